Background: an optimization exercise with open tools, aiming at small area. Do not read the settings as production practice. RTL that was checked went through simulation tests only; none was proved equivalent to the original. Order is by start time. A run may have started before the one above it ended, and the first run may already hold edits. Not every run is shown, and edits may drop behaviour that the tests do not exercise. Only the layout flow was run in runs 1 to 3; the RTL was not checked for function there. No activity file was given, so power comes from the tool's default toggle rates.

==> flow/design.v <==
module adder(
	  input	[31:0] data_a,
	  input	[31:0] data_b,
	  output [31:0] out
    );
assign out = data_a + data_b;
endmodule	 
module alu #(parameter WIDTH=32)
    (
	  input [3:0] control,
	  input [WIDTH-1:0] DATA_A,
	  input [WIDTH-1:0] DATA_B,
      output reg [WIDTH-1:0] OUT,
      input CI,
	  output reg CO,
	  output reg OVF,
	  output N, Z
    );
localparam Addition=4'b0000,
		  ShiftLeftLogical=4'b0001,  
		  SetLessThanSigned=4'b0010,
		  SetLessThanUnsigned=4'b0011,
		  EXOR=4'b0100,
		  ShiftRightLogical=4'b0101, 
		  ShifRightArithmetic=4'b0110,	
		  ORR=4'b0111,
		  AND=4'b1000,
		  SubtractionAB=4'b1011,
		  Move_Through=4'b1001,
		  Move_Not=4'b1010;
assign N = OUT[WIDTH-1];
assign Z = ~(|OUT);
always@(*) begin
	case(control)
		ShiftLeftLogical: begin
			OUT = DATA_A << DATA_B[4:0];
			CO = 1'b0;
			OVF = 1'b0;
		end
		ShiftRightLogical: begin
			OUT = DATA_A >> DATA_B[4:0];
			CO = 1'b0;
			OVF = 1'b0;
		end
		ShifRightArithmetic: begin
			OUT = $signed(DATA_A) >>> DATA_B[4:0];
			CO = 1'b0;
			OVF = 1'b0;
		end
		SetLessThanUnsigned: begin
			OUT = ($unsigned(DATA_A) < $unsigned(DATA_B));
			CO = 1'b0;
			OVF = 1'b0;
		end
		SetLessThanSigned: begin
			OUT = ($signed(DATA_A) < $signed(DATA_B));
			CO = 1'b0;
			OVF = 1'b0;
		end
		AND:begin
			OUT = DATA_A & DATA_B;
			CO = 1'b0;
			OVF = 1'b0;
		end
		EXOR:begin
			OUT = DATA_A ^ DATA_B;
			CO = 1'b0;
			OVF = 1'b0;
		end
		SubtractionAB:begin
			{CO,OUT} =  DATA_A +  $unsigned(~DATA_B) +  1'b1;
			OVF = (DATA_A[WIDTH-1] & ~DATA_B[WIDTH-1] & ~OUT[WIDTH-1]) | (~DATA_A[WIDTH-1] & DATA_B[WIDTH-1] & OUT[WIDTH-1]);
		end
		Addition:begin
			{CO,OUT} = DATA_A + DATA_B;
			OVF = (DATA_A[WIDTH-1] & DATA_B[WIDTH-1] & ~OUT[WIDTH-1]) | (~DATA_A[WIDTH-1] & ~DATA_B[WIDTH-1] & OUT[WIDTH-1]);
		end
		ORR:begin
			OUT = DATA_A | DATA_B;
			CO = 1'b0;
			OVF = 1'b0;
		end
		Move_Through:begin
			OUT = DATA_B;
			CO = 1'b0;
			OVF = 1'b0;
		end
		Move_Not:begin
			OUT = ~DATA_B;
			CO = 1'b0;
			OVF = 1'b0;
		end
		default:begin
            OUT = {WIDTH{1'b0}};
            CO = 1'b0;
            OVF = 1'b0;
		end
	endcase
end
endmodule	 
module alu_decoder(
    input funct7_5,
    input op_5,
    input [2:0] funct3,
    input [1:0] ALUOp,
    output reg [3:0] ALUControl
);
always @(*)
begin
    case(ALUOp)
        2'b00: ALUControl = 4'b0000;          
        2'b01: ALUControl = 4'b1011;          
        2'b10: begin
            case(funct3)
                3'b000: begin
                    ALUControl = {op_5,funct7_5} == 2'b11 ? 4'b1011 : 4'b0000;
                end
                3'b001: ALUControl = 4'b0001;
                3'b010: ALUControl = 4'b0010;
                3'b011: ALUControl = 4'b0011;
                3'b100: ALUControl = 4'b0100;
                3'b101: begin
                    ALUControl = funct7_5 == 1'b1 ? 4'b0110 : 4'b0101;
                end
                3'b110: ALUControl = 4'b0111;
                3'b111: ALUControl = 4'b1000;
            endcase
            end
        2'b11: ALUControl = 4'b1001;
    endcase
end
endmodule
module cond_unit(
    input [2:0]funct3,
    input Zero,
    input Overflow,
    input Negative,
    input CarryOut,
    output reg isCondSatisfied
);
always @(*) begin
    case (funct3)
        3'b000 : isCondSatisfied = Zero;                          
        3'b001 : isCondSatisfied = ~Zero;                         
        3'b100 : isCondSatisfied = Negative ^ Overflow;           
        3'b101 : isCondSatisfied = ~(Negative ^ Overflow);        
        3'b110 : isCondSatisfied = ~CarryOut;                     
        3'b111 : isCondSatisfied = CarryOut;                      
        default: isCondSatisfied = 1'b0;
    endcase
end
endmodule
module pc_logic(
    input [2:0] funct3,
    input Zero,
    input Overflow,
    input Negative,
    input CarryOut,
    input Branch, 
    input Jump, 
    input op_3,      
    output reg [1:0] PCSrc
);
wire isCondSatisfied;
cond_unit c_unit(.Zero(Zero), .Negative(Negative), .CarryOut(CarryOut), .Overflow(Overflow), .funct3(funct3), .isCondSatisfied(isCondSatisfied));
always @(*)
begin
    if (Jump == 1'b1 & op_3 == 1'b0) begin
        PCSrc = 2'b10;   
    end else if (Jump == 1'b1 |( Branch == 1'b1 & isCondSatisfied == 1'b1)) begin
        PCSrc = 2'b01;   
    end else begin
        PCSrc = 2'b00; 
    end
end
endmodule
module main_decoder(
    input [6:0] op,
    input [2:0] funct3,
    input [1:0] UARTOp,
    output reg RegWrite,
    output reg [2:0] ImmSrc,
    output reg ALUSrc,
    output reg MemWrite,
    output reg Branch,
    output reg [1:0] ALUOp,
    output reg Jump,
    output reg [1:0] ResultSrc,
    output reg [1:0] operation_byte_size,
    output reg [2:0] MemResultCtr,
    output reg [1:0] RegWriteSrcSelect
);
always @(*)
begin
    RegWrite = ~(op[5:0] == 6'b100011) | (op[6:0] == 7'b1100111 | op[6:0] == 7'b1101111); 
    case (op)
        7'b0000_011: ImmSrc = 3'b000;    
        7'b0010_011: ImmSrc = (funct3 == 3'b001 | funct3 == 3'b101) ? 3'b101 : 3'b000;
        7'b0010_111: ImmSrc = 3'b100;    
        7'b0100_011: ImmSrc = 3'b001;    
        7'b0110_011: ImmSrc = 3'b000;    
        7'b0110_111: ImmSrc = 3'b100;    
        7'b1100_011: ImmSrc = 3'b010;    
        7'b1100_111: ImmSrc = 3'b000;    
        7'b1101_111: ImmSrc = 3'b011;    
        default: ImmSrc = 3'b000;
    endcase
    ALUSrc = ~(op[6:0] == 7'b0110_011 | op[6:0] == 7'b1100_011);         
    MemWrite = (op[6:0] == 7'b0100_011);           
    Branch = (op[6:0] == 7'b1100_011);
    case (op)
        7'b0000_011: ALUOp =2'b00;       
        7'b0010_011: ALUOp =2'b10;       
        7'b0010_111: ALUOp =2'b00;    
        7'b0100_011: ALUOp =2'b00;       
        7'b0110_011: ALUOp =2'b10;       
        7'b0110_111: ALUOp =2'b11;        
        7'b1100_011: ALUOp =2'b01;       
        7'b1100_111: ALUOp =2'b00;       
        7'b1101_111: ALUOp =2'b00;    
        default: ALUOp =2'b00;
    endcase
    Jump = (op == 7'b1101_111 | op ==  7'b1100_111);
    ResultSrc[1] = (op == 7'b1101_111);      
    ResultSrc[0] = (op == 7'b0000_011);      
    if({op, funct3} == 10'b01_0001_1000) begin  
        operation_byte_size = 2'b00;            
    end else if({op, funct3} == 10'b01_0001_1001) begin      
        operation_byte_size = 2'b01; 
    end else begin
        operation_byte_size = 2'b11;         
    end
    case ({op, funct3})
        10'b00_0001_1000: MemResultCtr = 3'b001;
        10'b00_0001_1001: MemResultCtr = 3'b010;
        10'b00_0001_1010: MemResultCtr = 3'b011;
        10'b00_0001_1100: MemResultCtr = 3'b100;
        10'b00_0001_1101: MemResultCtr = 3'b101;
        default: MemResultCtr = 3'b000;
    endcase
    case (op)
        7'b1101_111: RegWriteSrcSelect = 2'b00;            
        7'b1100_111: RegWriteSrcSelect = 2'b00;            
        7'b0010_111: RegWriteSrcSelect = 2'b01;            
        7'b1100_111: RegWriteSrcSelect = 2'b00;           
        7'b1101_111: RegWriteSrcSelect = 2'b00;           
        default: begin 
            if(UARTOp == 2'b01) begin            
                 RegWriteSrcSelect = 2'b11;
            end else begin
                RegWriteSrcSelect = 2'b10;      
            end
        end     
    endcase
end
endmodule
module control_unit(
    output [1:0] PCSrc,
    output RegWrite,
    output [2:0] ImmSrc,
    output ALUSrc,
    output [3:0] ALUControl,
    output MemWrite,
    output [1:0] ResultSrc,
    output [1:0] operation_byte_size,
    output [2:0] MemResultCtr,
    input [6:0] op,
    input [2:0] funct3,
    input funct7_5,
    input Zero,
    input Negative,
    input Overflow,
    input CarryOut,
    input [31:0] ALUResult,          
    output [1:0] UARTOp,
    output [1:0] RegWriteSrcSelect
);
wire Branch;
wire [1:0] ALUOp;
wire Jump;
wire MemWriteINT;       
main_decoder m_decod(.op(op), .funct3(funct3), .RegWrite(RegWrite), .ImmSrc(ImmSrc), .ALUSrc(ALUSrc), .MemWrite(MemWriteINT),  .Branch(Branch), .ALUOp(ALUOp), .Jump(Jump), .ResultSrc(ResultSrc), .operation_byte_size(operation_byte_size), .MemResultCtr(MemResultCtr), .RegWriteSrcSelect(RegWriteSrcSelect), .UARTOp(UARTOp));
alu_decoder a_decod(.funct7_5(funct7_5), .op_5(op[5]), .funct3(funct3), .ALUOp(ALUOp), .ALUControl(ALUControl));
pc_logic p_logic(.funct3(funct3), .Zero(Zero), .Overflow(Overflow), .Negative(Negative), .CarryOut(CarryOut), .Branch(Branch), .Jump(Jump), .op_3(op[3]), .PCSrc(PCSrc));
assign UARTOp = 2'b00;
assign MemWrite = MemWriteINT & ~(UARTOp == 2'b10 | UARTOp == 2'b01);   
endmodule
module extender (
    output reg [31:0] out,
    input [31:0] in,
    input [2:0] control
);
always @(*) begin
    case (control)
        3'b000: out = {{20{in[31]}}, in[31:20]};     
        3'b001: out = {{20{in[31]}}, in[31:25], in[11:7]};
        3'b010: out = {{20{in[31]}}, in[7], in[30:25], in[11:8], 1'b0};
        3'b011: out = {{12{in[31]}}, in[19:12], in[20], in[30:21], 1'b0};
        3'b100: out = {{in[31:12]}, {12{1'b0}}};
        3'b101: out = {{20{1'b0}}, in[31:20]};       
        default: out = 32'd0;
    endcase
end
endmodule
module mem_res_extender (
    output reg [31:0] out,
    input [31:0] in,
    input [2:0] control
);
always @(*) begin
    case (control)
        3'b000: out = in;     
        3'b001: out = {{24{in[7]}}, in[7:0]};       
        3'b010: out = {{16{in[15]}}, in[15:0]};     
        3'b011: out = in;        
        3'b100: out = {{24{1'b0}}, in[7:0]};        
        3'b101: out = {{16{1'b0}}, in[15:0]};       
        default: out = in;
    endcase
end
endmodule
module mux_2to1 #(parameter WIDTH=4)
    (
	  input select,
	  input [WIDTH-1:0] input_0, input_1,
      output [WIDTH-1:0] output_value
    );
assign output_value = select ? input_1 : input_0;
endmodule
module mux_4to1 #(parameter WIDTH=4)
    (
	  input [1:0] select,
	  input [WIDTH-1:0] input_0, input_1, input_2, input_3,
      output reg [WIDTH-1:0] output_value
    );
always@(*) begin
	case(select)
		2'b00:output_value = input_0;
		2'b01:output_value = input_1;
		2'b10:output_value = input_2;
		2'b11:output_value = input_3;
		default: output_value = {WIDTH{1'b0}};
	endcase
end
endmodule
module mux_32to1 #(parameter WIDTH=4)
(
    input [4:0] select,
    input [WIDTH-1:0] input_0, input_1, input_2, input_3, input_4, input_5, input_6, input_7,
    input [WIDTH-1:0] input_8, input_9, input_10, input_11, input_12, input_13, input_14, input_15,
    input [WIDTH-1:0] input_16, input_17, input_18, input_19, input_20, input_21, input_22, input_23,
    input [WIDTH-1:0] input_24, input_25, input_26, input_27, input_28, input_29, input_30, input_31,
    output reg [WIDTH-1:0] output_value
);
always @(*) begin
    case (select)
        5'd0:  output_value = input_0;
        5'd1:  output_value = input_1;
        5'd2:  output_value = input_2;
        5'd3:  output_value = input_3;
        5'd4:  output_value = input_4;
        5'd5:  output_value = input_5;
        5'd6:  output_value = input_6;
        5'd7:  output_value = input_7;
        5'd8:  output_value = input_8;
        5'd9:  output_value = input_9;
        5'd10: output_value = input_10;
        5'd11: output_value = input_11;
        5'd12: output_value = input_12;
        5'd13: output_value = input_13;
        5'd14: output_value = input_14;
        5'd15: output_value = input_15;
        5'd16: output_value = input_16;
        5'd17: output_value = input_17;
        5'd18: output_value = input_18;
        5'd19: output_value = input_19;
        5'd20: output_value = input_20;
        5'd21: output_value = input_21;
        5'd22: output_value = input_22;
        5'd23: output_value = input_23;
        5'd24: output_value = input_24;
        5'd25: output_value = input_25;
        5'd26: output_value = input_26;
        5'd27: output_value = input_27;
        5'd28: output_value = input_28;
        5'd29: output_value = input_29;
        5'd30: output_value = input_30;
        5'd31: output_value = input_31;
        default: output_value = {WIDTH{1'b0}};
    endcase
end
endmodule
module decoder_5to32
(
    input [4:0] IN,
    output reg [31:0] OUT
);
always @(*) begin
    case(IN)
        5'd0:  OUT = 32'b00000000000000000000000000000001;
        5'd1:  OUT = 32'b00000000000000000000000000000010;
        5'd2:  OUT = 32'b00000000000000000000000000000100;
        5'd3:  OUT = 32'b00000000000000000000000000001000;
        5'd4:  OUT = 32'b00000000000000000000000000010000;
        5'd5:  OUT = 32'b00000000000000000000000000100000;
        5'd6:  OUT = 32'b00000000000000000000000001000000;
        5'd7:  OUT = 32'b00000000000000000000000010000000;
        5'd8:  OUT = 32'b00000000000000000000000100000000;
        5'd9:  OUT = 32'b00000000000000000000001000000000;
        5'd10: OUT = 32'b00000000000000000000010000000000;
        5'd11: OUT = 32'b00000000000000000000100000000000;
        5'd12: OUT = 32'b00000000000000000001000000000000;
        5'd13: OUT = 32'b00000000000000000010000000000000;
        5'd14: OUT = 32'b00000000000000000100000000000000;
        5'd15: OUT = 32'b00000000000000001000000000000000;
        5'd16: OUT = 32'b00000000000000010000000000000000;
        5'd17: OUT = 32'b00000000000000100000000000000000;
        5'd18: OUT = 32'b00000000000001000000000000000000;
        5'd19: OUT = 32'b00000000000010000000000000000000;
        5'd20: OUT = 32'b00000000000100000000000000000000;
        5'd21: OUT = 32'b00000000001000000000000000000000;
        5'd22: OUT = 32'b00000000010000000000000000000000;
        5'd23: OUT = 32'b00000000100000000000000000000000;
        5'd24: OUT = 32'b00000001000000000000000000000000;
        5'd25: OUT = 32'b00000010000000000000000000000000;
        5'd26: OUT = 32'b00000100000000000000000000000000;
        5'd27: OUT = 32'b00001000000000000000000000000000;
        5'd28: OUT = 32'b00010000000000000000000000000000;
        5'd29: OUT = 32'b00100000000000000000000000000000;
        5'd30: OUT = 32'b01000000000000000000000000000000;
        5'd31: OUT = 32'b10000000000000000000000000000000;
        default: OUT = 32'b0;
    endcase
end
endmodule
module register_rsten #(parameter WIDTH=32) (
	  input  clk, reset,we,
	  input	[WIDTH-1:0] data,
	  output reg [WIDTH-1:0] out
    );
always@(posedge clk) begin
	if (reset == 1'b1)
		out<={WIDTH{1'b0}};
	else if(we==1'b1)	
		out<=data;
end
endmodule	 
module register_file #(parameter WIDTH=32)
    (
	  input clk, write_enable, reset,
	  input [4:0] Source_select_0, Source_select_1, Debug_Source_select, Destination_select,
	  input	[WIDTH-1:0] DATA,
	  output [WIDTH-1:0] out_0, out_1, Debug_out
    );
wire [WIDTH-1:0] Reg_Out [31:0];
wire [31:0] Reg_enable;
genvar i;
register_rsten #(WIDTH) Reg_i (.clk(clk),.reset(reset),.we(1'b0),.data(32'h00),.out(Reg_Out[0]));
generate
    for (i = 1 ; i < 32 ; i = i + 1) begin : registers
        register_rsten #(WIDTH) Reg_i (.clk(clk),.reset(reset),.we(Reg_enable[i]& write_enable),.data(DATA),.out(Reg_Out[i]));
    end
endgenerate
decoder_5to32 dec (.IN(Destination_select),.OUT(Reg_enable));
mux_32to1 #(WIDTH) mux_0 (
    .select(Source_select_0),
    .input_0(Reg_Out[0]),
    .input_1(Reg_Out[1]),
    .input_2(Reg_Out[2]),
    .input_3(Reg_Out[3]),
    .input_4(Reg_Out[4]),
    .input_5(Reg_Out[5]),
    .input_6(Reg_Out[6]),
    .input_7(Reg_Out[7]),
    .input_8(Reg_Out[8]),
    .input_9(Reg_Out[9]),
    .input_10(Reg_Out[10]),
    .input_11(Reg_Out[11]),
    .input_12(Reg_Out[12]),
    .input_13(Reg_Out[13]),
    .input_14(Reg_Out[14]),
    .input_15(Reg_Out[15]),
    .input_16(Reg_Out[16]),
    .input_17(Reg_Out[17]),
    .input_18(Reg_Out[18]),
    .input_19(Reg_Out[19]),
    .input_20(Reg_Out[20]),
    .input_21(Reg_Out[21]),
    .input_22(Reg_Out[22]),
    .input_23(Reg_Out[23]),
    .input_24(Reg_Out[24]),
    .input_25(Reg_Out[25]),
    .input_26(Reg_Out[26]),
    .input_27(Reg_Out[27]),
    .input_28(Reg_Out[28]),
    .input_29(Reg_Out[29]),
    .input_30(Reg_Out[30]),
    .input_31(Reg_Out[31]),
    .output_value(out_0)
);
mux_32to1 #(WIDTH) mux_1 (
    .select(Source_select_1),
    .input_0(Reg_Out[0]),
    .input_1(Reg_Out[1]),
    .input_2(Reg_Out[2]),
    .input_3(Reg_Out[3]),
    .input_4(Reg_Out[4]),
    .input_5(Reg_Out[5]),
    .input_6(Reg_Out[6]),
    .input_7(Reg_Out[7]),
    .input_8(Reg_Out[8]),
    .input_9(Reg_Out[9]),
    .input_10(Reg_Out[10]),
    .input_11(Reg_Out[11]),
    .input_12(Reg_Out[12]),
    .input_13(Reg_Out[13]),
    .input_14(Reg_Out[14]),
    .input_15(Reg_Out[15]),
    .input_16(Reg_Out[16]),
    .input_17(Reg_Out[17]),
    .input_18(Reg_Out[18]),
    .input_19(Reg_Out[19]),
    .input_20(Reg_Out[20]),
    .input_21(Reg_Out[21]),
    .input_22(Reg_Out[22]),
    .input_23(Reg_Out[23]),
    .input_24(Reg_Out[24]),
    .input_25(Reg_Out[25]),
    .input_26(Reg_Out[26]),
    .input_27(Reg_Out[27]),
    .input_28(Reg_Out[28]),
    .input_29(Reg_Out[29]),
    .input_30(Reg_Out[30]),
    .input_31(Reg_Out[31]),
    .output_value(out_1)
);
mux_32to1 #(WIDTH) mux_2 (
    .select(Debug_Source_select),
    .input_0(Reg_Out[0]),
    .input_1(Reg_Out[1]),
    .input_2(Reg_Out[2]),
    .input_3(Reg_Out[3]),
    .input_4(Reg_Out[4]),
    .input_5(Reg_Out[5]),
    .input_6(Reg_Out[6]),
    .input_7(Reg_Out[7]),
    .input_8(Reg_Out[8]),
    .input_9(Reg_Out[9]),
    .input_10(Reg_Out[10]),
    .input_11(Reg_Out[11]),
    .input_12(Reg_Out[12]),
    .input_13(Reg_Out[13]),
    .input_14(Reg_Out[14]),
    .input_15(Reg_Out[15]),
    .input_16(Reg_Out[16]),
    .input_17(Reg_Out[17]),
    .input_18(Reg_Out[18]),
    .input_19(Reg_Out[19]),
    .input_20(Reg_Out[20]),
    .input_21(Reg_Out[21]),
    .input_22(Reg_Out[22]),
    .input_23(Reg_Out[23]),
    .input_24(Reg_Out[24]),
    .input_25(Reg_Out[25]),
    .input_26(Reg_Out[26]),
    .input_27(Reg_Out[27]),
    .input_28(Reg_Out[28]),
    .input_29(Reg_Out[29]),
    .input_30(Reg_Out[30]),
    .input_31(Reg_Out[31]),
    .output_value(Debug_out)
);
endmodule
module datapath(
    input clk,
    input reset,
    input [1:0]PCSrc,
    input RegWrite,
    input [2:0] ImmSrc,
    input ALUSrc,
    input [3:0] ALUControl,
    input MemWrite,
    input [1:0] ResultSrc,
    input [1:0] operation_byte_size, 
    input [2:0] MemResultCtr,
    output [6:0] op,
    output [2:0] funct3,
    output funct7_5,
    output Zero,
    output Negative,
    output Overflow,
    output CarryOut,
    input [4:0] Debug_Source_select,
    output [31:0] Debug_out,
    output [31:0] fetchPC,
    output [31:0]ALUResult,
    input [1:0] UARTOp,
    input [1:0] RegWriteSrcSelect,
    input [31:0] Instr,
    output [31:0] WriteData,
    input [31:0] MemReadResult
);
wire [31:0] PCNext;
wire [31:0] PC;
wire [31:0] PCPlus4;
wire [31:0] PCTarget;
wire [31:0] ImmExt;
wire [31:0] SrcA;
wire [31:0] SrcB;
wire [31:0] ReadData;
wire [31:0] Result;
wire [4:0] write_dest;
wire [31:0] WD3;
wire [31:0] FIFOOut = 32'b0;
assign fetchPC = PC;
mux_4to1 #(.WIDTH(32)) mux_b_pc(.select(PCSrc), .input_0(PCPlus4), .input_1(PCTarget), .input_2(ALUResult), .input_3(32'b0), .output_value(PCNext));
register_rsten #(.WIDTH(32)) pc_reg(.clk(clk), .reset(reset), .we(1'b1), .data(PCNext), .out(PC));
assign op = Instr[6:0];
assign funct3 = Instr[14:12];
assign funct7_5 = Instr[30];
assign write_dest = Instr[11:7];
adder pc_4_adder(.data_a(PC), .data_b(32'h0000_0004), .out(PCPlus4));
mux_4to1 #(.WIDTH(32)) mux_b_reg_f(.select(RegWriteSrcSelect), .input_0(PCPlus4), .input_1(PCTarget), .input_2(Result), .input_3(FIFOOut), .output_value(WD3));
register_file r_file(.clk(clk), .write_enable(RegWrite), .reset(reset), .Source_select_0(Instr[19:15]), .Source_select_1(Instr[24:20]), .Debug_Source_select(Debug_Source_select), .Destination_select(write_dest), .DATA(WD3), .out_0(SrcA), .out_1(WriteData), .Debug_out(Debug_out));
extender ext(.control(ImmSrc), .in(Instr), .out(ImmExt));
adder pc_imm_adder(.data_a(PC), .data_b(ImmExt), .out(PCTarget));
mux_2to1 #(.WIDTH(32)) mux_b_alu(.select(ALUSrc), .input_0(WriteData), .input_1(ImmExt), .output_value(SrcB));
alu alu_dp(.control(ALUControl), .DATA_A(SrcA), .DATA_B(SrcB), .OUT(ALUResult), .CI(1'b0), .CO(CarryOut), .OVF(Overflow), .N(Negative), .Z(Zero));
mem_res_extender mr_ext(.in(MemReadResult), .out(ReadData), .control(MemResultCtr));
mux_4to1 #(.WIDTH(32)) mux_a_mem(.select(ResultSrc), .input_0(ALUResult), .input_1(ReadData), .input_2(PCPlus4), .input_3(32'b0), .output_value(Result));
endmodule
module riscv(
    input clk,
    input reset,
    input [4:0] debug_reg_select,
    output [31:0] debug_reg_out,
    output [31:0] fetchPC,
    input  [31:0] imem_rdata,
    output [31:0] dmem_addr,
    output [31:0] dmem_wdata,
    output        dmem_we,
    output [1:0]  dmem_size,
    input  [31:0] dmem_rdata
);
wire [1:0] PCSrc;
wire RegWrite;
wire [2:0] ImmSrc;
wire ALUSrc;
wire [3:0] ALUControl;
wire MemWrite;
wire [1:0] ResultSrc;
wire [1:0] operation_byte_size;
wire [2:0] MemResultCtr;
wire [6:0] op;
wire [2:0] funct3;
wire funct7_5;
wire Zero;
wire Negative;
wire Overflow;
wire CarryOut;
wire [31:0] ALUResult;
wire [1:0] UARTOp;
wire [1:0] RegWriteSrcSelect;
datapath my_datapath(
    .clk(clk),
    .reset(reset),
    .PCSrc(PCSrc),
    .RegWrite(RegWrite),
    .ImmSrc(ImmSrc),
    .ALUSrc(ALUSrc),
    .ALUControl(ALUControl),
    .MemWrite(MemWrite),
    .ResultSrc(ResultSrc),
    .operation_byte_size(operation_byte_size),
    .MemResultCtr(MemResultCtr),
    .op(op),
    .funct3(funct3),
    .funct7_5(funct7_5),
    .Zero(Zero),
    .Negative(Negative),
    .Overflow(Overflow),
    .CarryOut(CarryOut),
    .Debug_Source_select(debug_reg_select),
    .Debug_out(debug_reg_out),
    .fetchPC(fetchPC),
    .ALUResult(ALUResult),
    .UARTOp(UARTOp),
    .RegWriteSrcSelect(RegWriteSrcSelect),
    .Instr(imem_rdata),
    .WriteData(dmem_wdata),
    .MemReadResult(dmem_rdata)
);
assign dmem_addr = ALUResult;
assign dmem_we   = MemWrite;
assign dmem_size = operation_byte_size;
control_unit my_controller(
    .PCSrc(PCSrc),
    .RegWrite(RegWrite),
    .ImmSrc(ImmSrc),
    .ALUSrc(ALUSrc),
    .ALUControl(ALUControl),
    .MemWrite(MemWrite),
    .ResultSrc(ResultSrc),
    .operation_byte_size(operation_byte_size),
    .MemResultCtr(MemResultCtr),
    .op(op),
    .funct3(funct3),
    .funct7_5(funct7_5),
    .Zero(Zero),
    .Negative(Negative),
    .Overflow(Overflow),
    .CarryOut(CarryOut),
    .ALUResult(ALUResult),
    .UARTOp(UARTOp),
    .RegWriteSrcSelect(RegWriteSrcSelect)
);
endmodule
==> flow/run.sh <==
#!/bin/bash
# synth_recipe.tcl (not shown) runs the flow's synth.tcl, then flattens the netlist and writes it again
# the make line also repeats each setting of config.mk as NAME=value (left out here)
make -C /OpenROAD-flow-scripts/flow DESIGN_CONFIG=/design/flow/config.mk WORK_HOME=/design/flow/orfs CLKGATE_MAP_FILE= SYNTH_SCRIPT=/design/flow/synth_recipe.tcl finish
==> flow/config.mk <==
export PLATFORM = sky130hd
export DESIGN_NAME = riscv
export DESIGN_NICKNAME = riscv
export VERILOG_FILES = /design/flow/design.v
export SDC_FILE = /design/flow/constraint.sdc
export NUM_CORES = 8
export LEC_CHECK = 0
export CAP_MARGIN = 20
export CORE_MARGIN = 2
export CORE_UTILIZATION = 25
export PLACE_DENSITY = 0.45
export SLEW_MARGIN = 20
==> flow/constraint.sdc <==
create_clock -name core_clock -period 15.0 [get_ports {clk}]
set_input_delay 3.0000 -clock core_clock [delete_from_list [all_inputs] [get_ports {clk}]]
set_output_delay 3.0000 -clock core_clock [all_outputs]
set_load 0.01 [all_outputs]
==> run_results.csv, run 1 <==
group,metric,value,unit
run_status,status,"finished clean",
route,wirelength,538,mm
cts,postCtsSetupBuffers,0,
synthesis,synth_edf_count,0,
cts,cts_root_buf,"clkbuf_16",
pwr,ir_drop,0.108,mV
floorplanning,io-pin-count,202,
place,portBuffers,201,
cts,cts.clk_slew.worst_paths,0.06,ns
pwr,p_clk_frac,0.447,
synthesis,syn_nets,8578,
timing,fin_skew,0.0546,ns
floorplanning,initial_core_util,0.252,
route,wire_per_inst,45.4,um
cts,clkLatencyLatePin,0.85,ns
setup_path,crit_path_end_kind,"primary output",
final_layout,layout-drive-gt1-share,0.110,
place,gp_congestion,1.05,
cts,clock-sinks,1024,
timing,maxSlewViolCount,0,
pwr,intPower,5050,uW
synthesis,ys_top_cells_by_area,"dfxtp_1 31%, a211oi_1 10%, a22oi_1 9.6%, nor2_1 6.9%, clkbuf_1 4.7%",
synthesis,synth_seq_cells,1024,
cts,cts_max_level,3,
min_path,holdPathStages,2,
min_path,hold_class,"reg -> reg",
route,ant_nets,0,
pwr,power.switching,2490,uW
setup_path,cp-startpoint,"imem_rdata[17]",
pwr,comb_power_share,0.170,
place,dpl_worst_slack,0.808,ns
timing,max_slew.worst_pin.slew,1.29,ns
flow_run,cap_viol_max_count,0,
global_routing,grtUsageTotal,0.387,
setup_path,ff2ff_path_depth,23,
min_path,min_from,"my_datapath.r_file.registers[12].Reg_i.out[13]",
synthesis,ys_warn_count,12,
timing,maxSlewHeadroom,0.139,
final_layout,final_cell_area,0.0776,mm2
timing,setup_viol,0,
route,dr.pass1.iters,14,
timing,rsz0062_at_grt,"no",
setup_path,cp_data_required_time,12.00,ns
setup_path,critPathLaunchType,"input port",
synthesis,synthFlopType,"dfxtp_1",
timing,post-route-period-util,0.982,
place,dp_hpwl,358,mm
route,route.detailed.drc,0,
synthesis,yosysSeqAreaShare,0.313,
global_routing,grt_pass1_wl,710,mm
route,avgViaCountPerCell,7.10,
global_routing,grt-ovfl-total,0,
setup_path,worstSetupPathType,"in -> out",
place,placed_area,0.0729,mm2
synthesis,synth_cells,8374,
floorplanning,core,0.260,mm2
floorplanning,rows,187,
synthesis,yosysMostFrequentCell,"nor2_1",
global_routing,grt_max_degree,100,
synthesis,yosysTopAreaCellShare,0.313,
timing,post-route-min-period,14.73,ns
cts,cts_tree,"yes",
cts,hold_buffers,0,
synthesis,synthArstFlopShare,0,
floorplanning,fp.dieH,516,um
timing,worst_slack,0.272,ns
route,dr.first_iter.drc_count,17044,
pwr,power_density,97.2,mW/mm2
pwr,p_sw_frac,0.330,
final_layout,syn2layout_area_growth,18.5,%
route,via_count,84192,
setup_path,r2r_start,"my_datapath.r_file.registers[28].Reg_i.out[4]",
pwr,p_seq_frac,0.383,
cts,cts_buffers,121,
setup_path,crit_arrival,11.73,ns
setup_path,path_max_fanout,16,
pwr,leakage,0.0267,uW
synthesis,yosysTopAreaCell,"dfxtp_1",
cts,post_cts_resized,0,
floorplanning,die_w,516,um
synthesis,netlist_area,0.0655,mm2
cts,clockBufferDepth,3,
synthesis,avgSynthCellArea,7.82,um2
final_layout,final_nets,8395,
timing,tns,0,ns
synthesis,synthDistinctLibCells,103,
floorplanning,die-area,0.266,mm2
global_routing,grt_pass1_vias,76072,
timing,max_clock_freq,67.9,MHz
synthesis,synth_common_cells,"1,212 x nor2_1, 1,024 x dfxtp_1, 879 x a211oi_1",
global_routing,antenna_found_initial,59,
setup_path,reg2reg_setup_slack,5.93,ns
timing,hold_viol,0,
==> placed cells by master, fill, tap and decap left out, types with 160 or more instances in the layout <==
cell type and instances:
a22o_1 160, and3_1 358, nor2_1 1073, nand4_1 179, dfxtp_1 1024, nand3_1 278, a22oi_1 833, clkdlybuf4s50_1 193
a21oi_1 295, a211oi_1 876, a221oi_1 181, nand2_1 294, o21ai_0 263, buf_4 364
==> area by class of cell <==
type,instances,area [um2]
inverter,134,508
clock buffer,159,3430
multi-input combinational,6324,42500
timing repair buffer,586,5160
tap,3496,4370
sequential,1024,20500
antenna,63,158
fill,27689,182000
clock inverter,68,1010
==> kinds of logic (layout without fill, tap and decap cells) <==
group	count (synthesis)	after routing	synth area share
AO/OA/AOI/OAI	3221	3221	0.364
AND/OR/NAND/NOR	2774	2774	0.207
XOR/XNOR	72	72	0.00963
adder cells (fa/ha/maj)	133	133	0.0258
other	0	63	0
multiplexers	124	124	0.0199
buffers and inverters	1026	947	0.0601
flip-flops	1024	1024	0.313
==> through the flow <==
step	hold slack (ns)	instances	util	total power, uW
CTS	0.532	11787	0.298	7470
finish	0.536	11854	0.299	7540
global route	0.548	11793	0.298	7660
detailed placement	0.523	11560	0.280	4140
global placement	0.515	11556	0.280	4140
floorplan	0.494	8374	-	3480
==> registers in the layout, indices dropped and copies added (netlist names) <==
name / cells
my_datapath.r_file.registers.Reg_i.out: 992
my_datapath.pc_reg.out: 32
==> critical path, stage by stage <==
cell and delay (ns):
clkdlybuf4s50_1 1.03, buf_4 0.33, nand3b_1 0.43, nor2_4 0.99, buf_4 0.63, a22oi_1 0.17
nand4_1 0.17, a2111o_1 0.57, nor2_1 0.14, inv_1 0.11, ha_1 0.28, or2_2 0.33
nor4_1 0.55, nand2_1 0.10, a21oi_1 0.36, o21ai_0 0.28, buf_4 0.24, o31a_1 0.27
o2111a_1 0.25, a211oi_1 0.30, a221o_1 0.50, clkdlybuf4s50_1 0.62
==> path summary, 6_finish.rpt <==
check | endpoint
worst max-delay path | dmem_addr[31]
worst min register to register | my_datapath.r_file.registers[12].Reg_i.out[13]
worst max register to register | my_datapath.pc_reg.out[17]
worst min-delay path | my_datapath.r_file.registers[12].Reg_i.out[13]
==> layer usage <==
layer	routed length, um	GRT usage
met5	565	0.00858
met4	48400	0.275
met3	72900	0.154
met2	215000	0.549
met1	201000	0.470
==> power groups by stage <==
stage | Clock [uW] | Sequential (uW) | Combinational [uW]
2_1_floorplan | 0 | 2880 | 593
3_3_place_gp | 0 | 2940 | 1200
3_5_place_dp | 0 | 2940 | 1200
4_1_cts | 3390 | 2880 | 1200
5_1_grt | 3490 | 2880 | 1290
6_report | 3380 | 2890 | 1280
==> inputs of run 2 (changes only) <==
==> flow/design.v (replaced) <==
module add_e (
    input  a, b, c,
    output s, nco, p, g
);
hax    h (.a(a), .b(b), .p(p), .g(g));
a21oix k (.a1(p), .a2(c), .b1(g), .y(nco));
xor2x  x (.a(p), .b(c), .y(s));
endmodule
module add_o (
    input  a, b, nc,
    output s, co, np, ng
);
xnor2x n1 (.a(a), .b(b), .y(np));
nand2x n2 (.a(a), .b(b), .y(ng));
o21aix k  (.a1(np), .a2(nc), .b1(ng), .y(co));
xor2x  x  (.a(np), .b(nc), .y(s));
endmodule
module addchain #(parameter N = 32) (
    input  [N-1:0] a,
    input  [N-1:0] b,
    input          ci,
    output [N-1:0] s,
    output [N-1:0] pp,
    output [N-1:0] gg
);
wire [N:0] c;       
assign c[0] = ci;
genvar i;
generate
    for (i = 0; i < N; i = i + 1) begin : bit_
        if (i % 2 == 0) begin : e
            add_e u (.a(a[i]), .b(b[i]), .c(c[i]), .s(s[i]), .nco(c[i+1]), .p(pp[i]), .g(gg[i]));
        end else begin : o
            add_o u (.a(a[i]), .b(b[i]), .nc(c[i]), .s(s[i]), .co(c[i+1]), .np(pp[i]), .ng(gg[i]));
        end
    end
endgenerate
endmodule
module shifter (
    input  [31:0] an,
    input  [4:0]  sa,
    input         fill,
    output [31:0] y
);
wire [31:0] s0 = an;
wire [31:0] s1, s2, s3, s4;
wire fn = ~fill;
genvar i;
generate
    for (i = 0; i < 32; i = i + 1) begin : m
        mux2ix u1 (.s(sa[0]), .a0(s0[i]), .a1(i + 1  < 32 ? s0[i+1]  : fn),   .y(s1[i]));
        mux2ix u2 (.s(sa[1]), .a0(s1[i]), .a1(i + 2  < 32 ? s1[i+2]  : fill), .y(s2[i]));
        mux2ix u3 (.s(sa[2]), .a0(s2[i]), .a1(i + 4  < 32 ? s2[i+4]  : fn),   .y(s3[i]));
        mux2ix u4 (.s(sa[3]), .a0(s3[i]), .a1(i + 8  < 32 ? s3[i+8]  : fill), .y(s4[i]));
        mux2ix u5 (.s(sa[4]), .a0(s4[i]), .a1(i + 16 < 32 ? s4[i+16] : fn),   .y(y[i]));
    end
endgenerate
endmodule
module ao222i(input a1, a2, b1, b2, c1, c2, output y);
assign y = ~((a1 & a2) | (b1 & b2) | (c1 & c2));
endmodule
module nand4x(input a, b, c, d, output y);
assign y = ~(a & b & c & d);
endmodule
module nand3x(input a, b, c, output y);
assign y = ~(a & b & c);
endmodule
module nand2x(input a, b, output y);
assign y = ~(a & b);
endmodule
module or3x(input a, b, c, output y);
assign y = a | b | c;
endmodule
module xor2x(input a, b, output y);
assign y = a ^ b;
endmodule
module xnor2x(input a, b, output y);
assign y = ~(a ^ b);
endmodule
module a21oix(input a1, a2, b1, output y);
assign y = ~((a1 & a2) | b1);
endmodule
module o21aix(input a1, a2, b1, output y);
assign y = ~((a1 | a2) & b1);
endmodule
module mux2ix(input s, a0, a1, output y);
assign y = ~(s ? a1 : a0);
endmodule
module hax(input a, b, output p, g);
assign p = a ^ b;
assign g = a & b;
endmodule
module dec5 (
    input  [4:0]  a,
    output [30:0] y
);
genvar k;
generate
    for (k = 1; k < 32; k = k + 1) begin : d
        assign y[k-1] = (a == k);
    end
endgenerate
endmodule
module rf_rdport (
    input  [30:0]  sel,
    input  [991:0] q,       
    output [31:0]  rd
);
genvar j, k;
generate
    for (j = 0; j < 32; j = j + 1) begin : b
        wire [30:0] d;
        for (k = 0; k < 31; k = k + 1) begin : t
            assign d[k] = q[32*k + j];
        end
        rdbit u (.s(sel), .d(d), .y(rd[j]));
    end
endgenerate
endmodule
module rdbit (
    input  [30:0] s,
    input  [30:0] d,
    output        y
);
wire [10:0] n;
genvar k;
generate
    for (k = 0; k < 10; k = k + 1) begin : g
        ao222i u (.a1(s[3*k]), .a2(d[3*k]), .b1(s[3*k+1]), .b2(d[3*k+1]),
                  .c1(s[3*k+2]), .c2(d[3*k+2]), .y(n[k]));
    end
endgenerate
nand2x u10 (.a(s[30]), .b(d[30]), .y(n[10]));
wire p0, p1, p2;
nand4x v0 (.a(n[0]), .b(n[1]), .c(n[2]), .d(n[3]), .y(p0));
nand4x v1 (.a(n[4]), .b(n[5]), .c(n[6]), .d(n[7]), .y(p1));
nand3x v2 (.a(n[8]), .b(n[9]), .c(n[10]), .y(p2));
or3x w (.a(p0), .b(p1), .c(p2), .y(y));
endmodule
module riscv(
    input clk,
    input reset,
    input [4:0] debug_reg_select,
    output [31:0] debug_reg_out,
    output [31:0] fetchPC,
    input  [31:0] imem_rdata,
    output [31:0] dmem_addr,
    output [31:0] dmem_wdata,
    output        dmem_we,
    output [1:0]  dmem_size,
    input  [31:0] dmem_rdata
);
wire [31:0] ins = imem_rdata;
wire b6 = ins[6];
wire b5 = ins[5];
wire b4 = ins[4];
wire b3 = ins[3];
wire b2 = ins[2];
wire [2:0] f3 = ins[14:12];
wire nr = ~reset;
wire is_load   = ~b6 & ~b5 & ~b4;
wire is_store  = ~b6 &  b5 & ~b4;
wire is_aluop  =  b4 & ~b2;             
wire is_op     =  b4 & ~b2 & b5;        
wire is_lui    =  b5 & b4 & b2;
wire is_auipc  = ~b5 & b4 & b2;
wire is_branch =  b6 & ~b2;
wire is_jal    =  b3;
wire is_jalr   =  b6 & b2 & ~b3;
wire is_link   =  b6 & b2;              
wire reg_write = ~(b5 & ~b4 & ~b2);     
reg  [31:0] pc;
wire [31:0] pc4;
wire [31:0] tgt;
wire [31:0] npc;
wire [31:2] ic;
assign ic[2] = 1'b1;
genvar gi;
generate
    for (gi = 2; gi < 32; gi = gi + 1) begin : inc
        assign pc4[gi] = pc[gi] ^ ic[gi];
        if (gi < 31) begin : c
            assign ic[gi+1] = ic[gi] & pc[gi];
        end
    end
endgenerate
assign pc4[1:0] = pc[1:0];
wire [31:0] imm_t;
assign imm_t[0]     = 1'b0;
assign imm_t[4:1]   = b6 ? (b3 ? ins[24:21] : ins[11:8]) : 4'b0;
assign imm_t[10:5]  = b6 ? ins[30:25] : 6'b0;
assign imm_t[11]    = b6 & (b3 ? ins[20] : ins[7]);
assign imm_t[19:12] = b2 ? ins[19:12] : {8{ins[31]}};
assign imm_t[31:20] = b6 ? {12{ins[31]}} : ins[31:20];
wire [31:2] tgt_pp, tgt_gg;
assign tgt[0] = pc[0];
assign tgt[1] = pc[1] ^ imm_t[1];
addchain #(30) tgt_add (.a(pc[31:2]), .b(imm_t[31:2]), .ci(pc[1] & imm_t[1]),
                        .s(tgt[31:2]), .pp(tgt_pp), .gg(tgt_gg));
wire [31:0] rs1, rs2, wd;
wire [991:0] q;
wire [30:0] wdec, sel1, sel2, sel3;
dec5 dec_w (.a(ins[11:7]), .y(wdec));
generate
    for (gi = 1; gi < 32; gi = gi + 1) begin : x
        reg [31:0] r;
        always @(posedge clk)
            if (reset | (reg_write & wdec[gi-1]))
                r <= wd;
        assign q[32*(gi-1) +: 32] = r;
    end
endgenerate
dec5 dec_1 (.a(ins[19:15] & {5{~(b4 & b2)}}), .y(sel1));
dec5 dec_2 (.a(ins[24:20]), .y(sel2));
dec5 dec_3 (.a(debug_reg_select), .y(sel3));
rf_rdport rp1 (.sel(sel1), .q(q), .rd(rs1));
rf_rdport rp2 (.sel(sel2), .q(q), .rd(rs2));
rf_rdport rp3 (.sel(sel3), .q(q), .rd(debug_reg_out));
wire lui_a   = b4 & b2;
wire store_a = b5 & ~b6;
wire [31:0] imm_a;
assign imm_a[4:0]   = lui_a ? 5'b0 : (store_a ? ins[11:7] : ins[24:20]);
assign imm_a[11:5]  = lui_a ? 7'b0 : ins[31:25];
assign imm_a[31:12] = lui_a ? ins[31:12] : {20{ins[31]}};
wire use_rs2 = b5 & ~b2 & (b4 | b6);    
wire [31:0] srcb = use_rs2 ? rs2 : imm_a;
wire sub = is_branch | (is_aluop & ~f3[2] & f3[1]) | (is_op & (f3 == 3'b000) & ins[30]);
wire [31:0] sum, pp, gg;
addchain #(32) alu_add (.a(rs1), .b(srcb ^ {32{sub}}), .ci(sub), .s(sum), .pp(pp), .gg(gg));
wire [31:0] p, g;
generate
    for (gi = 0; gi < 32; gi = gi + 1) begin : pg
        if (gi % 2 == 0) begin : e
            assign p[gi] = pp[gi];
            assign g[gi] = gg[gi];
        end else begin : o
            assign p[gi] = ~pp[gi];
            assign g[gi] = ~gg[gi];
        end
    end
endgenerate
wire sdiff = rs1[31] ^ srcb[31];
wire lt  = sdiff ? rs1[31]  : sum[31];
wire ltu = sdiff ? srcb[31] : sum[31];
wire eq  = &p;                           
wire cond = (f3[2] ? (f3[1] ? ltu : lt) : eq) ^ f3[0];
wire take = is_jal | (is_branch & cond);
wire left = ~f3[2];
wire [31:0] shin_n, shr, shr_rev;
generate
    for (gi = 0; gi < 32; gi = gi + 1) begin : rev
        mux2ix u (.s(left), .a0(rs1[gi]), .a1(rs1[31-gi]), .y(shin_n[gi]));
        assign shr_rev[gi] = shr[31-gi];
    end
endgenerate
shifter sh (.an(shin_n), .sa(srcb[4:0]), .fill(ins[30] & rs1[31]), .y(shr));
wire sx = ~f3[2];
wire [31:0] ld;
assign ld[7:0]   = dmem_rdata[7:0];
assign ld[15:8]  = (f3[1] | f3[0]) ? dmem_rdata[15:8] : {8{sx & dmem_rdata[7]}};
assign ld[31:16] = f3[1] ? dmem_rdata[31:16] : {16{sx & (f3[0] ? dmem_rdata[15] : dmem_rdata[7])}};
wire a_nr   = is_aluop & nr;
wire s_sum  = (is_lui & nr) | (a_nr & (f3 == 3'b000));
wire s_sll  = a_nr & (f3 == 3'b001);
wire s_slt  = a_nr & (f3 == 3'b010);
wire s_sltu = a_nr & (f3 == 3'b011);
wire s_sr   = a_nr & (f3 == 3'b101);
wire s_p    = a_nr & f3[2] & ~f3[0];                 
wire s_g    = a_nr & f3[2] & f3[1];                  
wire s_ld   = is_load & nr;
wire s_pc4  = is_link & nr;
wire s_tgt  = is_auipc & nr;
assign wd = ({32{s_sum}} & sum)
          | ({32{s_sll}} & shr_rev)
          | ({32{s_sr}}  & shr)
          | {31'b0, (s_slt & lt) | (s_sltu & ltu)}
          | ({32{s_p}}   & p)
          | ({32{s_g}}   & g)
          | ({32{s_ld}}  & ld)
          | ({32{s_pc4}} & pc4)
          | ({32{s_tgt}} & tgt);
wire n_sum = nr & is_jalr;
wire n_tgt = nr & take;
wire n_pc4 = nr & ~is_jalr & ~take;
assign npc = ({32{n_sum}} & sum) | ({32{n_tgt}} & tgt) | ({32{n_pc4}} & pc4);
always @(posedge clk)
    pc <= npc;
assign fetchPC    = pc;
assign dmem_addr  = sum;
assign dmem_wdata = rs2;
assign dmem_we    = is_store;
assign dmem_size  = {f3[1], f3[1] | f3[0]};
endmodule
--- a/flow/config.mk
+++ b/flow/config.mk
@@ -10,3 +10,4 @@
 export CORE_UTILIZATION = 25
 export PLACE_DENSITY = 0.45
 export SLEW_MARGIN = 20
+export SYNTH_HIERARCHICAL = 1
==> run 2 against run 1 <==
Sequential power grew 43%; sequential share of layout area grew 20 points; clock skew grew 0.026 ns; cell area fell by 16%; first-iteration DRC count decreased by 19%; area after synthesis decreased by 21%; non-clock buffer count is 56 higher; worst hold slack gained 0.017 ns; global-route usage down 13 points; highest routed layer unchanged; wire length is 47% lower; sequential cell count did not move; synthesized cell count decreased by 55%.
==> run_results.csv, run 2 <==
group,metric,value,unit
cts,cts_max_level,3,
route,via_count,48573,
synthesis,syn_nets,3861,
timing,hold_viol,0,
pwr,p_seq_frac,0.430,
timing,maxSlewViolCount,0,
floorplanning,initial_core_util,0.251,
floorplanning,fp.dieH,459,um
timing,fin_skew,0.0804,ns
pwr,power.switching,3320,uW
setup_path,slowest_delay,0.59,ns
final_layout,top_register,"x.r",
final_layout,final_util,0.316,
setup_path,crit_path_end_kind,"primary output",
timing,max_slew.worst_pin.slew,1.01,ns
pwr,comb_power_share,0.269,
final_layout,final_cell_area,0.0653,mm2
cts,cts_root_buf,"clkbuf_16",
floorplanning,io-pin-count,202,
pwr,ir_drop,0.100,mV
final_layout,fin_cells,7239,
global_routing,grt_pass1_wl,380,mm
floorplanning,die-area,0.211,mm2
final_layout,nFillCells,20645,
place,placed_area,0.0613,mm2
route,wire_per_inst,39.6,um
cts,postCtsSetupBuffers,0,
setup_path,cp_slowest_cell,"clkdlybuf4s50_1",
place,gp_congestion,0.946,
global_routing,grt_pass1_vias,44753,
timing,max_clock_freq,69.3,MHz
route,dr.first_iter.drc_count,13870,
floorplanning,rows,167,
timing,hold-worst-slack,0.553,ns
timing,tns,0,ns
synthesis,ys_warn_count,7,
cts,clockBufferDepth,3,
min_path,hold_class,"reg -> reg",
place,portBuffers,199,
pwr,p_clk_frac,0.302,
cts,clock-sinks,1024,
route,dr.pass1.iters,17,
final_layout,final_nets,4535,
synthesis,netlist_area,0.0518,mm2
global_routing,antenna_found_initial,22,
synthesis,synth_cells,3730,
pwr,intPower,6310,uW
final_layout,reg_top3,"x.r: 992 flops, pc: 32 flops",
final_layout,multi_input_area,0.0218,mm2
final_layout,largest_reg_flops,992,
global_routing,grtUsageTotal,0.258,
cts,hold_buffers,0,
route,route.detailed.drc,0,
route,avgViaCountPerCell,6.71,
final_layout,seqCellArea,0.0304,mm2
pwr,leakage,0.0224,uW
timing,post-route-min-period,14.43,ns
timing,setup_viol,0,
cts,clkLatencyLatePin,0.79,ns
run_status,status,"finished clean",
global_routing,grt-ovfl-total,0,
setup_path,cpMostUsedCell,"a21oi_2",
cts,cts_buffers,115,
global_routing,grt_max_degree,43,
setup_path,crit_arrival,11.43,ns
timing,post-route-period-util,0.962,
setup_path,critPathLaunchType,"input port",
setup_path,worstSetupPathType,"in -> out",
synthesis,avgSynthCellArea,13.9,um2
final_layout,syn2layout_area_growth,26.0,%
final_layout,layout-drive-gt1-share,0.184,
route,wirelength,287,mm
final_layout,layout_common_cells,"992 x a222oi_1, 992 x edfxtp_1, 410 x buf_4",
route,ant_nets,0,
place,dp_hpwl,190,mm
cts,cts_tree,"yes",
place,dp_cells,6991,
flow_run,cap_viol_max_count,0,
floorplanning,die_w,459,um
pwr,p_sw_frac,0.345,
timing,maxSlewHeadroom,0.325,
cts,cts.clk_slew.worst_paths,0.06,ns
setup_path,cp_data_required_time,12.00,ns
floorplanning,core,0.206,mm2
setup_path,path_max_fanout,7,
pwr,power_density,148,mW/mm2
run 2: stage by stage:
step                setup slack, ns  power [uW]
floorplan                    0.0652        5200
global placement             -0.225        6650
detailed placement           -0.223        6680
CTS                        0.000474        9560
global route               -0.00644        9890
finish                        0.573        9630
run 2: critical path: cells and delay by family:
kind / cells / cell delay, ns
adders and majority gates: 1 / 0.33
buffers and inverters: 7 / 1.94
and+or+nand+nor: 6 / 1.26
AOI/OAI and AO/OA: 30 / 4.64
xor gates and xnor gates: 1 / 0.24
run 2: worst paths after layout:
check	start	endpoint	slack, ns	cells after the start
setup / recovery	imem_rdata[4]	dmem_addr[29]	0.57	45
hold / removal	pc[0]	pc[0]	0.55	2
setup reg to reg	x[13].r[0]	pc[14]	5.59	46
hold reg to reg	pc[0]	pc[0]	0.55	2
run 2: timing repair:
action | in CTS | in global routing
pin swaps | 1 | 1
setup endpoints to repair | 4 | 5
endpoints found under the hold margin | 0 | 0
resized for setup | 4 | 13
run 2: area by class of cell:
cell class,instances,share of cell area
Timing Repair Buffer,642,0.0877
Multi-Input combinational cell,2603,0.333
Antenna cell,33,0.00127
Inverter,18,0.00104
Clock inverter,75,0.0118
Tap cell,2704,0.0518
Clock buffer,140,0.0465
Sequential cell,1024,0.466
run 2: power groups by stage:
| stage | sequential [uW] | clock, uW | combinational (uW) |
|---|---|---|---|
| 2_1_floorplan | 4090 | 0 | 1100 |
| 3_3_place_gp | 4150 | 0 | 2500 |
| 3_5_place_dp | 4170 | 0 | 2500 |
| 4_1_cts | 4120 | 2930 | 2510 |
| 5_1_grt | 4190 | 3040 | 2660 |
| 6_report | 4140 | 2900 | 2590 |
run 2: layer usage:
layer  GRT usage  vias to the layer above  routed length [um]
li1            -                    19100                   -
met1       0.345                    24280              108000
met2       0.375                     4437              118000
met3      0.0690                      752               40000
met4       0.149                        4               21200
met5           0                        -                  26
==> inputs of run 3 (changes only) <==
--- a/flow/config.mk
+++ b/flow/config.mk
@@ -7,7 +7,7 @@
 export LEC_CHECK = 0
 export CAP_MARGIN = 20
 export CORE_MARGIN = 2
-export CORE_UTILIZATION = 25
-export PLACE_DENSITY = 0.45
+export CORE_UTILIZATION = 45
+export PLACE_DENSITY = 0.6
 export SLEW_MARGIN = 20
 export SYNTH_HIERARCHICAL = 1
==> run 3 against run 2 <==
Cell area is 3.6% lower; global-route usage increased by 17 points; via count increased by 0.40%; clock skew down 0.035 ns.
==> run_results.csv, run 3 <==
group,metric,value,unit
cts,hold_buffers,0,
min_path,hold_path_end,"pc[0]",
synthesis,synth_cells,3730,
place,dp_hpwl,170,mm
setup_path,crit_arrival,11.65,ns
floorplanning,initial_core_util,0.453,
synthesis,syn_nets,3861,
global_routing,grt_pass1_wl,350,mm
route,wire_per_inst,43.5,um
final_layout,final_util,0.551,
pwr,intPower,6130,uW
timing,rsz0062_at_grt,"no",
global_routing,grt-ovfl-total,0,
route,via_count,48769,
pwr,p_seq_frac,0.445,
floorplanning,die-area,0.118,mm2
setup_path,cp_data_required_time,12.00,ns
setup_path,cp_slowest_cell,"or3_1",
route,dr.first_iter.drc_count,15613,
route,avgViaCountPerCell,8.17,
cts,cts_tree,"yes",
timing,max_clock_freq,68.3,MHz
pwr,power,9290,uW
final_layout,syn2layout_area_growth,21.5,%
timing,fin_skew,0.0459,ns
global_routing,antenna_found_initial,23,
min_path,hold_class,"reg -> reg",
route,wl_met1,84.4,mm
floorplanning,io-pin-count,202,
route,wl_met3,42.3,mm
timing,hold_viol,0,
final_layout,final_nets,4488,
min_path,min_from,"pc[0]",
pwr,power.switching,3170,uW
route,dr.pass1.iters,22,
setup_path,r2r_start,"x[22].r[0]",
cts,cts.clk_slew.worst_paths,0.06,ns
setup_path,critPathLaunchType,"input port",
global_routing,grtUsageTotal,0.424,
synthesis,avgSynthCellArea,13.9,um2
setup_path,reg2reg_to,"pc[17]",
cts,clock-sinks,1024,
floorplanning,fp.dieH,343,um
place,gp_congestion,1.04,
timing,maxSlewViolCount,0,
cts,cts_buffers,109,
pwr,comb_power_share,0.267,
synthesis,netlist_area,0.0518,mm2
final_layout,largest_reg_flops,992,
cts,clockBufferDepth,3,
pwr,power_density,148,mW/mm2
route,route.detailed.drc,0,
timing,max_slew.worst_pin.slew,1.25,ns
place,placed_area,0.0594,mm2
synthesis,ys_warn_count,7,
final_layout,layout-drive-gt1-share,0.173,
final_layout,reg_top3,"x.r: 992 flops, pc: 32 flops",
pwr,leakage,0.0219,uW
floorplanning,rows,124,
route,top_layer_used,"met5",
final_layout,layout_common_cells,"992 x a222oi_1, 992 x edfxtp_1, 379 x buf_4",
timing,hold-worst-slack,0.598,ns
place,portBuffers,199,
pwr,p_clk_frac,0.288,
pwr,p_sw_frac,0.341,
setup_path,ff2ff_path_depth,47,
floorplanning,die_w,343,um
global_routing,grt_pass1_vias,44968,
global_routing,grt_max_degree,43,
timing,maxSlewHeadroom,0.168,
setup_path,path_max_fanout,11,
run_status,status,"finished clean",
setup_path,worstSetupPathType,"in -> out",
route,ant_nets,0,
setup_path,reg2reg_setup_slack,5.32,ns
cts,cts_root_buf,"clkbuf_16",
route,wirelength,260,mm
cts,clkLatencyLatePin,0.74,ns
timing,setup_viol,0,
setup_path,slowest_delay,0.62,ns
final_layout,final_cell_area,0.0629,mm2
cts,cts_max_level,3,
timing,post-route-min-period,14.65,ns
final_layout,fin_cells,5970,
final_layout,top_register,"x.r",
min_path,holdPathStages,2,
timing,post-route-period-util,0.976,
setup_path,cpMostUsedCell,"a21oi_2",
flow_run,cap_viol_max_count,0,
place,dp_cells,5757,
pwr,ir_drop,0.0912,mV
route,wl_met2,109,mm
setup_path,crit_path_end_kind,"primary output",
floorplanning,core,0.114,mm2
==> run 3: layout make-up <==
cell class | instances | area [um2]
well taps | 1512 | 1890
clock inverters | 65 | 602
flip-flops and latches | 1024 | 30400
clock buffers | 133 | 2840
fillers | 9522 | 51300
repair buffers | 601 | 5300
inverters | 18 | 67.6
diodes | 14 | 35.0
multi-input cells | 2603 | 21700
==> run 3: worst max path at each step <==
| stage | startpoint | to | slack, ns | cells past startpoint |
|---|---|---|---|---|
| floorplan | imem_rdata[24] | dmem_addr[31] | 0.07 | 40 |
| global placement | imem_rdata[2] | dmem_addr[31] | -0.05 | 46 |
| detailed placement | imem_rdata[2] | dmem_addr[30] | -0.09 | 45 |
| CTS | imem_rdata[2] | dmem_addr[30] | -0.006 | 45 |
| global route | imem_rdata[2] | dmem_addr[28] | 0.05 | 44 |
| finish | imem_rdata[21] | dmem_addr[31] | 0.35 | 46 |
==> run 3: critical path: cells and delay by family <==
| kind | cells | cell delay (ns) |
|---|---|---|
| AO/OA/AOI/OAI | 32 | 5.04 |
| XOR/XNOR | 3 | 0.64 |
| buffers and inverters | 6 | 1.46 |
| AND/OR/NAND/NOR | 5 | 1.43 |
==> run 3: timing repair <==
action	CTS	global route
endpoints found under the setup margin	2	4
setup buffers	0	1
pin swaps	2	3
resized for setup	3	11
==> run 3: layer usage <==
metal	vias to the layer above	track usage
li1	18974	-
met1	23672	0.531
met2	5067	0.628
met3	1038	0.127
met4	18	0.298
met5	-	0
==> run 3: stage by stage <==
stage	setup WS, ns	TNS, ns
after global placement	-0.0538	-0.0872
after detailed placement	-0.0943	-0.186
after global routing	0.0505	0
final	0.353	0
after floorplan	0.0652	0
after CTS	-0.00639	-0.00639
==> run 3: power by group through the flow <==
stage | Sequential (uW) | Combinational [uW] | Clock, uW
floorplan | 4090 | 1100 | 0
global placement | 4140 | 2360 | 0
detailed placement | 4170 | 2380 | 0
CTS | 4110 | 2390 | 2670
global route | 4180 | 2530 | 2780
finish | 4140 | 2480 | 2670
==> inputs of run 4 (changes only) <==
--- a/flow/design.v
+++ b/flow/design.v
@@ -210,18 +210,14 @@
         assign q[32*(gi-1) +: 32] = r;
     end
 endgenerate
-dec5 dec_1 (.a(ins[19:15] & {5{~(b4 & b2)}}), .y(sel1));
+dec5 dec_1 (.a(ins[19:15]), .y(sel1));
 dec5 dec_2 (.a(ins[24:20]), .y(sel2));
 dec5 dec_3 (.a(debug_reg_select), .y(sel3));
 rf_rdport rp1 (.sel(sel1), .q(q), .rd(rs1));
 rf_rdport rp2 (.sel(sel2), .q(q), .rd(rs2));
 rf_rdport rp3 (.sel(sel3), .q(q), .rd(debug_reg_out));
-wire lui_a   = b4 & b2;
 wire store_a = b5 & ~b6;
-wire [31:0] imm_a;
-assign imm_a[4:0]   = lui_a ? 5'b0 : (store_a ? ins[11:7] : ins[24:20]);
-assign imm_a[11:5]  = lui_a ? 7'b0 : ins[31:25];
-assign imm_a[31:12] = lui_a ? ins[31:12] : {20{ins[31]}};
+wire [31:0] imm_a = {{21{ins[31]}}, ins[30:25], store_a ? ins[11:7] : ins[24:20]};
 wire use_rs2 = b5 & ~b2 & (b4 | b6);    
 wire [31:0] srcb = use_rs2 ? rs2 : imm_a;
 wire sub = is_branch | (is_aluop & ~f3[2] & f3[1]) | (is_op & (f3 == 3'b000) & ins[30]);
@@ -260,7 +256,8 @@
 assign ld[15:8]  = (f3[1] | f3[0]) ? dmem_rdata[15:8] : {8{sx & dmem_rdata[7]}};
 assign ld[31:16] = f3[1] ? dmem_rdata[31:16] : {16{sx & (f3[0] ? dmem_rdata[15] : dmem_rdata[7])}};
 wire a_nr   = is_aluop & nr;
-wire s_sum  = (is_lui & nr) | (a_nr & (f3 == 3'b000));
+wire s_sum  = a_nr & (f3 == 3'b000);
+wire s_lui  = is_lui & nr;
 wire s_sll  = a_nr & (f3 == 3'b001);
 wire s_slt  = a_nr & (f3 == 3'b010);
 wire s_sltu = a_nr & (f3 == 3'b011);
@@ -278,7 +275,8 @@
           | ({32{s_g}}   & g)
           | ({32{s_ld}}  & ld)
           | ({32{s_pc4}} & pc4)
-          | ({32{s_tgt}} & tgt);
+          | ({32{s_tgt}} & tgt)
+          | ({32{s_lui}} & {ins[31:12], 12'b0});
 wire n_sum = nr & is_jalr;
 wire n_tgt = nr & take;
 wire n_pc4 = nr & ~is_jalr & ~take;
--- a/flow/config.mk
+++ b/flow/config.mk
@@ -5,9 +5,10 @@
 export SDC_FILE = /design/flow/constraint.sdc
 export NUM_CORES = 8
 export LEC_CHECK = 0
-export CAP_MARGIN = 20
+export CAP_MARGIN = 0
 export CORE_MARGIN = 2
 export CORE_UTILIZATION = 45
+export CTS_BUF_LIST = sky130_fd_sc_hd__clkbuf_4
 export PLACE_DENSITY = 0.6
-export SLEW_MARGIN = 20
+export SLEW_MARGIN = 0
 export SYNTH_HIERARCHICAL = 1
==> run 4 against run 3 <==
Still clean; worst setup slack improved by 0.18 ns; combinational power fell by 9.3%; worst hold slack got worse by 0.053 ns; cell count rose by 2.8%; critical path type unchanged; largest power group unchanged.
==> run_results.csv, run 4 <==
group,metric,value,unit
final_layout,layout-drive-gt1-share,0.204,
cts,clkLatencyLatePin,1.23,ns
final_layout,fin_cells,6135,
cts,cts_tree,"yes",
timing,hold_viol,0,
floorplanning,die-area,0.118,mm2
setup_path,cp_slowest_cell,"clkdlybuf4s50_1",
final_layout,final_util,0.541,
timing,maxSlewHeadroom,0.0677,
timing,hold-worst-slack,0.546,ns
route,wirelength,258,mm
global_routing,grt_pass1_vias,45588,
final_layout,top_register,"x.r",
route,avgViaCountPerCell,8.11,
synthesis,ys_warn_count,7,
pwr,power_density,142,mW/mm2
pwr,p_seq_frac,0.459,
route,via_count,49772,
final_layout,final_nets,4557,
route,dr.first_iter.drc_count,15263,
pwr,p_sw_frac,0.344,
place,portBuffers,199,
timing,max_slew.worst_pin.slew,1.40,ns
pwr,p_clk_frac,0.285,
route,ant_nets,0,
setup_path,cp_data_required_time,12.00,ns
floorplanning,io-pin-count,202,
route,dr.pass1.iters,13,
cts,clockBufferDepth,4,
pwr,ir_drop,0.0644,mV
pwr,power.switching,3020,uW
final_layout,reg_top3,"x.r: 992 flops, pc: 32 flops",
place,dp_cells,5641,
setup_path,critPathLaunchType,"input port",
cts,cts_root_buf,"clkbuf_4",
floorplanning,fp.dieH,343,um
setup_path,path_max_fanout,9,
final_layout,layout_commonest_cell,"a222oi_1",
pwr,intPower,5750,uW
final_layout,layout_common_cells,"1,007 x a222oi_1, 992 x edfxtp_1, 406 x clkbuf_4",
timing,setup_viol,0,
pwr,leakage,0.0217,uW
floorplanning,initial_core_util,0.453,
synthesis,avgSynthCellArea,13.8,um2
setup_path,cpMostUsedCell,"a21oi_2",
setup_path,crit_path_end_kind,"primary output",
setup_path,crit_arrival,11.47,ns
cts,cts_max_level,5,
synthesis,synth_cells,3734,
cts,cts_buffers,293,
floorplanning,die_w,343,um
timing,rsz0062_at_grt,"no",
timing,post-route-min-period,14.47,ns
cts,cts.clk_slew.worst_paths,0.05,ns
timing,maxSlewViolCount,0,
floorplanning,rows,124,
place,placed_area,0.0583,mm2
final_layout,syn2layout_area_growth,19.5,%
global_routing,grt-ovfl-total,0,
pwr,comb_power_share,0.256,
timing,post-route-period-util,0.965,
place,gp_congestion,1.03,
min_path,hold_class,"reg -> reg",
flow_run,cap_viol_max_count,0,
timing,fin_skew,0.127,ns
timing,tns,0,ns
global_routing,grt_max_degree,44,
route,route.detailed.drc,0,
place,dp_hpwl,168,mm
final_layout,final_cell_area,0.0618,mm2
synthesis,netlist_area,0.0517,mm2
timing,max_clock_freq,69.1,MHz
final_layout,largest_reg_flops,992,
global_routing,antenna_found_initial,17,
global_routing,grtUsageTotal,0.422,
setup_path,worstSetupPathType,"in -> out",
synthesis,syn_nets,3865,
route,wire_per_inst,42.0,um
global_routing,grt_pass1_wl,349,mm
run_status,status,"finished clean",
cts,clock-sinks,1024,
setup_path,slowest_delay,0.59,ns
floorplanning,core,0.114,mm2
## run 4: final cells by class
type | instances | area (um2)
Fill cell | 9802 | 52400
Tap cell | 1512 | 1890
Clock buffer | 406 | 3050
Inverter | 16 | 60.1
Timing Repair Buffer | 492 | 4220
Multi-Input combinational cell | 2599 | 21700
Clock inverter | 71 | 370
Antenna cell | 15 | 37.5
Sequential cell | 1024 | 30400
## run 4: power by group through the flow
stage	combinational, uW	clock (uW)	sequential, uW
2_1_floorplan	1010	0	4000
3_3_place_gp	2130	0	4030
6_report	2250	2500	4020
3_5_place_dp	2140	0	4060
4_1_cts	2150	2530	4000
5_1_grt	2280	2670	4060
## run 4: worst max-delay path, delay by kind of cell
family / cells / cell delay (ns)
AO/OA/AOI/OAI: 33 / 5.32
XOR/XNOR: 2 / 0.39
adder cells (fa/ha/maj): 1 / 0.32
buffers and inverters: 3 / 1.21
AND/OR/NAND/NOR: 5 / 1.23
## run 4: layer usage
layer,routed length [um],global-route usage,share of wire
met1,86100,0.544,0.33
met4,22500,0.297,0.087
met3,42300,0.125,0.16
met2,107000,0.608,0.41
met5,39,0,0.00015
## run 4: path summary, 6_finish.rpt
| check | end | cells past startpoint | from | slack, ns |
|---|---|---|---|---|
| worst min-delay path | pc[0] | 2 | pc[0] | 0.55 |
| worst max-delay path | dmem_addr[31] | 44 | imem_rdata[20] | 0.53 |
| worst min register to register | pc[0] | 2 | pc[0] | 0.55 |
| worst max register to register | pc[7] | 47 | x[1].r[0] | 5.21 |
## run 4: metrics by stage
stage          worst slack, ns  power (uW)
6_report                 0.531        8760
3_3_place_gp           -0.0148        6160
4_1_cts                0.00695        8670
2_1_floorplan           0.0404        5010
5_1_grt                 0.0524        9010
3_5_place_dp           -0.0390        6200
## run 4: timing repair
action,CTS,global route
hold buffers,0,0
buffers inserted,1,1
setup endpoints to repair,2,5
gates resized for setup,2,19
pin swaps,1,5
==> inputs of run 5 (changes only) <==
--- a/flow/config.mk
+++ b/flow/config.mk
@@ -8,7 +8,7 @@
 export CAP_MARGIN = 0
 export CORE_MARGIN = 2
 export CORE_UTILIZATION = 45
-export CTS_BUF_LIST = sky130_fd_sc_hd__clkbuf_4
+export CTS_BUF_LIST = sky130_fd_sc_hd__clkbuf_8
 export PLACE_DENSITY = 0.6
 export SLEW_MARGIN = 0
 export SYNTH_HIERARCHICAL = 1
==> run 5 against run 4 <==
Die area is the same; combinational power is essentially flat; first-iteration DRC count grew 0.37%; global-route usage shrank 0.068 points; sequential power is essentially flat; clock power shrank 2%; cell count shrank 2.6%; non-clock buffer count is the same; via count shrank 1.8%; cell area shrank 0.27%; critical endpoint unchanged.
==> run_results.csv, run 5 <==
group,metric,value,unit
route,ant_nets,0,
global_routing,use_met1,0.545,
timing,hold_viol,0,
route,wirelength,257,mm
setup_path,slowest_delay,0.59,ns
floorplanning,initial_core_util,0.453,
setup_path,cp_slowest_cell,"clkdlybuf4s50_1",
pwr,ir_drop,0.0734,mV
pwr,leakage,0.0214,uW
timing,rsz0062_at_grt,"no",
synthesis,netlist_area,0.0517,mm2
place,gp_congestion,1.03,
final_layout,largest_reg_flops,992,
run_status,status,"finished clean",
cts,cts_root_buf,"clkbuf_8",
global_routing,grt_pass1_vias,44448,
final_layout,layout_commonest_cell,"a222oi_1",
final_layout,reg_top3,"x.r: 992 flops, pc: 32 flops",
floorplanning,die_w,343,um
place,portBuffers,199,
setup_path,crit_arrival,11.47,ns
cts,cts.clk_slew.worst_paths,0.06,ns
synthesis,syn_nets,3865,
timing,fin_skew,0.0400,ns
cts,clkLatencyLatePin,0.90,ns
route,avgViaCountPerCell,8.18,
final_layout,final_nets,4436,
setup_path,crit_buf_inv,4,
timing,worst_slack,0.533,ns
timing,post-route-period-util,0.964,
timing,max_clock_freq,69.1,MHz
global_routing,grtUsageTotal,0.421,
final_layout,seqCellArea,0.0304,mm2
synthesis,ys_warn_count,7,
pwr,power,8700,uW
cts,clockBufferDepth,3,
route,route.detailed.drc,0,
floorplanning,die-area,0.118,mm2
setup_path,cpMostUsedCell,"a21oi_2",
cts,hold_buffers,0,
place,dp_hpwl,168,mm
flow_run,cap_viol_max_count,0,
place,dpl_worst_slack,-0.0390,ns
final_layout,nFillCells,9742,
cts,clock-sinks,1024,
global_routing,grt-ovfl-total,0,
cts,cts_buffers,172,
setup_path,crit_path_end_kind,"primary output",
global_routing,top_usage_layer,"met2",
setup_path,worstSetupPathType,"in -> out",
synthesis,synth_cells,3734,
global_routing,use_met2,0.610,
setup_path,path_max_fanout,6,
global_routing,grt_max_degree,44,
pwr,power_density,141,mW/mm2
setup_path,critPathLaunchType,"input port",
route,dr.first_iter.drc_count,15320,
global_routing,grt_use_met3,0.123,
cts,cts_tree,"yes",
min_path,hold_class,"reg -> reg",
global_routing,antenna_found_initial,16,
route,wire_per_inst,43.1,um
floorplanning,io-pin-count,202,
floorplanning,fp.dieH,343,um
timing,post-route-min-period,14.47,ns
timing,max_slew.worst_pin.slew,1.32,ns
setup_path,cp_data_required_time,12.00,ns
floorplanning,rows,124,
timing,setup_viol,0,
setup_path,cpLargestDelayFamily,"compound AO/OA/AOI/OAI gates",
global_routing,grt_pass1_wl,349,mm
cts,cts_max_level,4,
final_layout,multi_input_area,0.0217,mm2
route,via_count,48884,
final_layout,syn2layout_area_growth,19.2,%
route,dr.pass1.iters,15,
final_layout,top_register,"x.r",
final_layout,layout-drive-gt1-share,0.164,
timing,maxSlewViolCount,0,
timing,maxSlewHeadroom,0.120,
final_layout,layout_common_cells,"1,007 x a222oi_1, 992 x edfxtp_1, 290 x buf_4",
synthesis,avgSynthCellArea,13.8,um2
floorplanning,core,0.114,mm2
## run 5: cell count changes in the layout (fill, tap and decap cells not counted), moves of 2 or more
cell,delta
clkbuf_8,+174
clkbuf_4,-406
bufinv_16,+4
clkinvlp_4,+8
inv_8,+2
diode_2,-4
clkinv_2,+6
inv_1,+58
clkinv_1,-8
inv_2,-5
inv_6,+5
## run 5: power breakdown
part | total (uW) | leakage, uW | switching (uW) | internal, uW
Combinational | 2240 | 0.00909 | 1490 | 750
Clock | 2440 | 0.00187 | 1220 | 1220
Sequential | 4020 | 0.0105 | 317 | 3700
## run 5: metal layers
metal / share of wire / vias up / wire (um)
met5: 0 / - / 0
met2: 0.42 / 5229 / 107000
met1: 0.34 / 23813 / 87000
met4: 0.085 / 0 / 21800
met3: 0.16 / 883 / 41700
li1: - / 18959 / -
## run 5: stage by stage
step / hold WS [ns] / cells / util / cell area, um2 / setup TNS (ns)
6_report: 0.564 / 5973 / 0.539 / 61600 / 0
3_3_place_gp: 0.523 / 5641 / 0.510 / 58300 / -0.0148
2_1_floorplan: 0.464 / 3734 / - / 51700 / 0
3_5_place_dp: 0.539 / 5641 / 0.510 / 58300 / -0.0390
4_1_cts: 0.549 / 5961 / 0.539 / 61600 / 0
5_1_grt: 0.575 / 5965 / 0.539 / 61600 / 0
## run 5: path summary, 6_finish.rpt
check	startpoint	endpoint	slack, ns	depth (start not counted)
worst max-delay path	imem_rdata[23]	dmem_addr[31]	0.53	45
worst min-delay path	pc[0]	pc[0]	0.56	2
worst max register to register	x[10].r[0]	pc[17]	5.17	47
worst min register to register	pc[0]	pc[0]	0.56	2
## run 5: repair_timing
item	in CTS	in global routing
buffers inserted	1	1
gates resized for setup	2	19
setup endpoints to repair	2	5
pin swaps	1	4
## run 5: area by class of cell
cell class                 instances  area share
timing repair buffer             492      0.0684
antenna                           11    0.000447
sequential                      1024       0.494
multi-input combinational       2599       0.352
inverter                          16    0.000975
clock inverter                   145      0.0142
tap                             1512      0.0307
clock buffer                     174      0.0389
## run 5: worst reg2reg max path: cells and delay by family (launching register included)
family          cells  cell delay [ns]
simple gates        5             1.62
fa+ha+maj           1             0.33
mux                 1             0.09
flops               1             0.41
compound gates     35             6.03
xor+xnor            2             0.39
buf+inv             3             0.83
==> inputs of run 6 (changes only) <==
--- a/flow/config.mk
+++ b/flow/config.mk
@@ -7,8 +7,10 @@
 export LEC_CHECK = 0
 export CAP_MARGIN = 0
 export CORE_MARGIN = 2
-export CORE_UTILIZATION = 45
-export CTS_BUF_LIST = sky130_fd_sc_hd__clkbuf_8
-export PLACE_DENSITY = 0.6
+export CORE_UTILIZATION = 60
+export CTS_BUF_LIST = sky130_fd_sc_hd__clkbuf_16
+export CTS_CLUSTER_DIAMETER = 80
+export CTS_CLUSTER_SIZE = 30
+export PLACE_DENSITY = 0.75
 export SLEW_MARGIN = 0
 export SYNTH_HIERARCHICAL = 1
==> run 6 against run 5 <==
Still clean; cell count shrank 9.7%; global-route usage grew 12 points; via count rose by 2.5%; worst hold slack worse by 0.011 ns; critical path type unchanged.
==> run_results.csv, run 6 <==
group,metric,value,unit
run_status,status,"finished clean",
route,route.detailed.drc,0,
final_layout,layout-drive-gt1-share,0.138,
place,dp_cells,5288,
setup_path,cpMostUsedCell,"a21oi_2",
final_layout,final_nets,4326,
floorplanning,initial_core_util,0.606,
pwr,p_sw_frac,0.354,
floorplanning,io-pin-count,202,
pwr,p_clk_frac,0.200,
timing,rsz0062_at_grt,"no",
pwr,power.switching,2780,uW
setup_path,worstSetupPathType,"in -> out",
floorplanning,die-area,0.0885,mm2
synthesis,netlist_area,0.0517,mm2
place,dp_hpwl,162,mm
pwr,leakage,0.0204,uW
final_layout,layout_commonest_cell,"a222oi_1",
global_routing,grt_pass1_wl,340,mm
floorplanning,fp.dieH,297,um
global_routing,antenna_found_initial,37,
timing,post-route-min-period,14.57,ns
place,gp_congestion,1.08,
setup_path,crit_path_end_kind,"primary output",
route,via_count,50105,
place,portBuffers,199,
pwr,power_density,132,mW/mm2
global_routing,grt_pass1_vias,45566,
timing,hold_viol,0,
synthesis,ys_warn_count,7,
pwr,power,7840,uW
synthesis,syn_nets,3865,
setup_path,path_max_fanout,8,
timing,fin_skew,0.0699,ns
synthesis,synth_cells,3734,
pwr,comb_power_share,0.286,
setup_path,critPathLaunchType,"input port",
synthesis,avgSynthCellArea,13.8,um2
timing,max_slew.worst_pin.slew,1.38,ns
final_layout,layout_common_cells,"1,007 x a222oi_1, 992 x edfxtp_1, 306 x buf_4",
final_layout,top_register,"x.r",
cts,cts_max_level,2,
global_routing,grt-ovfl-total,0,
floorplanning,rows,107,
cts,cts_buffers,46,
cts,clock-sinks,1024,
cts,clkLatencyLatePin,0.70,ns
route,wire_per_inst,46.0,um
timing,maxSlewHeadroom,0.0765,
global_routing,grt_max_degree,44,
flow_run,cap_viol_max_count,0,
pwr,intPower,5060,uW
route,avgViaCountPerCell,9.29,
setup_path,cp_data_required_time,12.00,ns
timing,worst_slack,0.434,ns
global_routing,grtUsageTotal,0.538,
final_layout,largest_reg_flops,992,
route,dr.pass1.iters,22,
min_path,hold_class,"reg -> reg",
timing,post-route-period-util,0.971,
cts,cts_root_buf,"clkbuf_16",
setup_path,cp_slowest_cell,"clkdlybuf4s50_1",
pwr,p_seq_frac,0.514,
route,ant_nets,0,
final_layout,reg_top3,"x.r: 992 flops, pc: 32 flops",
timing,setup_viol,0,
route,wirelength,248,mm
timing,tns,0,ns
setup_path,slowest_delay,0.58,ns
cts,clockBufferDepth,3,
setup_path,crit_arrival,11.57,ns
cts,hold_buffers,0,
cts,cts_tree,"yes",
final_layout,syn2layout_area_growth,15.1,%
floorplanning,die_w,297,um
pwr,ir_drop,0.162,mV
final_layout,fin_cells,5394,
floorplanning,core,0.0853,mm2
route,dr.first_iter.drc_count,17930,
place,dpl_worst_slack,0.149,ns
cts,cts.clk_slew.worst_paths,0.10,ns
timing,maxSlewViolCount,0,
timing,max_clock_freq,68.7,MHz
setup_path,reg2reg_setup_slack,5.31,ns
[run 6: layer usage]
metal | routed length [um] | track usage
met1 | 74000 | 0.658
met5 | 239 | 0
met3 | 48800 | 0.234
met4 | 26400 | 0.385
met2 | 98600 | 0.762
[run 6: worst max-delay path, delay by kind of cell]
kind                       cells  cell delay (ns)
AOI/OAI and AO/OA             33             5.26
xor gates and xnor gates       2             0.39
adders and majority gates      1             0.33
buffers and inverters          4             1.48
and+or+nand+nor                5             1.10
[run 6: path summary, 6_finish.rpt]
| check | startpoint | end | cells past startpoint |
|---|---|---|---|
| min | pc[0] | pc[0] | 2 |
| min reg2reg | pc[0] | pc[0] | 2 |
| max reg2reg | x[10].r[0] | pc[8] | 45 |
| max | imem_rdata[24] | dmem_addr[31] | 45 |
[run 6: power by group through the flow]
stage	clock network (uW)	registers (uW)	logic, uW
final	1570	4030	2240
after floorplan	0	4000	1010
after global routing	1640	4060	2250
after detailed placement	0	4070	2090
after global placement	0	4030	2070
after CTS	1550	4000	2100
[run 6: layout make-up]
class                   count  area, um2
diodes                     34       85.1
clock buffers              47       1180
clock inverters            22        302
fillers                  6060      25800
inverters                  16       60.1
multi-input cells        2599      21600
flip-flops and latches   1024      30400
well taps                1144       1430
repair buffers            508       4360
[run 6: per-stage QoR]
| step | util | hold slack (ns) | cell area [um2] |
|---|---|---|---|
| after global placement | 0.678 | 0.515 | 57800 |
| final | 0.698 | 0.554 | 59500 |
| after global routing | 0.697 | 0.591 | 59400 |
| after detailed placement | 0.678 | 0.526 | 57800 |
| after CTS | 0.696 | 0.543 | 59300 |
| after floorplan | - | 0.464 | 51700 |
[run 6: repair_timing]
item,4_1_cts,5_1_grt
hold endpoints to repair,0,0
setup buffers,0,3
endpoints found under the setup margin,0,4
resized for setup,0,17
==> inputs of run 7 (changes only) <==
==> flow/flow/run.sh (new file) <==
#!/bin/bash
# Own layout flow: the standard ORFS flow (standard.sh, all steps), with
#  - every input and output port buffered by the smallest buffer, buf_1,
#    instead of the flow's default port buffer cell;
#  - the clock tree built from clkbuf_16 clusters of up to 30 sinks, without
#    dummy loads.
# Each ORFS step writes its full log under orfs/logs/; make's own output goes
# to make_finish.log in this folder.
set -euo pipefail
export BUFFER_PORTS_ARGS="-buffer_cell sky130_fd_sc_hd__buf_1"
export CTS_ARGS="-sink_clustering_enable -repair_clock_nets -dont_use_dummy_load -buf_list sky130_fd_sc_hd__clkbuf_16 -sink_clustering_size 30 -sink_clustering_max_diameter 80"
bash standard.sh > make_finish.log 2>&1
==> flow/standard.sh (new file) <==
#!/bin/bash
# synth_recipe.tcl (not shown) runs the flow's synth.tcl, then flattens the netlist and writes it again
# the make line also repeats each setting of config.mk as NAME=value (left out here)
make -C /OpenROAD-flow-scripts/flow DESIGN_CONFIG=/design/flow/config.mk WORK_HOME=/design/flow/orfs CLKGATE_MAP_FILE= SYNTH_SCRIPT=/design/flow/synth_recipe.tcl "${@:-finish}"
--- a/flow/config.mk
+++ b/flow/config.mk
@@ -8,9 +8,6 @@
 export CAP_MARGIN = 0
 export CORE_MARGIN = 2
 export CORE_UTILIZATION = 60
-export CTS_BUF_LIST = sky130_fd_sc_hd__clkbuf_16
-export CTS_CLUSTER_DIAMETER = 80
-export CTS_CLUSTER_SIZE = 30
 export PLACE_DENSITY = 0.75
 export SLEW_MARGIN = 0
 export SYNTH_HIERARCHICAL = 1
removed: flow/run.sh
==> run 7 against run 6 <==
Clock-buffer cell count decreased by 1; worst hold slack better by 0.0083 ns; maximum frequency is 0.45% lower; combinational power is 9.8% lower; still clean; worst setup slack worse by 0.065 ns; clock power down 9.6%; sequential cell count did not move; highest routed layer unchanged; via count fell by 1.8%; global-route usage fell by 1.4 points; largest power group unchanged; critical path depth down 6; non-clock buffer count down 78; critical endpoint unchanged.
==> run_results.csv, run 7 <==
group,metric,value,unit
setup_path,slowest_delay,0.61,ns
global_routing,grt_pass1_vias,44091,
setup_path,path_max_fanout,28,
global_routing,grt_pass1_wl,331,mm
floorplanning,die-area,0.0885,mm2
setup_path,cp_slowest_cell,"a222oi_1",
place,dp_cells,5213,
final_layout,layout-drive-gt1-share,0.118,
timing,hold_viol,0,
synthesis,avgSynthCellArea,13.8,um2
setup_path,cp_data_required_time,12.00,ns
timing,maxSlewViolCount,0,
floorplanning,initial_core_util,0.606,
timing,worst_slack,0.369,ns
route,dr.pass1.iters,28,
setup_path,critPathLaunchType,"input port",
floorplanning,fp.dieH,297,um
global_routing,grtUsageTotal,0.524,
floorplanning,io-pin-count,202,
final_layout,largest_reg_flops,992,
route,dr.first_iter.drc_count,17273,
cts,cts.clk_slew.worst_paths,0.05,ns
route,wire_per_inst,45.9,um
final_layout,reg_top3,"x.r: 992 flops, pc: 32 flops",
pwr,leakage,0.0193,uW
cts,clkLatencyLatePin,0.71,ns
pwr,power_density,130,mW/mm2
flow_run,cap_viol_max_count,0,
timing,post-route-period-util,0.975,
setup_path,crit_path_end_kind,"primary output",
cts,post_cts_resized,0,
timing,maxSlewHeadroom,0.0826,
pwr,ir_drop,0.127,mV
route,ant_nets,0,
place,dpl_worst_slack,0.117,ns
cts,cts_max_level,2,
setup_path,cpMostUsedCell,"a21oi_2",
timing,tns,0,ns
final_layout,nFillCells,6241,
cts,cts_buffers,46,
timing,max_slew.worst_pin.slew,1.38,ns
final_layout,final_nets,4248,
route,via_count,49182,
final_layout,top_register,"x.r",
cts,hold_buffers,0,
route,route.detailed.drc,0,
cts,clockBufferDepth,3,
pwr,power,7470,uW
cts,cts_tree,"yes",
route,avgViaCountPerCell,9.32,
timing,hold-worst-slack,0.562,ns
final_layout,seqCellArea,0.0304,mm2
place,portBuffers,199,
floorplanning,rows,107,
synthesis,netlist_area,0.0517,mm2
final_layout,syn2layout_area_growth,10.9,%
final_layout,fin_cells,5277,
floorplanning,die_w,297,um
timing,rsz0062_at_grt,"no",
timing,setup_viol,0,
setup_path,worstSetupPathType,"in -> out",
timing,post-route-min-period,14.63,ns
final_layout,multi_input_area,0.0217,mm2
floorplanning,core,0.0853,mm2
setup_path,crit_arrival,11.63,ns
cts,clock-sinks,1024,
synthesis,syn_nets,3865,
route,wirelength,242,mm
global_routing,grt_max_degree,44,
synthesis,ys_warn_count,7,
min_path,hold_class,"reg -> reg",
final_layout,layout_commonest_cell,"a222oi_1",
cts,postCtsSetupBuffers,0,
place,dp_hpwl,154,mm
timing,max_clock_freq,68.3,MHz
run_status,status,"finished clean",
global_routing,grt-ovfl-total,0,
global_routing,antenna_found_initial,22,
final_layout,layout_common_cells,"1,007 x a222oi_1, 992 x edfxtp_1, 230 x nand4_1",
place,gp_congestion,1.11,
synthesis,synth_cells,3734,
timing,fin_skew,0.139,ns
cts,cts_root_buf,"clkbuf_16",
## run 7: cell type report
cell class	count	area share
Sequential cell	1024	0.531
Multi-Input combinational cell	2599	0.378
Timing Repair Buffer	430	0.0440
Tap cell	1144	0.0250
Clock buffer	46	0.0201
Inverter	16	0.00105
Antenna cell	18	0.000786
## run 7: metal layers
layer	routed length (um)	track usage
met5	275	0.0195
met1	72700	0.655
met3	48000	0.215
met4	27300	0.400
met2	94000	0.721
## run 7: final timing paths
| path | from | endpoint | slack [ns] | depth (start not counted) |
|---|---|---|---|---|
| hold reg to reg | pc[1] | pc[1] | 0.56 | 2 |
| setup reg to reg | x[7].r[0] | pc[2] | 4.77 | 46 |
| setup / recovery | imem_rdata[24] | dmem_addr[31] | 0.37 | 39 |
| hold / removal | pc[1] | pc[1] | 0.56 | 2 |
## run 7: power by group
group,leakage (uW),switching (uW),internal [uW]
combinational,0.00824,1490,536
sequential,0.0105,323,3700
clock,0.000567,875,550
total,0.0193,2680,4780
## run 7: stage by stage
| stage | instance area (um2) | util |
|---|---|---|
| after floorplan | 51700 | - |
| after global placement | 56100 | 0.658 |
| after detailed placement | 56100 | 0.658 |
| after CTS | 57200 | 0.671 |
| after global routing | 57300 | 0.672 |
| final | 57300 | 0.672 |
## run 7: critical path: cells and delay by family
family | cells | cell delay [ns]
compound gates | 28 | 5.22
xor+xnor | 3 | 0.90
buf+inv | 4 | 1.14
simple gates | 4 | 1.34
==> inputs of run 8 (changes only) <==
--- a/flow/design.v
+++ b/flow/design.v
@@ -21,7 +21,8 @@
     input          ci,
     output [N-1:0] s,
     output [N-1:0] pp,
-    output [N-1:0] gg
+    output [N-1:0] gg,
+    output         co       
 );
 wire [N:0] c;       
 assign c[0] = ci;
@@ -35,6 +36,44 @@
         end
     end
 endgenerate
+assign co = c[N];
+endmodule
+module addsel #(parameter N = 16) (
+    input  [N-1:0] a,
+    input  [N-1:0] b,
+    input          ci,
+    output [N-1:0] s,
+    output [N-1:0] pp,
+    output [N-1:0] gg
+);
+wire [N:0] c0, c1;       
+wire [N-1:0] s0n, s1n;   
+genvar i;
+generate
+    for (i = 0; i < N; i = i + 1) begin : bit_
+        if (i == 0) begin : f
+            hax    h  (.a(a[i]), .b(b[i]), .p(pp[i]), .g(gg[i]));
+            invx   k0 (.a(gg[i]), .y(c0[i+1]));
+            nor2x  k1 (.a(gg[i]), .b(pp[i]), .y(c1[i+1]));
+            invx   x0 (.a(pp[i]), .y(s0n[i]));
+            assign s1n[i] = pp[i];
+        end else if (i % 2 == 0) begin : e
+            hax    h  (.a(a[i]), .b(b[i]), .p(pp[i]), .g(gg[i]));
+            a21oix k0 (.a1(pp[i]), .a2(c0[i]), .b1(gg[i]), .y(c0[i+1]));
+            a21oix k1 (.a1(pp[i]), .a2(c1[i]), .b1(gg[i]), .y(c1[i+1]));
+            xnor2x x0 (.a(pp[i]), .b(c0[i]), .y(s0n[i]));
+            xnor2x x1 (.a(pp[i]), .b(c1[i]), .y(s1n[i]));
+        end else begin : o
+            xnor2x n1 (.a(a[i]), .b(b[i]), .y(pp[i]));
+            nand2x n2 (.a(a[i]), .b(b[i]), .y(gg[i]));
+            o21aix k0 (.a1(pp[i]), .a2(c0[i]), .b1(gg[i]), .y(c0[i+1]));
+            o21aix k1 (.a1(pp[i]), .a2(c1[i]), .b1(gg[i]), .y(c1[i+1]));
+            xnor2x x0 (.a(pp[i]), .b(c0[i]), .y(s0n[i]));
+            xnor2x x1 (.a(pp[i]), .b(c1[i]), .y(s1n[i]));
+        end
+        mux2ix m (.s(ci), .a0(s0n[i]), .a1(s1n[i]), .y(s[i]));
+    end
+endgenerate
 endmodule
 module shifter (
     input  [31:0] an,
@@ -90,6 +129,21 @@
 assign p = a ^ b;
 assign g = a & b;
 endmodule
+module ao22i(input a1, a2, b1, b2, output y);
+assign y = ~((a1 & a2) | (b1 & b2));
+endmodule
+module ao221i(input a1, a2, b1, b2, c1, output y);
+assign y = ~((a1 & a2) | (b1 & b2) | c1);
+endmodule
+module oa22(input a1, a2, b1, b2, output y);
+assign y = (a1 | a2) & (b1 | b2);
+endmodule
+module invx(input a, output y);
+assign y = ~a;
+endmodule
+module nor2x(input a, b, output y);
+assign y = ~(a | b);
+endmodule
 module dec5 (
     input  [4:0]  a,
     output [30:0] y
@@ -195,8 +249,9 @@
 wire [31:2] tgt_pp, tgt_gg;
 assign tgt[0] = pc[0];
 assign tgt[1] = pc[1] ^ imm_t[1];
+wire tgt_co;
 addchain #(30) tgt_add (.a(pc[31:2]), .b(imm_t[31:2]), .ci(pc[1] & imm_t[1]),
-                        .s(tgt[31:2]), .pp(tgt_pp), .gg(tgt_gg));
+                        .s(tgt[31:2]), .pp(tgt_pp), .gg(tgt_gg), .co(tgt_co));
 wire [31:0] rs1, rs2, wd;
 wire [991:0] q;
 wire [30:0] wdec, sel1, sel2, sel3;
@@ -219,42 +274,38 @@
 wire store_a = b5 & ~b6;
 wire [31:0] imm_a = {{21{ins[31]}}, ins[30:25], store_a ? ins[11:7] : ins[24:20]};
 wire use_rs2 = b5 & ~b2 & (b4 | b6);    
-wire [31:0] srcb = use_rs2 ? rs2 : imm_a;
 wire sub = is_branch | (is_aluop & ~f3[2] & f3[1]) | (is_op & (f3 == 3'b000) & ins[30]);
-wire [31:0] sum, pp, gg;
-addchain #(32) alu_add (.a(rs1), .b(srcb ^ {32{sub}}), .ci(sub), .s(sum), .pp(pp), .gg(gg));
-wire [31:0] p, g;
+wire [31:0] nsrcb, beff;
 generate
-    for (gi = 0; gi < 32; gi = gi + 1) begin : pg
-        if (gi % 2 == 0) begin : e
-            assign p[gi] = pp[gi];
-            assign g[gi] = gg[gi];
-        end else begin : o
-            assign p[gi] = ~pp[gi];
-            assign g[gi] = ~gg[gi];
-        end
+    for (gi = 0; gi < 32; gi = gi + 1) begin : opb
+        mux2ix m (.s(use_rs2), .a0(imm_a[gi]), .a1(rs2[gi]), .y(nsrcb[gi]));
+        xnor2x x (.a(nsrcb[gi]), .b(sub), .y(beff[gi]));
     end
 endgenerate
-wire sdiff = rs1[31] ^ srcb[31];
-wire lt  = sdiff ? rs1[31]  : sum[31];
-wire ltu = sdiff ? srcb[31] : sum[31];
-wire eq  = &p;                           
+wire [31:0] sum, pp, gg;
+wire c16;
+addchain #(16) alu_add (.a(rs1[15:0]), .b(beff[15:0]), .ci(sub), .s(sum[15:0]),
+                        .pp(pp[15:0]), .gg(gg[15:0]), .co(c16));
+addsel #(16) alu_addh (.a(rs1[31:16]), .b(beff[31:16]), .ci(c16), .s(sum[31:16]),
+                       .pp(pp[31:16]), .gg(gg[31:16]));
+wire b31 = ~nsrcb[31];
+wire sdiff = rs1[31] ^ b31;
+wire lt  = sdiff ? rs1[31] : sum[31];
+wire ltu = sdiff ? b31     : sum[31];
+wire eq  = &{pp[30], pp[28], pp[26], pp[24], pp[22], pp[20], pp[18], pp[16],
+             pp[14], pp[12], pp[10], pp[8], pp[6], pp[4], pp[2], pp[0]}
+         & ~|{pp[31], pp[29], pp[27], pp[25], pp[23], pp[21], pp[19], pp[17],
+              pp[15], pp[13], pp[11], pp[9], pp[7], pp[5], pp[3], pp[1]};
 wire cond = (f3[2] ? (f3[1] ? ltu : lt) : eq) ^ f3[0];
 wire take = is_jal | (is_branch & cond);
 wire left = ~f3[2];
-wire [31:0] shin_n, shr, shr_rev;
+wire [31:0] shin_n, shr;
 generate
     for (gi = 0; gi < 32; gi = gi + 1) begin : rev
         mux2ix u (.s(left), .a0(rs1[gi]), .a1(rs1[31-gi]), .y(shin_n[gi]));
-        assign shr_rev[gi] = shr[31-gi];
     end
 endgenerate
-shifter sh (.an(shin_n), .sa(srcb[4:0]), .fill(ins[30] & rs1[31]), .y(shr));
-wire sx = ~f3[2];
-wire [31:0] ld;
-assign ld[7:0]   = dmem_rdata[7:0];
-assign ld[15:8]  = (f3[1] | f3[0]) ? dmem_rdata[15:8] : {8{sx & dmem_rdata[7]}};
-assign ld[31:16] = f3[1] ? dmem_rdata[31:16] : {16{sx & (f3[0] ? dmem_rdata[15] : dmem_rdata[7])}};
+shifter sh (.an(shin_n), .sa(beff[4:0]), .fill(ins[30] & rs1[31]), .y(shr));
 wire a_nr   = is_aluop & nr;
 wire s_sum  = a_nr & (f3 == 3'b000);
 wire s_lui  = is_lui & nr;
@@ -264,23 +315,202 @@
 wire s_sr   = a_nr & (f3 == 3'b101);
 wire s_p    = a_nr & f3[2] & ~f3[0];                 
 wire s_g    = a_nr & f3[2] & f3[1];                  
-wire s_ld   = is_load & nr;
+wire ns_p   = ~s_p;
+wire ns_g   = ~s_g;
 wire s_pc4  = is_link & nr;
 wire s_tgt  = is_auipc & nr;
-assign wd = ({32{s_sum}} & sum)
-          | ({32{s_sll}} & shr_rev)
-          | ({32{s_sr}}  & shr)
-          | {31'b0, (s_slt & lt) | (s_sltu & ltu)}
-          | ({32{s_p}}   & p)
-          | ({32{s_g}}   & g)
-          | ({32{s_ld}}  & ld)
-          | ({32{s_pc4}} & pc4)
-          | ({32{s_tgt}} & tgt)
-          | ({32{s_lui}} & {ins[31:12], 12'b0});
+wire slt_bit = (s_slt & lt) | (s_sltu & ltu);
+wire s_ld   = is_load & nr;
+wire s_ldh  = s_ld & (f3[1] | f3[0]);                
+wire s_ldw  = s_ld & f3[1];                          
+wire ldx8   = s_ld & (f3 == 3'b000) & dmem_rdata[7];
+wire ldx16  = s_ld & ~f3[2] & ~f3[1] & (f3[0] ? dmem_rdata[15] : dmem_rdata[7]);
+wire nldx8  = ~ldx8;
+wire nldx16 = ~ldx16;
+generate
+    if (1) begin : wb
+        wire wb0_1, wb0_2, wb0_3;
+        ao222i u_wb0_1 (.a1(s_sum), .a2(sum[0]), .b1(s_sr), .b2(shr[0]), .c1(s_sll), .c2(shr[31]), .y(wb0_1));
+        ao222i u_wb0_2 (.a1(s_p), .a2(pp[0]), .b1(s_g), .b2(gg[0]), .c1(s_ld), .c2(dmem_rdata[0]), .y(wb0_2));
+        ao221i u_wb0_3 (.a1(s_pc4), .a2(pc4[0]), .b1(s_tgt), .b2(tgt[0]), .c1(slt_bit), .y(wb0_3));
+        nand3x u_wb0 (.a(wb0_1), .b(wb0_2), .c(wb0_3), .y(wd[0]));
+        wire wb1_1, wb1_2, wb1_3;
+        oa22 u_wb1_1 (.a1(ns_p), .a2(pp[1]), .b1(ns_g), .b2(gg[1]), .y(wb1_1));
+        ao222i u_wb1_2 (.a1(s_sum), .a2(sum[1]), .b1(s_sr), .b2(shr[1]), .c1(s_sll), .c2(shr[30]), .y(wb1_2));
+        ao222i u_wb1_3 (.a1(s_ld), .a2(dmem_rdata[1]), .b1(s_pc4), .b2(pc4[1]), .c1(s_tgt), .c2(tgt[1]), .y(wb1_3));
+        nand3x u_wb1 (.a(wb1_1), .b(wb1_2), .c(wb1_3), .y(wd[1]));
+        wire wb2_1, wb2_2, wb2_3;
+        ao222i u_wb2_1 (.a1(s_sum), .a2(sum[2]), .b1(s_sr), .b2(shr[2]), .c1(s_sll), .c2(shr[29]), .y(wb2_1));
+        ao222i u_wb2_2 (.a1(s_p), .a2(pp[2]), .b1(s_g), .b2(gg[2]), .c1(s_ld), .c2(dmem_rdata[2]), .y(wb2_2));
+        ao22i u_wb2_3 (.a1(s_pc4), .a2(pc4[2]), .b1(s_tgt), .b2(tgt[2]), .y(wb2_3));
+        nand3x u_wb2 (.a(wb2_1), .b(wb2_2), .c(wb2_3), .y(wd[2]));
+        wire wb3_1, wb3_2, wb3_3;
+        oa22 u_wb3_1 (.a1(ns_p), .a2(pp[3]), .b1(ns_g), .b2(gg[3]), .y(wb3_1));
+        ao222i u_wb3_2 (.a1(s_sum), .a2(sum[3]), .b1(s_sr), .b2(shr[3]), .c1(s_sll), .c2(shr[28]), .y(wb3_2));
+        ao222i u_wb3_3 (.a1(s_ld), .a2(dmem_rdata[3]), .b1(s_pc4), .b2(pc4[3]), .c1(s_tgt), .c2(tgt[3]), .y(wb3_3));
+        nand3x u_wb3 (.a(wb3_1), .b(wb3_2), .c(wb3_3), .y(wd[3]));
+        wire wb4_1, wb4_2, wb4_3;
+        ao222i u_wb4_1 (.a1(s_sum), .a2(sum[4]), .b1(s_sr), .b2(shr[4]), .c1(s_sll), .c2(shr[27]), .y(wb4_1));
+        ao222i u_wb4_2 (.a1(s_p), .a2(pp[4]), .b1(s_g), .b2(gg[4]), .c1(s_ld), .c2(dmem_rdata[4]), .y(wb4_2));
+        ao22i u_wb4_3 (.a1(s_pc4), .a2(pc4[4]), .b1(s_tgt), .b2(tgt[4]), .y(wb4_3));
+        nand3x u_wb4 (.a(wb4_1), .b(wb4_2), .c(wb4_3), .y(wd[4]));
+        wire wb5_1, wb5_2, wb5_3;
+        oa22 u_wb5_1 (.a1(ns_p), .a2(pp[5]), .b1(ns_g), .b2(gg[5]), .y(wb5_1));
+        ao222i u_wb5_2 (.a1(s_sum), .a2(sum[5]), .b1(s_sr), .b2(shr[5]), .c1(s_sll), .c2(shr[26]), .y(wb5_2));
+        ao222i u_wb5_3 (.a1(s_ld), .a2(dmem_rdata[5]), .b1(s_pc4), .b2(pc4[5]), .c1(s_tgt), .c2(tgt[5]), .y(wb5_3));
+        nand3x u_wb5 (.a(wb5_1), .b(wb5_2), .c(wb5_3), .y(wd[5]));
+        wire wb6_1, wb6_2, wb6_3;
+        ao222i u_wb6_1 (.a1(s_sum), .a2(sum[6]), .b1(s_sr), .b2(shr[6]), .c1(s_sll), .c2(shr[25]), .y(wb6_1));
+        ao222i u_wb6_2 (.a1(s_p), .a2(pp[6]), .b1(s_g), .b2(gg[6]), .c1(s_ld), .c2(dmem_rdata[6]), .y(wb6_2));
+        ao22i u_wb6_3 (.a1(s_pc4), .a2(pc4[6]), .b1(s_tgt), .b2(tgt[6]), .y(wb6_3));
+        nand3x u_wb6 (.a(wb6_1), .b(wb6_2), .c(wb6_3), .y(wd[6]));
+        wire wb7_1, wb7_2, wb7_3;
+        oa22 u_wb7_1 (.a1(ns_p), .a2(pp[7]), .b1(ns_g), .b2(gg[7]), .y(wb7_1));
+        ao222i u_wb7_2 (.a1(s_sum), .a2(sum[7]), .b1(s_sr), .b2(shr[7]), .c1(s_sll), .c2(shr[24]), .y(wb7_2));
+        ao222i u_wb7_3 (.a1(s_ld), .a2(dmem_rdata[7]), .b1(s_pc4), .b2(pc4[7]), .c1(s_tgt), .c2(tgt[7]), .y(wb7_3));
+        nand3x u_wb7 (.a(wb7_1), .b(wb7_2), .c(wb7_3), .y(wd[7]));
+        wire wb8_1, wb8_2, wb8_3;
+        ao222i u_wb8_1 (.a1(s_sum), .a2(sum[8]), .b1(s_sr), .b2(shr[8]), .c1(s_sll), .c2(shr[23]), .y(wb8_1));
+        ao222i u_wb8_2 (.a1(s_p), .a2(pp[8]), .b1(s_g), .b2(gg[8]), .c1(s_ldh), .c2(dmem_rdata[8]), .y(wb8_2));
+        ao221i u_wb8_3 (.a1(s_pc4), .a2(pc4[8]), .b1(s_tgt), .b2(tgt[8]), .c1(ldx8), .y(wb8_3));
+        nand3x u_wb8 (.a(wb8_1), .b(wb8_2), .c(wb8_3), .y(wd[8]));
+        wire wb9_1, wb9_2, wb9_3;
+        oa22 u_wb9_1 (.a1(ns_p), .a2(pp[9]), .b1(ns_g), .b2(gg[9]), .y(wb9_1));
+        ao222i u_wb9_2 (.a1(s_sum), .a2(sum[9]), .b1(s_sr), .b2(shr[9]), .c1(s_sll), .c2(shr[22]), .y(wb9_2));
+        ao222i u_wb9_3 (.a1(s_ldh), .a2(dmem_rdata[9]), .b1(s_pc4), .b2(pc4[9]), .c1(s_tgt), .c2(tgt[9]), .y(wb9_3));
+        nand4x u_wb9 (.a(wb9_1), .b(wb9_2), .c(wb9_3), .d(nldx8), .y(wd[9]));
+        wire wb10_1, wb10_2, wb10_3;
+        ao222i u_wb10_1 (.a1(s_sum), .a2(sum[10]), .b1(s_sr), .b2(shr[10]), .c1(s_sll), .c2(shr[21]), .y(wb10_1));
+        ao222i u_wb10_2 (.a1(s_p), .a2(pp[10]), .b1(s_g), .b2(gg[10]), .c1(s_ldh), .c2(dmem_rdata[10]), .y(wb10_2));
+        ao221i u_wb10_3 (.a1(s_pc4), .a2(pc4[10]), .b1(s_tgt), .b2(tgt[10]), .c1(ldx8), .y(wb10_3));
+        nand3x u_wb10 (.a(wb10_1), .b(wb10_2), .c(wb10_3), .y(wd[10]));
+        wire wb11_1, wb11_2, wb11_3;
+        oa22 u_wb11_1 (.a1(ns_p), .a2(pp[11]), .b1(ns_g), .b2(gg[11]), .y(wb11_1));
+        ao222i u_wb11_2 (.a1(s_sum), .a2(sum[11]), .b1(s_sr), .b2(shr[11]), .c1(s_sll), .c2(shr[20]), .y(wb11_2));
+        ao222i u_wb11_3 (.a1(s_ldh), .a2(dmem_rdata[11]), .b1(s_pc4), .b2(pc4[11]), .c1(s_tgt), .c2(tgt[11]), .y(wb11_3));
+        nand4x u_wb11 (.a(wb11_1), .b(wb11_2), .c(wb11_3), .d(nldx8), .y(wd[11]));
+        wire wb12_1, wb12_2, wb12_3;
+        ao222i u_wb12_1 (.a1(s_sum), .a2(sum[12]), .b1(s_sr), .b2(shr[12]), .c1(s_sll), .c2(shr[19]), .y(wb12_1));
+        ao222i u_wb12_2 (.a1(s_p), .a2(pp[12]), .b1(s_g), .b2(gg[12]), .c1(s_ldh), .c2(dmem_rdata[12]), .y(wb12_2));
+        ao222i u_wb12_3 (.a1(s_pc4), .a2(pc4[12]), .b1(s_tgt), .b2(tgt[12]), .c1(s_lui), .c2(ins[12]), .y(wb12_3));
+        nand4x u_wb12 (.a(wb12_1), .b(wb12_2), .c(wb12_3), .d(nldx8), .y(wd[12]));
+        wire wb13_1, wb13_2, wb13_3, wb13_4;
+        oa22 u_wb13_1 (.a1(ns_p), .a2(pp[13]), .b1(ns_g), .b2(gg[13]), .y(wb13_1));
+        ao222i u_wb13_2 (.a1(s_sum), .a2(sum[13]), .b1(s_sr), .b2(shr[13]), .c1(s_sll), .c2(shr[18]), .y(wb13_2));
+        ao222i u_wb13_3 (.a1(s_ldh), .a2(dmem_rdata[13]), .b1(s_pc4), .b2(pc4[13]), .c1(s_tgt), .c2(tgt[13]), .y(wb13_3));
+        a21oix u_wb13_4 (.a1(s_lui), .a2(ins[13]), .b1(ldx8), .y(wb13_4));
+        nand4x u_wb13 (.a(wb13_1), .b(wb13_2), .c(wb13_3), .d(wb13_4), .y(wd[13]));
+        wire wb14_1, wb14_2, wb14_3;
+        ao222i u_wb14_1 (.a1(s_sum), .a2(sum[14]), .b1(s_sr), .b2(shr[14]), .c1(s_sll), .c2(shr[17]), .y(wb14_1));
+        ao222i u_wb14_2 (.a1(s_p), .a2(pp[14]), .b1(s_g), .b2(gg[14]), .c1(s_ldh), .c2(dmem_rdata[14]), .y(wb14_2));
+        ao222i u_wb14_3 (.a1(s_pc4), .a2(pc4[14]), .b1(s_tgt), .b2(tgt[14]), .c1(s_lui), .c2(ins[14]), .y(wb14_3));
+        nand4x u_wb14 (.a(wb14_1), .b(wb14_2), .c(wb14_3), .d(nldx8), .y(wd[14]));
+        wire wb15_1, wb15_2, wb15_3, wb15_4;
+        oa22 u_wb15_1 (.a1(ns_p), .a2(pp[15]), .b1(ns_g), .b2(gg[15]), .y(wb15_1));
+        ao222i u_wb15_2 (.a1(s_sum), .a2(sum[15]), .b1(s_sr), .b2(shr[15]), .c1(s_sll), .c2(shr[16]), .y(wb15_2));
+        ao222i u_wb15_3 (.a1(s_ldh), .a2(dmem_rdata[15]), .b1(s_pc4), .b2(pc4[15]), .c1(s_tgt), .c2(tgt[15]), .y(wb15_3));
+        a21oix u_wb15_4 (.a1(s_lui), .a2(ins[15]), .b1(ldx8), .y(wb15_4));
+        nand4x u_wb15 (.a(wb15_1), .b(wb15_2), .c(wb15_3), .d(wb15_4), .y(wd[15]));
+        wire wb16_1, wb16_2, wb16_3;
+        ao222i u_wb16_1 (.a1(s_sum), .a2(sum[16]), .b1(s_sr), .b2(shr[16]), .c1(s_sll), .c2(shr[15]), .y(wb16_1));
+        ao222i u_wb16_2 (.a1(s_p), .a2(pp[16]), .b1(s_g), .b2(gg[16]), .c1(s_ldw), .c2(dmem_rdata[16]), .y(wb16_2));
+        ao222i u_wb16_3 (.a1(s_pc4), .a2(pc4[16]), .b1(s_tgt), .b2(tgt[16]), .c1(s_lui), .c2(ins[16]), .y(wb16_3));
+        nand4x u_wb16 (.a(wb16_1), .b(wb16_2), .c(wb16_3), .d(nldx16), .y(wd[16]));
+        wire wb17_1, wb17_2, wb17_3, wb17_4;
+        oa22 u_wb17_1 (.a1(ns_p), .a2(pp[17]), .b1(ns_g), .b2(gg[17]), .y(wb17_1));
+        ao222i u_wb17_2 (.a1(s_sum), .a2(sum[17]), .b1(s_sr), .b2(shr[17]), .c1(s_sll), .c2(shr[14]), .y(wb17_2));
+        ao222i u_wb17_3 (.a1(s_ldw), .a2(dmem_rdata[17]), .b1(s_pc4), .b2(pc4[17]), .c1(s_tgt), .c2(tgt[17]), .y(wb17_3));
+        a21oix u_wb17_4 (.a1(s_lui), .a2(ins[17]), .b1(ldx16), .y(wb17_4));
+        nand4x u_wb17 (.a(wb17_1), .b(wb17_2), .c(wb17_3), .d(wb17_4), .y(wd[17]));
+        wire wb18_1, wb18_2, wb18_3;
+        ao222i u_wb18_1 (.a1(s_sum), .a2(sum[18]), .b1(s_sr), .b2(shr[18]), .c1(s_sll), .c2(shr[13]), .y(wb18_1));
+        ao222i u_wb18_2 (.a1(s_p), .a2(pp[18]), .b1(s_g), .b2(gg[18]), .c1(s_ldw), .c2(dmem_rdata[18]), .y(wb18_2));
+        ao222i u_wb18_3 (.a1(s_pc4), .a2(pc4[18]), .b1(s_tgt), .b2(tgt[18]), .c1(s_lui), .c2(ins[18]), .y(wb18_3));
+        nand4x u_wb18 (.a(wb18_1), .b(wb18_2), .c(wb18_3), .d(nldx16), .y(wd[18]));
+        wire wb19_1, wb19_2, wb19_3, wb19_4;
+        oa22 u_wb19_1 (.a1(ns_p), .a2(pp[19]), .b1(ns_g), .b2(gg[19]), .y(wb19_1));
+        ao222i u_wb19_2 (.a1(s_sum), .a2(sum[19]), .b1(s_sr), .b2(shr[19]), .c1(s_sll), .c2(shr[12]), .y(wb19_2));
+        ao222i u_wb19_3 (.a1(s_ldw), .a2(dmem_rdata[19]), .b1(s_pc4), .b2(pc4[19]), .c1(s_tgt), .c2(tgt[19]), .y(wb19_3));
+        a21oix u_wb19_4 (.a1(s_lui), .a2(ins[19]), .b1(ldx16), .y(wb19_4));
+        nand4x u_wb19 (.a(wb19_1), .b(wb19_2), .c(wb19_3), .d(wb19_4), .y(wd[19]));
+        wire wb20_1, wb20_2, wb20_3;
+        ao222i u_wb20_1 (.a1(s_sum), .a2(sum[20]), .b1(s_sr), .b2(shr[20]), .c1(s_sll), .c2(shr[11]), .y(wb20_1));
+        ao222i u_wb20_2 (.a1(s_p), .a2(pp[20]), .b1(s_g), .b2(gg[20]), .c1(s_ldw), .c2(dmem_rdata[20]), .y(wb20_2));
+        ao222i u_wb20_3 (.a1(s_pc4), .a2(pc4[20]), .b1(s_tgt), .b2(tgt[20]), .c1(s_lui), .c2(ins[20]), .y(wb20_3));
+        nand4x u_wb20 (.a(wb20_1), .b(wb20_2), .c(wb20_3), .d(nldx16), .y(wd[20]));
+        wire wb21_1, wb21_2, wb21_3, wb21_4;
+        oa22 u_wb21_1 (.a1(ns_p), .a2(pp[21]), .b1(ns_g), .b2(gg[21]), .y(wb21_1));
+        ao222i u_wb21_2 (.a1(s_sum), .a2(sum[21]), .b1(s_sr), .b2(shr[21]), .c1(s_sll), .c2(shr[10]), .y(wb21_2));
+        ao222i u_wb21_3 (.a1(s_ldw), .a2(dmem_rdata[21]), .b1(s_pc4), .b2(pc4[21]), .c1(s_tgt), .c2(tgt[21]), .y(wb21_3));
+        a21oix u_wb21_4 (.a1(s_lui), .a2(ins[21]), .b1(ldx16), .y(wb21_4));
+        nand4x u_wb21 (.a(wb21_1), .b(wb21_2), .c(wb21_3), .d(wb21_4), .y(wd[21]));
+        wire wb22_1, wb22_2, wb22_3;
+        ao222i u_wb22_1 (.a1(s_sum), .a2(sum[22]), .b1(s_sr), .b2(shr[22]), .c1(s_sll), .c2(shr[9]), .y(wb22_1));
+        ao222i u_wb22_2 (.a1(s_p), .a2(pp[22]), .b1(s_g), .b2(gg[22]), .c1(s_ldw), .c2(dmem_rdata[22]), .y(wb22_2));
+        ao222i u_wb22_3 (.a1(s_pc4), .a2(pc4[22]), .b1(s_tgt), .b2(tgt[22]), .c1(s_lui), .c2(ins[22]), .y(wb22_3));
+        nand4x u_wb22 (.a(wb22_1), .b(wb22_2), .c(wb22_3), .d(nldx16), .y(wd[22]));
+        wire wb23_1, wb23_2, wb23_3, wb23_4;
+        oa22 u_wb23_1 (.a1(ns_p), .a2(pp[23]), .b1(ns_g), .b2(gg[23]), .y(wb23_1));
+        ao222i u_wb23_2 (.a1(s_sum), .a2(sum[23]), .b1(s_sr), .b2(shr[23]), .c1(s_sll), .c2(shr[8]), .y(wb23_2));
+        ao222i u_wb23_3 (.a1(s_ldw), .a2(dmem_rdata[23]), .b1(s_pc4), .b2(pc4[23]), .c1(s_tgt), .c2(tgt[23]), .y(wb23_3));
+        a21oix u_wb23_4 (.a1(s_lui), .a2(ins[23]), .b1(ldx16), .y(wb23_4));
+        nand4x u_wb23 (.a(wb23_1), .b(wb23_2), .c(wb23_3), .d(wb23_4), .y(wd[23]));
+        wire wb24_1, wb24_2, wb24_3;
+        ao222i u_wb24_1 (.a1(s_sum), .a2(sum[24]), .b1(s_sr), .b2(shr[24]), .c1(s_sll), .c2(shr[7]), .y(wb24_1));
+        ao222i u_wb24_2 (.a1(s_p), .a2(pp[24]), .b1(s_g), .b2(gg[24]), .c1(s_ldw), .c2(dmem_rdata[24]), .y(wb24_2));
+        ao222i u_wb24_3 (.a1(s_pc4), .a2(pc4[24]), .b1(s_tgt), .b2(tgt[24]), .c1(s_lui), .c2(ins[24]), .y(wb24_3));
+        nand4x u_wb24 (.a(wb24_1), .b(wb24_2), .c(wb24_3), .d(nldx16), .y(wd[24]));
+        wire wb25_1, wb25_2, wb25_3, wb25_4;
+        oa22 u_wb25_1 (.a1(ns_p), .a2(pp[25]), .b1(ns_g), .b2(gg[25]), .y(wb25_1));
+        ao222i u_wb25_2 (.a1(s_sum), .a2(sum[25]), .b1(s_sr), .b2(shr[25]), .c1(s_sll), .c2(shr[6]), .y(wb25_2));
+        ao222i u_wb25_3 (.a1(s_ldw), .a2(dmem_rdata[25]), .b1(s_pc4), .b2(pc4[25]), .c1(s_tgt), .c2(tgt[25]), .y(wb25_3));
+        a21oix u_wb25_4 (.a1(s_lui), .a2(ins[25]), .b1(ldx16), .y(wb25_4));
+        nand4x u_wb25 (.a(wb25_1), .b(wb25_2), .c(wb25_3), .d(wb25_4), .y(wd[25]));
+        wire wb26_1, wb26_2, wb26_3;
+        ao222i u_wb26_1 (.a1(s_sum), .a2(sum[26]), .b1(s_sr), .b2(shr[26]), .c1(s_sll), .c2(shr[5]), .y(wb26_1));
+        ao222i u_wb26_2 (.a1(s_p), .a2(pp[26]), .b1(s_g), .b2(gg[26]), .c1(s_ldw), .c2(dmem_rdata[26]), .y(wb26_2));
+        ao222i u_wb26_3 (.a1(s_pc4), .a2(pc4[26]), .b1(s_tgt), .b2(tgt[26]), .c1(s_lui), .c2(ins[26]), .y(wb26_3));
+        nand4x u_wb26 (.a(wb26_1), .b(wb26_2), .c(wb26_3), .d(nldx16), .y(wd[26]));
+        wire wb27_1, wb27_2, wb27_3, wb27_4;
+        oa22 u_wb27_1 (.a1(ns_p), .a2(pp[27]), .b1(ns_g), .b2(gg[27]), .y(wb27_1));
+        ao222i u_wb27_2 (.a1(s_sum), .a2(sum[27]), .b1(s_sr), .b2(shr[27]), .c1(s_sll), .c2(shr[4]), .y(wb27_2));
+        ao222i u_wb27_3 (.a1(s_ldw), .a2(dmem_rdata[27]), .b1(s_pc4), .b2(pc4[27]), .c1(s_tgt), .c2(tgt[27]), .y(wb27_3));
+        a21oix u_wb27_4 (.a1(s_lui), .a2(ins[27]), .b1(ldx16), .y(wb27_4));
+        nand4x u_wb27 (.a(wb27_1), .b(wb27_2), .c(wb27_3), .d(wb27_4), .y(wd[27]));
+        wire wb28_1, wb28_2, wb28_3;
+        ao222i u_wb28_1 (.a1(s_sum), .a2(sum[28]), .b1(s_sr), .b2(shr[28]), .c1(s_sll), .c2(shr[3]), .y(wb28_1));
+        ao222i u_wb28_2 (.a1(s_p), .a2(pp[28]), .b1(s_g), .b2(gg[28]), .c1(s_ldw), .c2(dmem_rdata[28]), .y(wb28_2));
+        ao222i u_wb28_3 (.a1(s_pc4), .a2(pc4[28]), .b1(s_tgt), .b2(tgt[28]), .c1(s_lui), .c2(ins[28]), .y(wb28_3));
+        nand4x u_wb28 (.a(wb28_1), .b(wb28_2), .c(wb28_3), .d(nldx16), .y(wd[28]));
+        wire wb29_1, wb29_2, wb29_3, wb29_4;
+        oa22 u_wb29_1 (.a1(ns_p), .a2(pp[29]), .b1(ns_g), .b2(gg[29]), .y(wb29_1));
+        ao222i u_wb29_2 (.a1(s_sum), .a2(sum[29]), .b1(s_sr), .b2(shr[29]), .c1(s_sll), .c2(shr[2]), .y(wb29_2));
+        ao222i u_wb29_3 (.a1(s_ldw), .a2(dmem_rdata[29]), .b1(s_pc4), .b2(pc4[29]), .c1(s_tgt), .c2(tgt[29]), .y(wb29_3));
+        a21oix u_wb29_4 (.a1(s_lui), .a2(ins[29]), .b1(ldx16), .y(wb29_4));
+        nand4x u_wb29 (.a(wb29_1), .b(wb29_2), .c(wb29_3), .d(wb29_4), .y(wd[29]));
+        wire wb30_1, wb30_2, wb30_3;
+        ao222i u_wb30_1 (.a1(s_sum), .a2(sum[30]), .b1(s_sr), .b2(shr[30]), .c1(s_sll), .c2(shr[1]), .y(wb30_1));
+        ao222i u_wb30_2 (.a1(s_p), .a2(pp[30]), .b1(s_g), .b2(gg[30]), .c1(s_ldw), .c2(dmem_rdata[30]), .y(wb30_2));
+        ao222i u_wb30_3 (.a1(s_pc4), .a2(pc4[30]), .b1(s_tgt), .b2(tgt[30]), .c1(s_lui), .c2(ins[30]), .y(wb30_3));
+        nand4x u_wb30 (.a(wb30_1), .b(wb30_2), .c(wb30_3), .d(nldx16), .y(wd[30]));
+        wire wb31_1, wb31_2, wb31_3, wb31_4;
+        oa22 u_wb31_1 (.a1(ns_p), .a2(pp[31]), .b1(ns_g), .b2(gg[31]), .y(wb31_1));
+        ao222i u_wb31_2 (.a1(s_sum), .a2(sum[31]), .b1(s_sr), .b2(shr[31]), .c1(s_sll), .c2(shr[0]), .y(wb31_2));
+        ao222i u_wb31_3 (.a1(s_ldw), .a2(dmem_rdata[31]), .b1(s_pc4), .b2(pc4[31]), .c1(s_tgt), .c2(tgt[31]), .y(wb31_3));
+        a21oix u_wb31_4 (.a1(s_lui), .a2(ins[31]), .b1(ldx16), .y(wb31_4));
+        nand4x u_wb31 (.a(wb31_1), .b(wb31_2), .c(wb31_3), .d(wb31_4), .y(wd[31]));
+    end
+endgenerate
 wire n_sum = nr & is_jalr;
 wire n_tgt = nr & take;
 wire n_pc4 = nr & ~is_jalr & ~take;
-assign npc = ({32{n_sum}} & sum) | ({32{n_tgt}} & tgt) | ({32{n_pc4}} & pc4);
+generate
+    for (gi = 0; gi < 32; gi = gi + 1) begin : np
+        wire n;
+        ao222i a (.a1(n_sum), .a2(sum[gi]), .b1(n_tgt), .b2(tgt[gi]), .c1(n_pc4), .c2(pc4[gi]), .y(n));
+        invx   v (.a(n), .y(npc[gi]));
+    end
+endgenerate
 always @(posedge clk)
     pc <= npc;
 assign fetchPC    = pc;
--- a/flow/config.mk
+++ b/flow/config.mk
@@ -7,7 +7,7 @@
 export LEC_CHECK = 0
 export CAP_MARGIN = 0
 export CORE_MARGIN = 2
-export CORE_UTILIZATION = 60
+export CORE_UTILIZATION = 55.0
 export PLACE_DENSITY = 0.75
 export SLEW_MARGIN = 0
 export SYNTH_HIERARCHICAL = 1
==> run 8 against run 7 <==
Clock skew down 0.048 ns; sequential cell count is the same; first-iteration DRC count grew 1.9%; cell count down 0.97%; register-to-register slack better by 1.6 ns; worst setup slack better by 0.50 ns; non-clock buffer count is 64 lower; area after synthesis decreased by 0.65%; clock-buffer cell count down 1; cell area decreased by 1.2%; utilization is 6.2 points lower; global-route usage decreased by 5.5 points.
==> run_results.csv, run 8 <==
group,metric,value,unit
run_status,status,"finished clean",
final_layout,largest_reg_flops,992,
synthesis,avgSynthCellArea,14.3,um2
timing,rsz0062_at_grt,"no",
floorplanning,fp.dieH,310,um
final_layout,layout_commonest_cell,"a222oi_1",
min_path,min_from,"pc[1]",
final_layout,reg_top3,"x.r: 992 flops, pc: 32 flops",
setup_path,worstSetupPathType,"in -> out",
setup_path,path_max_fanout,24,
setup_path,cp_data_required_time,12.00,ns
final_layout,final_cell_area,0.0567,mm2
global_routing,grtUsageTotal,0.469,
timing,tns,0,ns
cts,clockBufferDepth,3,
timing,hold_viol,0,
synthesis,ys_warn_count,7,
floorplanning,io-pin-count,202,
final_layout,fin_cells,5226,
route,via_count,47582,
pwr,power_density,132,mW/mm2
setup_path,slowest_delay,0.93,ns
timing,maxSlewViolCount,0,
synthesis,synth_cells,3584,
setup_path,cp_slowest_cell,"nand2b_1",
cts,cts_root_buf,"clkbuf_16",
cts,postCtsSetupBuffers,0,
synthesis,netlist_area,0.0513,mm2
place,portBuffers,199,
setup_path,r2r_start,"x[7].r[0]",
global_routing,grt_pass1_vias,42727,
min_path,hold_class,"reg -> reg",
timing,post-route-period-util,0.942,
floorplanning,die_w,310,um
min_path,holdPathStages,2,
flow_run,cap_viol_max_count,0,
final_layout,final_nets,4093,
route,wire_per_inst,44.7,um
route,dr.first_iter.drc_count,17602,
setup_path,ff2ff_path_depth,33,
route,ant_nets,0,
route,avgViaCountPerCell,9.10,
route,route.detailed.drc,0,
route,wirelength,234,mm
place,placed_area,0.0555,mm2
floorplanning,core,0.0929,mm2
place,dp_cells,5169,
cts,cts_tree,"yes",
timing,post-route-min-period,14.13,ns
final_layout,nFillCells,7123,
global_routing,grt_max_degree,37,
cts,post_cts_resized,0,
timing,setup_viol,0,
cts,hold_buffers,0,
setup_path,crit_arrival,11.13,ns
cts,cts_buffers,45,
final_layout,layout_common_cells,"1,066 x a222oi_1, 992 x edfxtp_1, 246 x mux2i_1",
place,dp_hpwl,147,mm
timing,fin_skew,0.0911,ns
final_layout,top_register,"x.r",
final_layout,layout-drive-gt1-share,0.107,
pwr,ir_drop,0.0846,mV
route,dr.pass1.iters,23,
setup_path,cpMostUsedCell,"a21oi_2",
global_routing,grt-ovfl-total,0,
final_layout,syn2layout_area_growth,10.4,%
floorplanning,initial_core_util,0.553,
global_routing,grt_pass1_wl,318,mm
setup_path,crit_path_end_kind,"primary output",
cts,clkLatencyLatePin,0.72,ns
place,gp_congestion,1.09,
cts,cts_max_level,2,
floorplanning,die-area,0.0958,mm2
pwr,leakage,0.0192,uW
floorplanning,rows,112,
synthesis,syn_nets,3715,
global_routing,antenna_found_initial,10,
timing,max_slew.worst_pin.slew,1.25,ns
cts,clock-sinks,1024,
timing,maxSlewHeadroom,0.170,
final_layout,multi_input_area,0.0213,mm2
final_layout,seqCellArea,0.0304,mm2
cts,cts.clk_slew.worst_paths,0.11,ns
setup_path,critPathLaunchType,"input port",
timing,max_clock_freq,70.8,MHz
setup_path,reg2reg_to,"pc[31]",
setup_path,reg2reg_setup_slack,6.32,ns
min_path,hold_path_end,"pc[1]",
run 8: changes by cell type in the layout (fill, tap and decap cells not counted), sizes merged, moves of 24 or more:
cell and change:
a22oi -24, a221oi -28, a222oi +59, mux2i +39, xnor2 +34, o21ai -26, nand2 -58, inv +37
o211ai -36, buf -63
run 8: worst max path at each step:
| stage | from | end | slack, ns | cells after the start |
|---|---|---|---|---|
| floorplan | imem_rdata[24] | dmem_addr[31] | 0.34 | 25 |
| global placement | imem_rdata[23] | dmem_addr[23] | 1.61 | 27 |
| detailed placement | imem_rdata[23] | dmem_addr[23] | 1.54 | 27 |
| CTS | imem_rdata[23] | dmem_addr[23] | 1.54 | 27 |
| global route | imem_rdata[23] | dmem_addr[23] | 0.78 | 28 |
| finish | imem_rdata[23] | dmem_addr[23] | 0.87 | 27 |
run 8: power by group:
group,switching [uW],total [uW],internal [uW]
Clock,874,1410,538
Combinational,1480,2060,580
Sequential,314,4000,3690
Total,2670,7470,4810
run 8: cell type report:
class,count,area share
diodes,12,0.000530
clock buffers,45,0.0199
inverters,54,0.00358
multi-input cells,2471,0.376
flip-flops and latches,1024,0.537
well taps,1254,0.0277
repair buffers,366,0.0355
run 8: critical path: cells and delay by family:
kind	cells	cell delay, ns
compound gates	15	3.39
simple gates	4	2.06
buf+inv	4	1.22
mux	2	0.90
fa+ha+maj	1	0.41
xor+xnor	1	0.09
run 8: stage by stage:
step / total power [uW] / hold WS, ns / worst slack, ns / utilization
floorplan: 5090 / 0.503 / 0.343 / -
global placement: 5900 / 0.557 / 1.61 / 0.597
detailed placement: 5960 / 0.552 / 1.54 / 0.597
CTS: 7290 / 0.581 / 1.54 / 0.610
global route: 7610 / 0.617 / 0.776 / 0.610
finish: 7470 / 0.585 / 0.868 / 0.610
run 8: per-layer routing:
layer  vias up  track usage  share of wire
li1      17990            -              -
met1     22285        0.573           0.30
met2      5958        0.669           0.40
met3      1345        0.186           0.19
met4         4        0.355           0.11
met5         -            0        0.00011
==> inputs of run 9 (changes only) <==
--- a/flow/design.v
+++ b/flow/design.v
@@ -76,25 +76,64 @@
 endgenerate
 endmodule
 module shifter (
-    input  [31:0] an,
+    input  [31:0] a,
+    input         left,
     input  [4:0]  sa,
-    input         fill,
+    input         f,
     output [31:0] y
 );
-wire [31:0] s0 = an;
-wire [31:0] s1, s2, s3, s4;
-wire fn = ~fill;
+wire r0 = ~left & ~sa[0], r1 = ~left & sa[0], l0 = left & ~sa[0], l1 = left & sa[0];
+wire [3:0] d, e;      
+assign d = {sa[2] & sa[1], sa[2] & ~sa[1], ~sa[2] & sa[1], ~sa[2] & ~sa[1]};
+assign e = {sa[4] & sa[3], sa[4] & ~sa[3], ~sa[4] & sa[3], ~sa[4] & ~sa[3]};
+wire d23 = sa[2], d123 = sa[2] | sa[1];
+wire e23 = sa[4], e123 = sa[4] | sa[3];
+wire [31:0] sa_, sb_;
 genvar i;
 generate
     for (i = 0; i < 32; i = i + 1) begin : m
-        mux2ix u1 (.s(sa[0]), .a0(s0[i]), .a1(i + 1  < 32 ? s0[i+1]  : fn),   .y(s1[i]));
-        mux2ix u2 (.s(sa[1]), .a0(s1[i]), .a1(i + 2  < 32 ? s1[i+2]  : fill), .y(s2[i]));
-        mux2ix u3 (.s(sa[2]), .a0(s2[i]), .a1(i + 4  < 32 ? s2[i+4]  : fn),   .y(s3[i]));
-        mux2ix u4 (.s(sa[3]), .a0(s3[i]), .a1(i + 8  < 32 ? s3[i+8]  : fill), .y(s4[i]));
-        mux2ix u5 (.s(sa[4]), .a0(s4[i]), .a1(i + 16 < 32 ? s4[i+16] : fn),   .y(y[i]));
+        if (i < 31) begin : a4
+            sel4 u (.s0(r0), .d0(a[i]), .s1(r1), .d1(a[i+1]), .s2(l0), .d2(a[31-i]), .s3(l1), .d3(a[30-i]), .y(sa_[i]));
+        end else begin : a3
+            sel3 u (.s0(r0), .d0(a[i]), .s1(l0), .d1(a[31-i]), .s2(sa[0]), .d2(f), .y(sa_[i]));
+        end
+        if (i + 6 < 32) begin : b4
+            sel4 u (.s0(d[0]), .d0(sa_[i]), .s1(d[1]), .d1(sa_[i+2]), .s2(d[2]), .d2(sa_[i+4]), .s3(d[3]), .d3(sa_[i+6]), .y(sb_[i]));
+        end else if (i + 4 < 32) begin : b4f
+            sel4 u (.s0(d[0]), .d0(sa_[i]), .s1(d[1]), .d1(sa_[i+2]), .s2(d[2]), .d2(sa_[i+4]), .s3(d[3]), .d3(f), .y(sb_[i]));
+        end else if (i + 2 < 32) begin : b3
+            sel3 u (.s0(d[0]), .d0(sa_[i]), .s1(d[1]), .d1(sa_[i+2]), .s2(d23), .d2(f), .y(sb_[i]));
+        end else begin : b2
+            sel2 u (.s0(d[0]), .d0(sa_[i]), .s1(d123), .d1(f), .y(sb_[i]));
+        end
+        if (i + 24 < 32) begin : c4
+            sel4 u (.s0(e[0]), .d0(sb_[i]), .s1(e[1]), .d1(sb_[i+8]), .s2(e[2]), .d2(sb_[i+16]), .s3(e[3]), .d3(sb_[i+24]), .y(y[i]));
+        end else if (i + 16 < 32) begin : c4f
+            sel4 u (.s0(e[0]), .d0(sb_[i]), .s1(e[1]), .d1(sb_[i+8]), .s2(e[2]), .d2(sb_[i+16]), .s3(e[3]), .d3(f), .y(y[i]));
+        end else if (i + 8 < 32) begin : c3
+            sel3 u (.s0(e[0]), .d0(sb_[i]), .s1(e[1]), .d1(sb_[i+8]), .s2(e23), .d2(f), .y(y[i]));
+        end else begin : c2
+            sel2 u (.s0(e[0]), .d0(sb_[i]), .s1(e123), .d1(f), .y(y[i]));
+        end
     end
 endgenerate
 endmodule
+module sel4(input s0, d0, s1, d1, s2, d2, s3, d3, output y);
+wire n0, n1;
+ao222i u0 (.a1(s0), .a2(d0), .b1(s1), .b2(d1), .c1(s2), .c2(d2), .y(n0));
+nand2x u1 (.a(s3), .b(d3), .y(n1));
+nand2x u2 (.a(n0), .b(n1), .y(y));
+endmodule
+module sel3(input s0, d0, s1, d1, s2, d2, output y);
+wire n0;
+ao222i u0 (.a1(s0), .a2(d0), .b1(s1), .b2(d1), .c1(s2), .c2(d2), .y(n0));
+invx u1 (.a(n0), .y(y));
+endmodule
+module sel2(input s0, d0, s1, d1, output y);
+wire n0;
+mux2ix u0 (.s(s1), .a0(d0), .a1(d1), .y(n0));
+invx u1 (.a(n0), .y(y));
+endmodule
 module ao222i(input a1, a2, b1, b2, c1, c2, output y);
 assign y = ~((a1 & a2) | (b1 & b2) | (c1 & c2));
 endmodule
@@ -144,6 +183,9 @@
 module nor2x(input a, b, output y);
 assign y = ~(a | b);
 endmodule
+module a21ox(input a1, a2, b1, output y);
+assign y = (a1 & a2) | b1;
+endmodule
 module dec5 (
     input  [4:0]  a,
     output [30:0] y
@@ -155,6 +197,27 @@
     end
 endgenerate
 endmodule
+module dec5w (
+    input  [4:0]  a,
+    input         en,
+    input         force1,
+    output [30:0] y
+);
+wire [3:0] h;       
+wire [7:0] l;       
+genvar k;
+generate
+    for (k = 0; k < 4; k = k + 1) begin : hi
+        assign h[k] = en & (a[4:3] == k);
+    end
+    for (k = 0; k < 8; k = k + 1) begin : lo
+        assign l[k] = (a[2:0] == k);
+    end
+    for (k = 1; k < 32; k = k + 1) begin : d
+        a21ox u (.a1(h[k/8]), .a2(l[k%8]), .b1(force1), .y(y[k-1]));
+    end
+endgenerate
+endmodule
 module rf_rdport (
     input  [30:0]  sel,
     input  [991:0] q,       
@@ -255,12 +318,12 @@
 wire [31:0] rs1, rs2, wd;
 wire [991:0] q;
 wire [30:0] wdec, sel1, sel2, sel3;
-dec5 dec_w (.a(ins[11:7]), .y(wdec));
+dec5w dec_w (.a(ins[11:7]), .en(reg_write), .force1(reset), .y(wdec));
 generate
     for (gi = 1; gi < 32; gi = gi + 1) begin : x
         reg [31:0] r;
         always @(posedge clk)
-            if (reset | (reg_write & wdec[gi-1]))
+            if (wdec[gi-1])
                 r <= wd;
         assign q[32*(gi-1) +: 32] = r;
     end
@@ -298,14 +361,8 @@
               pp[15], pp[13], pp[11], pp[9], pp[7], pp[5], pp[3], pp[1]};
 wire cond = (f3[2] ? (f3[1] ? ltu : lt) : eq) ^ f3[0];
 wire take = is_jal | (is_branch & cond);
-wire left = ~f3[2];
-wire [31:0] shin_n, shr;
-generate
-    for (gi = 0; gi < 32; gi = gi + 1) begin : rev
-        mux2ix u (.s(left), .a0(rs1[gi]), .a1(rs1[31-gi]), .y(shin_n[gi]));
-    end
-endgenerate
-shifter sh (.an(shin_n), .sa(beff[4:0]), .fill(ins[30] & rs1[31]), .y(shr));
+wire [31:0] shr;
+shifter sh (.a(rs1), .left(~f3[2]), .sa(beff[4:0]), .f(ins[30] & rs1[31]), .y(shr));
 wire a_nr   = is_aluop & nr;
 wire s_sum  = a_nr & (f3 == 3'b000);
 wire s_lui  = is_lui & nr;
==> flow/flow/run.sh (replaced) <==
#!/bin/bash
# Own layout flow: the standard ORFS flow (standard.sh, all steps), with
#  - every input and output port buffered by the smallest buffer, buf_1,
#    instead of the flow's default port buffer cell;
#  - the clock tree built from clkbuf_16 clusters of up to 28 sinks, without
#    dummy loads.
# Each ORFS step writes its full log under orfs/logs/; make's own output goes
# to make_finish.log in this folder.
set -euo pipefail
export BUFFER_PORTS_ARGS="-buffer_cell sky130_fd_sc_hd__buf_1"
export CTS_ARGS="-sink_clustering_enable -repair_clock_nets -dont_use_dummy_load -buf_list sky130_fd_sc_hd__clkbuf_16 -sink_clustering_size 28 -sink_clustering_max_diameter 90"
bash standard.sh > make_finish.log 2>&1
--- a/flow/config.mk
+++ b/flow/config.mk
@@ -5,9 +5,9 @@
 export SDC_FILE = /design/flow/constraint.sdc
 export NUM_CORES = 8
 export LEC_CHECK = 0
-export CAP_MARGIN = 0
+export CAP_MARGIN = 10
 export CORE_MARGIN = 2
 export CORE_UTILIZATION = 55.0
 export PLACE_DENSITY = 0.75
-export SLEW_MARGIN = 0
+export SLEW_MARGIN = 10
 export SYNTH_HIERARCHICAL = 1
==> run 9 against run 8 <==
Synthesized cell count increased by 1.1%; worst hold slack worse by 0.011 ns; highest routed layer unchanged; sequential share of layout area rose by 0.32 points.
==> run_results.csv, run 9 <==
group,metric,value,unit
setup_path,crit_arrival,11.46,ns
synthesis,syn_nets,3753,
final_layout,layout_commonest_cell,"a222oi_1",
timing,maxSlewViolCount,0,
timing,setup_viol,0,
place,dpl_worst_slack,1.35,ns
final_layout,top_register,"x.r",
floorplanning,die-area,0.0950,mm2
setup_path,cp_slowest_cell,"nor2_4",
timing,hold-worst-slack,0.574,ns
final_layout,nFillCells,7076,
route,dr.pass1.iters,17,
synthesis,ys_warn_count,7,
final_layout,layout-drive-gt1-share,0.109,
final_layout,reg_top3,"x.r: 992 flops, pc: 32 flops",
timing,max_slew.worst_pin.slew,1.39,ns
floorplanning,io-pin-count,202,
timing,max_clock_freq,69.1,MHz
setup_path,path_max_fanout,18,
min_path,min_from,"pc[1]",
pwr,leakage,0.0191,uW
setup_path,crit_buf_inv,4,
route,ant_nets,0,
setup_path,cp_data_required_time,12.00,ns
run_status,status,"finished clean",
cts,clock-sinks,1024,
timing,worst_slack,0.537,ns
floorplanning,fp.dieH,308,um
setup_path,critical_path_depth,28,
route,dr.first_iter.drc_count,19311,
pwr,ir_drop,0.113,mV
final_layout,syn2layout_area_growth,10.6,%
final_layout,layout_common_cells,"1,152 x a222oi_1, 992 x edfxtp_1, 296 x nand2_1",
setup_path,crit_path_end_kind,"primary output",
floorplanning,initial_core_util,0.555,
global_routing,grt-ovfl-total,0,
setup_path,cp-startpoint,"imem_rdata[22]",
cts,cts_root_buf,"clkbuf_16",
setup_path,cpLargestDelayFamily,"compound AO/OA/AOI/OAI gates",
setup_path,worstSetupPathType,"in -> out",
cts,post_cts_resized,0,
timing,maxSlewHeadroom,0.0682,
floorplanning,die_w,308,um
timing,post-route-period-util,0.964,
timing,fin_skew,0.126,ns
global_routing,grtUsageTotal,0.486,
cts,cts_max_level,2,
timing,hold_viol,0,
cts,postCtsSetupBuffers,0,
place,gp_congestion,1.12,
route,wirelength,240,mm
timing,post-route-min-period,14.46,ns
route,route.detailed.drc,0,
pwr,power_density,135,mW/mm2
min_path,holdPathStages,2,
setup_path,ff2ff_path_depth,32,
global_routing,antenna_found_initial,17,
cts,clockBufferDepth,3,
global_routing,grt_max_degree,39,
cts,cts_buffers,48,
floorplanning,rows,111,
route,avgViaCountPerCell,9.29,
final_layout,largest_reg_flops,992,
route,wire_per_inst,45.9,um
setup_path,slowest_delay,0.84,ns
place,dp_hpwl,150,mm
final_layout,final_nets,4155,
cts,hold_buffers,0,
synthesis,netlist_area,0.0509,mm2
final_layout,final_util,0.615,
min_path,hold_class,"reg -> reg",
synthesis,synth_cells,3622,
cts,clkLatencyLatePin,0.72,ns
timing,rsz0062_at_grt,"no",
timing,tns,0,ns
global_routing,grt_pass1_vias,42885,
cts,cts_tree,"yes",
global_routing,grt_pass1_wl,325,mm
place,portBuffers,199,
floorplanning,core,0.0917,mm2
flow_run,cap_viol_max_count,0,
synthesis,avgSynthCellArea,14.1,um2
setup_path,critPathLaunchType,"input port",
cts,cts.clk_slew.worst_paths,0.05,ns
setup_path,r2r_start,"x[19].r[0]",
route,via_count,48549,
==> run 9: area by class of cell <==
| cell class | instances | area, um2 | share of cell area |
|---|---|---|---|
| multi-input cells | 2501 | 20800 | 0.370 |
| clock buffers | 48 | 1200 | 0.0213 |
| diodes | 19 | 47.5 | 0.000844 |
| inverters | 76 | 285 | 0.00506 |
| flip-flops and latches | 1024 | 30400 | 0.540 |
| well taps | 1186 | 1480 | 0.0263 |
| repair buffers | 373 | 2070 | 0.0367 |
==> run 9: tightest hold or removal path: stages (launching register included) <==
cell	delay, ns
dfxtp_1	0.38
a222oi_1	0.11
inv_1	0.06
==> run 9: stage by stage <==
step           cells  total power, uW  area (um2)
6_report        5227             7630       56300
5_1_grt         5209             7760       56300
2_1_floorplan   3622             5090       50900
3_3_place_gp    5160             6000       55100
3_5_place_dp    5160             6060       55100
4_1_cts         5208             7430       56300
==> run 9: power breakdown <==
| part | internal [uW] | switching, uW | leakage, uW |
|---|---|---|---|
| sequential | 3710 | 324 | 0.0105 |
| clock | 571 | 878 | 0.000592 |
| combinational | 576 | 1570 | 0.00799 |
==> run 9: worst paths after layout <==
path / endpoint / slack, ns
worst min register to register: pc[1] / 0.57
worst max-delay path: dmem_addr[21] / 0.54
worst max register to register: pc[7] / 6.20
worst min-delay path: pc[1] / 0.57
==> run 9: metal layers <==
metal	wire, um	part of all wire	global-route usage
met4	25400	0.11	0.361
met2	94800	0.40	0.684
met1	72300	0.30	0.601
met5	30	0.00013	0.00258
met3	47200	0.20	0.196
==> inputs of run 10 (changes only) <==
--- a/flow/design.v
+++ b/flow/design.v
@@ -186,14 +186,29 @@
 module a21ox(input a1, a2, b1, output y);
 assign y = (a1 & a2) | b1;
 endmodule
+module oa221(input a1, a2, b1, b2, c1, output y);
+assign y = (a1 | a2) & (b1 | b2) & c1;
+endmodule
 module dec5 (
     input  [4:0]  a,
     output [30:0] y
 );
+wire [4:0] na;
+wire [3:0] nh;      
+wire [7:0] nl;      
 genvar k;
 generate
+    for (k = 0; k < 5; k = k + 1) begin : n
+        invx u (.a(a[k]), .y(na[k]));
+    end
+    for (k = 0; k < 4; k = k + 1) begin : h
+        nand2x u (.a((k & 2) != 0 ? a[4] : na[4]), .b((k & 1) != 0 ? a[3] : na[3]), .y(nh[k]));
+    end
+    for (k = 0; k < 8; k = k + 1) begin : l
+        nand3x u (.a((k & 4) != 0 ? a[2] : na[2]), .b((k & 2) != 0 ? a[1] : na[1]), .c((k & 1) != 0 ? a[0] : na[0]), .y(nl[k]));
+    end
     for (k = 1; k < 32; k = k + 1) begin : d
-        assign y[k-1] = (a == k);
+        nor2x u (.a(nh[k/8]), .b(nl[k%8]), .y(y[k-1]));
     end
 endgenerate
 endmodule
@@ -377,11 +392,15 @@
 wire s_pc4  = is_link & nr;
 wire s_tgt  = is_auipc & nr;
 wire slt_bit = (s_slt & lt) | (s_sltu & ltu);
+wire nslt_bit = ~slt_bit;
 wire s_ld   = is_load & nr;
 wire s_ldh  = s_ld & (f3[1] | f3[0]);                
 wire s_ldw  = s_ld & f3[1];                          
-wire ldx8   = s_ld & (f3 == 3'b000) & dmem_rdata[7];
-wire ldx16  = s_ld & ~f3[2] & ~f3[1] & (f3[0] ? dmem_rdata[15] : dmem_rdata[7]);
+wire s_lb   = s_ld & (f3 == 3'b000);                 
+wire s_lbh  = s_ld & ~f3[2] & ~f3[1];                
+wire x16    = f3[0] ? dmem_rdata[15] : dmem_rdata[7];
+wire ldx8   = s_lb & dmem_rdata[7];
+wire ldx16  = s_lbh & x16;
 wire nldx8  = ~ldx8;
 wire nldx16 = ~ldx16;
 generate
@@ -389,38 +408,41 @@
         wire wb0_1, wb0_2, wb0_3;
         ao222i u_wb0_1 (.a1(s_sum), .a2(sum[0]), .b1(s_sr), .b2(shr[0]), .c1(s_sll), .c2(shr[31]), .y(wb0_1));
         ao222i u_wb0_2 (.a1(s_p), .a2(pp[0]), .b1(s_g), .b2(gg[0]), .c1(s_ld), .c2(dmem_rdata[0]), .y(wb0_2));
-        ao221i u_wb0_3 (.a1(s_pc4), .a2(pc4[0]), .b1(s_tgt), .b2(tgt[0]), .c1(slt_bit), .y(wb0_3));
-        nand3x u_wb0 (.a(wb0_1), .b(wb0_2), .c(wb0_3), .y(wd[0]));
+        ao22i u_wb0_3 (.a1(s_pc4), .a2(pc4[0]), .b1(s_tgt), .b2(tgt[0]), .y(wb0_3));
+        nand4x u_wb0 (.a(wb0_1), .b(wb0_2), .c(wb0_3), .d(nslt_bit), .y(wd[0]));
         wire wb1_1, wb1_2, wb1_3;
         oa22 u_wb1_1 (.a1(ns_p), .a2(pp[1]), .b1(ns_g), .b2(gg[1]), .y(wb1_1));
         ao222i u_wb1_2 (.a1(s_sum), .a2(sum[1]), .b1(s_sr), .b2(shr[1]), .c1(s_sll), .c2(shr[30]), .y(wb1_2));
         ao222i u_wb1_3 (.a1(s_ld), .a2(dmem_rdata[1]), .b1(s_pc4), .b2(pc4[1]), .c1(s_tgt), .c2(tgt[1]), .y(wb1_3));
         nand3x u_wb1 (.a(wb1_1), .b(wb1_2), .c(wb1_3), .y(wd[1]));
-        wire wb2_1, wb2_2, wb2_3;
+        wire wb2_1, wb2_2, wb2_3, wb2_4;
         ao222i u_wb2_1 (.a1(s_sum), .a2(sum[2]), .b1(s_sr), .b2(shr[2]), .c1(s_sll), .c2(shr[29]), .y(wb2_1));
         ao222i u_wb2_2 (.a1(s_p), .a2(pp[2]), .b1(s_g), .b2(gg[2]), .c1(s_ld), .c2(dmem_rdata[2]), .y(wb2_2));
-        ao22i u_wb2_3 (.a1(s_pc4), .a2(pc4[2]), .b1(s_tgt), .b2(tgt[2]), .y(wb2_3));
-        nand3x u_wb2 (.a(wb2_1), .b(wb2_2), .c(wb2_3), .y(wd[2]));
+        nand2x u_wb2_3 (.a(s_pc4), .b(pc4[2]), .y(wb2_3));
+        nand2x u_wb2_4 (.a(s_tgt), .b(tgt[2]), .y(wb2_4));
+        nand4x u_wb2 (.a(wb2_1), .b(wb2_2), .c(wb2_3), .d(wb2_4), .y(wd[2]));
         wire wb3_1, wb3_2, wb3_3;
         oa22 u_wb3_1 (.a1(ns_p), .a2(pp[3]), .b1(ns_g), .b2(gg[3]), .y(wb3_1));
         ao222i u_wb3_2 (.a1(s_sum), .a2(sum[3]), .b1(s_sr), .b2(shr[3]), .c1(s_sll), .c2(shr[28]), .y(wb3_2));
         ao222i u_wb3_3 (.a1(s_ld), .a2(dmem_rdata[3]), .b1(s_pc4), .b2(pc4[3]), .c1(s_tgt), .c2(tgt[3]), .y(wb3_3));
         nand3x u_wb3 (.a(wb3_1), .b(wb3_2), .c(wb3_3), .y(wd[3]));
-        wire wb4_1, wb4_2, wb4_3;
+        wire wb4_1, wb4_2, wb4_3, wb4_4;
         ao222i u_wb4_1 (.a1(s_sum), .a2(sum[4]), .b1(s_sr), .b2(shr[4]), .c1(s_sll), .c2(shr[27]), .y(wb4_1));
         ao222i u_wb4_2 (.a1(s_p), .a2(pp[4]), .b1(s_g), .b2(gg[4]), .c1(s_ld), .c2(dmem_rdata[4]), .y(wb4_2));
-        ao22i u_wb4_3 (.a1(s_pc4), .a2(pc4[4]), .b1(s_tgt), .b2(tgt[4]), .y(wb4_3));
-        nand3x u_wb4 (.a(wb4_1), .b(wb4_2), .c(wb4_3), .y(wd[4]));
+        nand2x u_wb4_3 (.a(s_pc4), .b(pc4[4]), .y(wb4_3));
+        nand2x u_wb4_4 (.a(s_tgt), .b(tgt[4]), .y(wb4_4));
+        nand4x u_wb4 (.a(wb4_1), .b(wb4_2), .c(wb4_3), .d(wb4_4), .y(wd[4]));
         wire wb5_1, wb5_2, wb5_3;
         oa22 u_wb5_1 (.a1(ns_p), .a2(pp[5]), .b1(ns_g), .b2(gg[5]), .y(wb5_1));
         ao222i u_wb5_2 (.a1(s_sum), .a2(sum[5]), .b1(s_sr), .b2(shr[5]), .c1(s_sll), .c2(shr[26]), .y(wb5_2));
         ao222i u_wb5_3 (.a1(s_ld), .a2(dmem_rdata[5]), .b1(s_pc4), .b2(pc4[5]), .c1(s_tgt), .c2(tgt[5]), .y(wb5_3));
         nand3x u_wb5 (.a(wb5_1), .b(wb5_2), .c(wb5_3), .y(wd[5]));
-        wire wb6_1, wb6_2, wb6_3;
+        wire wb6_1, wb6_2, wb6_3, wb6_4;
         ao222i u_wb6_1 (.a1(s_sum), .a2(sum[6]), .b1(s_sr), .b2(shr[6]), .c1(s_sll), .c2(shr[25]), .y(wb6_1));
         ao222i u_wb6_2 (.a1(s_p), .a2(pp[6]), .b1(s_g), .b2(gg[6]), .c1(s_ld), .c2(dmem_rdata[6]), .y(wb6_2));
-        ao22i u_wb6_3 (.a1(s_pc4), .a2(pc4[6]), .b1(s_tgt), .b2(tgt[6]), .y(wb6_3));
-        nand3x u_wb6 (.a(wb6_1), .b(wb6_2), .c(wb6_3), .y(wd[6]));
+        nand2x u_wb6_3 (.a(s_pc4), .b(pc4[6]), .y(wb6_3));
+        nand2x u_wb6_4 (.a(s_tgt), .b(tgt[6]), .y(wb6_4));
+        nand4x u_wb6 (.a(wb6_1), .b(wb6_2), .c(wb6_3), .d(wb6_4), .y(wd[6]));
         wire wb7_1, wb7_2, wb7_3;
         oa22 u_wb7_1 (.a1(ns_p), .a2(pp[7]), .b1(ns_g), .b2(gg[7]), .y(wb7_1));
         ao222i u_wb7_2 (.a1(s_sum), .a2(sum[7]), .b1(s_sr), .b2(shr[7]), .c1(s_sll), .c2(shr[24]), .y(wb7_2));
@@ -429,7 +451,7 @@
         wire wb8_1, wb8_2, wb8_3;
         ao222i u_wb8_1 (.a1(s_sum), .a2(sum[8]), .b1(s_sr), .b2(shr[8]), .c1(s_sll), .c2(shr[23]), .y(wb8_1));
         ao222i u_wb8_2 (.a1(s_p), .a2(pp[8]), .b1(s_g), .b2(gg[8]), .c1(s_ldh), .c2(dmem_rdata[8]), .y(wb8_2));
-        ao221i u_wb8_3 (.a1(s_pc4), .a2(pc4[8]), .b1(s_tgt), .b2(tgt[8]), .c1(ldx8), .y(wb8_3));
+        ao222i u_wb8_3 (.a1(s_pc4), .a2(pc4[8]), .b1(s_tgt), .b2(tgt[8]), .c1(s_lb), .c2(dmem_rdata[7]), .y(wb8_3));
         nand3x u_wb8 (.a(wb8_1), .b(wb8_2), .c(wb8_3), .y(wd[8]));
         wire wb9_1, wb9_2, wb9_3;
         oa22 u_wb9_1 (.a1(ns_p), .a2(pp[9]), .b1(ns_g), .b2(gg[9]), .y(wb9_1));
@@ -439,7 +461,7 @@
         wire wb10_1, wb10_2, wb10_3;
         ao222i u_wb10_1 (.a1(s_sum), .a2(sum[10]), .b1(s_sr), .b2(shr[10]), .c1(s_sll), .c2(shr[21]), .y(wb10_1));
         ao222i u_wb10_2 (.a1(s_p), .a2(pp[10]), .b1(s_g), .b2(gg[10]), .c1(s_ldh), .c2(dmem_rdata[10]), .y(wb10_2));
-        ao221i u_wb10_3 (.a1(s_pc4), .a2(pc4[10]), .b1(s_tgt), .b2(tgt[10]), .c1(ldx8), .y(wb10_3));
+        ao222i u_wb10_3 (.a1(s_pc4), .a2(pc4[10]), .b1(s_tgt), .b2(tgt[10]), .c1(s_lb), .c2(dmem_rdata[7]), .y(wb10_3));
         nand3x u_wb10 (.a(wb10_1), .b(wb10_2), .c(wb10_3), .y(wd[10]));
         wire wb11_1, wb11_2, wb11_3;
         oa22 u_wb11_1 (.a1(ns_p), .a2(pp[11]), .b1(ns_g), .b2(gg[11]), .y(wb11_1));
@@ -452,10 +474,10 @@
         ao222i u_wb12_3 (.a1(s_pc4), .a2(pc4[12]), .b1(s_tgt), .b2(tgt[12]), .c1(s_lui), .c2(ins[12]), .y(wb12_3));
         nand4x u_wb12 (.a(wb12_1), .b(wb12_2), .c(wb12_3), .d(nldx8), .y(wd[12]));
         wire wb13_1, wb13_2, wb13_3, wb13_4;
-        oa22 u_wb13_1 (.a1(ns_p), .a2(pp[13]), .b1(ns_g), .b2(gg[13]), .y(wb13_1));
+        oa221 u_wb13_1 (.a1(ns_p), .a2(pp[13]), .b1(ns_g), .b2(gg[13]), .c1(nldx8), .y(wb13_1));
         ao222i u_wb13_2 (.a1(s_sum), .a2(sum[13]), .b1(s_sr), .b2(shr[13]), .c1(s_sll), .c2(shr[18]), .y(wb13_2));
         ao222i u_wb13_3 (.a1(s_ldh), .a2(dmem_rdata[13]), .b1(s_pc4), .b2(pc4[13]), .c1(s_tgt), .c2(tgt[13]), .y(wb13_3));
-        a21oix u_wb13_4 (.a1(s_lui), .a2(ins[13]), .b1(ldx8), .y(wb13_4));
+        nand2x u_wb13_4 (.a(s_lui), .b(ins[13]), .y(wb13_4));
         nand4x u_wb13 (.a(wb13_1), .b(wb13_2), .c(wb13_3), .d(wb13_4), .y(wd[13]));
         wire wb14_1, wb14_2, wb14_3;
         ao222i u_wb14_1 (.a1(s_sum), .a2(sum[14]), .b1(s_sr), .b2(shr[14]), .c1(s_sll), .c2(shr[17]), .y(wb14_1));
@@ -463,10 +485,10 @@
         ao222i u_wb14_3 (.a1(s_pc4), .a2(pc4[14]), .b1(s_tgt), .b2(tgt[14]), .c1(s_lui), .c2(ins[14]), .y(wb14_3));
         nand4x u_wb14 (.a(wb14_1), .b(wb14_2), .c(wb14_3), .d(nldx8), .y(wd[14]));
         wire wb15_1, wb15_2, wb15_3, wb15_4;
-        oa22 u_wb15_1 (.a1(ns_p), .a2(pp[15]), .b1(ns_g), .b2(gg[15]), .y(wb15_1));
+        oa221 u_wb15_1 (.a1(ns_p), .a2(pp[15]), .b1(ns_g), .b2(gg[15]), .c1(nldx8), .y(wb15_1));
         ao222i u_wb15_2 (.a1(s_sum), .a2(sum[15]), .b1(s_sr), .b2(shr[15]), .c1(s_sll), .c2(shr[16]), .y(wb15_2));
         ao222i u_wb15_3 (.a1(s_ldh), .a2(dmem_rdata[15]), .b1(s_pc4), .b2(pc4[15]), .c1(s_tgt), .c2(tgt[15]), .y(wb15_3));
-        a21oix u_wb15_4 (.a1(s_lui), .a2(ins[15]), .b1(ldx8), .y(wb15_4));
+        nand2x u_wb15_4 (.a(s_lui), .b(ins[15]), .y(wb15_4));
         nand4x u_wb15 (.a(wb15_1), .b(wb15_2), .c(wb15_3), .d(wb15_4), .y(wd[15]));
         wire wb16_1, wb16_2, wb16_3;
         ao222i u_wb16_1 (.a1(s_sum), .a2(sum[16]), .b1(s_sr), .b2(shr[16]), .c1(s_sll), .c2(shr[15]), .y(wb16_1));
@@ -474,10 +496,10 @@
         ao222i u_wb16_3 (.a1(s_pc4), .a2(pc4[16]), .b1(s_tgt), .b2(tgt[16]), .c1(s_lui), .c2(ins[16]), .y(wb16_3));
         nand4x u_wb16 (.a(wb16_1), .b(wb16_2), .c(wb16_3), .d(nldx16), .y(wd[16]));
         wire wb17_1, wb17_2, wb17_3, wb17_4;
-        oa22 u_wb17_1 (.a1(ns_p), .a2(pp[17]), .b1(ns_g), .b2(gg[17]), .y(wb17_1));
+        oa221 u_wb17_1 (.a1(ns_p), .a2(pp[17]), .b1(ns_g), .b2(gg[17]), .c1(nldx16), .y(wb17_1));
         ao222i u_wb17_2 (.a1(s_sum), .a2(sum[17]), .b1(s_sr), .b2(shr[17]), .c1(s_sll), .c2(shr[14]), .y(wb17_2));
         ao222i u_wb17_3 (.a1(s_ldw), .a2(dmem_rdata[17]), .b1(s_pc4), .b2(pc4[17]), .c1(s_tgt), .c2(tgt[17]), .y(wb17_3));
-        a21oix u_wb17_4 (.a1(s_lui), .a2(ins[17]), .b1(ldx16), .y(wb17_4));
+        nand2x u_wb17_4 (.a(s_lui), .b(ins[17]), .y(wb17_4));
         nand4x u_wb17 (.a(wb17_1), .b(wb17_2), .c(wb17_3), .d(wb17_4), .y(wd[17]));
         wire wb18_1, wb18_2, wb18_3;
         ao222i u_wb18_1 (.a1(s_sum), .a2(sum[18]), .b1(s_sr), .b2(shr[18]), .c1(s_sll), .c2(shr[13]), .y(wb18_1));
@@ -485,10 +507,10 @@
         ao222i u_wb18_3 (.a1(s_pc4), .a2(pc4[18]), .b1(s_tgt), .b2(tgt[18]), .c1(s_lui), .c2(ins[18]), .y(wb18_3));
         nand4x u_wb18 (.a(wb18_1), .b(wb18_2), .c(wb18_3), .d(nldx16), .y(wd[18]));
         wire wb19_1, wb19_2, wb19_3, wb19_4;
-        oa22 u_wb19_1 (.a1(ns_p), .a2(pp[19]), .b1(ns_g), .b2(gg[19]), .y(wb19_1));
+        oa221 u_wb19_1 (.a1(ns_p), .a2(pp[19]), .b1(ns_g), .b2(gg[19]), .c1(nldx16), .y(wb19_1));
         ao222i u_wb19_2 (.a1(s_sum), .a2(sum[19]), .b1(s_sr), .b2(shr[19]), .c1(s_sll), .c2(shr[12]), .y(wb19_2));
         ao222i u_wb19_3 (.a1(s_ldw), .a2(dmem_rdata[19]), .b1(s_pc4), .b2(pc4[19]), .c1(s_tgt), .c2(tgt[19]), .y(wb19_3));
-        a21oix u_wb19_4 (.a1(s_lui), .a2(ins[19]), .b1(ldx16), .y(wb19_4));
+        nand2x u_wb19_4 (.a(s_lui), .b(ins[19]), .y(wb19_4));
         nand4x u_wb19 (.a(wb19_1), .b(wb19_2), .c(wb19_3), .d(wb19_4), .y(wd[19]));
         wire wb20_1, wb20_2, wb20_3;
         ao222i u_wb20_1 (.a1(s_sum), .a2(sum[20]), .b1(s_sr), .b2(shr[20]), .c1(s_sll), .c2(shr[11]), .y(wb20_1));
@@ -496,10 +518,10 @@
         ao222i u_wb20_3 (.a1(s_pc4), .a2(pc4[20]), .b1(s_tgt), .b2(tgt[20]), .c1(s_lui), .c2(ins[20]), .y(wb20_3));
         nand4x u_wb20 (.a(wb20_1), .b(wb20_2), .c(wb20_3), .d(nldx16), .y(wd[20]));
         wire wb21_1, wb21_2, wb21_3, wb21_4;
-        oa22 u_wb21_1 (.a1(ns_p), .a2(pp[21]), .b1(ns_g), .b2(gg[21]), .y(wb21_1));
+        oa221 u_wb21_1 (.a1(ns_p), .a2(pp[21]), .b1(ns_g), .b2(gg[21]), .c1(nldx16), .y(wb21_1));
         ao222i u_wb21_2 (.a1(s_sum), .a2(sum[21]), .b1(s_sr), .b2(shr[21]), .c1(s_sll), .c2(shr[10]), .y(wb21_2));
         ao222i u_wb21_3 (.a1(s_ldw), .a2(dmem_rdata[21]), .b1(s_pc4), .b2(pc4[21]), .c1(s_tgt), .c2(tgt[21]), .y(wb21_3));
-        a21oix u_wb21_4 (.a1(s_lui), .a2(ins[21]), .b1(ldx16), .y(wb21_4));
+        nand2x u_wb21_4 (.a(s_lui), .b(ins[21]), .y(wb21_4));
         nand4x u_wb21 (.a(wb21_1), .b(wb21_2), .c(wb21_3), .d(wb21_4), .y(wd[21]));
         wire wb22_1, wb22_2, wb22_3;
         ao222i u_wb22_1 (.a1(s_sum), .a2(sum[22]), .b1(s_sr), .b2(shr[22]), .c1(s_sll), .c2(shr[9]), .y(wb22_1));
@@ -507,10 +529,10 @@
         ao222i u_wb22_3 (.a1(s_pc4), .a2(pc4[22]), .b1(s_tgt), .b2(tgt[22]), .c1(s_lui), .c2(ins[22]), .y(wb22_3));
         nand4x u_wb22 (.a(wb22_1), .b(wb22_2), .c(wb22_3), .d(nldx16), .y(wd[22]));
         wire wb23_1, wb23_2, wb23_3, wb23_4;
-        oa22 u_wb23_1 (.a1(ns_p), .a2(pp[23]), .b1(ns_g), .b2(gg[23]), .y(wb23_1));
+        oa221 u_wb23_1 (.a1(ns_p), .a2(pp[23]), .b1(ns_g), .b2(gg[23]), .c1(nldx16), .y(wb23_1));
         ao222i u_wb23_2 (.a1(s_sum), .a2(sum[23]), .b1(s_sr), .b2(shr[23]), .c1(s_sll), .c2(shr[8]), .y(wb23_2));
         ao222i u_wb23_3 (.a1(s_ldw), .a2(dmem_rdata[23]), .b1(s_pc4), .b2(pc4[23]), .c1(s_tgt), .c2(tgt[23]), .y(wb23_3));
-        a21oix u_wb23_4 (.a1(s_lui), .a2(ins[23]), .b1(ldx16), .y(wb23_4));
+        nand2x u_wb23_4 (.a(s_lui), .b(ins[23]), .y(wb23_4));
         nand4x u_wb23 (.a(wb23_1), .b(wb23_2), .c(wb23_3), .d(wb23_4), .y(wd[23]));
         wire wb24_1, wb24_2, wb24_3;
         ao222i u_wb24_1 (.a1(s_sum), .a2(sum[24]), .b1(s_sr), .b2(shr[24]), .c1(s_sll), .c2(shr[7]), .y(wb24_1));
@@ -518,10 +540,10 @@
         ao222i u_wb24_3 (.a1(s_pc4), .a2(pc4[24]), .b1(s_tgt), .b2(tgt[24]), .c1(s_lui), .c2(ins[24]), .y(wb24_3));
         nand4x u_wb24 (.a(wb24_1), .b(wb24_2), .c(wb24_3), .d(nldx16), .y(wd[24]));
         wire wb25_1, wb25_2, wb25_3, wb25_4;
-        oa22 u_wb25_1 (.a1(ns_p), .a2(pp[25]), .b1(ns_g), .b2(gg[25]), .y(wb25_1));
+        oa221 u_wb25_1 (.a1(ns_p), .a2(pp[25]), .b1(ns_g), .b2(gg[25]), .c1(nldx16), .y(wb25_1));
         ao222i u_wb25_2 (.a1(s_sum), .a2(sum[25]), .b1(s_sr), .b2(shr[25]), .c1(s_sll), .c2(shr[6]), .y(wb25_2));
         ao222i u_wb25_3 (.a1(s_ldw), .a2(dmem_rdata[25]), .b1(s_pc4), .b2(pc4[25]), .c1(s_tgt), .c2(tgt[25]), .y(wb25_3));
-        a21oix u_wb25_4 (.a1(s_lui), .a2(ins[25]), .b1(ldx16), .y(wb25_4));
+        nand2x u_wb25_4 (.a(s_lui), .b(ins[25]), .y(wb25_4));
         nand4x u_wb25 (.a(wb25_1), .b(wb25_2), .c(wb25_3), .d(wb25_4), .y(wd[25]));
         wire wb26_1, wb26_2, wb26_3;
         ao222i u_wb26_1 (.a1(s_sum), .a2(sum[26]), .b1(s_sr), .b2(shr[26]), .c1(s_sll), .c2(shr[5]), .y(wb26_1));
@@ -529,10 +551,10 @@
         ao222i u_wb26_3 (.a1(s_pc4), .a2(pc4[26]), .b1(s_tgt), .b2(tgt[26]), .c1(s_lui), .c2(ins[26]), .y(wb26_3));
         nand4x u_wb26 (.a(wb26_1), .b(wb26_2), .c(wb26_3), .d(nldx16), .y(wd[26]));
         wire wb27_1, wb27_2, wb27_3, wb27_4;
-        oa22 u_wb27_1 (.a1(ns_p), .a2(pp[27]), .b1(ns_g), .b2(gg[27]), .y(wb27_1));
+        oa221 u_wb27_1 (.a1(ns_p), .a2(pp[27]), .b1(ns_g), .b2(gg[27]), .c1(nldx16), .y(wb27_1));
         ao222i u_wb27_2 (.a1(s_sum), .a2(sum[27]), .b1(s_sr), .b2(shr[27]), .c1(s_sll), .c2(shr[4]), .y(wb27_2));
         ao222i u_wb27_3 (.a1(s_ldw), .a2(dmem_rdata[27]), .b1(s_pc4), .b2(pc4[27]), .c1(s_tgt), .c2(tgt[27]), .y(wb27_3));
-        a21oix u_wb27_4 (.a1(s_lui), .a2(ins[27]), .b1(ldx16), .y(wb27_4));
+        nand2x u_wb27_4 (.a(s_lui), .b(ins[27]), .y(wb27_4));
         nand4x u_wb27 (.a(wb27_1), .b(wb27_2), .c(wb27_3), .d(wb27_4), .y(wd[27]));
         wire wb28_1, wb28_2, wb28_3;
         ao222i u_wb28_1 (.a1(s_sum), .a2(sum[28]), .b1(s_sr), .b2(shr[28]), .c1(s_sll), .c2(shr[3]), .y(wb28_1));
@@ -540,10 +562,10 @@
         ao222i u_wb28_3 (.a1(s_pc4), .a2(pc4[28]), .b1(s_tgt), .b2(tgt[28]), .c1(s_lui), .c2(ins[28]), .y(wb28_3));
         nand4x u_wb28 (.a(wb28_1), .b(wb28_2), .c(wb28_3), .d(nldx16), .y(wd[28]));
         wire wb29_1, wb29_2, wb29_3, wb29_4;
-        oa22 u_wb29_1 (.a1(ns_p), .a2(pp[29]), .b1(ns_g), .b2(gg[29]), .y(wb29_1));
+        oa221 u_wb29_1 (.a1(ns_p), .a2(pp[29]), .b1(ns_g), .b2(gg[29]), .c1(nldx16), .y(wb29_1));
         ao222i u_wb29_2 (.a1(s_sum), .a2(sum[29]), .b1(s_sr), .b2(shr[29]), .c1(s_sll), .c2(shr[2]), .y(wb29_2));
         ao222i u_wb29_3 (.a1(s_ldw), .a2(dmem_rdata[29]), .b1(s_pc4), .b2(pc4[29]), .c1(s_tgt), .c2(tgt[29]), .y(wb29_3));
-        a21oix u_wb29_4 (.a1(s_lui), .a2(ins[29]), .b1(ldx16), .y(wb29_4));
+        nand2x u_wb29_4 (.a(s_lui), .b(ins[29]), .y(wb29_4));
         nand4x u_wb29 (.a(wb29_1), .b(wb29_2), .c(wb29_3), .d(wb29_4), .y(wd[29]));
         wire wb30_1, wb30_2, wb30_3;
         ao222i u_wb30_1 (.a1(s_sum), .a2(sum[30]), .b1(s_sr), .b2(shr[30]), .c1(s_sll), .c2(shr[1]), .y(wb30_1));
@@ -551,10 +573,10 @@
         ao222i u_wb30_3 (.a1(s_pc4), .a2(pc4[30]), .b1(s_tgt), .b2(tgt[30]), .c1(s_lui), .c2(ins[30]), .y(wb30_3));
         nand4x u_wb30 (.a(wb30_1), .b(wb30_2), .c(wb30_3), .d(nldx16), .y(wd[30]));
         wire wb31_1, wb31_2, wb31_3, wb31_4;
-        oa22 u_wb31_1 (.a1(ns_p), .a2(pp[31]), .b1(ns_g), .b2(gg[31]), .y(wb31_1));
+        oa221 u_wb31_1 (.a1(ns_p), .a2(pp[31]), .b1(ns_g), .b2(gg[31]), .c1(nldx16), .y(wb31_1));
         ao222i u_wb31_2 (.a1(s_sum), .a2(sum[31]), .b1(s_sr), .b2(shr[31]), .c1(s_sll), .c2(shr[0]), .y(wb31_2));
         ao222i u_wb31_3 (.a1(s_ldw), .a2(dmem_rdata[31]), .b1(s_pc4), .b2(pc4[31]), .c1(s_tgt), .c2(tgt[31]), .y(wb31_3));
-        a21oix u_wb31_4 (.a1(s_lui), .a2(ins[31]), .b1(ldx16), .y(wb31_4));
+        nand2x u_wb31_4 (.a(s_lui), .b(ins[31]), .y(wb31_4));
         nand4x u_wb31 (.a(wb31_1), .b(wb31_2), .c(wb31_3), .d(wb31_4), .y(wd[31]));
     end
 endgenerate
==> flow/flow/run.sh (replaced) <==
#!/bin/bash
# Own layout flow: the standard ORFS flow (standard.sh, all steps), with
#  - every input and output port buffered by the smallest buffer, buf_1,
#    instead of the flow's default port buffer cell;
#  - the clock tree built from clkbuf_16 clusters of up to 28 sinks, without
#    dummy loads, under a clkbuf_8 root buffer.
# Each ORFS step writes its full log under orfs/logs/; make's own output goes
# to make_finish.log in this folder.
set -euo pipefail
export BUFFER_PORTS_ARGS="-buffer_cell sky130_fd_sc_hd__buf_1"
export CTS_ARGS="-sink_clustering_enable -repair_clock_nets -dont_use_dummy_load -buf_list sky130_fd_sc_hd__clkbuf_16 -sink_clustering_size 28 -sink_clustering_max_diameter 90 -root_buf sky130_fd_sc_hd__clkbuf_8"
bash standard.sh > make_finish.log 2>&1
--- a/flow/config.mk
+++ b/flow/config.mk
@@ -8,6 +8,6 @@
 export CAP_MARGIN = 10
 export CORE_MARGIN = 2
 export CORE_UTILIZATION = 55.0
-export PLACE_DENSITY = 0.75
+export PLACE_DENSITY = 0.8
 export SLEW_MARGIN = 10
 export SYNTH_HIERARCHICAL = 1
==> run 10 against run 9 <==
Sequential cell count did not move; largest cell class unchanged; via count rose by 1.4%; sequential power rose by 1%; combinational power barely moved; critical endpoint is now dmem_addr[22]; register-to-register slack improved by 0.22 ns; critical path depth did not move; cell area fell by 0.73%; non-clock buffer count fell by 24; worst setup slack improved by 0.039 ns.
==> run_results.csv, run 10 <==
group,metric,value,unit
setup_path,reg2reg_setup_slack,6.42,ns
cts,cts_buffers,46,
synthesis,avgSynthCellArea,14.0,um2
final_layout,reg_top3,"x.r: 992 flops, pc: 32 flops",
place,dp_hpwl,141,mm
floorplanning,die_w,308,um
pwr,ir_drop,0.136,mV
timing,fin_skew,0.169,ns
final_layout,final_nets,4159,
floorplanning,io-pin-count,202,
setup_path,crit_path_end_kind,"primary output",
final_layout,final_cell_area,0.0559,mm2
cts,clkLatencyLatePin,0.87,ns
route,wirelength,230,mm
route,wire_per_inst,44.0,um
synthesis,synth_cells,3646,
flow_run,cap_viol_max_count,0,
cts,clock-sinks,1024,
route,via_count,49239,
timing,max_slew.worst_pin.slew,1.36,ns
global_routing,grt_pass1_wl,316,mm
setup_path,cp_slowest_cell,"or3_1",
setup_path,crit_arrival,11.42,ns
final_layout,layout_commonest_cell,"a222oi_1",
timing,post-route-min-period,14.42,ns
setup_path,worstSetupPathType,"in -> out",
timing,hold_viol,0,
timing,hold-worst-slack,0.570,ns
floorplanning,rows,111,
floorplanning,core,0.0917,mm2
route,dr.pass1.iters,29,
place,portBuffers,199,
timing,max_clock_freq,69.3,MHz
setup_path,critPathLaunchType,"input port",
timing,tns,0,ns
place,placed_area,0.0548,mm2
min_path,hold_class,"reg -> reg",
timing,maxSlewHeadroom,0.0830,
global_routing,grt_max_degree,41,
floorplanning,die-area,0.0950,mm2
cts,clockBufferDepth,3,
global_routing,grt_pass1_vias,43638,
global_routing,grt-ovfl-total,0,
route,route.detailed.drc,0,
route,ant_nets,0,
final_layout,top_register,"x.r",
place,gp_congestion,1.19,
cts,cts_root_buf,"clkbuf_8",
cts,cts.clk_slew.worst_paths,0.07,ns
synthesis,ys_warn_count,7,
route,avgViaCountPerCell,9.42,
global_routing,antenna_found_initial,19,
cts,hold_buffers,0,
setup_path,cp_data_required_time,12.00,ns
pwr,power_density,136,mW/mm2
setup_path,ff2ff_path_depth,32,
final_layout,layout-drive-gt1-share,0.0974,
synthesis,netlist_area,0.0509,mm2
setup_path,reg2reg_to,"pc[19]",
timing,post-route-period-util,0.962,
final_layout,layout_common_cells,"1,154 x a222oi_1, 992 x edfxtp_1, 331 x nand2_1",
setup_path,slowest_delay,0.64,ns
run_status,status,"finished clean",
global_routing,grtUsageTotal,0.463,
route,dr.first_iter.drc_count,21420,
cts,postCtsSetupBuffers,0,
pwr,leakage,0.0190,uW
cts,post_cts_resized,0,
floorplanning,fp.dieH,308,um
timing,rsz0062_at_grt,"no",
setup_path,cp-startpoint,"imem_rdata[22]",
setup_path,crit_end,"dmem_addr[22]",
cts,cts_tree,"yes",
final_layout,syn2layout_area_growth,9.89,%
setup_path,r2r_start,"x[19].r[1]",
cts,cts_max_level,2,
synthesis,syn_nets,3777,
timing,maxSlewViolCount,0,
final_layout,largest_reg_flops,992,
place,dp_cells,5165,
setup_path,path_max_fanout,15,
floorplanning,initial_core_util,0.555,
final_layout,fin_cells,5225,
timing,setup_viol,0,
run 10: power by group:
group          switching (uW)  internal (uW)
Combinational            1570            587
Clock                     857            514
Sequential                340           3730
run 10: cell type report:
cell class / instances / area (um2)
inverter: 89 / 334
timing repair buffer: 349 / 1880
sequential: 1024 / 30400
fill: 6959 / 35700
tap: 1186 / 1480
antenna: 13 / 32.5
multi-input combinational: 2518 / 20700
clock buffer: 46 / 1090
run 10: layer usage:
| metal | GRT usage | routed length, um | vias to the layer above |
|---|---|---|---|
| met4 | 0.326 | 24300 | 16 |
| met5 | 0.0145 | 259 | - |
| met2 | 0.636 | 88400 | 6627 |
| li1 | - | - | 18322 |
| met3 | 0.243 | 50500 | 1487 |
| met1 | 0.556 | 66400 | 22787 |
run 10: worst min path at each step:
stage	startpoint	to	slack, ns	depth (start not counted)
after CTS	pc[1]	pc[1]	0.56	2
after floorplan	pc[1]	pc[1]	0.50	2
after global routing	pc[1]	pc[1]	0.60	2
after detailed placement	pc[1]	pc[1]	0.55	2
after global placement	pc[1]	pc[1]	0.52	2
final	pc[1]	pc[1]	0.57	2
run 10: through the flow:
step           worst slack [ns]  power (uW)  utilization
2_1_floorplan             0.169        5170            -
3_3_place_gp               1.51        5990        0.598
3_5_place_dp               1.40        6080        0.598
4_1_cts                    1.40        7360        0.610
5_1_grt                   0.504        7720        0.610
6_report                  0.575        7600        0.610
run 10: worst max-delay path, delay by kind of cell:
kind / cells / cell delay (ns)
AO/OA/AOI/OAI: 16 / 3.73
AND/OR/NAND/NOR: 4 / 2.03
buffers and inverters: 4 / 1.29
multiplexers: 2 / 0.81
XOR/XNOR: 2 / 0.55
==> inputs of run 11 (changes only) <==
--- a/flow/design.v
+++ b/flow/design.v
@@ -189,26 +189,25 @@
 module oa221(input a1, a2, b1, b2, c1, output y);
 assign y = (a1 | a2) & (b1 | b2) & c1;
 endmodule
+module and2x(input a, b, output y);
+assign y = a & b;
+endmodule
 module dec5 (
     input  [4:0]  a,
     output [30:0] y
 );
-wire [4:0] na;
-wire [3:0] nh;      
-wire [7:0] nl;      
+wire [3:0] h;       
+wire [7:0] l;       
 genvar k;
 generate
-    for (k = 0; k < 5; k = k + 1) begin : n
-        invx u (.a(a[k]), .y(na[k]));
-    end
-    for (k = 0; k < 4; k = k + 1) begin : h
-        nand2x u (.a((k & 2) != 0 ? a[4] : na[4]), .b((k & 1) != 0 ? a[3] : na[3]), .y(nh[k]));
+    for (k = 0; k < 4; k = k + 1) begin : hi
+        assign h[k] = (a[4:3] == k);
     end
-    for (k = 0; k < 8; k = k + 1) begin : l
-        nand3x u (.a((k & 4) != 0 ? a[2] : na[2]), .b((k & 2) != 0 ? a[1] : na[1]), .c((k & 1) != 0 ? a[0] : na[0]), .y(nl[k]));
+    for (k = 0; k < 8; k = k + 1) begin : lo
+        assign l[k] = (a[2:0] == k);
     end
     for (k = 1; k < 32; k = k + 1) begin : d
-        nor2x u (.a(nh[k/8]), .b(nl[k%8]), .y(y[k-1]));
+        and2x u (.a(h[k/8]), .b(l[k%8]), .y(y[k-1]));
     end
 endgenerate
 endmodule
==> flow/flow/run.sh (replaced) <==
#!/bin/bash
# Own layout flow: the standard ORFS flow (standard.sh, all steps), with
#  - every input and output port buffered by the smallest buffer, buf_1,
#    instead of the flow's default port buffer cell;
#  - the clock tree built from clkbuf_16 clusters of up to 28 sinks, without
#    dummy loads, under a clkbuf_8 root buffer;
#  - timing-driven global placement that sizes and buffers nets once, at 30%
#    overflow, instead of at the flow's default overflow levels.
# Each ORFS step writes its full log under orfs/logs/; make's own output goes
# to make_finish.log in this folder.
set -euo pipefail
export BUFFER_PORTS_ARGS="-buffer_cell sky130_fd_sc_hd__buf_1"
export CTS_ARGS="-sink_clustering_enable -repair_clock_nets -dont_use_dummy_load -buf_list sky130_fd_sc_hd__clkbuf_16 -sink_clustering_size 28 -sink_clustering_max_diameter 90 -root_buf sky130_fd_sc_hd__clkbuf_8"
export GLOBAL_PLACEMENT_ARGS="-timing_driven_net_reweight_overflow {30}"
bash standard.sh > make_finish.log 2>&1
--- a/flow/config.mk
+++ b/flow/config.mk
@@ -8,6 +8,6 @@
 export CAP_MARGIN = 10
 export CORE_MARGIN = 2
 export CORE_UTILIZATION = 55.0
-export PLACE_DENSITY = 0.8
+export PLACE_DENSITY = 0.75
 export SLEW_MARGIN = 10
 export SYNTH_HIERARCHICAL = 1
==> run 11 against run 10 <==
Critical endpoint is now dmem_addr[30]; non-clock buffer count fell by 19; area after synthesis increased by 0.54%; cell count up 0.54%; via count shrank 2.7%; clock skew decreased by 0.010 ns; sequential share of layout area grew 0.17 points; sequential cell count is the same; still clean on timing, DRC and antenna; register-to-register slack got worse by 0.27 ns; critical path depth rose by 1.
==> run_results.csv, run 11 <==
group,metric,value,unit
pwr,p_sw_frac,0.366,
timing,maxSlewHeadroom,0.0936,
pwr,ir_drop,0.126,mV
pwr,comb_power_share,0.285,
route,dr.pass1.iters,23,
global_routing,grt-ovfl-total,0,
final_layout,top_register,"x.r",
run_status,status,"finished clean",
final_layout,fin_cells,5253,
timing,max_slew.worst_pin.slew,1.36,ns
setup_path,reg2reg_to,"x[17].r[0]",
route,wire_per_inst,45.1,um
setup_path,worstSetupPathType,"in -> out",
cts,clkLatencyLatePin,0.92,ns
setup_path,cp_data_required_time,12.00,ns
timing,fin_skew,0.159,ns
timing,hold-worst-slack,0.576,ns
cts,hold_buffers,0,
final_layout,final_nets,4126,
floorplanning,rows,111,
synthesis,ys_warn_count,7,
pwr,leakage,0.0191,uW
route,ant_nets,0,
floorplanning,core,0.0919,mm2
final_layout,layout-drive-gt1-share,0.0979,
final_layout,syn2layout_area_growth,8.97,%
setup_path,crit_path_end_kind,"primary output",
final_layout,layout_commonest_cell,"a222oi_1",
timing,maxSlewViolCount,0,
route,wirelength,237,mm
cts,postCtsSetupBuffers,0,
setup_path,crit_arrival,11.06,ns
global_routing,grt_pass1_wl,320,mm
global_routing,grt_max_degree,41,
setup_path,path_max_fanout,12,
global_routing,grt_pass1_vias,42567,
setup_path,ff2ff_path_depth,31,
final_layout,final_util,0.606,
setup_path,cpMostUsedCell,"a21oi_2",
floorplanning,io-pin-count,202,
timing,hold_viol,0,
cts,cts_max_level,2,
setup_path,critPathLaunchType,"input port",
pwr,p_seq_frac,0.532,
global_routing,antenna_found_initial,15,
synthesis,synth_cells,3631,
place,dp_cells,5188,
floorplanning,fp.dieH,309,um
pwr,power.switching,2800,uW
setup_path,cp_slowest_cell,"buf_1",
timing,max_clock_freq,71.1,MHz
route,avgViaCountPerCell,9.12,
floorplanning,die-area,0.0955,mm2
setup_path,reg2reg_setup_slack,6.15,ns
place,portBuffers,199,
cts,cts_buffers,47,
min_path,holdPathStages,2,
final_layout,layout_common_cells,"1,154 x a222oi_1, 992 x edfxtp_1, 319 x nand2_1",
floorplanning,initial_core_util,0.556,
cts,clockBufferDepth,3,
cts,cts_root_buf,"clkbuf_8",
cts,clock-sinks,1024,
cts,post_cts_resized,0,
pwr,p_clk_frac,0.184,
timing,setup_viol,0,
synthesis,syn_nets,3762,
cts,cts.clk_slew.worst_paths,0.09,ns
min_path,hold_path_end,"pc[1]",
flow_run,cap_viol_max_count,0,
final_layout,largest_reg_flops,992,
route,route.detailed.drc,0,
timing,tns,0,ns
floorplanning,die_w,309,um
setup_path,slowest_delay,0.69,ns
timing,post-route-period-util,0.937,
synthesis,avgSynthCellArea,14.1,um2
route,dr.first_iter.drc_count,18020,
global_routing,grtUsageTotal,0.477,
min_path,min_from,"pc[1]",
route,via_count,47886,
setup_path,r2r_start,"x[16].r[0]",
final_layout,reg_top3,"x.r: 992 flops, pc: 32 flops",
place,gp_congestion,1.04,
place,dp_hpwl,149,mm
cts,cts_tree,"yes",
min_path,hold_class,"reg -> reg",
timing,post-route-min-period,14.06,ns
pwr,power_density,137,mW/mm2
timing,rsz0062_at_grt,"no",
pwr,intPower,4840,uW
synthesis,netlist_area,0.0512,mm2
-- run 11: layout make-up --
| cell class | count | area, um2 |
|---|---|---|
| inverters | 74 | 278 |
| flip-flops and latches | 1024 | 30400 |
| clock buffers | 47 | 1120 |
| multi-input cells | 2518 | 20600 |
| repair buffers | 330 | 1740 |
| well taps | 1243 | 1560 |
| fillers | 7213 | 36200 |
| diodes | 17 | 42.5 |
-- run 11: critical path: cells and delay by family --
| kind | cells | cell delay, ns |
|---|---|---|
| compound gates | 17 | 3.49 |
| simple gates | 4 | 1.65 |
| buf+inv | 4 | 1.51 |
| mux | 2 | 0.77 |
| fa+ha+maj | 1 | 0.44 |
| xor+xnor | 1 | 0.14 |
-- run 11: worst max path at each step --
stage | from | end | slack, ns | cells past startpoint
2_1_floorplan | imem_rdata[4] | dmem_addr[31] | 0.17 | 23
3_3_place_gp | imem_rdata[20] | dmem_addr[30] | 1.46 | 29
3_5_place_dp | imem_rdata[20] | dmem_addr[30] | 1.49 | 29
4_1_cts | imem_rdata[20] | dmem_addr[30] | 1.47 | 29
5_1_grt | imem_rdata[20] | dmem_addr[30] | 0.93 | 29
6_report | imem_rdata[20] | dmem_addr[30] | 0.94 | 29
-- run 11: routing by layer --
metal | vias up | GRT usage | routed length, um
met5 | - | 0.00303 | 69
met4 | 10 | 0.360 | 25000
met3 | 1300 | 0.179 | 45500
met2 | 5688 | 0.686 | 95400
met1 | 22622 | 0.584 | 70800
li1 | 18266 | - | -
-- run 11: power groups by stage --
stage	Clock [uW]	Sequential, uW	Combinational (uW)
4_1_cts	1380	4040	2020
6_report	1410	4060	2180
5_1_grt	1490	4100	2200
3_5_place_dp	0	4100	2020
2_1_floorplan	0	4040	1130
3_3_place_gp	0	4060	2000
-- run 11: through the flow --
step | worst slack [ns] | instance area (um2) | power [uW]
detailed placement | 1.49 | 54600 | 6120
floorplan | 0.169 | 51200 | 5170
global route | 0.927 | 55700 | 7790
global placement | 1.46 | 54600 | 6060
CTS | 1.47 | 55700 | 7450
finish | 0.944 | 55800 | 7650
==> inputs of run 12 (changes only) <==
--- a/flow/design.v
+++ b/flow/design.v
@@ -192,6 +192,9 @@
 module and2x(input a, b, output y);
 assign y = a & b;
 endmodule
+module a22ox(input a1, a2, b1, b2, output y);
+assign y = (a1 & a2) | (b1 & b2);
+endmodule
 module dec5 (
     input  [4:0]  a,
     output [30:0] y
@@ -306,7 +309,7 @@
 wire [31:0] npc;
 wire [31:2] ic;
 assign ic[2] = 1'b1;
-genvar gi;
+genvar gi, gj;
 generate
     for (gi = 2; gi < 32; gi = gi + 1) begin : inc
         assign pc4[gi] = pc[gi] ^ ic[gi];
@@ -335,10 +338,15 @@
 dec5w dec_w (.a(ins[11:7]), .en(reg_write), .force1(reset), .y(wdec));
 generate
     for (gi = 1; gi < 32; gi = gi + 1) begin : x
-        reg [31:0] r;
+        reg  [31:0] r;
+        wire [31:0] d;
+        wire        wn;
+        invx i (.a(wdec[gi-1]), .y(wn));
+        for (gj = 0; gj < 32; gj = gj + 1) begin : b
+            a22ox m (.a1(wdec[gi-1]), .a2(wd[gj]), .b1(wn), .b2(r[gj]), .y(d[gj]));
+        end
         always @(posedge clk)
-            if (wdec[gi-1])
-                r <= wd;
+            r <= d;
         assign q[32*(gi-1) +: 32] = r;
     end
 endgenerate
==> run 12 against run 11 <==
Sequential share of layout area down 17 points; wire length grew 17%; power rose by 2.9%; sequential cell count did not move; maximum frequency down 1.3%; clock skew hardly changed.
==> run_results.csv, run 12 <==
group,metric,value,unit
final_layout,reg_top3,"x.r: 992 flops, pc: 32 flops",
global_routing,grt_pass1_vias,52284,
pwr,p_seq_frac,0.493,
final_layout,largest_reg_flops,992,
run_status,status,"finished clean",
timing,rsz0062_at_grt,"no",
global_routing,grt_max_degree,41,
setup_path,reg2reg_setup_slack,6.74,ns
place,dp_hpwl,170,mm
route,avgViaCountPerCell,9.39,
pwr,comb_power_share,0.321,
setup_path,cp_data_required_time,12.00,ns
place,dpl_worst_slack,1.50,ns
global_routing,grt_pass1_wl,380,mm
setup_path,reg2reg_to,"x[28].r[0]",
cts,cts.clk_slew.worst_paths,0.08,ns
timing,post-route-min-period,14.24,ns
min_path,hold_class,"reg -> reg",
pwr,power_density,143,mW/mm2
final_layout,syn2layout_area_growth,9.77,%
floorplanning,core,0.0901,mm2
synthesis,syn_nets,4785,
final_layout,top_register,"x.r",
cts,cts_max_level,2,
synthesis,synth_cells,4654,
timing,post-route-period-util,0.949,
floorplanning,io-pin-count,202,
timing,hold-worst-slack,0.538,ns
synthesis,avgSynthCellArea,10.8,um2
timing,maxSlewViolCount,0,
route,dr.pass1.iters,40,
final_layout,layout-drive-gt1-share,0.0907,
setup_path,crit_end,"dmem_addr[18]",
synthesis,ys_warn_count,7,
floorplanning,fp.dieH,306,um
min_path,holdPathStages,1,
pwr,power.switching,3190,uW
cts,postCtsSetupBuffers,0,
cts,cts_root_buf,"clkbuf_8",
route,route.detailed.drc,0,
route,wirelength,276,mm
setup_path,cp_slowest_cell,"nor3b_1",
pwr,p_clk_frac,0.186,
pwr,p_sw_frac,0.405,
pwr,leakage,0.0207,uW
global_routing,grtUsageTotal,0.553,
floorplanning,rows,110,
setup_path,cpLargestDelayFamily,"compound AO/OA/AOI/OAI gates",
floorplanning,initial_core_util,0.555,
timing,worst_slack,0.761,ns
cts,hold_buffers,0,
route,wire_per_inst,44.1,um
global_routing,grt-ovfl-total,0,
cts,cts_tree,"yes",
setup_path,path_max_fanout,15,
setup_path,crit_arrival,11.24,ns
global_routing,antenna_found_initial,18,
timing,max_clock_freq,70.2,MHz
setup_path,worstSetupPathType,"in -> out",
setup_path,critPathLaunchType,"input port",
setup_path,crit_path_end_kind,"primary output",
cts,clockBufferDepth,3,
final_layout,layout_common_cells,"1,154 x a222oi_1, 1,024 x dfxtp_1, 993 x a22o_1",
cts,clkLatencyLatePin,0.95,ns
place,portBuffers,199,
setup_path,critical_path_depth,27,
route,dr.first_iter.drc_count,20288,
setup_path,ff2ff_path_depth,31,
synthesis,netlist_area,0.0500,mm2
final_layout,layout_commonest_cell,"a222oi_1",
timing,maxSlewHeadroom,0.0782,
setup_path,r2r_start,"x[22].r[1]",
route,via_count,58743,
place,gp_congestion,1.09,
setup_path,crit_buf_inv,3,
final_layout,nFillCells,7783,
cts,clock-sinks,1024,
pwr,ir_drop,0.123,mV
setup_path,slowest_delay,1.16,ns
timing,hold_viol,0,
timing,max_slew.worst_pin.slew,1.38,ns
cts,post_cts_resized,0,
final_layout,final_nets,5194,
cts,cts_buffers,48,
setup_path,cp-startpoint,"imem_rdata[21]",
pwr,intPower,4680,uW
flow_run,cap_viol_max_count,0,
route,ant_nets,0,
timing,setup_viol,0,
floorplanning,die-area,0.0934,mm2
floorplanning,die_w,306,um
timing,fin_skew,0.159,ns
timing,tns,0,ns
run 12: worst reg2reg max path: cells and delay by family (launching register included):
family | cells | cell delay [ns]
xor+xnor | 2 | 0.70
simple gates | 4 | 1.84
mux | 2 | 0.48
compound gates | 19 | 3.75
flops | 1 | 0.36
buf+inv | 4 | 1.02
run 12: power by group through the flow:
stage	registers [uW]	clock network (uW)	logic, uW
floorplan	3760	0	1450
global placement	3860	0	2310
detailed placement	3890	0	2340
CTS	3830	1420	2350
global route	3930	1520	2560
finish	3880	1460	2530
run 12: worst min-delay path by stage:
| stage | from | end | slack, ns |
|---|---|---|---|
| after floorplan | x[10].r[0] | x[10].r[0] | 0.48 |
| after global placement | x[13].r[26] | x[13].r[26] | 0.49 |
| after detailed placement | x[31].r[26] | x[31].r[26] | 0.50 |
| after CTS | x[16].r[19] | x[16].r[19] | 0.53 |
| after global routing | x[29].r[27] | x[29].r[27] | 0.55 |
| final | x[4].r[9] | x[4].r[9] | 0.54 |
run 12: routing by layer:
layer  global-route usage  up-vias  wire length, um
li1                     -    22410                -
met1                0.647    27641            89700
met2                0.740     6800           103000
met3                0.283     1870            51100
met4                0.465       22            32100
met5               0.0181        -              413
run 12: final cells by class:
| cell class | instances | area, um2 | share of cell area |
|---|---|---|---|
| Multi-Input combinational cell | 3510 | 29300 | 0.533 |
| Sequential cell | 1024 | 20500 | 0.373 |
| Timing Repair Buffer | 374 | 2060 | 0.0376 |
| Tap cell | 1176 | 1470 | 0.0268 |
| Clock buffer | 48 | 1140 | 0.0208 |
| Inverter | 105 | 394 | 0.00718 |
| Antenna cell | 20 | 50.0 | 0.000911 |
run 12: metrics by stage:
step | cells | utilization | instance area, um2 | power, uW
after floorplan | 4654 | - | 50000 | 5210
after global placement | 6189 | 0.596 | 53700 | 6170
after detailed placement | 6189 | 0.596 | 53700 | 6230
after CTS | 6237 | 0.609 | 54900 | 7610
after global routing | 6238 | 0.609 | 54900 | 8010
final | 6257 | 0.609 | 54900 | 7870
==> inputs of run 13 (changes only) <==
--- a/flow/config.mk
+++ b/flow/config.mk
@@ -7,7 +7,7 @@
 export LEC_CHECK = 0
 export CAP_MARGIN = 10
 export CORE_MARGIN = 2
-export CORE_UTILIZATION = 55.0
-export PLACE_DENSITY = 0.75
+export CORE_UTILIZATION = 48.0
+export PLACE_DENSITY = 0.68
 export SLEW_MARGIN = 10
 export SYNTH_HIERARCHICAL = 1
==> run 13 against run 12 <==
Clock skew shrank 0.050 ns; die area grew 14%; cell count grew 3.0%; highest routed layer unchanged.
==> run_results.csv, run 13 <==
group,metric,value,unit
run_status,status,"finished clean",
min_path,min_from,"x[26].r[23]",
timing,post-route-period-util,0.936,
pwr,power_density,143,mW/mm2
setup_path,worstSetupPathType,"in -> out",
route,wire_per_inst,43.9,um
cts,cts_tree,"yes",
setup_path,cp_data_required_time,12.00,ns
route,wirelength,283,mm
final_layout,nFillCells,9334,
global_routing,grt-ovfl-total,0,
timing,fin_skew,0.110,ns
cts,cts_root_buf,"clkbuf_8",
synthesis,avgSynthCellArea,10.8,um2
route,ant_nets,0,
timing,setup_viol,0,
place,gp_congestion,1.06,
setup_path,slowest_delay,1.23,ns
route,dr.pass1.iters,17,
final_layout,final_cell_area,0.0551,mm2
setup_path,critPathLaunchType,"input port",
final_layout,top_register,"x.r",
route,avgViaCountPerCell,8.96,
route,via_count,57757,
final_layout,layout-drive-gt1-share,0.0899,
setup_path,path_max_fanout,22,
cts,post_cts_resized,0,
cts,cts_buffers,47,
timing,maxSlewViolCount,0,
place,portBuffers,199,
global_routing,antenna_found_initial,17,
final_layout,final_nets,5184,
global_routing,use_met2,0.688,
setup_path,crit_path_end_kind,"primary output",
synthesis,syn_nets,4785,
min_path,hold_class,"reg -> reg",
global_routing,grt_pass1_vias,52028,
floorplanning,io-pin-count,202,
global_routing,grt_use_met3,0.220,
place,placed_area,0.0539,mm2
final_layout,syn2layout_area_growth,10.1,%
synthesis,ys_warn_count,7,
synthesis,synth_cells,4654,
cts,cts.clk_slew.worst_paths,0.09,ns
global_routing,use_met1,0.586,
floorplanning,die_w,327,um
route,dr.first_iter.drc_count,19760,
final_layout,multi_input_area,0.0293,mm2
pwr,ir_drop,0.0874,mV
flow_run,cap_viol_max_count,0,
floorplanning,rows,118,
timing,hold_viol,0,
timing,hold-worst-slack,0.535,ns
final_layout,layout_common_cells,"1,154 x a222oi_1, 1,024 x dfxtp_1, 993 x a22o_1",
floorplanning,die-area,0.107,mm2
cts,clockBufferDepth,3,
setup_path,cp_slowest_cell,"nor3_1",
cts,hold_buffers,0,
cts,clkLatencyLatePin,0.89,ns
setup_path,cpLargestDelayFamily,"compound AO/OA/AOI/OAI gates",
pwr,leakage,0.0206,uW
final_layout,seqCellArea,0.0205,mm2
floorplanning,core,0.103,mm2
global_routing,grt_max_degree,41,
global_routing,top_usage_layer,"met2",
cts,clock-sinks,1024,
timing,maxSlewHeadroom,0.0353,
final_layout,largest_reg_flops,992,
global_routing,grt_pass1_wl,388,mm
cts,postCtsSetupBuffers,0,
timing,rsz0062_at_grt,"no",
floorplanning,fp.dieH,327,um
final_layout,layout_commonest_cell,"a222oi_1",
setup_path,cp-startpoint,"imem_rdata[20]",
timing,tns,0,ns
timing,post-route-min-period,14.04,ns
setup_path,crit_buf_inv,3,
route,route.detailed.drc,0,
timing,max_slew.worst_pin.slew,1.44,ns
timing,max_clock_freq,71.2,MHz
floorplanning,initial_core_util,0.483,
place,dp_hpwl,173,mm
final_layout,reg_top3,"x.r: 992 flops, pc: 32 flops",
setup_path,r2r_start,"x[19].r[1]",
cts,cts_max_level,2,
setup_path,crit_arrival,11.04,ns
global_routing,grtUsageTotal,0.495,
pwr,power,7860,uW
synthesis,netlist_area,0.0500,mm2
-- run 13: changes by cell type in the layout (fill, tap and decap cells not counted), moves of 2 or more --
cell,before,now
buf_4,175,166
inv_2,20,23
diode_2,20,14
a21o_2,28,31
a21o_1,3,0
clkinv_1,3,5
inv_1,82,77
-- run 13: metrics by stage --
step	util	setup WS, ns	cells
4_1_cts	0.532	1.71	6431
2_1_floorplan	-	0.169	4654
3_5_place_dp	0.521	1.74	6384
3_3_place_gp	0.521	1.87	6384
6_report	0.532	0.961	6445
5_1_grt	0.532	0.883	6436
-- run 13: path summary, 6_finish.rpt --
check | end | slack, ns | cells past startpoint
hold / removal | x[26].r[23] | 0.53 | 1
setup / recovery | dmem_addr[17] | 0.96 | 27
hold reg to reg | x[26].r[23] | 0.53 | 1
setup reg to reg | x[26].r[0] | 6.59 | 31
-- run 13: metal layers --
| metal | up-vias | routed length (um) |
|---|---|---|
| met5 | - | 468 |
| met4 | 16 | 30400 |
| met3 | 1716 | 51500 |
| met2 | 6625 | 109000 |
| met1 | 27005 | 91400 |
| li1 | 22395 | - |
-- run 13: where the power goes --
group	switching [uW]	leakage (uW)	total, uW	internal [uW]
sequential	601	0.00840	3880	3280
clock	924	0.000554	1450	526
combinational	1660	0.0116	2530	868
-- run 13: final cells by class --
cell class / instances / area share
Antenna cell: 14 / 0.000636
Clock buffer: 47 / 0.0203
Inverter: 105 / 0.00716
Multi-Input combinational cell: 3510 / 0.532
Sequential cell: 1024 / 0.372
Tap cell: 1380 / 0.0314
Timing Repair Buffer: 365 / 0.0362

==> re-timing with driven ports <==
Ports are ideal in the flow. The routed layouts listed here were re-timed in OpenROAD. Step 1 assumes that a clkbuf_16 drives the clock port and a buf_2 every other input. Step 2 times the ports against the registers' clock, not the clock port: input delays grow and output delays shrink by t, the midpoint of the rising clock arrivals with the driver on. a / b / c = ideal ports / drivers / drivers and shift; a / b = the first two.
run | shift t [ns] | setup slack, ns | hold slack, ns | slew at the worst register clock pin (ns) | pins driven straight from the clock port
run 1 | 0.922 | 0.272 / 0.239 / 0.239 | 0.536 / 0.536 / 0.536 | 0.08 / 0.08 | 1
run 2 | 0.835 | 0.573 / 0.538 / 0.538 | 0.553 / 0.553 / 0.553 | 0.07 / 0.07 | 1
run 3 | 0.790 | 0.353 / 0.324 / 0.324 | 0.598 / 0.598 / 0.598 | 0.08 / 0.08 | 1
run 4 | 1.243 | 0.531 / 0.505 / 0.505 | 0.546 / 0.546 / 0.546 | 0.08 / 0.08 | 1
run 5 | 0.943 | 0.533 / 0.507 / 0.507 | 0.564 / 0.564 / 0.564 | 0.07 / 0.07 | 1
run 6 | 0.736 | 0.434 / 0.407 / 0.407 | 0.554 / 0.554 / 0.554 | 0.12 / 0.12 | 1
run 7 | 0.715 | 0.369 / 0.342 / 0.342 | 0.562 / 0.562 / 0.562 | 0.12 / 0.12 | 1
run 8 | 0.754 | 0.868 / 0.845 / 0.845 | 0.585 / 0.585 / 0.585 | 0.12 / 0.12 | 1
run 9 | 0.739 | 0.537 / 0.510 / 0.510 | 0.574 / 0.574 / 0.574 | 0.12 / 0.12 | 1
run 10 | 0.855 | 0.575 / 0.550 / 0.550 | 0.570 / 0.570 / 0.570 | 0.11 / 0.11 | 1
run 11 | 0.920 | 0.944 / 0.913 / 0.913 | 0.576 / 0.576 / 0.576 | 0.11 / 0.11 | 1
run 12 | 0.951 | 0.761 / 0.735 / 0.735 | 0.538 / 0.538 / 0.538 | 0.12 / 0.12 | 1
run 13 | 0.914 | 0.961 / 0.926 / 0.926 | 0.535 / 0.535 / 0.535 | 0.12 / 0.12 | 1
After both steps every run listed still meets setup and hold.
